Source: an optimization exercise on an open RTL-to-GDS flow (aim: small area, a short achievable clock period and few clock cycles per item). Production flows keep margins and buffers that such runs may drop. At most, simulation tests tie the RTL to the original design; equivalence was not proved. Order is by start time. A run may have started before the one above it ended, and the first run may already hold edits. Not every run is shown, and edits may drop behaviour that the tests do not exercise. Only the layout flow was run in runs 2 to 6, 10 and 11; the RTL was not checked for function there. Power figures rest on the tool's default switching activity, not on a simulated workload.

File: flow/config.mk
export PLATFORM = sky130hd
export DESIGN_NAME = inv
export DESIGN_NICKNAME = inv
export VERILOG_FILES = /design/flow/design.v
export SDC_FILE = /design/flow/constraint.sdc
export NUM_CORES = 4
export LEC_CHECK = 0
export CAP_MARGIN = 20
export CELL_PAD_IN_SITES_DETAIL_PLACEMENT = 1
export CELL_PAD_IN_SITES_GLOBAL_PLACEMENT = 2
export CORE_MARGIN = 2
export CORE_UTILIZATION = 35
export SLEW_MARGIN = 20
File: flow/constraint.sdc
create_clock -name core_clock -period 10.0 [get_ports {clk}]
set_input_delay 2.0000 -clock core_clock [delete_from_list [all_inputs] [get_ports {clk}]]
set_output_delay 2.0000 -clock core_clock [all_outputs]
set_load 0.01 [all_outputs]
File: flow/run.sh
#!/bin/bash
# synth_recipe.tcl (not shown) runs the flow's synth.tcl, then flattens the netlist and writes it again
# the make line also repeats each setting of config.mk as NAME=value (left out here)
make -C /OpenROAD-flow-scripts/flow DESIGN_CONFIG=/design/flow/config.mk WORK_HOME=/design/flow/orfs CLKGATE_MAP_FILE= SYNTH_SCRIPT=/design/flow/synth_recipe.tcl finish
File: flow/design.v
module FA_CLA_prefix(a,b,cin,s,q);
	input 		a;
	input 		b;
	input 		cin;
	output 		s;
	output	[1:0]	q;
	assign q[0] = a ^ b;
	assign s = q[0] ^ cin;
	assign q[1] = a & b;
endmodule
module cin_generation_logic(r,c0,cin);
	input	[1:0]	r;
	input		c0;
	output		cin;
	assign cin = (r[0] & c0) | r[1];
endmodule
module prefix_logic(ql,qh,r);
	input	[1:0]	ql;
	input	[1:0]	qh;
	output	[1:0]	r;
	assign r[0] = qh[0] & ql[0];
	assign r[1] = (qh[0] & ql[1]) | qh[1];
endmodule
module group_q_generation #(parameter Groupsize = 8)(a,b,cin,s,qg);
	input	[Groupsize - 1:0]	a;
	input	[Groupsize - 1:0]	b;
	input				         cin;
	output	[Groupsize - 1:0]	s;
	output	[1:0]			qg;
	wire	[2 * Groupsize - 1:0]	q;
	wire	[Groupsize - 1:0]	c;
	assign c[0] = cin;
	generate
	genvar i;
	for(i = 0;i < Groupsize;i = i + 1) begin: parallel_FA_CLA_prefix
		FA_CLA_prefix f(.a(a[i]),
						.b(b[i]),
						.cin(c[i]),
						.s(s[i]),
						.q(q[i * 2 + 1:i * 2]));
		if(i != Groupsize - 1)begin: special_case
			assign c[i + 1] = q[i * 2 + 1] | q[i * 2] & c[i];
		end
	end
	if(Groupsize == 1) begin: case_gs1
		assign qg[1] = q[1];
		assign qg[0] = q[0];
	end
	else if(Groupsize == 2) begin: case_gs2
		assign qg[1] = q[3] | (q[1] & q[2]);
		assign qg[0] = q[2] & q[0];
	end
	else if(Groupsize == 4) begin: case_gs4
		assign qg[1] = q[7] | (q[5] & q[6]) | (q[3] & q[6] & q[4]) | (q[1] & q[6] & q[4] & q[2]);
		assign qg[0] = q[6] & q[4] & q[2] & q[0];
	end
	else if(Groupsize == 8) begin: case_gs8b
		assign qg[1] = q[15] | (q[13] & q[14]) | (q[11] & q[14] & q[12]) | (q[9] & q[14] & q[12] & q[10]) | (q[7] & q[14] & q[12] & q[10] & q[8]) | (q[5] & q[14] & q[12] & q[10] & q[8] & q[6]) | (q[3] & q[14] & q[12] & q[10] & q[8] & q[6] & q[4]) | (q[1] & q[14] & q[12] & q[10] & q[8] & q[6] & q[4] & q[2]);
		assign qg[0] = q[14] & q[12] & q[10] & q[8] & q[6] & q[4] & q[2] & q[0];
	end 
	else if(Groupsize == 16) begin: case_gs16
		assign qg[1] = q[31] | (q[29] & q[30]) | (q[27] & q[30] & q[28]) | (q[25] & q[30] & q[28] & q[26]) | (q[7] & q[30] & q[28] & q[26] & q[24]) | (q[21] & q[30] & q[28] & q[26] & q[24] & q[22]) | (q[19] & q[30] & q[28] & q[26] & q[24] & q[22] & q[20]) | (q[17] & q[30] & q[28] & q[26] & q[24] & q[22] & q[20] & q[18]) | (q[15] & q[30] & q[28] & q[26] & q[24] & q[22] & q[20] & q[18] & q[16]) | (q[13] & q[30] & q[28] & q[26] & q[24] & q[22] & q[20] & q[18] & q[16] & q[14]) | (q[11] & q[30] & q[28] & q[26] & q[24] & q[22] & q[20] & q[18] & q[16] & q[14] & q[12]) | (q[9] & q[30] & q[28] & q[26] & q[24] & q[22] & q[20] & q[18] & q[16] & q[14] & q[12] & q[10] ) | (q[7] & q[30] & q[28] & q[26] & q[24] & q[22] & q[20] & q[18] & q[16] & q[14] & q[12] & q[10] & q[8]) | (q[5] & q[30] & q[28] & q[26] & q[24] & q[22] & q[20] & q[18] & q[16] & q[14] & q[12] & q[10] & q[8] & q[6]) | (q[3] & q[30] & q[28] & q[26] & q[24] & q[22] & q[20] & q[18] & q[16] & q[14] & q[12] & q[10] & q[8] & q[6] & q[4]) | (q[1] & q[30] & q[28] & q[26] & q[24] & q[22] & q[20] & q[18] & q[16] & q[14] & q[12] & q[10] & q[8] & q[6] & q[4] & q[2]);
		assign qg[0] = q[30] & q[28] & q[26] & q[24] & q[22] & q[20] & q[18] & q[16] & q[14] & q[12] & q[10] & q[8] & q[6] & q[4] & q[2];
	end	
	endgenerate
endmodule
module parallel_prefix_tree_first_half #(parameter Treesize = 256 / 8)(q,r);
	input	[Treesize * 2 - 1:0]	q;
	output	[Treesize * 2 - 1:0]	r;
	generate
	genvar i;
	if(Treesize == 2) begin: trival_case
		assign r[1:0] = q[1:0];
		prefix_logic f(.ql(q[1:0]),
							.qh(q[3:2]),
							.r(r[3:2])
							);
	end
	else begin: recursive_case
		wire	[Treesize * 2 - 1:0]	r_temp;
		parallel_prefix_tree_first_half #(.Treesize(Treesize / 2))
		recursion_lsbh(.q(q[Treesize - 1:0]),
							.r(r_temp[Treesize - 1:0])
							);
		parallel_prefix_tree_first_half #(.Treesize(Treesize / 2))
		recursion_msbh(.q(q[Treesize * 2 - 1:Treesize]),
							.r(r_temp[Treesize * 2 - 1:Treesize])
							);
		for(i = 0;i < Treesize * 2;i = i + 2) begin: parallel_stitch_up
			if(i != Treesize * 2 - 2) begin: parallel_stitch_up_pass
				assign r[i + 1:i] = r_temp[i + 1:i];
			end
			else begin: parallel_stitch_up_produce
				prefix_logic f(.ql(r_temp[Treesize - 1:Treesize - 2]),
									.qh(r_temp[Treesize * 2 - 1:Treesize * 2 - 2]),
									.r(r[Treesize * 2 - 1:Treesize * 2 - 2])
									);
			end
		end
	end
	endgenerate
endmodule
module parallel_prefix_tree_second_half #(parameter Treesize = 256 / 8)(q,r);
	input	[Treesize * 2 - 1:0]	q;
	output	[Treesize * 2 - 1:0]	r;
	wire	[Treesize * 2 * ($clog2(Treesize) - 1) - 1:0]	r_temp;
	assign r_temp[Treesize * 2 - 1:0] = q[Treesize * 2 - 1:0];
	generate
	genvar i, j;
	for(i = 0;i < $clog2(Treesize) - 2;i = i + 1) begin: second_half_level
		assign r_temp[Treesize * 2 * (i + 1) + ((Treesize / (2 ** i)) - 1 - 2 ** ($clog2(Treesize / 4) - i)) * 2 - 1:Treesize * 2 * (i + 1)] = r_temp[Treesize * 2 * i + ((Treesize / (2 ** i)) - 1 - 2 ** ($clog2(Treesize / 4) - i)) * 2 - 1:Treesize * 2 * i];
		for(j = (Treesize / (2 ** i)) - 1 - 2 ** ($clog2(Treesize / 4) - i);j < Treesize;j = j + 2 ** ($clog2(Treesize / 2) - i)) begin: second_half_level_logic
			prefix_logic f(.ql(r_temp[Treesize * 2 * i + (j - 2 ** ($clog2(Treesize / 4) - i)) * 2 + 1:Treesize * 2 * i + (j - 2 ** ($clog2(Treesize / 4) - i)) * 2]),
						   .qh(r_temp[Treesize * 2 * i + j * 2 + 1:Treesize * 2 * i + j * 2]),
						   .r(r_temp[Treesize * 2 * (i + 1) + j * 2 + 1:Treesize * 2 * (i + 1) + j * 2]));
			if(j != Treesize - 1 - 2 ** ($clog2(Treesize / 4) - i)) begin: second_half_level_direct_connect
				assign r_temp[Treesize * 2 * (i + 1) + (j + 2 ** ($clog2(Treesize / 2) - i)) * 2 - 1:Treesize * 2 * (i + 1) + j * 2 + 2] = r_temp[Treesize * 2 * i + (j + 2 ** ($clog2(Treesize / 2) - i)) * 2 - 1:Treesize * 2 * i + j * 2 + 2];
			end
		end
		assign r_temp[Treesize * 2 * (i + 2) - 1:Treesize * 2 * (i + 2) - (2 ** ($clog2(Treesize / 4) - i)) * 2] = r_temp[Treesize * 2 * (i + 1) - 1:Treesize * 2 * (i + 1) - (2 ** ($clog2(Treesize / 4) - i)) * 2];
	end
	assign r[1:0] = r_temp[Treesize * 2 * ($clog2(Treesize) - 2) + 1:Treesize * 2 * ($clog2(Treesize) - 2)];
	for(i = 1;i < Treesize;i = i + 2) begin: final_r_odd
		assign r[i * 2 + 1:i * 2] = r_temp[Treesize * 2 * ($clog2(Treesize) - 2) + i * 2 + 1:Treesize * 2 * ($clog2(Treesize) - 2) + i * 2];
	end
	for(i = 2;i < Treesize;i = i + 2) begin: final_r_even
		prefix_logic f(.ql(r_temp[Treesize * 2 * ($clog2(Treesize) - 2) + i * 2 - 1:Treesize * 2 * ($clog2(Treesize) - 2) + i * 2 - 2]),
					   .qh(r_temp[Treesize * 2 * ($clog2(Treesize) - 2) + i * 2 + 1:Treesize * 2 * ($clog2(Treesize) - 2) + i * 2]),
					   .r(r[i * 2 + 1:i * 2]));
	end
	endgenerate
endmodule
module register1 #(parameter Groupsize = 8) (
    input wire clk,       
    input wire reset,     
    input wire  [1:0] data_in,   
    output wire [1:0] data_out   
);
    reg [1:0] reg_data;   
    always @(posedge clk or negedge reset) begin
        if (!reset) begin
            reg_data <= 2'b00;   
        end else begin
            reg_data <= data_in;   
        end
    end
    assign data_out = reg_data;   
endmodule
module register2 #(parameter Groupsize = 8) (
    input wire clk,       
    input wire reset,     
    input wire  data_in,   
    output wire data_out   
);
    reg  reg_data;   
    always @(posedge clk or negedge reset) begin
        if (!reset) begin
            reg_data <= 1'b0;   
        end else begin
            reg_data <= data_in;   
        end
    end
    assign data_out = reg_data;   
endmodule
module register3 #(parameter Groupsize = 8) (
    input wire clk,       
    input wire reset,     
    input wire  [7:0] data_in,   
    output wire [7:0] data_out   
);
    reg [7:0] reg_data;   
    always @(posedge clk or negedge reset) begin
        if (!reset) begin
            reg_data <= 8'b0;   
        end else begin
            reg_data <= data_in;   
        end
    end
    assign data_out = reg_data;   
endmodule
module BKAA(
	input wire                      clk,reset,
	input	wire  [256 - 1:0]  A,
	input	wire  [256 - 1:0]  B,
	input                           C_in,
	output wire [256 - 1:0]  Sum,
	output wire                     Cout
	);
	wire  [256 - 1:0]		   S;
	wire  [256 - 1:0]		   S_tmp;
	wire	[256 / 8 * 2 - 1:0]	r;
	wire  [256 / 8 * 2 - 1:0] r_out;	
	wire	[256 / 8 * 2 - 1:0]	r_temp;
	wire	[256 / 8 * 2 - 1:0]	r_temp_out;
	wire	[256 / 8:0]			cin;
	wire	[256 / 8:0]			cin_out;
	wire	[256 / 8 * 2 - 1:0]	q;
	wire	[256 / 8 * 2 - 1:0]	q_out;	
	assign cin[0] = C_in;
	generate
	genvar i;
		register2 #(.Groupsize(8))  
		r0(.clk(clk),
		   .reset(reset),
		   .data_in(cin[0]),
		   .data_out(cin_out[0])
		  );
	for(i = 0;i < 256 / 8;i = i + 1) begin: parallel_FA_CLA_prefix  
		group_q_generation #(.Groupsize(8))
		f(.a(A[8 * (i + 1) - 1:8 * i]),
		  .b(B[8 * (i + 1) - 1:8 * i]),
		  .cin(cin_out[i]),
		  .s(S_tmp[8 * (i + 1) - 1:8 * i]),
		  .qg(q[i * 2 + 1:i * 2]));
	end
	for(i = 0;i < 256 / 8;i = i + 1) begin: registerP0   
		register3 #(.Groupsize(8))
		r3(.clk(clk),
		   .reset(reset),
		   .data_in(S_tmp[8 * (i + 1) - 1:8 * i]),
		   .data_out(S[8 * (i + 1) - 1:8 * i])
		  );
	end	
	for(i = 0;i < 256 / 8;i = i + 1) begin: registerP
		register1 #(.Groupsize(8))
		r4(.clk(clk),
		   .reset(reset),
		   .data_in(q[i * 2 + 1:i * 2]),
		   .data_out(q_out[i * 2 + 1:i * 2])
		  );
	end
	parallel_prefix_tree_first_half #(.Treesize(256 / 8))
	t1(.q(q_out[256 / 8 * 2 - 1:0]),
	   .r(r_temp[256 / 8 * 2 - 1:0])
		);
	for(i = 0;i < 256 / 8;i = i + 1) begin: registerP1  
		register1 #(.Groupsize(8))
		r5(.clk(clk),
		   .reset(reset),
		   .data_in(r_temp[2 * i + 1:2 * i]),
		   .data_out(r_temp_out[2 * i + 1:2 * i])
		  );
	end
	parallel_prefix_tree_second_half #(.Treesize(256 / 8))  
	t2(.q(r_temp_out[256 / 8 * 2 - 1:0]),
	   .r(r[256 / 8 * 2 - 1:0])
		); 
	for(i = 0;i < 256 / 8;i = i + 1) begin: registerC
		register1 #(.Groupsize(8))
		r6(.clk(clk),
		   .reset(reset),
		   .data_in(r[2 * i + 1:2 * i]),
		   .data_out(r_out[2 * i + 1:2 * i])
		  );
	end
	for(i = 0;i < 256 / 8;i = i + 1) begin: cin_generation
		cin_generation_logic f(	.r(r_out[2 * i + 1:2 * i]),
										.c0(C_in),
										.cin(cin[i + 1]));
	end
	for(i = 0;i < 256 / 8;i = i + 1) begin: registerD
		register2 #(.Groupsize(8))
		r7(.clk(clk),
		   .reset(reset),
		   .data_in(cin[i + 1]),
		   .data_out(cin_out[i + 1])
		  );
	end
	assign Sum    = S[256 - 1:0];  
	assign Cout = cin_out[32];  
	endgenerate
endmodule
module e_ppn_add_sub #(parameter LAT = 6) (
   input  wire          clk,
   input  wire          reset_n,
   input  wire          start_add_sub,
   input  wire [256:0]  a_i,
   input  wire [256:0]  b_i,
   input  wire          add_sub_sel,
   output wire          done_add,
   output wire [256:0]  s_o,
   output wire          c_o
);
   wire [256:0] b_eff = add_sub_sel ? ~b_i : b_i;
   wire         c_lo;
   reg  [2:0]   cnt;
   BKAA u_bkaa (
      .clk   (clk),
      .reset (reset_n),
      .A     (a_i[255:0]),
      .B     (b_eff[255:0]),
      .C_in  (add_sub_sel),
      .Sum   (s_o[255:0]),
      .Cout  (c_lo)
   );
   assign s_o[256] = a_i[256] ^ b_eff[256] ^ c_lo;
   assign c_o      = (a_i[256] & b_eff[256]) | (c_lo & (a_i[256] ^ b_eff[256]));
   always @(posedge clk or negedge reset_n) begin
      if (!reset_n)
         cnt <= 3'd0;
      else if (!start_add_sub)
         cnt <= 3'd0;
      else if (cnt != LAT)
         cnt <= cnt + 3'd1;
   end
   assign done_add = start_add_sub && (cnt == LAT);
endmodule
module compare_1bit (
   input  logic a,
   input  logic b,
   output logic eq,
   output logic lt,
   output logic gt
);
assign eq = a~^b;
assign gt = a&(~b);
assign lt = (~a)&b;
endmodule
module compare_32bit (
   input  logic [W-1:0] a,
   input  logic [W-1:0] b,
   output logic         eq,
   output logic         gt,
   output logic         lt
);
parameter W = 32;
/*verilator lint_off UNUSED*/
logic [W-1:0] eq_temp;
logic [W-1:0] gt_temp;
logic [W-1:0] lt_temp;
/*verilator lint_off UNUSED*/
assign eq = eq_temp[0] &
            eq_temp[1] &
            eq_temp[2] &
            eq_temp[3] &
            eq_temp[4] &
            eq_temp[5] &
            eq_temp[6] &
            eq_temp[7] &
            eq_temp[8] &
            eq_temp[9] &
            eq_temp[10]&
            eq_temp[11]&
	    eq_temp[12]&
	    eq_temp[13]&
	    eq_temp[14]&
	    eq_temp[15]&
	    eq_temp[16]&
	    eq_temp[17]&
	    eq_temp[18]&
	    eq_temp[19]&
	    eq_temp[20]&
	    eq_temp[21]&
	    eq_temp[22]&
	    eq_temp[23]&
	    eq_temp[24]&
	    eq_temp[25]&
	    eq_temp[26]&
	    eq_temp[27]&
	    eq_temp[28]&
	    eq_temp[29]&
	    eq_temp[30]&
	    eq_temp[31];    
assign gt = gt_temp[31]| 
            (eq_temp[31]&gt_temp[30])|
	    (eq_temp[31]&eq_temp[30]&gt_temp[29])|
	    (eq_temp[31]&eq_temp[30]&eq_temp[29]&gt_temp[28])| 
	    (eq_temp[31]&eq_temp[30]&eq_temp[29]&eq_temp[28]&gt_temp[27])|
            (eq_temp[31]&eq_temp[30]&eq_temp[29]&eq_temp[28]&eq_temp[27]&gt_temp[26])|
	    (eq_temp[31]&eq_temp[30]&eq_temp[29]&eq_temp[28]&eq_temp[27]&eq_temp[26]&gt_temp[25])|
	    (eq_temp[31]&eq_temp[30]&eq_temp[29]&eq_temp[28]&eq_temp[27]&eq_temp[26]&eq_temp[25]&gt_temp[24])|
	    (eq_temp[31]&eq_temp[30]&eq_temp[29]&eq_temp[28]&eq_temp[27]&eq_temp[26]&eq_temp[25]&eq_temp[24]&gt_temp[23])|
	    (eq_temp[31]&eq_temp[30]&eq_temp[29]&eq_temp[28]&eq_temp[27]&eq_temp[26]&eq_temp[25]&eq_temp[24]&eq_temp[23]&gt_temp[22])|
	    (eq_temp[31]&eq_temp[30]&eq_temp[29]&eq_temp[28]&eq_temp[27]&eq_temp[26]&eq_temp[25]&eq_temp[24]&eq_temp[23]&eq_temp[22]&gt_temp[21])|
	    (eq_temp[31]&eq_temp[30]&eq_temp[29]&eq_temp[28]&eq_temp[27]&eq_temp[26]&eq_temp[25]&eq_temp[24]&eq_temp[23]&eq_temp[22]&eq_temp[21]&gt_temp[20])|
	    (eq_temp[31]&eq_temp[30]&eq_temp[29]&eq_temp[28]&eq_temp[27]&eq_temp[26]&eq_temp[25]&eq_temp[24]&eq_temp[23]&eq_temp[22]&eq_temp[21]&eq_temp[20]&gt_temp[19])|
	    (eq_temp[31]&eq_temp[30]&eq_temp[29]&eq_temp[28]&eq_temp[27]&eq_temp[26]&eq_temp[25]&eq_temp[24]&eq_temp[23]&eq_temp[22]&eq_temp[21]&eq_temp[20]&eq_temp[19]&gt_temp[18])|
	    (eq_temp[31]&eq_temp[30]&eq_temp[29]&eq_temp[28]&eq_temp[27]&eq_temp[26]&eq_temp[25]&eq_temp[24]&eq_temp[23]&eq_temp[22]&eq_temp[21]&eq_temp[20]&eq_temp[19]&eq_temp[18]&gt_temp[17])|
	    (eq_temp[31]&eq_temp[30]&eq_temp[29]&eq_temp[28]&eq_temp[27]&eq_temp[26]&eq_temp[25]&eq_temp[24]&eq_temp[23]&eq_temp[22]&eq_temp[21]&eq_temp[20]&eq_temp[19]&eq_temp[18]&eq_temp[17]&gt_temp[16])|
	    (eq_temp[31]&eq_temp[30]&eq_temp[29]&eq_temp[28]&eq_temp[27]&eq_temp[26]&eq_temp[25]&eq_temp[24]&eq_temp[23]&eq_temp[22]&eq_temp[21]&eq_temp[20]&eq_temp[19]&eq_temp[18]&eq_temp[17]&eq_temp[16]&gt_temp[15])|
            (eq_temp[31]&eq_temp[30]&eq_temp[29]&eq_temp[28]&eq_temp[27]&eq_temp[26]&eq_temp[25]&eq_temp[24]&eq_temp[23]&eq_temp[22]&eq_temp[21]&eq_temp[20]&eq_temp[19]&eq_temp[18]&eq_temp[17]&eq_temp[16]&eq_temp[15]&gt_temp[14])|
	    (eq_temp[31]&eq_temp[30]&eq_temp[29]&eq_temp[28]&eq_temp[27]&eq_temp[26]&eq_temp[25]&eq_temp[24]&eq_temp[23]&eq_temp[22]&eq_temp[21]&eq_temp[20]&eq_temp[19]&eq_temp[18]&eq_temp[17]&eq_temp[16]&eq_temp[15]&eq_temp[14]&gt_temp[13])|
	    (eq_temp[31]&eq_temp[30]&eq_temp[29]&eq_temp[28]&eq_temp[27]&eq_temp[26]&eq_temp[25]&eq_temp[24]&eq_temp[23]&eq_temp[22]&eq_temp[21]&eq_temp[20]&eq_temp[19]&eq_temp[18]&eq_temp[17]&eq_temp[16]&eq_temp[15]&eq_temp[14]&eq_temp[13]&gt_temp[12])|
	    (eq_temp[31]&eq_temp[30]&eq_temp[29]&eq_temp[28]&eq_temp[27]&eq_temp[26]&eq_temp[25]&eq_temp[24]&eq_temp[23]&eq_temp[22]&eq_temp[21]&eq_temp[20]&eq_temp[19]&eq_temp[18]&eq_temp[17]&eq_temp[16]&eq_temp[15]&eq_temp[14]&eq_temp[13]&eq_temp[12]&gt_temp[11])|
	    (eq_temp[31]&eq_temp[30]&eq_temp[29]&eq_temp[28]&eq_temp[27]&eq_temp[26]&eq_temp[25]&eq_temp[24]&eq_temp[23]&eq_temp[22]&eq_temp[21]&eq_temp[20]&eq_temp[19]&eq_temp[18]&eq_temp[17]&eq_temp[16]&eq_temp[15]&eq_temp[14]&eq_temp[13]&eq_temp[12]&eq_temp[11]&gt_temp[10])|
            (eq_temp[31]&eq_temp[30]&eq_temp[29]&eq_temp[28]&eq_temp[27]&eq_temp[26]&eq_temp[25]&eq_temp[24]&eq_temp[23]&eq_temp[22]&eq_temp[21]&eq_temp[20]&eq_temp[19]&eq_temp[18]&eq_temp[17]&eq_temp[16]&eq_temp[15]&eq_temp[14]&eq_temp[13]&eq_temp[12]&eq_temp[11]&eq_temp[10]&gt_temp[9])|
	    (eq_temp[31]&eq_temp[30]&eq_temp[29]&eq_temp[28]&eq_temp[27]&eq_temp[26]&eq_temp[25]&eq_temp[24]&eq_temp[23]&eq_temp[22]&eq_temp[21]&eq_temp[20]&eq_temp[19]&eq_temp[18]&eq_temp[17]&eq_temp[16]&eq_temp[15]&eq_temp[14]&eq_temp[13]&eq_temp[12]&eq_temp[11]&eq_temp[10]&eq_temp[9]&gt_temp[8])|
            (eq_temp[31]&eq_temp[30]&eq_temp[29]&eq_temp[28]&eq_temp[27]&eq_temp[26]&eq_temp[25]&eq_temp[24]&eq_temp[23]&eq_temp[22]&eq_temp[21]&eq_temp[20]&eq_temp[19]&eq_temp[18]&eq_temp[17]&eq_temp[16]&eq_temp[15]&eq_temp[14]&eq_temp[13]&eq_temp[12]&eq_temp[11]&eq_temp[10]&eq_temp[9]&eq_temp[8]&gt_temp[7])|
            (eq_temp[31]&eq_temp[30]&eq_temp[29]&eq_temp[28]&eq_temp[27]&eq_temp[26]&eq_temp[25]&eq_temp[24]&eq_temp[23]&eq_temp[22]&eq_temp[21]&eq_temp[20]&eq_temp[19]&eq_temp[18]&eq_temp[17]&eq_temp[16]&eq_temp[15]&eq_temp[14]&eq_temp[13]&eq_temp[12]&eq_temp[11]&eq_temp[10]&eq_temp[9]&eq_temp[8]&eq_temp[7]&gt_temp[6])|
            (eq_temp[31]&eq_temp[30]&eq_temp[29]&eq_temp[28]&eq_temp[27]&eq_temp[26]&eq_temp[25]&eq_temp[24]&eq_temp[23]&eq_temp[22]&eq_temp[21]&eq_temp[20]&eq_temp[19]&eq_temp[18]&eq_temp[17]&eq_temp[16]&eq_temp[15]&eq_temp[14]&eq_temp[13]&eq_temp[12]&eq_temp[11]&eq_temp[10]&eq_temp[9]&eq_temp[8]&eq_temp[7]&eq_temp[6]&gt_temp[5])|
            (eq_temp[31]&eq_temp[30]&eq_temp[29]&eq_temp[28]&eq_temp[27]&eq_temp[26]&eq_temp[25]&eq_temp[24]&eq_temp[23]&eq_temp[22]&eq_temp[21]&eq_temp[20]&eq_temp[19]&eq_temp[18]&eq_temp[17]&eq_temp[16]&eq_temp[15]&eq_temp[14]&eq_temp[13]&eq_temp[12]&eq_temp[11]&eq_temp[10]&eq_temp[9]&eq_temp[8]&eq_temp[7]&eq_temp[6]&eq_temp[5]&gt_temp[4])|	
            (eq_temp[31]&eq_temp[30]&eq_temp[29]&eq_temp[28]&eq_temp[27]&eq_temp[26]&eq_temp[25]&eq_temp[24]&eq_temp[23]&eq_temp[22]&eq_temp[21]&eq_temp[20]&eq_temp[19]&eq_temp[18]&eq_temp[17]&eq_temp[16]&eq_temp[15]&eq_temp[14]&eq_temp[13]&eq_temp[12]&eq_temp[11]&eq_temp[10]&eq_temp[9]&eq_temp[8]&eq_temp[7]&eq_temp[6]&eq_temp[5]&eq_temp[4]&gt_temp[3])|
            (eq_temp[31]&eq_temp[30]&eq_temp[29]&eq_temp[28]&eq_temp[27]&eq_temp[26]&eq_temp[25]&eq_temp[24]&eq_temp[23]&eq_temp[22]&eq_temp[21]&eq_temp[20]&eq_temp[19]&eq_temp[18]&eq_temp[17]&eq_temp[16]&eq_temp[15]&eq_temp[14]&eq_temp[13]&eq_temp[12]&eq_temp[11]&eq_temp[10]&eq_temp[9]&eq_temp[8]&eq_temp[7]&eq_temp[6]&eq_temp[5]&eq_temp[4]&eq_temp[3]&gt_temp[2])|
            (eq_temp[31]&eq_temp[30]&eq_temp[29]&eq_temp[28]&eq_temp[27]&eq_temp[26]&eq_temp[25]&eq_temp[24]&eq_temp[23]&eq_temp[22]&eq_temp[21]&eq_temp[20]&eq_temp[19]&eq_temp[18]&eq_temp[17]&eq_temp[16]&eq_temp[15]&eq_temp[14]&eq_temp[13]&eq_temp[12]&eq_temp[11]&eq_temp[10]&eq_temp[9]&eq_temp[8]&eq_temp[7]&eq_temp[6]&eq_temp[5]&eq_temp[4]&eq_temp[3]&eq_temp[2]&gt_temp[1])|
            (eq_temp[31]&eq_temp[30]&eq_temp[29]&eq_temp[28]&eq_temp[27]&eq_temp[26]&eq_temp[25]&eq_temp[24]&eq_temp[23]&eq_temp[22]&eq_temp[21]&eq_temp[20]&eq_temp[19]&eq_temp[18]&eq_temp[17]&eq_temp[16]&eq_temp[15]&eq_temp[14]&eq_temp[13]&eq_temp[12]&eq_temp[11]&eq_temp[10]&eq_temp[9]&eq_temp[8]&eq_temp[7]&eq_temp[6]&eq_temp[5]&eq_temp[4]&eq_temp[3]&eq_temp[2]&eq_temp[1]&gt_temp[0])  
	    ;
assign lt = ~(eq|gt);
compare_1bit compare_0  (.a(a[0]),  .b(b[0]),  .eq(eq_temp[0]),  .gt(gt_temp[0]),  .lt(lt_temp[0]));
compare_1bit compare_1  (.a(a[1]),  .b(b[1]),  .eq(eq_temp[1]),  .gt(gt_temp[1]),  .lt(lt_temp[1]));
compare_1bit compare_2  (.a(a[2]),  .b(b[2]),  .eq(eq_temp[2]),  .gt(gt_temp[2]),  .lt(lt_temp[2]));
compare_1bit compare_3  (.a(a[3]),  .b(b[3]),  .eq(eq_temp[3]),  .gt(gt_temp[3]),  .lt(lt_temp[3]));
compare_1bit compare_4  (.a(a[4]),  .b(b[4]),  .eq(eq_temp[4]),  .gt(gt_temp[4]),  .lt(lt_temp[4]));
compare_1bit compare_5  (.a(a[5]),  .b(b[5]),  .eq(eq_temp[5]),  .gt(gt_temp[5]),  .lt(lt_temp[5]));
compare_1bit compare_6  (.a(a[6]),  .b(b[6]),  .eq(eq_temp[6]),  .gt(gt_temp[6]),  .lt(lt_temp[6]));
compare_1bit compare_7  (.a(a[7]),  .b(b[7]),  .eq(eq_temp[7]),  .gt(gt_temp[7]),  .lt(lt_temp[7]));
compare_1bit compare_8  (.a(a[8]),  .b(b[8]),  .eq(eq_temp[8]),  .gt(gt_temp[8]),  .lt(lt_temp[8]));
compare_1bit compare_9  (.a(a[9]),  .b(b[9]),  .eq(eq_temp[9]),  .gt(gt_temp[9]),  .lt(lt_temp[9]));
compare_1bit compare_10 (.a(a[10]), .b(b[10]), .eq(eq_temp[10]), .gt(gt_temp[10]), .lt(lt_temp[10]));
compare_1bit compare_11 (.a(a[11]), .b(b[11]), .eq(eq_temp[11]), .gt(gt_temp[11]), .lt(lt_temp[11]));
compare_1bit compare_12 (.a(a[12]), .b(b[12]), .eq(eq_temp[12]), .gt(gt_temp[12]), .lt(lt_temp[12]));
compare_1bit compare_13 (.a(a[13]), .b(b[13]), .eq(eq_temp[13]), .gt(gt_temp[13]), .lt(lt_temp[13]));
compare_1bit compare_14 (.a(a[14]), .b(b[14]), .eq(eq_temp[14]), .gt(gt_temp[14]), .lt(lt_temp[14]));
compare_1bit compare_15 (.a(a[15]), .b(b[15]), .eq(eq_temp[15]), .gt(gt_temp[15]), .lt(lt_temp[15]));
compare_1bit compare_16 (.a(a[16]), .b(b[16]), .eq(eq_temp[16]), .gt(gt_temp[16]), .lt(lt_temp[16]));
compare_1bit compare_17 (.a(a[17]), .b(b[17]), .eq(eq_temp[17]), .gt(gt_temp[17]), .lt(lt_temp[17]));
compare_1bit compare_18 (.a(a[18]), .b(b[18]), .eq(eq_temp[18]), .gt(gt_temp[18]), .lt(lt_temp[18]));
compare_1bit compare_19 (.a(a[19]), .b(b[19]), .eq(eq_temp[19]), .gt(gt_temp[19]), .lt(lt_temp[19]));
compare_1bit compare_20 (.a(a[20]), .b(b[20]), .eq(eq_temp[20]), .gt(gt_temp[20]), .lt(lt_temp[20]));
compare_1bit compare_21 (.a(a[21]), .b(b[21]), .eq(eq_temp[21]), .gt(gt_temp[21]), .lt(lt_temp[21]));
compare_1bit compare_22 (.a(a[22]), .b(b[22]), .eq(eq_temp[22]), .gt(gt_temp[22]), .lt(lt_temp[22]));
compare_1bit compare_23 (.a(a[23]), .b(b[23]), .eq(eq_temp[23]), .gt(gt_temp[23]), .lt(lt_temp[23]));
compare_1bit compare_24 (.a(a[24]), .b(b[24]), .eq(eq_temp[24]), .gt(gt_temp[24]), .lt(lt_temp[24]));
compare_1bit compare_25 (.a(a[25]), .b(b[25]), .eq(eq_temp[25]), .gt(gt_temp[25]), .lt(lt_temp[25]));
compare_1bit compare_26 (.a(a[26]), .b(b[26]), .eq(eq_temp[26]), .gt(gt_temp[26]), .lt(lt_temp[26]));
compare_1bit compare_27 (.a(a[27]), .b(b[27]), .eq(eq_temp[27]), .gt(gt_temp[27]), .lt(lt_temp[27]));
compare_1bit compare_28 (.a(a[28]), .b(b[28]), .eq(eq_temp[28]), .gt(gt_temp[28]), .lt(lt_temp[28]));
compare_1bit compare_29 (.a(a[29]), .b(b[29]), .eq(eq_temp[29]), .gt(gt_temp[29]), .lt(lt_temp[29]));
compare_1bit compare_30 (.a(a[30]), .b(b[30]), .eq(eq_temp[30]), .gt(gt_temp[30]), .lt(lt_temp[30]));
compare_1bit compare_31 (.a(a[31]), .b(b[31]), .eq(eq_temp[31]), .gt(gt_temp[31]), .lt(lt_temp[31]));
endmodule
module compare_256bit (
   input  logic [W-1:0] a,
   input  logic [W-1:0] b,
   output logic         eq,
   output logic         gt,
   output logic         lt
);
parameter W = 256;
/*verilator lint_off UNUSED*/
logic [7:0] eq_temp;
logic [7:0] gt_temp;
logic [7:0] lt_temp;
assign eq = eq_temp[0] & eq_temp[1] & eq_temp[2] & eq_temp[3] & eq_temp[4] & eq_temp[5] & eq_temp[6] & eq_temp[7];
assign gt = gt_temp[7] | (eq_temp[7] & gt_temp[6]) | (eq_temp[7] & eq_temp[6] & gt_temp[5]) |
            (eq_temp[7] & eq_temp[6] & eq_temp[5] & gt_temp[4]) |
            (eq_temp[7] & eq_temp[6] & eq_temp[5] & eq_temp[4] & gt_temp[3]) |
            (eq_temp[7] & eq_temp[6] & eq_temp[5] & eq_temp[4] & eq_temp[3] & gt_temp[2]) |
            (eq_temp[7] & eq_temp[6] & eq_temp[5] & eq_temp[4] & eq_temp[3] & eq_temp[2] & gt_temp[1]) |
            (eq_temp[7] & eq_temp[6] & eq_temp[5] & eq_temp[4] & eq_temp[3] & eq_temp[2] & eq_temp[1] & gt_temp[0]);
assign lt = (!eq&!gt);
compare_32bit compare_0 (.a(a[31:0]   ), .b(b[31:0]   ), .eq(eq_temp[0]), .gt(gt_temp[0]), .lt(lt_temp[0]));
compare_32bit compare_1 (.a(a[63:32]  ), .b(b[63:32]  ), .eq(eq_temp[1]), .gt(gt_temp[1]), .lt(lt_temp[1]));
compare_32bit compare_2 (.a(a[95:64]  ), .b(b[95:64]  ), .eq(eq_temp[2]), .gt(gt_temp[2]), .lt(lt_temp[2]));
compare_32bit compare_3 (.a(a[127:96] ), .b(b[128:96] ), .eq(eq_temp[3]), .gt(gt_temp[3]), .lt(lt_temp[3]));
compare_32bit compare_4 (.a(a[159:128]), .b(b[159:128]), .eq(eq_temp[4]), .gt(gt_temp[4]), .lt(lt_temp[4]));
compare_32bit compare_5 (.a(a[191:160]), .b(b[191:160]), .eq(eq_temp[5]), .gt(gt_temp[5]), .lt(lt_temp[5]));
compare_32bit compare_6 (.a(a[223:192]), .b(b[223:192]), .eq(eq_temp[6]), .gt(gt_temp[6]), .lt(lt_temp[6]));
compare_32bit compare_7 (.a(a[255:224]), .b(b[255:224]), .eq(eq_temp[7]), .gt(gt_temp[7]), .lt(lt_temp[7]));
endmodule
module inv_control #(
   parameter WIDTH = 256    
) (
  input                     clk,
  input                     reset_n,
  input wire [WIDTH:0]      u,
  input wire [WIDTH:0]      v,
  input wire [WIDTH:0]      r,
  input wire [WIDTH:0]      s,
  input wire [WIDTH-1:0]    P,
  input wire [WIDTH-1:0]    nu_in,
  input wire                start_inv,
  input wire [WIDTH:0]	    denta_result,
  input wire                done_denta,
  input wire                done_sigma,
  output reg [WIDTH:0]      u_cal,
  output reg [WIDTH:0]      v_cal,
  output reg [WIDTH:0]      r_cal,
  output reg [WIDTH:0]      s_cal,
  output reg [1:0]          sel_u,
  output reg [1:0]          sel_v,
  output reg [1:0]          sel_r,
  output reg [1:0]          sel_s,
  output reg [2:0]          sel_denta,
  output reg [1:0]          sel_sigma,
  output reg                start_denta,
  output reg                start_sigma,
  output reg                done_inv,
  output reg [WIDTH:0]      inv
);
  parameter [13:0] IDLE        = 14'b00000000000001;
  parameter [13:0] LOAD        = 14'b00000000000010;
  parameter [13:0] CHECK       = 14'b00000000000100;
  parameter [13:0] P1          = 14'b00000000001000;
  parameter [13:0] P2          = 14'b00000000010000;
  parameter [13:0] P3          = 14'b00000000100000;
  parameter [13:0] P4          = 14'b00000001000000;
  parameter [13:0] P5          = 14'b00000010000000;
  parameter [13:0] P6          = 14'b00000100000000;
  parameter [13:0] P7          = 14'b00001000000000;
  parameter [13:0] CALSIGMA    = 14'b00010000000000;
  parameter [13:0] CALUVRS     = 14'b00100000000000;
  parameter [13:0] STORE       = 14'b01000000000000;
  parameter [13:0] DONE        = 14'b10000000000000;
  reg [13:0] state;
  reg [13:0] n_state;
  reg [13:0] pre_state;
  reg [10:0]  pi0;
  reg         sel;
  wire        uv_gt;
   compare_256bit u_cmp_uv (.a(u), .b(v), .eq(), .gt(uv_gt), .lt());
   always @(*) begin
      case(state)
         IDLE: begin
            n_state = start_inv ? LOAD : IDLE;
         end
         LOAD: begin
            n_state = CHECK;
         end
         CHECK: begin
            n_state = pi0 < 'd512 ? P1 : DONE;
         end
         P1: begin
            if(v > 'd0) begin
              if(u[0] == 'b0) begin
                 n_state = P2;
              end
              else begin
                 if(v[0] == 'b0) begin
                    n_state = P3;
                 end
                 else begin
                    if(uv_gt) begin
                       n_state = P4;
                    end
                    else begin
                       n_state = P5;
                    end
                 end
              end
           end 
           else begin
              if(r > P) begin
                 n_state = P6;
              end
              else begin
                 n_state = P7;
              end
           end
        end
        P2: begin
           if(done_denta) begin
              n_state = CALSIGMA;
           end
           else begin
              n_state = P2;
           end
        end
        P3: begin
           if(done_denta) begin
              n_state = CALSIGMA;
           end
           else begin
              n_state = P3;
           end
        end
        P4: begin
           if(done_denta) begin
              n_state = CALSIGMA;
           end
           else begin
              n_state = P4;
           end
        end
        P5: begin
           if(done_denta) begin
              n_state = CALSIGMA;
           end
           else begin
              n_state = P5;
           end
        end
        P6: begin
           if(done_denta) begin
              n_state = CALSIGMA;
           end
           else begin
              n_state = P6;
           end
        end
        P7: begin
           if(done_denta) begin
              n_state = CALSIGMA;
           end
           else begin
              n_state = P7;
           end
        end
        CALSIGMA: begin
           n_state = done_sigma ? CALUVRS : CALSIGMA;
        end
        CALUVRS: begin
           n_state = STORE;
        end
        STORE: begin
           n_state = CHECK;
        end
        DONE: begin
           n_state = done_denta ? IDLE : DONE;
        end
        default: begin
           n_state = IDLE;
        end
     endcase
  end
  always @(posedge clk or negedge reset_n) begin
     if(!reset_n) begin
        state <= IDLE;
     end
	  else if (!start_inv) begin
		  state <= IDLE;	
	  end
     else begin
        state <= n_state;
     end
  end
 always @(posedge clk or negedge reset_n) begin
      if(!reset_n) begin
         sel <= 1'b0;
      end
      else begin
         sel <= (pi0 == 0 && state != STORE) ? 1'b1 : 1'b0;
      end
  end
  always @(posedge clk or negedge reset_n) begin
     if(!reset_n) begin
        pi0            <= 'd0;
        u_cal          <= 'd0;
        v_cal          <= 'd0;
        r_cal          <= 'd0;
        s_cal          <= 'd0;
        sel_u          <= 'd0;
        sel_v          <= 'd0;
        sel_r          <= 'd0;
        sel_s          <= 'd0;
        start_denta    <= 'd0;
        start_sigma    <= 'd0;
        done_inv       <= 'd0;
        sel_denta      <= 'd0;
        sel_sigma      <= 'd0; 
        pre_state      <= IDLE;
		  inv            <= 'd0;
     end
     else begin
        case(state)
           IDLE: begin
              pi0                <= 'd0;
              u_cal              <= 'd0;
              v_cal              <= 'd0;
              r_cal              <= 'd0;
              s_cal              <= 'd0;
              sel_u              <= 'd0;
              sel_v              <= 'd0;
              sel_r              <= 'd0;
              sel_s              <= 'd0;
              start_denta        <= 'd0;
              start_sigma        <= 'd0;
              done_inv           <= 'd0;
              sel_denta          <= 'd0;
              sel_sigma          <= 'd0; 
              pre_state          <= IDLE;
				  inv                <= 'd0;
           end
           LOAD: begin
              pi0                <= pi0;
				  u_cal              <= sel ? {1'b0,P} : u;
              v_cal              <= sel ? {1'b0,nu_in} : v;
              r_cal              <= sel ? 'd0 : r;
              s_cal              <= sel ? 'd1 : s;
              sel_u              <= 'd0;
              sel_v              <= 'd0;
              sel_r              <= 'd0;  
              sel_s              <= 'd0;
              start_denta        <= 'd0;
              start_sigma        <= 'd0;
              done_inv           <= 'd0;
              sel_denta          <= 'd0;
              sel_sigma          <= 'd0;
              pre_state          <= pre_state;
				  inv                <= 'd0;
           end
           CHECK: begin
              pi0                <= pi0;
				  u_cal              <= sel ? {1'b0,P} : u;
              v_cal              <= sel ? {1'b0,nu_in} : v;
              r_cal              <= sel ? 'd0 : r;
              s_cal              <= sel ? 'd1 : s;
              sel_u              <= 'd0;
              sel_v              <= 'd0;
              sel_r              <= 'd0;  
              sel_s              <= 'd0;
              start_denta        <= 'd0;
              start_sigma        <= 'd0;
              done_inv           <= 'd0;
				  sel_denta          <= 'd0;
              sel_sigma          <= 'd0;
              pre_state          <= pre_state;
				  inv                <= 'd0;
           end
           P1: begin
              pi0                <= pi0;
				  u_cal 					<= u_cal;
              v_cal 					<= v_cal;
              r_cal 					<= r_cal;
              s_cal 					<= s_cal;
              sel_u              <= sel_u;
              sel_v              <= sel_v;
              sel_r              <= sel_r;
              sel_s              <= sel_s;
              start_denta        <= 'd0;
              start_sigma        <= 'd0;
              done_inv           <= 'd0;
              sel_denta          <= sel_denta;
              sel_sigma          <= 'd0;
              pre_state          <= pre_state;
				  inv                <= 'd0;
           end
           P2: begin
              pi0                <= pi0;
				  u_cal 					<= u_cal;
              v_cal 					<= v_cal;
              r_cal 					<= r_cal;
              s_cal 					<= s_cal;
              sel_u              <= sel_u;
              sel_v              <= sel_v;
              sel_r              <= sel_r;
              sel_s              <= sel_s;
				  start_denta        <= 'b1;
              start_sigma        <= (done_denta) ? 1'b1 : 1'b0;
              done_inv           <= 'd0;
              sel_denta          <= 3'b000;    
              sel_sigma          <= 2'b00;     
              pre_state          <= P2;
				  inv                <= 'd0;
           end
           P3: begin
              pi0                <= pi0;
				  u_cal 					<= u_cal;
              v_cal 					<= v_cal;
              r_cal 					<= r_cal;
              s_cal 					<= s_cal;
              sel_u              <= sel_u;
              sel_v              <= sel_v;
              sel_r              <= sel_r;
              sel_s              <= sel_s;    
              start_denta        <= 'b1;
              start_sigma        <= (done_denta) ? 1'b1 : 1'b0;
              done_inv           <= 'd0;
              sel_denta          <= 3'b001;   
              sel_sigma          <= 2'b01;    
              pre_state          <= P3;
				  inv                <= 'd0;
           end
           P4: begin
              pi0                <= pi0;
				  u_cal 					<= u_cal;
              v_cal 					<= v_cal;
              r_cal 					<= r_cal;
              s_cal 					<= s_cal;
              sel_u              <= sel_u;
              sel_v              <= sel_v;
              sel_r              <= sel_r;
              sel_s              <= sel_s;
              start_denta        <= 'b1;
              start_sigma        <= (done_denta) ? 1'b1 : 1'b0;
              done_inv           <= 'd0;
              sel_denta          <= 3'b010;   
              sel_sigma          <= 2'b10;    
              pre_state          <= P4;
				  inv                <= 'd0;
           end
           P5: begin
              pi0                <= pi0;
				  u_cal 					<= u_cal;
              v_cal 					<= v_cal;
              r_cal 					<= r_cal;
              s_cal 					<= s_cal;
              sel_u              <= sel_u;
              sel_v              <= sel_v;
              sel_r              <= sel_r;
              sel_s              <= sel_s;    
              start_denta        <= 'b1;
              start_sigma        <= (done_denta) ? 1'b1 : 1'b0;
              done_inv           <= 'd0;
              sel_denta          <= 3'b011;   
              sel_sigma          <= 2'b10;    
              pre_state          <= P5;
				  inv                <= 'd0;
           end
           P6: begin
              pi0                <= pi0;
				  u_cal 					<= u_cal;
              v_cal 					<= v_cal;
              r_cal 					<= r_cal;
              s_cal 					<= s_cal;
              sel_u              <= sel_u;
              sel_v              <= sel_v;
              sel_r              <= sel_r;
              sel_s              <= sel_s;   
              start_denta        <= 'b1;
              start_sigma        <= (done_denta) ? 1'b1 : 1'b0;
              done_inv           <= 'd0;
              sel_denta          <= 3'b100;   
              sel_sigma          <= 2'b11;    
              pre_state          <= P6;
				  inv                <= 'd0;
           end
           P7: begin
              pi0                <= pi0;
				  u_cal 					<= u_cal;
              v_cal 					<= v_cal;
              r_cal 					<= r_cal;
              s_cal 					<= s_cal;
              sel_u              <= sel_u;
              sel_v              <= sel_v;
              sel_r              <= sel_r;
              sel_s              <= sel_s;   
              start_denta        <= 'b1;
              start_sigma        <= (done_denta) ? 1'b1 : 1'b0;
              done_inv           <= 'd0;
              sel_denta          <= 3'b100;   
              sel_sigma          <= 2'b11;    
              pre_state          <= P7;
				  inv                <= 'd0;
           end
           CALSIGMA: begin
              pi0              <= pi0;
              u_cal            <= u_cal;
              v_cal            <= v_cal;
              r_cal            <= r_cal;
              s_cal            <= s_cal;
              sel_u            <= sel_u;
              sel_v            <= sel_v;
              sel_r            <= sel_r;
              sel_s            <= sel_s;
              start_denta      <= 'd0;
              start_sigma      <= 'd1;
              done_inv         <= 'd0;
              sel_denta        <= sel_denta;
              sel_sigma        <= sel_sigma;
              pre_state        <= pre_state;
				  inv              <= 'd0;
           end
           CALUVRS: begin
              pi0              <= pi0;
              u_cal            <= u_cal;
              v_cal            <= v_cal;
              r_cal            <= r_cal;
              s_cal            <= s_cal;
              case(pre_state)
                 P2: begin
                    sel_u              <= 2'b01;        
                    sel_v              <= 2'b00;        
                    sel_r              <= 2'b10;        
                    sel_s              <= 2'b01;        
                 end 
                 P3: begin
                    sel_u              <= 2'b00;        
                    sel_v              <= 2'b01;        
                    sel_r              <= 2'b01;        
                    sel_s              <= 2'b10;        
                 end
                 P4: begin
                    sel_u              <= 2'b10;        
                    sel_v              <= 2'b00;        
                    sel_r              <= 2'b10;        
                    sel_s              <= 2'b01;        
                 end
                 P5: begin
					     sel_u              <= 2'b00;        
                    sel_v              <= 2'b10;        
						  sel_r              <= 2'b01;        
                    sel_s              <= 2'b10;        
                 end
                 P6: begin
                    sel_u              <= 2'b00;        
                    sel_v              <= 2'b00;        
                    sel_r              <= 2'b11;        
                    sel_s              <= 2'b11;        
                 end
                 P7: begin
                    sel_u              <= 2'b00;        
                    sel_v              <= 2'b00;        
                    sel_r              <= 2'b01;        
                    sel_s              <= 2'b11;        
                 end
                 default: begin
                    sel_u              <= sel_u;
                    sel_v              <= sel_v;
                    sel_r              <= sel_r;
                    sel_s              <= sel_s;
                 end
              endcase
              start_denta      <= 'd0;
              start_sigma      <= 'd0;
              done_inv         <= 'd0;
              sel_denta        <= sel_denta;
              sel_sigma        <= sel_sigma;
              pre_state        <= pre_state;
				  inv              <= 'd0;
           end
           STORE: begin
              pi0              <= pi0 + 11'd1;
              u_cal            <= u_cal;
              v_cal            <= v_cal;
              r_cal            <= r_cal;
              s_cal            <= s_cal;
              sel_u            <= sel_u;
              sel_v            <= sel_v;
              sel_r            <= sel_r;
              sel_s            <= sel_s;
				  start_denta      <= 'd0;
              start_sigma      <= 'd0;
              done_inv         <= 'd0;
              sel_denta        <= sel_denta;
              sel_sigma        <= sel_sigma;
              pre_state        <= IDLE;
				  inv              <= 'd0;
           end
           DONE: begin
              pi0              <= pi0;
              u_cal            <= u_cal;
              v_cal            <= v_cal;
              r_cal            <= r_cal;
              s_cal            <= s_cal;
              sel_u            <= sel_u;
              sel_v            <= sel_v;
              sel_r            <= sel_r;
              sel_s            <= sel_s;
              start_denta      <= 'b1;
              start_sigma      <= 'd0;
              done_inv         <= (done_denta) ? 1'b1 : 1'b0;
              sel_denta        <= (r > 0) ? 3'b110  : 3'b101;
              sel_sigma        <= sel_sigma;
              pre_state        <= IDLE;
				  inv              <= (done_denta) ? denta_result : 'd0;
           end
           default: begin
              pi0              <= 'd0;
              u_cal            <= 'd0;
              v_cal            <= 'd0;
              r_cal            <= 'd0;
              s_cal            <= 'd0;
              sel_u            <= 'd0;
              sel_v            <= 'd0;
              sel_r            <= 'd0;
              sel_s            <= 'd0;
				  start_denta      <= 'd0;
              start_sigma      <= 'd0;
              done_inv         <= 'd0;
              sel_denta        <= 'd0;
              sel_sigma        <= 'd0;
              pre_state        <= IDLE;
				  inv              <= 'd0;
           end
        endcase
     end
  end
endmodule
module inv #(parameter WIDTH = 256)
   (
   input wire               clk,
   input wire               reset_n,
   input wire               start_inv,
   input wire [WIDTH - 1:0] a,   
   input wire [WIDTH - 1:0] P,
   output wire              done_inv,
   output wire [WIDTH:0]    result
   ); 
   reg [WIDTH - 1:0] nu_in;   
   reg               start;
   reg [WIDTH:0]      u;
   reg [WIDTH:0]      v;
   reg [WIDTH:0]      r;
   reg [WIDTH:0]      s;
   wire [WIDTH:0]     u_cal;
   wire [WIDTH:0]     v_cal;
   wire [WIDTH:0]     r_cal;
   wire [WIDTH:0]     s_cal;
   wire               done_denta;
   wire               done_sigma;
   wire [1:0]         sel_u;
   wire [1:0]         sel_v;
   wire [1:0]         sel_r;
   wire [1:0]         sel_s;
   wire [2:0]         sel_denta;
   wire [1:0]         sel_sigma;
   wire               start_denta;
   wire               start_sigma;
   reg  [WIDTH:0] 	 nu1_denta; 
   reg  [WIDTH:0]     nu2_denta;
   wire               c_denta;
	wire [WIDTH:0]     denta_result;
   reg  [WIDTH:0] 	 nu1_sigma;
   reg  [WIDTH:0] 	 nu2_sigma;
   wire               c_sigma;
	wire [WIDTH:0]     sigma_result;
   always @(posedge clk or negedge reset_n) begin
      if(!reset_n) begin
         start  <= 'b0;
         nu_in  <= 'd0;
      end
      else begin
         start  <= start_inv;
         nu_in  <= a;
      end
   end
   inv_control inv_ctrl (
										.clk(clk),
										.reset_n(reset_n),
										.u(u),
										.v(v),
										.r(r),
										.s(s),
										.nu_in(nu_in),
										.P(P),
										.start_inv(start),
										.denta_result(denta_result),
										.done_denta(done_denta),
										.done_sigma(done_sigma),
										.u_cal(u_cal),
										.v_cal(v_cal),
										.r_cal(r_cal),
										.s_cal(s_cal),
										.sel_u(sel_u),
										.sel_v(sel_v),
										.sel_r(sel_r),
										.sel_s(sel_s),
										.sel_denta(sel_denta),
										.sel_sigma(sel_sigma),
										.start_denta(start_denta),
										.start_sigma(start_sigma),
										.done_inv(done_inv),
										.inv(result)
   );
      e_ppn_add_sub u_denta (
										.clk(clk),
										.reset_n(reset_n),
										.start_add_sub(start_denta),
										.a_i(nu1_denta),
										.b_i(nu2_denta),
										.add_sub_sel(1'b1),
										.done_add(done_denta),
										.s_o(denta_result),
										.c_o(c_denta)
   );
      e_ppn_add_sub u_sigma (
										.clk(clk),
										.reset_n(reset_n),
										.start_add_sub(start_sigma),
										.a_i(nu1_sigma),
										.b_i(nu2_sigma),
										.add_sub_sel(1'b0),
										.done_add(done_sigma),
										.s_o(sigma_result),
										.c_o(c_sigma)
   );
always @(posedge clk or negedge reset_n) begin    
      if(!reset_n) begin
         u <= 'd0;
      end
      else begin
         case (sel_u)
            'd0: begin  
               u <= u_cal;
            end
            'd1: begin  
               u <= {1'b0,u_cal[WIDTH:1]};
            end
            'd2: begin  
               u <= {1'b0,denta_result[WIDTH:1]};
            end
            default: begin
               u <= u;
            end
         endcase
      end
   end
   always @(posedge clk or negedge reset_n) begin    
      if(!reset_n) begin
        v <= 'd0;
      end
      else begin
         case (sel_v)
            'd0: begin  
               v <= v_cal;
            end
            'd1: begin  
               v <= {1'b0,v_cal[WIDTH:1]};
            end
            'd2: begin   
               v <= {1'b0,denta_result[WIDTH:1]};
            end
            default: begin
               v <= v;
            end
         endcase
      end
   end
   always @(posedge clk or negedge reset_n) begin    
      if(!reset_n) begin
         r <= 'd0;
      end
      else begin
         case (sel_r)
            'd0: begin  
               r <= r_cal;
            end
            'd1: begin  
               r <= {r_cal[WIDTH - 1:0],1'b0};
            end
            'd2: begin  
               r <= sigma_result[WIDTH:0];
            end
            'd3: begin  
               r <= {denta_result[WIDTH - 1:0],1'b0};
            end
         endcase
      end
   end
   always @(posedge clk or negedge reset_n) begin    
      if(!reset_n) begin
         s <= 'd0;
      end
      else begin
         case (sel_s)
            'd0: begin   
               s <= s_cal;
            end
            'd1: begin  
               s <= {s_cal[WIDTH - 1:0],1'b0};
            end
            'd2: begin  
               s <= sigma_result[WIDTH:0];
            end
            'd3: begin  
               s <= {1'b0,sigma_result[WIDTH:1]};
            end
         endcase
      end
   end
   always @(posedge clk or negedge reset_n) begin
      if(!reset_n) begin                             
         nu1_denta <= 'd0;
         nu2_denta <= 'd0;
      end
      else begin
         case (sel_denta)
            'd0: begin  
                nu1_denta <= r_cal;
                nu2_denta <= s_cal;
            end
            'd1: begin  
                nu1_denta <= s_cal;
                nu2_denta <= r_cal;
            end
				'd2: begin  
                nu1_denta <= u_cal;
                nu2_denta <= v_cal;
            end
				'd3: begin  
                nu1_denta <= v_cal;
                nu2_denta <= u_cal;
            end
				'd4: begin  
                nu1_denta <= r_cal;
                nu2_denta <= {1'b0,P[WIDTH-1:0]};
            end
				'd5: begin  
                nu1_denta <= {1'b0,P[WIDTH-1:0]};
                nu2_denta <= r_cal;
            end
				'd6: begin  
                nu1_denta <= {P[WIDTH-1:0],1'b0};
                nu2_denta <= r_cal;
            end				
            default: begin
                nu1_denta <= nu1_denta;
                nu2_denta <= nu2_denta;
            end
         endcase
      end
   end
   always @(posedge clk or negedge reset_n) begin
      if(!reset_n) begin                             
         nu1_sigma <= 'd0;
         nu2_sigma <= 'd0;
      end
      else begin
         case (sel_sigma)
            'd0: begin  
                nu1_sigma <= denta_result;
                nu2_sigma <= s_cal;
            end
            'd1: begin  
                nu1_sigma <= denta_result;
                nu2_sigma <= r_cal;
            end
            'd2: begin  
                nu1_sigma <= r_cal;
                nu2_sigma <= s_cal;
            end
            'd3: begin  
                nu1_sigma <= s_cal;
                nu2_sigma <= {1'b0,P[WIDTH-1:0]};
            end		
         endcase
      end
   end
endmodule
==> results of run 1 <==
[stage by stage]
step,util,total power (uW)
after global placement,0.376,21600
after global routing,0.406,44600
after CTS,0.406,43800
after detailed placement,0.376,21600
final,0.406,43300
after floorplan,-,20000
[per-layer routing]
metal  wire [um]  vias to the layer above  part of all wire
met1      468000                    98500              0.44
met2      497000                     5042              0.47
met5         356                        -           0.00034
li1            -                    79300                 -
met4       40100                       54             0.038
met3       52100                     1323             0.049
[layout by cell type (no fill, tap or decap), types with 44 or more instances in the layout]
cell type                         instances
sky130_fd_sc_hd__buf_12                  74
sky130_fd_sc_hd__bufinv_16               52
sky130_fd_sc_hd__clkinv_2                93
sky130_fd_sc_hd__a21o_1                 171
sky130_fd_sc_hd__mux2i_1               1029
sky130_fd_sc_hd__o22ai_1                401
sky130_fd_sc_hd__nand3_1                127
sky130_fd_sc_hd__dfrtp_1               4563
sky130_fd_sc_hd__a21oi_1               1849
sky130_fd_sc_hd__clkbuf_8               128
sky130_fd_sc_hd__o31ai_1                264
sky130_fd_sc_hd__clkdlybuf4s50_1        771
sky130_fd_sc_hd__a22oi_1                513
sky130_fd_sc_hd__clkbuf_1                97
sky130_fd_sc_hd__nor4_1                 104
sky130_fd_sc_hd__fa_1                   447
sky130_fd_sc_hd__mux4_2                 511
sky130_fd_sc_hd__buf_4                  270
sky130_fd_sc_hd__diode_2                176
sky130_fd_sc_hd__nand2_1               1598
sky130_fd_sc_hd__ha_1                  1029
sky130_fd_sc_hd__clkbuf_16              576
sky130_fd_sc_hd__nand4_1                179
sky130_fd_sc_hd__inv_1                 1378
sky130_fd_sc_hd__o211ai_1               217
sky130_fd_sc_hd__a221oi_1               461
sky130_fd_sc_hd__o21ai_0               1969
sky130_fd_sc_hd__nor2b_1                131
sky130_fd_sc_hd__a22o_1                 517
sky130_fd_sc_hd__and3_1                  44
sky130_fd_sc_hd__nor3_1                  48
sky130_fd_sc_hd__nor2_1                1972
sky130_fd_sc_hd__nand2b_1               106
sky130_fd_sc_hd__and2_1                 345
sky130_fd_sc_hd__a211oi_1               139
[synthesized netlist by cell type, drive strengths merged, types with 7 or more instances]
| master | count | area [um2] |
|---|---|---|
| a21o | 172 | 1290 |
| nand2 | 1600 | 6010 |
| or2 | 43 | 269 |
| nand2b | 107 | 669 |
| xor2 | 40 | 350 |
| a221oi | 461 | 4040 |
| nor4 | 150 | 938 |
| o21a | 14 | 105 |
| nor3b | 7 | 52.6 |
| dfrtp | 4573 | 114000 |
| and4 | 13 | 114 |
| o211ai | 217 | 1630 |
| xnor2 | 36 | 315 |
| a22o | 517 | 4530 |
| clkbuf | 1207 | 4530 |
| nand3 | 130 | 656 |
| a2111oi | 21 | 184 |
| a22oi | 513 | 3850 |
| nor4b | 10 | 87.6 |
| nand4 | 179 | 1120 |
| nor2 | 1979 | 7430 |
| o2111ai | 9 | 78.8 |
| a211o | 7 | 61.3 |
| o21ai | 1978 | 9900 |
| mux4 | 511 | 11500 |
| ha | 1035 | 12900 |
| and3 | 46 | 288 |
| o21bai | 12 | 90.1 |
| inv | 1378 | 5170 |
| a31oi | 11 | 68.8 |
| or3 | 12 | 75.1 |
| nor2b | 131 | 820 |
| or4 | 12 | 97.6 |
| mux2i | 1029 | 10300 |
| and2 | 345 | 2160 |
| o31ai | 265 | 1990 |
| a21oi | 1850 | 9260 |
| buf | 346 | 1880 |
| a211oi | 140 | 1050 |
| nor3 | 50 | 250 |
| o22ai | 401 | 2510 |
| fa | 447 | 8950 |
[worst max-delay path, delay by kind of cell]
| family | cells | cell delay (ns) |
|---|---|---|
| buf+inv | 2 | 0.86 |
| simple gates | 7 | 3.48 |
| fa+ha+maj | 1 | 0.33 |
| compound gates | 2 | 0.34 |
[cell type report]
class | count | area (um2)
Clock buffer | 801 | 16500
Inverter | 1379 | 5180
Tap cell | 8879 | 11100
Antenna cell | 176 | 440
Fill cell | 71500 | 393000
Timing Repair Buffer | 1120 | 11300
Clock inverter | 232 | 3030
Sequential cell | 4575 | 115000
Multi-Input combinational cell | 14500 | 107000
[power groups by stage]
stage	Clock, uW	Sequential, uW	Combinational [uW]
final	22000	19300	1980
after detailed placement	0	19600	2010
after floorplan	0	19300	650
after global placement	0	19600	1980
after CTS	22400	19300	2030
after global routing	23100	19300	2170
[how the worst max path moves through the flow]
stage | startpoint | depth (start not counted) | end
3_5_place_dp | P[255] | 12 | inv_ctrl.state[8]
4_1_cts | v[252] | 11 | inv_ctrl.state[7]
3_3_place_gp | P[255] | 12 | inv_ctrl.state[8]
6_report | P[255] | 12 | inv_ctrl.state[8]
5_1_grt | P[255] | 12 | inv_ctrl.state[8]
2_1_floorplan | P[253] | 11 | inv_ctrl.state[8]
[kinds of logic (layout without fill, tap and decap cells)]
family | Yosys count | after routing
AOI/OAI and AO/OA | 6620 | 6620
xor gates and xnor gates | 76 | 76
adders and majority gates | 1482 | 1482
buffers and inverters | 2932 | 3532
DFF | 4575 | 4575
muxes | 1542 | 1542
other | 1 | 177
and+or+nand+nor | 4825 | 4825
==> notes.md, run 1 <==
- The reported leakage power is between 0.1 and 0.15 uW.
- The kind of end point of the critical path is a flop.
- The internal power of the cells is around 32000 uW.
- Derived from the worst setup path, the maximum achievable clock frequency is between 0.15 and 0.2 GHz.
- After routing, the total negative slack on setup checks comes to 0 ns.
- The slew at the pin closest to its max-slew limit is ~1.2 ns.
- In this run, the number of DRC markers left after iteration 0 of detailed routing was 15300.
- The distinct cell type count after synthesis is slightly below 80.
- For this design the total switching power over the nets is 10900 uW.
- For this run, global-route usage on met1 was measured as 0.429.
- The area added between synthesis and finish is 15.8%.
- The end of the worst register-to-register path is inv_ctrl.state[7].
- The clock period could shrink to a little over 6 ns.
- Dividing total power by cell area gives a power density of between 150 and 200 nW/um2.
- The global-route wire length before repair is roughly 1500000 um.
- At the later pin of the worst-skew pair, clock insertion delay measures 1.14 ns.
- The TritonCTS buffer count is 571.
- A synthesized cell averages roughly 11 um2.
- The complex-gate fraction of the synthesized area is 0.176.
- The part of the total power dissipated in combinational logic is 0.046.
- The worst-case vdd ir drop is 0.000198 V.
- The total I/O pin count is 773.
- The count of clock tree sinks is 4575.
- Among all flip-flop cells after synthesis, the most frequent one is sky130_fd_sc_hd__dfrtp_1.
- The path class of the lowest-slack min-delay path is flop to flop.
- The signal on the critical path passes through clkdlybuf4s50_1 > inv_1 > ha_1 > nand4_1 > nor3_1 > nand2_1 > or4_1 > nor3_2 > and3_1 > and3_1 > a21oi_1 > a22o_1.
- The register share of total power is 0.446.
- The routing layer with the top usage in global route is met2.
- The number of buffers inserted by port buffering is between 700 and 800.
- The final-report hold violation count is 0.
- The worst max-slew margin expressed relative to the limit is 0.194.
- The initial antenna violation count came to ~170.
- For this run, the register share of the synthesized area comes to 0.492.
- The floorplan step defined a core boundary enclosing 663000 um2.
- The relative contribution of the clock network to total power is 0.508.
- The startpoint of the most critical hold path is u_sigma.u_bkaa.registerC[7].r6.reg_data[1].
- Before antenna repair, the detailed router went through 6 iterations.
- The met3 track utilization from global routing is 0.0424.
- For this block, the via count after detailed routing is 184000.
- Entering global routing, the biggest net connects ~170 pins.
- For this run, the total global-route usage over all layers was measured as 0.310.
- The post-cts gate resize count is 0.
- For hold timing, the worst endpoint is u_sigma.u_bkaa.registerD[7].r7.reg_data.
- Across all hold checks on the routed design, the worst slack comes to about 0.34 ns.
- Using the TritonRoute via totals, the vias-per-cell ratio works out to a little under 6.
- The detail route stage leaves a number of antenna-violating nets equal to 0.
- The critical path startpoint category is an input pin.
- Including well taps, the total number of placed cells is about 30000.
- Of the total synthesized cell area, the portion taken by AND, OR, NAND and NOR gates is 0.0909.
- The beginning of the worst register-to-register path is v[255].
- Of the total synthesized cell area, the portion taken by XOR and XNOR cells is 0.00286.
- For this configuration, the core starts out at a cell density of 0.351.
- Of the total synthesized cell area, the portion taken by full adders, half adders and majority gates is 0.0942.
- On the worst path, the slowest cell contributes a delay of slightly below 0.9 ns.
- The setup slack of the worst register-to-register path is a little under 4 ns.
- In the final routed layout, each cell accounts on average for ~33 um.
- The final clock period utilization by the worst path is 0.606.
- Summing all non-filler instances in the final layout gives an area of between 200000 and 300000 um2.
- The clock passes through at most 4 buffers.
- The most repeated library cell on the critical path is sky130_fd_sc_hd__and3_1.
- Between clock sinks in the finished design, the worst skew comes to 0.0478 ns.
- The number of enable-type register cells in the synthesized netlist is 0.
- Buffers added to address setup during post-CTS repair amount to 0.
- The fraction of final layout cells sized beyond drive strength 1 is 0.0856.
- The final cell count without fillers is about 32000.
- The number of levels in the clock H-tree is 6.
- The flow ran to the end and the layout has no timing, DRC or antenna violations.
- The proportion of synthesized flip-flops having asynchronous set or reset is 1.00.
- The die height is 819 um.
- TritonCTS built the clock tree.
- Along the worst path, the maximum fanout reaches 6.
- Counting every instance in the synthesized netlist gives approximately 22000.
- The clock tree root buffer cell is sky130_fd_sc_hd__clkbuf_16.
- Summing every instance area after synthesis gives 233000 um2.
- Across all setup checks in the final design, the least slack found is about 3.9 ns.
- The multiplexer fraction of the synthesized cell area is 0.0939.
- The number of nets in the final layout is ~24000.
- The post-detailed-routing wire length is between 1000000 and 1500000 um.
- In this run the core area contains around 300 standard-cell rows.
- The die is between 800 and 900 um wide.
- The overall die area is between 600000 and 700000 um2.
- The total grt overflow is 0.
- Routability-driven placement finished with a final weighted congestion of between 0.8 and 0.9.
- For this run, global-route usage on met2 was measured as 0.501.
- The worst hold path passes through 0 cells.
- The worst setup timing slack at the placement stage is just under 3 ns.
- The post-synth net total is between 20000 and 25000.
- The synthesized flop and latch total is 4575.
- Data arrives at the worst endpoint at 7.06 ns.
- The switching share of power is 0.251.
- The number of setup violations in the final report is 0.
- After clock tree synthesis, the flow added hold-fix buffers numbering 0.
- Once detailed placement completed, the half-perimeter wirelength came to ~730000 um.
- The placed instance area is roughly 250000 um2.
- The number of warning messages in the yosys log is 9.
- Clock-pin slew was measured on the worst setup and hold paths at ~0.060 ns.
- The final max-slew violation count is 0.
- The cell depth of the worst flop-to-flop path is 11.
- The slowest stage of the critical path belongs to the cell sky130_fd_sc_hd__nor3_2.
- The number of global-route vias before repair came to between 150k and 200k.
- The main combinational cell family by area after synthesis is compound AO/OA/AOI/OAI gates.
- The residual DRC count is 0.
- Setup repair after global routing left no endpoint under its margin.
- The worst endpoint required time is around 11 ns.
- Max-cap violations in this run came to 0.
- The worst setup path is of the input pin to flop kind.
Testbench counts, summed over its fixed seeds: cycles 701,346, items 72.
==> run 2: too many edits to list; what changed since run 1 <==
flow/design.v: 1219 -> 8816 lines; modules unchanged: 0
  inv: edited, 251 -> 76 lines
  inv_csub: new, 4098 lines, not shown
  inv_add: new, 4642 lines, shown in part
  removed: FA_CLA_prefix, cin_generation_logic, prefix_logic, group_q_generation, parallel_prefix_tree_first_half, parallel_prefix_tree_second_half, register1, register2, register3, BKAA, e_ppn_add_sub, compare_1bit, compare_32bit, compare_256bit, inv_control
==> module inv as of run 2 <==
module inv #(parameter WIDTH = 256)
   (
   input  wire               clk,
   input  wire               reset_n,
   input  wire               start_inv,
   input  wire [WIDTH - 1:0] a,
   input  wire [WIDTH - 1:0] P,
   output wire               done_inv,
   output wire [WIDTH:0]     result
   );
   reg  [255:0] U, V, CV;
   reg  [256:0] CU;
   reg  [9:0]   cnt;
   reg          busy, ph2, done, sig;
   assign done_inv = done;
   assign result   = CU;
   wire         load = start_inv & ~busy & ~done;
   wire [254:0] x = U[255:1];
   wire [254:0] y = V[255:1];
   wire         ge, eq_unused;
   wire [254:0] dm;
   inv_csub u_csub (.x(x), .y(y), .ge(ge), .eq(eq_unused), .d(dm));
   wire         even = ~U[0];
   wire         fin  = ~even & ~(|x) & ~(|y);
   wire [1:0]   m = ph2  ? 2'd0 :
                    even ? (U[1] ? 2'd0 : U[2] ? 2'd1 : 2'd2) :
                    fin  ? 2'd0 :
                    (x[0] ^ y[0]) ? 2'd0 : (x[1] ^ y[1]) ? 2'd1 : 2'd2;
   wire [254:0] z  = even ? x : dm;
   wire [254:0] zs = (m == 2'd0) ? z : (m == 2'd1) ? {1'b0, z[254:1]} : {2'b0, z[254:2]};
   wire         swp = ~even & ~ge & ~ph2;
   wire [256:0] sum;
   wire         sge;
   inv_add u_add (.a(CU), .b(ph2 ? ~{1'b0, CV} : {1'b0, CV}), .ci(ph2), .s(sum), .co(sge));
   wire [256:0] zc  = (swp | (fin & sig)) ? {1'b0, CV} : CU;
   wire [256:0] zcs = (m == 2'd0) ? {zc[255:0], 1'b0} :
                      (m == 2'd1) ? {zc[254:0], 2'b0} : {zc[253:0], 3'b0};
   wire [9:0] cnt_n = cnt + {8'd0, m} + 10'd1;
   always @(posedge clk or negedge reset_n) begin
      if (!reset_n) begin
         busy <= 1'b0;
         done <= 1'b0;
         ph2  <= 1'b0;
         sig  <= 1'b0;
         cnt  <= 10'd0;
      end else if (!start_inv) begin
         busy <= 1'b0;
         done <= 1'b0;
      end else if (load) begin
         busy <= 1'b1;
         ph2  <= 1'b0;
         sig  <= 1'b1;
         cnt  <= 10'd0;
      end else if (busy) begin
         cnt <= cnt_n;
         if (fin)
            ph2 <= 1'b1;
         if (swp)
            sig <= ~sig;
         if (cnt_n[9]) begin
            busy <= 1'b0;
            done <= 1'b1;
         end
      end else begin
         done <= 1'b0;
      end
   end
   always @(posedge clk) begin
      U  <= load ? a : {1'b0, zs};
      if (load | swp)
         V <= load ? P : U;
      CU <= load ? 257'd0 : (ph2 & sge) ? {sum[255:0], 1'b0} : zcs;
      if (load | (busy & ~ph2 & ~even))
         CV <= load ? 256'd1 : sum[255:0];
   end
endmodule
==> module inv_add as of run 2, first 43 of 4642 lines <==
module inv_add (input wire [256:0] a, input wire [256:0] b, input wire ci,
                output wire [256:0] s, output wire co);
   wire [256:0] ad_p = a ^ b;
   wire [256:0] ad_g = {a[256:1] & b[256:1], (a[0] & b[0]) | (ad_p[0] & ci)};
   wire [256:0] ad_G0, ad_P0;
   assign ad_G0[0] = ad_g[0];
   assign ad_P0[0] = ad_p[0];
   assign ad_G0[1] = ad_g[1] | (ad_p[1] & ad_g[0]);
   assign ad_P0[1] = ad_p[1] & ad_p[0];
   assign ad_G0[2] = ad_g[2];
   assign ad_P0[2] = ad_p[2];
   assign ad_G0[3] = ad_g[3] | (ad_p[3] & ad_g[2]);
   assign ad_P0[3] = ad_p[3] & ad_p[2];
   assign ad_G0[4] = ad_g[4];
   assign ad_P0[4] = ad_p[4];
   assign ad_G0[5] = ad_g[5] | (ad_p[5] & ad_g[4]);
   assign ad_P0[5] = ad_p[5] & ad_p[4];
   assign ad_G0[6] = ad_g[6];
   assign ad_P0[6] = ad_p[6];
   assign ad_G0[7] = ad_g[7] | (ad_p[7] & ad_g[6]);
   assign ad_P0[7] = ad_p[7] & ad_p[6];
   assign ad_G0[8] = ad_g[8];
   assign ad_P0[8] = ad_p[8];
   assign ad_G0[9] = ad_g[9] | (ad_p[9] & ad_g[8]);
   assign ad_P0[9] = ad_p[9] & ad_p[8];
   assign ad_G0[10] = ad_g[10];
   assign ad_P0[10] = ad_p[10];
   assign ad_G0[11] = ad_g[11] | (ad_p[11] & ad_g[10]);
   assign ad_P0[11] = ad_p[11] & ad_p[10];
   assign ad_G0[12] = ad_g[12];
   assign ad_P0[12] = ad_p[12];
   assign ad_G0[13] = ad_g[13] | (ad_p[13] & ad_g[12]);
   assign ad_P0[13] = ad_p[13] & ad_p[12];
   assign ad_G0[14] = ad_g[14];
   assign ad_P0[14] = ad_p[14];
   assign ad_G0[15] = ad_g[15] | (ad_p[15] & ad_g[14]);
   assign ad_P0[15] = ad_p[15] & ad_p[14];
   assign ad_G0[16] = ad_g[16];
   assign ad_P0[16] = ad_p[16];
   assign ad_G0[17] = ad_g[17] | (ad_p[17] & ad_g[16]);
   assign ad_P0[17] = ad_p[17] & ad_p[16];
   assign ad_G0[18] = ad_g[18];
   assign ad_P0[18] = ad_p[18];
==> run 2 against run 1 <==
Still clean. Die area decreased by 65%. Register-to-register slack got worse by 2.6 ns. Global-route usage increased by 0.56 points. Non-clock buffer count decreased by 231. Wire length decreased by 64%. Worst setup slack got worse by 2.6 ns. Utilization increased by 1.3 points.
==> notes.md, run 2 <==
- The flow ran to the end and the layout has no timing, DRC or antenna violations.
- In the global route stage, overall resource usage came out at 0.316.
- The DRC marker count from the first detailed-route iteration is 5760.
- Traced cell by cell, the critical path runs through clkinv_2 > nor4_1 > nand4_1 > nor4_1 > nand4_1 > nor2_1 > o21ai_0 > and2_4 > inv_8 > nand2_4 > nand2_4 > buf_4 > a221o_1 > a21oi_1 > a221o_1.
- For this configuration, the core starts out at a cell density of 0.352.
- The finished layout holds about 13000 standard cells, fillers aside.
- In this run the standard cell core region covers 227000 um2.
- The number of levels in the clock H-tree is 4.
- The die height is approximately 480 um.
- The total of hold buffers inserted after clock tree synthesis is 0.
- The slew at the pin closest to its max-slew limit is roughly 1.3 ns.
- The CTS tree is done.
- The library cell used most frequently in the layout, excluding fill and tap cells, is sky130_fd_sc_hd__nand2_1.
- approximately 770 I/O pins were placed.
- The worst max-slew margin expressed relative to the limit is 0.165.
- Clock latency on the worst-skew pair, taken at its later pin, is approximately 0.84 ns.
- The largest registers in the layout are CU (256), CV (256), U (256).
- The floorplan step defined a die boundary enclosing approximately 230000 um2.
- The number of global-route vias before repair is 81100.
- The final-report hold violation count was 0.
- The worst register-to-register path has a depth of 15.
- The total grt overflow is 0.
- The synthesized area per cell is slightly above 8 um2.
- The post-detailed-routing wire length is 380000 um.
- The TritonCTS buffer count is ~140.
- Setup violations remaining at the end of the flow were counted as 0.
- The final max-slew violation count is 0.
- The worst endpoint required time is 10.71 ns.
- The post-route cell area is between 90000 and 100000 um2.
- The clock slew seen by the registers of the worst setup and hold paths is around 0.06 ns.
- The number of enable-type register cells in the synthesized netlist is 511.
- The count of placed standard cells including taps is ~13000.
- Based on the critical path, the design can be clocked at up to between 0.1 and 0.15 GHz.
- The biggest area consumer among synthesized cells is sky130_fd_sc_hd__edfxtp_1.
- In the synthesized netlist, the number of instances is 9713.
- The initial antenna violation count is 34.
- The most used flip-flop cell after synthesis is sky130_fd_sc_hd__dfxtp_1.
- In this run the worst path has a maximum fanout of 84.
- In the finished design, the share of the clock period the worst path needs comes to 0.864.
- Broken down by cell family, the worst path's largest delay share belongs to simple AND/OR/NAND/NOR gates.
- The library cells used most frequently in the layout, excluding fill and tap cells, are sky130_fd_sc_hd__nand2_1 (1235), sky130_fd_sc_hd__nor2_1 (920), sky130_fd_sc_hd__clkdlybuf4s50_1 (770), sky130_fd_sc_hd__a21oi_1 (687), sky130_fd_sc_hd__o21ai_0 (638).
- The worst setup path is of the flop to flop kind.
- The data arrival time of the critical path is ~9.3 ns.
- The residual DRC count is 0.
- The post-route minimum period is about 8.6 ns.
- The min-delay analysis places its worst path in the category flop to flop.
- Along the worst hold path, the cell count comes to 2.
- Synthesis instantiated just over 90 different standard cells from the library.
- At the end of routability-driven placement, the weighted congestion stood at 0.907.
- The critical path startpoint category is a flop.
- After synthesis, the share of flip-flops with an asynchronous set or reset is 0.0135.
- In this run the number of cells on the critical path is 15.
- Across all hold checks on the routed design, the worst slack comes to 0.491 ns.
- After synthesis the cells add up to between 80000 and 90000 um2.
- Once detailed placement completed, the half-perimeter wirelength came to 269000 um.
- After detailed routing, the average wire length per cell comes to approximately 29 um.
- The maximum buffer depth of the clock tree is 3.
- After synthesis, the cell types taking the most area are sky130_fd_sc_hd__edfxtp_1 (19%), sky130_fd_sc_hd__dfxtp_1 (13%), sky130_fd_sc_hd__ha_1 (8.0%).
- In this design, the stage delay of the slowest critical-path cell is approximately 1.0 ns.
- By count the netlist is led by sky130_fd_sc_hd__nand2_1 (1243), sky130_fd_sc_hd__nor2_1 (930), sky130_fd_sc_hd__a21oi_1 (688).
- The detailed-route via count is just under 80000.
- For this run, the number of Yosys warnings is 1.
- The layout has approximately 27000 filler cells.
- Once detail routing completed, the nets flagged for antenna violations numbered 0.
- The die span in x is between 400 and 500 um.
- The share of the synthesized area in the top cell type is 0.192.
- The global-route wire length before repair is ~550000 um.
- Among all cell types in the netlist, the one instantiated most often is sky130_fd_sc_hd__nand2_1.
- The final layout contains ~11000 nets.
- The kind of end point of the critical path is a flop.
- The area added between synthesis and finish is 19.2%.
- Entering global routing, the biggest net connects ~190 pins.
- For this design, the slowest cell found on the critical path is sky130_fd_sc_hd__nand2_4.
- The placed instances occupy a cell area of about 91000 um2.
- The largest clock skew in the final design is approximately 0.038 ns.
- Together, buffers and inverters on the worst path number 3.
- Setup repair after global routing left no endpoint under its margin.
- The post-CTS setup repair buffer count is 0.
- Once the clock tree was built, the resizer swapped 0 gates to a different size.
- After detailed routing, the number of vias per cell comes to around 5.9.
- In this run the clock root is driven by a sky130_fd_sc_hd__clkbuf_16.
- Counting every net in the synthesized netlist gives 10800.
- The count of max-cap constraint violations is 0.
- Synthesis inferred ~1000 register bits.
- Input and output buffers added on the ports amount to 770.
- The iteration count of the initial detailed-routing pass is 9.
- The tree built by TritonCTS fans out to just over 1000 sinks.
- The number of standard-cell rows in the floorplan is 175.
- Of the synthesized area, sequential elements account for 0.324.
- Of the cells placed in the final design, the portion with a size suffix greater than 1 is 0.0480.
- The final sum of negative setup slack is 0 ns.
run 2: changes by cell type after synthesis, sizes merged, moves of 430 or more:
cell / previous run / this run
a21oi: 1850 / 693
dfxtp: 0 / 512
dfrtp: 4573 / 14
a22o: 517 / 20
mux2i: 1029 / 413
clkbuf: 1207 / 403
fa: 447 / 17
edfxtp: 0 / 511
ha: 1035 / 514
inv: 1378 / 398
mux4: 511 / 0
nor2: 1979 / 930
o21ai: 1978 / 683
run 2: final timing paths:
| check | from | to | slack, ns |
|---|---|---|---|
| max in group asynchronous | reset_n | ph2 | 7.86 |
| min in group asynchronous | reset_n | cnt[2] | 1.60 |
| hold reg to reg | cnt[0] | cnt[0] | 0.49 |
| setup reg to reg | U[0] | U[210] | 1.36 |
| setup / recovery | U[0] | U[210] | 1.36 |
| hold / removal | cnt[0] | cnt[0] | 0.49 |
run 2: cell type report:
cell class / instances / area, um2 / share of cell area
multi-input combinational: 7710 / 50500 / 0.529
clock inverter: 56 / 759 / 0.00795
timing repair buffer: 889 / 8940 / 0.0936
inverter: 400 / 1520 / 0.0159
sequential: 1037 / 26000 / 0.272
antenna: 11 / 27.5 / 0.000288
tap: 3009 / 3760 / 0.0394
clock buffer: 209 / 4030 / 0.0422
run 2: logic make-up (layout without fill, tap and decap cells):
| logic type | count (synthesis) | count (layout) | share of synthesized area |
|---|---|---|---|
| and+or+nand+nor | 3059 | 3059 | 0.168 |
| other | 1 | 12 | 0.0000468 |
| AOI/OAI and AO/OA | 2929 | 2929 | 0.237 |
| adders and majority gates | 531 | 531 | 0.0846 |
| xor gates and xnor gates | 726 | 726 | 0.0794 |
| DFF | 1037 | 1037 | 0.324 |
| buffers and inverters | 966 | 1554 | 0.0480 |
| muxes | 464 | 464 | 0.0588 |
run 2: routing by layer:
layer / track usage / vias up / part of all wire
li1: - / 36600 / -
met1: 0.409 / 39600 / 0.43
met2: 0.503 / 2400 / 0.45
met3: 0.0628 / 596 / 0.066
met4: 0.150 / 22 / 0.052
met5: 0 / - / 0.00038
run 2: per-stage QoR:
step	setup slack, ns	utilization
floorplan	0.389	-
global placement	1.82	0.398
detailed placement	1.63	0.399
CTS	1.63	0.420
global route	1.42	0.420
finish	1.36	0.420
run 2: worst min-delay path: stages, from the launching register on:
cell and delay (ns):
sky130_fd_sc_hd__dfrtp_1 0.34, sky130_fd_sc_hd__nand2_1 0.05, sky130_fd_sc_hd__o21ai_0 0.07
Power of run 2 is not shown: default switching activity piles up to over one toggle a cycle in this logic, so the estimate is an artifact.
==> run 3: changes to the inputs <==
--- a/flow/design.v
+++ b/flow/design.v
@@ -26,3 +26,2 @@
                     even ? (U[1] ? 2'd0 : U[2] ? 2'd1 : 2'd2) :
-                    fin  ? 2'd0 :
                     (x[0] ^ y[0]) ? 2'd0 : (x[1] ^ y[1]) ? 2'd1 : 2'd2;
@@ -37,3 +36,3 @@
                       (m == 2'd1) ? {zc[254:0], 2'b0} : {zc[253:0], 3'b0};
-   wire [9:0] cnt_n = cnt + {8'd0, m} + 10'd1;
+   wire [9:0] cnt_n = cnt + (fin ? 10'd1 : {8'd0, m} + 10'd1);
    always @(posedge clk or negedge reset_n) begin
@@ -71,3 +70,4 @@
          V <= load ? P : U;
-      CU <= load ? 257'd0 : (ph2 & sge) ? {sum[255:0], 1'b0} : zcs;
+      CU <= load ? 257'd0 : (ph2 & sge) ? {sum[255:0], 1'b0} :
+            fin ? {zc[255:0], 1'b0} : zcs;
       if (load | (busy & ~ph2 & ~even))
--- a/flow/config.mk
+++ b/flow/config.mk
@@ -7,2 +7,3 @@
 export LEC_CHECK = 0
+export ABC_CLOCK_PERIOD_IN_PS = 4000
 export CAP_MARGIN = 20
@@ -11,3 +12,4 @@
 export CORE_MARGIN = 2
-export CORE_UTILIZATION = 35
+export CORE_UTILIZATION = 40
+export SETUP_SLACK_MARGIN = 5
 export SLEW_MARGIN = 20
==> run 3 against run 2 <==
Still clean on timing, DRC and antenna. Sequential cell count is the same. Sequential share of layout area is 3.9 points lower. Global-route usage increased by 6.3 points. Non-clock buffer count grew 548. Final cell count grew 2.8%. Clock-buffer cell count grew 1. Maximum frequency is 57% higher. Via count increased by 11%. Largest cell class unchanged.
==> notes.md, run 3 <==
- The half-perimeter wire length of the detailed placement result is ~270000 um.
- sky130_fd_sc_hd__edfxtp_1 takes more of the synthesized area than any other cell.
- The final-report hold violation count is 0.
- In this run the clock root is driven by a sky130_fd_sc_hd__clkbuf_16.
- The filler cells instantiated in the layout total roughly 23000.
- The area used by multi-input combinational logic is a little under 60000 um2.
- The kind of end point of the critical path is a flop.
- In this run the tightest slew margin relative to its limit is 0.244.
- After synthesis, the share of flip-flops with an asynchronous set or reset is 0.0135.
- The area used by sequential logic in the layout is about 26000 um2.
- The signal on the critical path passes through nor4_1 > nand4_1 > nor4_1 > nand4_1 > o21ai_4 > buf_6 > buf_6 > nor2_1 > a2111oi_4 > a21o_1.
- The initial antenna violation count came to 36.
- The net count of the finished layout is 11900.
- The category of the critical setup timing path is flop to flop.
- The most common library cell in the layout ignoring fill and taps is sky130_fd_sc_hd__nand2_1.
- Summed over all failing endpoints, the final setup total negative slack is 0 ns.
- The wire length per cell after detailed routing is 32.5 um.
- Measured along the x axis, the die boundary spans approximately 460 um.
- The most used flip-flop cell after synthesis is sky130_fd_sc_hd__dfxtp_1.
- The path class of the lowest-slack min-delay path is flop to flop.
- The total of hold buffers inserted after clock tree synthesis is 0.
- The multiplexer fraction of the synthesized cell area is 0.0671.
- In the post-synthesis netlist, the biggest area contributors are sky130_fd_sc_hd__edfxtp_1 (19%), sky130_fd_sc_hd__dfxtp_1 (12%), sky130_fd_sc_hd__ha_1 (7.8%).
- Setup violations remaining at the end of the flow were counted as 0.
- Port buffering added between 700 and 800 buffers.
- Across all layers, the routed design uses 88100 vias.
- The library cells used most frequently in the layout, excluding fill and tap cells, are sky130_fd_sc_hd__nand2_1 (1326), sky130_fd_sc_hd__clkdlybuf4s50_1 (770), sky130_fd_sc_hd__a21oi_1 (728), sky130_fd_sc_hd__nor2_1 (592), sky130_fd_sc_hd__edfxtp_1 (511).
- The final max-slew violation count came to 0.
- The number of standard-cell rows in the floorplan is roughly 170.
- The netlist uses about 110 different library cells.
- In the final layout, the registers with the most flip-flops are CU (256), CV (256), U (256).
- The pre-antenna-repair detailed-routing pass consisted of 8 iterations.
- The total global routing track utilization is 0.379.
- The number of enable-type register cells in the synthesized netlist is 511.
- The die is between 400 and 500 um tall.
- In the global route stage, met1 resource usage came out at 0.459.
- In the finished design, the share of the clock period the worst path needs comes to 0.550.
- Counting every instance in the synthesized netlist gives a little under 10000.
- The post-synth design cell area is around 83000 um2.
- The flow ran to the end and the layout has no timing, DRC or antenna violations.
- The routed design could run at a clock period as short as between 5 and 6 ns.
- For this design the top-level I/O count stands at between 700 and 800.
- The CTS tree is done.
- The tool flagged a number of max-cap violations equal to 0.
- The total grt overflow is 0.
- The maximum buffer depth of the clock tree is 3.
- Of the total synthesized cell area, the portion taken by XOR and XNOR cells is 0.0738.
- The area of the placeable core is ~200000 um2.
- For this run, global-route usage on met2 was measured as 0.609.
- The clock reaches the later pin of the worst-skew pair after 0.85 ns.
- After detailed routing, the total wire length is approximately 450000 um.
- Entering global routing, the biggest net connects between 150 and 200 pins.
- Relative to the synthesized area, the layout overhead comes to 35.1%.
- Of all nets on the critical path, the largest fanout is 90.
- The slowest library cell on the worst path is sky130_fd_sc_hd__nor4_1.
- The fraction of final layout cells sized beyond drive strength 1 is 0.179.
- For the final database, setup skew stands at around 0.047 ns.
- The H-tree generated during clock tree synthesis spans 4 levels.
- At the pin with the least slew margin, the transition time is approximately 1.1 ns.
- In this run the remaining antenna-violating nets after routing total 0.
- Clock-pin slew was measured on the worst setup and hold paths at 0.06 ns.
- In this run, the number of DRC markers left after iteration 0 of detailed routing was about 7800.
- Derived from the worst setup path, the maximum achievable clock frequency is approximately 0.18 GHz.
- The longest individual stage delay on the worst path is approximately 0.95 ns.
- The number of warning messages in the yosys log is 1.
- The global routing stage identified its most utilized layer as met2.
- The residual DRC count is 0.
- Data on the critical path is required at its endpoint by around 11 ns.
- Counting instances in the post-synthesis netlist gives the leading cell types as sky130_fd_sc_hd__nand2_1 (1420), sky130_fd_sc_hd__a21oi_1 (824), sky130_fd_sc_hd__nor2_1 (617).
- The initial standard-cell utilization of the core is 0.403.
- By area, the combinational part of the netlist is dominated by compound AO/OA/AOI/OAI gates.
- The clock net in this run drives a total of slightly above 1000 sinks.
- The first global-routing pass estimated between 500000 and 600000 um of wire.
- The synthesized flop and latch total is roughly 1000.
- The critical path startpoint category is a flop.
- The synthesized area per cell is around 8.3 um2.
- For this run, the register share of the synthesized area comes to 0.314.
- The die covers 210000 um2.
- The TritonCTS buffer count is 140.
- Among all cell types in the netlist, the one instantiated most often is sky130_fd_sc_hd__nand2_1.
- The post-synth net total is between 10000 and 15000.
- Data arrives at the worst endpoint at 6.28 ns.
- The average via count per standard cell is 6.43.
- The share of synthesized area in the top cell type comes to 0.186.
- The congestion estimate from routability-driven global placement came to between 0.9 and 1.
- For met3 alone, demand over resource in global routing was 0.0653.
- The number of global-route vias before repair is a little under 90000.
- Setup repair after global routing could not meet its margin everywhere.
- The complex-gate fraction of the synthesized area is 0.249.
- Of the total synthesized cell area, the portion taken by AND, OR, NAND and NOR gates is 0.163.
- The fraction of the mapped netlist area in adder cells is 0.0826.
[run 3: cell count changes in the layout (fill, tap and decap cells not counted), sizes merged, moves of 58 or more]
cell / before / now
a21o: 197 / 327
nor2: 930 / 620
clkbuf: 209 / 267
a22oi: 118 / 202
a21oi: 693 / 828
o31ai: 31 / 89
o21ai: 683 / 487
nand2: 1243 / 1429
a2111oi: 11 / 85
buf: 119 / 605
o22ai: 274 / 96
[run 3: through the flow]
step           setup slack [ns]  instances  cell area, um2  hold slack [ns]   util
6_report                   4.50      13700          112000            0.496  0.544
5_1_grt                    4.41      13700          112000            0.518  0.544
4_1_cts                    4.60      13300          102000            0.496  0.499
3_5_place_dp               1.68      12800           92500            0.489  0.451
3_3_place_gp               1.75      12800           92500            0.470  0.451
2_1_floorplan              5.02       9892           82600            0.456      -
[run 3: final timing paths]
path / startpoint / end / slack [ns] / cells after the start
min: cnt[7] / cnt[7] / 0.50 / 1
min in group asynchronous: reset_n / cnt[6] / 1.59 / 1
max in group asynchronous: reset_n / ph2 / 7.88 / 1
max reg2reg: V[212] / CU[147] / 4.50 / 10
min reg2reg: cnt[7] / cnt[7] / 0.50 / 1
max: V[212] / CU[147] / 4.50 / 10
[run 3: cell families after synthesis]
logic type,Yosys count
multiplexers,526
buffers and inverters,1038
AND/OR/NAND/NOR,2997
other,1
adder cells (fa/ha/maj),535
AO/OA/AOI/OAI,3062
flip-flops,1037
XOR/XNOR,696
[run 3: final cells by class]
type	count	share of cell area
repair buffers	1437	0.149
inverters	417	0.0143
clock buffers	210	0.0363
clock inverters	48	0.00498
diodes	25	0.000561
well taps	2688	0.0301
flip-flops and latches	1037	0.233
multi-input cells	7835	0.532
[run 3: per-layer routing]
layer | wire, um | part of all wire
met1 | 170000 | 0.38
met4 | 40300 | 0.090
met5 | 81 | 0.00018
met2 | 201000 | 0.45
met3 | 34400 | 0.077
[run 3: timing repair]
action                                  in CTS  in global routing
endpoints found under the setup margin     994                845
buffers inserted                           145                284
pin swaps                                   76                344
cloned                                      61                 75
resized for setup                          522               1140
[run 3: critical path, delay by kind of cell (launching register included)]
family                 cells  cell delay (ns)
flip-flops                 1             0.62
AO/OA/AOI/OAI              3             0.71
buffers and inverters      2             1.43
AND/OR/NAND/NOR            5             2.47
Power of run 3 is left out for the same reason.
==> run 4: changes to the inputs <==
--- a/flow/design.v
+++ b/flow/design.v
@@ -25,6 +25,8 @@
    wire [1:0]   m = ph2  ? 2'd0 :
-                    even ? (U[1] ? 2'd0 : U[2] ? 2'd1 : 2'd2) :
-                    (x[0] ^ y[0]) ? 2'd0 : (x[1] ^ y[1]) ? 2'd1 : 2'd2;
+                    even ? (U[1] ? 2'd0 : U[2] ? 2'd1 : U[3] ? 2'd2 : 2'd3) :
+                    (x[0] ^ y[0]) ? 2'd0 : (x[1] ^ y[1]) ? 2'd1 :
+                    (x[2] ^ y[2]) ? 2'd2 : 2'd3;
    wire [254:0] z  = even ? x : dm;
-   wire [254:0] zs = (m == 2'd0) ? z : (m == 2'd1) ? {1'b0, z[254:1]} : {2'b0, z[254:2]};
+   wire [254:0] zs = (m == 2'd0) ? z : (m == 2'd1) ? {1'b0, z[254:1]} :
+                     (m == 2'd2) ? {2'b0, z[254:2]} : {3'b0, z[254:3]};
    wire         swp = ~even & ~ge & ~ph2;
@@ -32,6 +34,8 @@
    wire         sge;
-   inv_add u_add (.a(CU), .b(ph2 ? ~{1'b0, CV} : {1'b0, CV}), .ci(ph2), .s(sum), .co(sge));
+   wire [256:0] sumv;
+   inv_add u_add (.a(CU), .b({ph2, CV}), .ci(ph2), .fi(fin), .s(sum), .sv(sumv), .co(sge));
    wire [256:0] zc  = (swp | (fin & sig)) ? {1'b0, CV} : CU;
    wire [256:0] zcs = (m == 2'd0) ? {zc[255:0], 1'b0} :
-                      (m == 2'd1) ? {zc[254:0], 2'b0} : {zc[253:0], 3'b0};
+                      (m == 2'd1) ? {zc[254:0], 2'b0} :
+                      (m == 2'd2) ? {zc[253:0], 3'b0} : {zc[252:0], 4'b0};
    wire [9:0] cnt_n = cnt + (fin ? 10'd1 : {8'd0, m} + 10'd1);
@@ -73,3 +77,3 @@
       if (load | (busy & ~ph2 & ~even))
-         CV <= load ? 256'd1 : sum[255:0];
+         CV <= load ? 256'd1 : sumv[255:0];
    end
@@ -4174,4 +4178,4 @@
 endmodule
-module inv_add (input wire [256:0] a, input wire [256:0] b, input wire ci,
-                output wire [256:0] s, output wire co);
+module inv_add (input wire [256:0] a, input wire [256:0] b, input wire ci, input wire fi,
+                output wire [256:0] s, output wire [256:0] sv, output wire co);
    wire [256:0] ad_p = a ^ b;
@@ -8814,2 +8818,3 @@
    assign s = ad_p ^ {ad_G8[255:0], ci};
+   assign sv = (ad_p ^ {257{fi}}) ^ {ad_G8[255:0], ci};
    assign co = ad_G8[256];
--- a/flow/config.mk
+++ b/flow/config.mk
@@ -7,3 +7,3 @@
 export LEC_CHECK = 0
-export ABC_CLOCK_PERIOD_IN_PS = 4000
+export ABC_CLOCK_PERIOD_IN_PS = 3000
 export CAP_MARGIN = 20
==> run 4 against run 3 <==
Global-route usage shrank 0.13 points. Via count up 3.3%. Critical path depth up 10. Die area grew 3.0%. Largest cell class unchanged. Highest routed layer unchanged.
==> notes.md, run 4 <==
- The initial antenna violation count is 68.
- For this run, the leading register cell type out of synthesis is sky130_fd_sc_hd__dfxtp_1.
- In the final layout, the registers with the most flip-flops are CU (256), CV (256), U (256).
- Fill cells in the final layout number approximately 24000.
- TritonCTS built the clock tree.
- The die is 465 um tall.
- sky130_fd_sc_hd__nand2_1 is the most common cell in the netlist.
- The biggest area consumer among synthesized cells is sky130_fd_sc_hd__edfxtp_1.
- The final-report hold violation count is 0.
- The detailed-route via count is slightly above 90000.
- Setup repair after global routing could not meet its margin everywhere.
- The H-tree was split into 4 levels.
- Clock tree synthesis found a total of slightly above 1000 sinks.
- The synthesized area per cell is a little over 8 um2.
- At the end of the flow, the number of nets in the layout was around 12000.
- In the final routed layout, each cell accounts on average for about 33 um.
- The synthesized design contains approximately 500 enable-type register cells.
- In the synthesized netlist, the cells that appear most often are sky130_fd_sc_hd__nand2_1 (1310), sky130_fd_sc_hd__nor2_1 (900), sky130_fd_sc_hd__a21oi_1 (880).
- The DRC marker count from the first detailed-route iteration is 9195.
- The final max-slew violation count is 0.
- Adding up every negative setup slack in the final design gives 0 ns.
- The synthesized instance count is ~10000.
- At the later pin of the worst-skew pair, clock insertion delay measures about 0.84 ns.
- The routed design has 461000 um of wire.
- Summing all multi-input logic gate instances after layout gives approximately 60000 um2.
- In this run the deepest clock path goes through 3 buffers.
- By area the synthesized netlist is led by sky130_fd_sc_hd__edfxtp_1 (18%), sky130_fd_sc_hd__dfxtp_1 (12%), sky130_fd_sc_hd__ha_1 (7.7%).
- Setup violations remaining at the end of the flow were counted as 0.
- The number of hold buffers added after CTS was 0.
- The die span in x is between 400 and 500 um.
- Of the total synthesized cell area, the portion taken by full adders, half adders and majority gates is 0.0805.
- The worst setup path is launched from a flop.
- The worst max-slew margin expressed relative to the limit is 0.103.
- The peak clock frequency supported by timing is between 0.15 and 0.2 GHz.
- The largest clock skew in the final design is between 0.04 and 0.05 ns.
- Of the total synthesized cell area, the portion taken by AND, OR, NAND and NOR gates is 0.158.
- The top cell types in the final layout, fill and taps aside, are sky130_fd_sc_hd__nand2_1 (1284), sky130_fd_sc_hd__nor2_1 (870), sky130_fd_sc_hd__a21oi_1 (784), sky130_fd_sc_hd__clkdlybuf4s50_1 (769), sky130_fd_sc_hd__xnor2_1 (518).
- The share of the synthesized area in the top cell type is 0.180.
- The largest net degree at the start of global routing is around 180.
- The number of buffers inserted by port buffering is between 700 and 800.
- The final clock period utilization by the worst path is 0.532.
- For this run, the number of Yosys warnings is 1.
- For the pin with the worst max-slew slack, the measured transition is 1.34 ns.
- The overall die area is around 220000 um2.
- The main combinational cell family by area after synthesis is compound AO/OA/AOI/OAI gates.
- After detailed routing, the number of remaining DRC violations is 0.
- The area added between synthesis and finish is 30.2%.
- The post-synth design cell area is approximately 85000 um2.
- The run finished with no timing, DRC or antenna violations.
- The data arrival time of the critical path is between 6 and 7 ns.
- The post-route minimum period is 5.32 ns.
- For this run, the total global-route usage over all layers was measured as 0.378.
- The average via count per standard cell is around 6.5.
- The clock tree root buffer cell is sky130_fd_sc_hd__clkbuf_16.
- Pin placement for this block handled between 700 and 800 I/O pins.
- Detailed placement finished with a half-perimeter wire length of roughly 280000 um.
- The first global-routing pass estimated roughly 610000 um of wire.
- The kind of end point of the critical path is a flop.
- The complex-gate fraction of the synthesized area is 0.246.
- Synthesis inferred around 1000 register bits.
- The placer's final routability congestion estimate is ~0.94.
- The worst endpoint required time is 10.71 ns.
- The number of nets with antenna violations after detailed routing is 0.
- The sequential-to-total area share from yosys stat is 0.305.
- In this run the worst path has a maximum fanout of 7.
- The clock slew seen by the registers of the worst setup and hold paths is around 0.06 ns.
- The number of standard-cell rows in the floorplan is approximately 170.
- The tool flagged a number of max-cap violations equal to 0.
- Of the total synthesized cell area, the portion taken by XOR and XNOR cells is 0.0747.
- The number of global-route vias before repair is ~89000.
- The first detailed-routing pass ran for 7 iterations.
- When the netlist entered floorplanning its net count stood at 11300.
- The multiplexer fraction of the synthesized cell area is 0.0868.
- The initial standard-cell utilization of the core is 0.402.
- The distinct cell type count after synthesis is between 100 and 150.
- Summing all flip-flop and latch instances after layout gives between 20000 and 30000 um2.
- The TritonCTS buffer count is between 100 and 150.
- The area of the placeable core is between 200000 and 250000 um2.
- The worst setup path is of the flop to flop kind.
- The library cell used most frequently in the layout, excluding fill and tap cells, is sky130_fd_sc_hd__nand2_1.
- Summed over all layers, the global routing overflow is 0.
- The proportion of synthesized flip-flops having asynchronous set or reset is 0.0135.
- The path class of the lowest-slack min-delay path is flop to flop.
- The fraction of final layout cells sized beyond drive strength 1 is 0.155.
run 4: changes by cell type after synthesis, moves of 77 or more:
cell,delta
sky130_fd_sc_hd__a2111oi_0,-78
sky130_fd_sc_hd__a21o_1,-101
sky130_fd_sc_hd__mux2_2,+77
sky130_fd_sc_hd__mux2i_1,+131
sky130_fd_sc_hd__nand2_1,-110
sky130_fd_sc_hd__nor2_1,+283
sky130_fd_sc_hd__o21ai_0,+150
sky130_fd_sc_hd__o2bb2ai_1,+97
sky130_fd_sc_hd__xnor2_1,+285
sky130_fd_sc_hd__xor2_1,-256
run 4: final cells by class:
class                   instances  area share
well taps                    2821      0.0319
repair buffers               1311       0.136
inverters                     408      0.0140
clock inverters                65     0.00585
multi-input cells            8208       0.541
diodes                         48     0.00108
flip-flops and latches       1037       0.235
clock buffers                 196      0.0362
run 4: logic make-up (layout without fill, tap and decap cells):
kind of cell             Yosys count  in the layout
XOR/XNOR                         725            725
multiplexers                     720            720
other                              1             49
flip-flops                      1037           1037
adder cells (fa/ha/maj)          537            537
AND/OR/NAND/NOR                 3047           3058
buffers and inverters           1035           1980
AO/OA/AOI/OAI                   3163           3167
run 4: critical path, stage by stage (launching register included):
cell and delay (ns):
sky130_fd_sc_hd__edfxtp_1 0.42, sky130_fd_sc_hd__ha_1 0.36, sky130_fd_sc_hd__nand2_1 0.12, sky130_fd_sc_hd__nor3_1 0.49
sky130_fd_sc_hd__o311ai_1 0.24, sky130_fd_sc_hd__a31oi_1 0.42, sky130_fd_sc_hd__a211oi_1 0.13, sky130_fd_sc_hd__buf_4 0.19
sky130_fd_sc_hd__o21ai_2 0.46, sky130_fd_sc_hd__a21oi_1 0.18, sky130_fd_sc_hd__and2_4 0.23, sky130_fd_sc_hd__a2bb2oi_4 0.20
sky130_fd_sc_hd__o31ai_4 0.33, sky130_fd_sc_hd__a21oi_4 0.13, sky130_fd_sc_hd__buf_6 0.14, sky130_fd_sc_hd__o21ai_4 0.21
sky130_fd_sc_hd__buf_12 0.15, sky130_fd_sc_hd__buf_4 0.11, sky130_fd_sc_hd__buf_8 0.10, sky130_fd_sc_hd__nand2_2 0.23
sky130_fd_sc_hd__o22ai_1 0.34
run 4: layer usage:
| metal | up-vias | share of wire | global-route usage |
|---|---|---|---|
| li1 | 39700 | - | - |
| met1 | 45600 | 0.38 | 0.467 |
| met2 | 4446 | 0.44 | 0.589 |
| met3 | 1211 | 0.098 | 0.0920 |
| met4 | 26 | 0.078 | 0.237 |
| met5 | - | 0.00037 | 0 |
run 4: metrics by stage:
step           worst slack [ns]  hold WS (ns)  instance area, um2  instances   util
6_report                   4.68         0.500              111000      14100  0.523
5_1_grt                    4.69         0.533              111000      14100  0.523
4_1_cts                    4.89         0.503              104000      13800  0.490
3_5_place_dp               2.59         0.491               95100      13300  0.449
3_3_place_gp               2.55         0.473               95100      13300  0.449
2_1_floorplan              2.43         0.456               85200      10300      -
run 4: worst paths after layout:
check | endpoint | start | slack [ns] | depth (start not counted)
max | CU[249] | CV[104] | 4.68 | 20
min | cnt[2] | cnt[2] | 0.50 | 2
max reg2reg | CU[249] | CV[104] | 4.68 | 20
min reg2reg | cnt[2] | cnt[2] | 0.50 | 2
max in group asynchronous | ph2 | reset_n | 7.91 | 1
min in group asynchronous | cnt[8] | reset_n | 1.60 | 1
run 4: repair_timing:
| item | 4_1_cts | 5_1_grt |
|---|---|---|
| gates resized for setup | 396 | 801 |
| buffers inserted | 125 | 195 |
| pin swaps | 66 | 230 |
| cloned | 42 | 87 |
| setup endpoints to repair | 1183 | 990 |
| endpoints found under the hold margin | 0 | 0 |
Power of run 4 is left out for the same reason.
==> run 5: changes to the inputs <==
--- a/flow/config.mk
+++ b/flow/config.mk
@@ -7,3 +7,2 @@
 export LEC_CHECK = 0
-export ABC_CLOCK_PERIOD_IN_PS = 3000
 export CAP_MARGIN = 20
@@ -15 +14,2 @@
 export SLEW_MARGIN = 20
+export TNS_END_PERCENT = 5
==> run 5 against run 4 <==
First-iteration DRC count is 16% lower. Sequential cell count stayed put. Register-to-register slack improved by 0.02 ns. Area after synthesis did not move. Synthesized cell count is the same. Worst setup slack improved by 0.025 ns. Largest cell class unchanged.
==> notes.md, run 5 <==
- Using the TritonRoute via totals, the vias-per-cell ratio works out to 6.33.
- The TritonCTS buffer count is approximately 140.
- Dividing the detail-routed wire length by the instance count gives 30.6 um.
- The post-synth net total is between 10000 and 15000.
- The final-report hold violation count is 0.
- Pin placement for this block handled slightly below 800 I/O pins.
- In the synthesized netlist the async set-or-reset flop fraction comes to 0.0135.
- The portion of synthesized area spent on multiplexers is 0.0868.
- The largest net degree at the start of global routing is between 150 and 200.
- For this design, the sink count on the clock tree is approximately 1000.
- For this block, the initial DRC count from the detailed router was slightly below 8000.
- The share of synthesized area in the top cell type comes to 0.180.
- The post-detailed-routing wire length is about 420000 um.
- The synthesized instance count is ~10000.
- Setup repair after global routing could not meet its margin everywhere.
- The clock tree root buffer cell is sky130_fd_sc_hd__clkbuf_16.
- The worst pin sits at a relative slew slack of 0.123.
- The top cell types in the final layout, fill and taps aside, are sky130_fd_sc_hd__nand2_1 (1295), sky130_fd_sc_hd__nor2_1 (878), sky130_fd_sc_hd__a21oi_1 (857), sky130_fd_sc_hd__clkdlybuf4s50_1 (770), sky130_fd_sc_hd__o21ai_0 (586).
- The most frequently used cell type in the post-synthesis netlist is sky130_fd_sc_hd__nand2_1.
- For this run, the slowest stage of the critical path takes 0.80 ns.
- The CTS tree is done.
- In this run the worst hold path is classified as flop to flop.
- The number of buffers inserted by port buffering is 770.
- The core region is 212000 um2.
- The sequential-to-total area share from yosys stat is 0.305.
- The global-route wire length before repair is between 600000 and 700000 um.
- The category of the critical setup timing path is flop to flop.
- The iteration count of the initial detailed-routing pass is 9.
- In the final design database the tool counted about 12000 nets.
- The peak clock frequency supported by timing is between 0.15 and 0.2 GHz.
- The simple-gate area share of the yosys netlist is 0.158.
- The routed layout has 87600 vias.
- In the final layout, the registers with the most flip-flops are CU (256), CV (256), U (256).
- The post-route minimum period is 5.30 ns.
- Routability-driven placement finished with a final weighted congestion of 0.963.
- The number of filler cells placed in the layout is around 24000.
- The most used flip-flop cell after synthesis is sky130_fd_sc_hd__dfxtp_1.
- By count the netlist is led by sky130_fd_sc_hd__nand2_1 (1310), sky130_fd_sc_hd__nor2_1 (900), sky130_fd_sc_hd__a21oi_1 (880).
- The largest clock skew in the final design is around 0.044 ns.
- The detail route stage leaves a number of antenna-violating nets equal to 0.
- The number of global-route vias before repair is between 80000 and 90000.
- The biggest area consumer among synthesized cells is sky130_fd_sc_hd__edfxtp_1.
- The cell area that synthesis handed to floorplanning was roughly 85000 um2.
- Across every metal layer, demand over resource in global routing totals 0.368.
- The maximum buffer depth of the clock tree is 3.
- The share of the synthesized netlist area taken by xor and xnor gates is 0.0747.
- After floorplanning, the core was divided into approximately 170 placement rows.
- The tool flagged a number of max-cap violations equal to 0.
- The number of setup violations in the final report is 0.
- The insertion delay to the later sink of the worst-skew pair is around 0.8 ns.
- The fraction of the mapped netlist area in adder cells is 0.0805.
- The final max-slew violation count is 0.
- The complex-gate fraction of the synthesized area is 0.246.
- The combined buffer and inverter count along the critical path is 4.
- Registers take roughly 26000 um2.
- In the final layout, the share of cells above drive strength 1 is 0.0992.
- The die height is approximately 470 um.
- The worst setup path is captured at a flop.
- The final clock period utilization by the worst path is 0.530.
- The initial standard-cell utilization of the core is 0.402.
- Along the worst path, the maximum fanout reaches 152.
- The total overflow left after global routing is 0.
- The die span in x is roughly 470 um.
- For the pin with the worst max-slew slack, the measured transition is 1.32 ns.
- The synthesized flop and latch total is 1037.
- Summed over all failing endpoints, the final setup total negative slack is 0 ns.
- The signal on the critical path passes through nor4_2 > nand4_1 > nor4_1 > nand4_1 > buf_4 > o21ai_4 > buf_4 > buf_16 > buf_6 > a222oi_1 > nand2_1 > a21oi_1.
- The multi-input combinational cells in the finished layout cover a total of about 57000 um2.
- The floorplan step defined a die boundary enclosing between 200000 and 250000 um2.
- The run finished with no timing, DRC or antenna violations.
- For this run, the number of Yosys warnings is 1.
- The initial antenna violation count was 46.
- Yosys attributes the largest share of cell area to sky130_fd_sc_hd__edfxtp_1 (18%), sky130_fd_sc_hd__dfxtp_1 (12%), sky130_fd_sc_hd__ha_1 (7.7%).
- The number of levels in the clock H-tree is 4.
- The netlist uses about 120 different library cells.
- The worst setup path is launched from a flop.
- The half-perimeter wire length of the detailed placement result is 282000 um.
- The library cell used most frequently in the layout, excluding fill and tap cells, is sky130_fd_sc_hd__nand2_1.
- Compared with the post-synthesis result, the final layout area differs by 22.7%.
- In the routed design, unresolved DRC markers number 0.
- The clock slew seen by the registers of the worst setup and hold paths is 0.06 ns.
- The family with the most delay on the worst path is simple AND/OR/NAND/NOR gates.
- The worst endpoint required time is approximately 11 ns.
- The main combinational cell family by area after synthesis is compound AO/OA/AOI/OAI gates.
- The synthesized area per cell is 8.28 um2.
- Data on the critical path arrives at its endpoint at about 6.0 ns.
- The slowest stage of the critical path belongs to the cell sky130_fd_sc_hd__nor4_1.
- The synthesized design contains 511 enable-type register cells.
## run 5: cell counts after synthesis
No cell type changed its count.
## run 5: metrics by stage
stage | util | cell area (um2) | hold WS (ns) | setup WS (ns) | instances
2_1_floorplan | - | 85200 | 0.456 | 2.43 | 10300
3_3_place_gp | 0.450 | 95200 | 0.479 | 2.35 | 13300
3_5_place_dp | 0.450 | 95200 | 0.483 | 2.60 | 13300
4_1_cts | 0.485 | 103000 | 0.496 | 4.79 | 13700
5_1_grt | 0.493 | 104000 | 0.529 | 4.67 | 13800
6_report | 0.493 | 104000 | 0.494 | 4.70 | 13800
## run 5: path summary, 6_finish.rpt
check / from / to / slack, ns / cells past startpoint
setup / recovery: V[73] / CU[225] / 4.70 / 12
hold / removal: cnt[2] / cnt[2] / 0.49 / 2
setup reg to reg: V[73] / CU[225] / 4.70 / 12
hold reg to reg: cnt[2] / cnt[2] / 0.49 / 2
max in group asynchronous: reset_n / ph2 / 7.91 / 1
min in group asynchronous: reset_n / cnt[0] / 1.62 / 1
## run 5: kinds of logic after synthesis
group | count (synthesis)
and+or+nand+nor | 3047
DFF | 1037
AOI/OAI and AO/OA | 3163
muxes | 720
other | 1
adders and majority gates | 537
xor gates and xnor gates | 725
buffers and inverters | 1035
## run 5: worst min-delay path, cell delays in order, from the launching register on
cell                      delay, ns
sky130_fd_sc_hd__dfrtp_1       0.35
sky130_fd_sc_hd__nand2_1       0.05
sky130_fd_sc_hd__o21ai_0       0.06
## run 5: timing repair
item | CTS | global route
cloned | 29 | 17
resized for setup | 274 | 201
buffers inserted | 83 | 72
setup endpoints to repair | 1032 | 767
hold buffers | 0 | 0
pin swaps | 44 | 44
## run 5: area by class of cell
cell class	instances	share of cell area
Clock buffer	215	0.0405
Multi-Input combinational cell	8200	0.546
Sequential cell	1037	0.249
Antenna cell	24	0.000576
Timing Repair Buffer	1084	0.111
Inverter	408	0.0148
Tap cell	2821	0.0338
Clock inverter	47	0.00418
## run 5: metal layers
layer | vias to the layer above | part of all wire | global-route usage
li1 | 39200 | - | -
met1 | 43900 | 0.40 | 0.460
met2 | 3566 | 0.44 | 0.584
met3 | 992 | 0.083 | 0.0814
met4 | 26 | 0.070 | 0.212
met5 | - | 0.00036 | 0
Power of run 5 is left out for the same reason.
==> run 6: changes to the inputs <==
==> flow/flow/run.sh (new file) <==
#!/bin/bash
# The standard layout (standard.sh, all steps), except that the
# input and output ports are buffered with the smallest buffer cell.
set -euo pipefail
bash standard.sh 'BUFFER_PORTS_ARGS=-buffer_cell sky130_fd_sc_hd__buf_1' finish > standard_flow.log 2>&1
==> flow/standard.sh (new file) <==
#!/bin/bash
# synth_recipe.tcl (not shown) runs the flow's synth.tcl, then flattens the netlist and writes it again
# the make line also repeats each setting of config.mk as NAME=value (left out here)
make -C /OpenROAD-flow-scripts/flow DESIGN_CONFIG=/design/flow/config.mk WORK_HOME=/design/flow/orfs CLKGATE_MAP_FILE= SYNTH_SCRIPT=/design/flow/synth_recipe.tcl "${@:-finish}"
removed: flow/run.sh
==> run 6 against run 5 <==
Die area is the same. Register-to-register slack gained 0.11 ns. First-iteration DRC count grew 0.96%. Critical path type unchanged. Final cell count grew 0.60%. Maximum frequency grew 2.2%. Clock-buffer cell count grew 5. Worst setup slack gained 0.11 ns. Highest routed layer unchanged. Synthesized cell count is the same. Sequential cell count is the same. Still clean.
==> notes.md, run 6 <==
- The flow ran to the end and the layout has no timing, DRC or antenna violations.
- Counting flops with a built-in enable in the synthesized netlist gives just over 500.
- The fraction of final layout cells sized beyond drive strength 1 is 0.114.
- The longest individual stage delay on the worst path is roughly 0.47 ns.
- The later pin in the worst-skew pair is clocked with a latency of slightly above 0.8 ns.
- The half-perimeter wire length of the detailed placement result is ~280000 um.
- For the pin with the worst max-slew slack, the measured transition is 1.13 ns.
- The number of buffers inserted by port buffering is 770.
- For this run, the register share of the synthesized area comes to 0.305.
- By startpoint and endpoint, the worst setup path is classified as flop to flop.
- Synthesis inferred 1037 register bits.
- The maximum buffer depth of the clock tree is 3.
- The number of global-route vias before repair is between 80000 and 90000.
- The wire length per cell after detailed routing is 30.8 um.
- The number of warning messages in the yosys log is 1.
- The path class of the lowest-slack min-delay path is flop to flop.
- The biggest area consumer among synthesized cells is sky130_fd_sc_hd__edfxtp_1.
- The worst setup path is captured at a flop.
- The most common library cell in the layout ignoring fill and taps is sky130_fd_sc_hd__nand2_1.
- The most used flip-flop cell after synthesis is sky130_fd_sc_hd__dfxtp_1.
- Synthesis handed over a netlist of 10300 instances.
- Once detail routing completed, the nets flagged for antenna violations numbered 0.
- The proportion of synthesized flip-flops having asynchronous set or reset is 0.0135.
- The share of the synthesized area in the top cell type is 0.180.
- The H-tree was split into 4 levels.
- The slowest library cell on the worst path is sky130_fd_sc_hd__o211ai_1.
- The final-report hold violation count is 0.
- The iteration count of the initial detailed-routing pass is 8.
- Entering global routing, the biggest net connects roughly 180 pins.
- The synthesized area per cell is about 8.3 um2.
- The peak clock frequency supported by timing is between 0.15 and 0.2 GHz.
- Compared with the post-synthesis result, the final layout area differs by 19.1%.
- Data on the critical path is required at its endpoint by 10.66 ns.
- In the final design database the tool counted between 10000 and 15000 nets.
- TritonCTS built the clock tree.
- For this design, the sink count on the clock tree is roughly 1000.
- The largest registers in the layout are CU (256), CV (256), U (256).
- The area of the placeable core is ~210000 um2.
- The final max-slew violation count is 0.
- After routing, the total negative slack on setup checks comes to 0 ns.
- The final route contains approximately 90000 vias.
- The worst pin sits at a relative slew slack of 0.239.
- The distinct cell type count after synthesis is 116.
- Traced cell by cell, the critical path runs through inv_1 > ha_1 > and4_1 > and4_4 > inv_1 > o211ai_1 > nand3_2 > buf_4 > nand2_8 > a221oi_4 > buf_12 > a31oi_4 > buf_6 > buf_16 > buf_16 > buf_12 > mux2i_4 > xor2_2 > a21oi_1 > a21oi_1 > o21ai_0 > a21oi_1 > o21ai_0.
- The first routing iteration left a little under 8000 violations.
- In this run the vertical extent of the chip is ~470 um.
- The average via count per standard cell is around 6.3.
- The most frequently used cell type in the post-synthesis netlist is sky130_fd_sc_hd__nand2_1.
- The post-detailed-routing wire length is about 430000 um.
- The number of clock buffers added by TritonCTS is 143.
- In this run the count of I/O pins placed on the die edge is 773.
- The number of hold buffers added after CTS was 0.
- The first global-routing pass estimated around 600000 um of wire.
- The clock slew seen by the registers of the worst setup and hold paths is ~0.060 ns.
- Setup repair after global routing could not meet its margin everywhere.
- The number of nets handed over by synthesis was 11300.
- The commonest cells after synthesis are sky130_fd_sc_hd__nand2_1 (1310), sky130_fd_sc_hd__nor2_1 (900), sky130_fd_sc_hd__a21oi_1 (880).
- The die is approximately 470 um wide.
- At the worst endpoint, the arrival time is a little under 6 ns.
- Setup violations remaining at the end of the flow were counted as 0.
- Sorting the synthesized cells by area gives the leading types as sky130_fd_sc_hd__edfxtp_1 (18%), sky130_fd_sc_hd__dfxtp_1 (12%), sky130_fd_sc_hd__ha_1 (7.7%).
- The overall die area is around 220000 um2.
- The largest fanout on the critical path is 8.
- Of the available clock period, the critical path in the final layout requires 0.519.
- Leaving out fill and tap cells, the most frequent cells in the layout are sky130_fd_sc_hd__nand2_1 (1293), sky130_fd_sc_hd__nor2_1 (879), sky130_fd_sc_hd__a21oi_1 (844), sky130_fd_sc_hd__buf_1 (770), sky130_fd_sc_hd__o21ai_0 (571).
- The mapped netlist covers 85000 um2.
- Subtracting the final worst setup slack from the clock period gives ~5.2 ns.
- The residual DRC count is 0.
- Across the run, the number of max-cap violations was 0.
- The placer's final routability congestion estimate is 0.949.
- The clock tree root buffer cell is sky130_fd_sc_hd__clkbuf_16.
- Between clock sinks in the finished design, the worst skew comes to between 0.03 and 0.04 ns.
- After global routing the overflow that remains totals 0.
- By instance count, the cell type seen most on the critical path is sky130_fd_sc_hd__a21oi_1.
- The worst setup path is launched from a flop.
- The initial antenna violation count is 50.
- In the global route stage, overall resource usage came out at 0.371.
- The number of standard-cell rows in the floorplan is ~170.
- For this configuration, the core starts out at a cell density of 0.402.
==> run 6: cell counts after synthesis <==
Identical to the previous run, type by type.
==> run 6: area by class of cell <==
type,count,area [um2]
antenna,32,80.1
clock buffer,220,4310
clock inverter,44,449
timing repair buffer,1158,7620
multi-input combinational,8199,57800
tap,2821,3530
fill,25000,110000
sequential,1037,26000
inverter,408,1560
==> run 6: final timing paths <==
kind | cells past startpoint | slack (ns) | start | end
max in group asynchronous | 1 | 8.24 | reset_n | ph2
worst min-delay path | 2 | 0.49 | cnt[2] | cnt[2]
worst max register to register | 23 | 4.81 | V[105] | U[224]
worst max-delay path | 23 | 4.81 | V[105] | U[224]
worst min register to register | 2 | 0.49 | cnt[2] | cnt[2]
min in group asynchronous | 1 | 1.23 | reset_n | cnt[5]
==> run 6: critical path, delay by kind of cell, from the launching register on <==
family,cells,cell delay (ns)
AO/OA/AOI/OAI,8,1.61
buffers and inverters,8,1.14
AND/OR/NAND/NOR,4,0.95
adder cells (fa/ha/maj),1,0.39
flip-flops,1,0.38
XOR/XNOR,1,0.27
multiplexers,1,0.25
==> run 6: what timing repair did <==
item,in CTS,in global routing
pin swaps,43,88
buffers inserted,88,135
endpoints found under the setup margin,1028,830
resized for setup,317,336
cloned,35,17
==> run 6: cell families after synthesis <==
family	count (synthesis)	synth area share
AOI/OAI and AO/OA	3163	0.246
and+or+nand+nor	3047	0.158
xor gates and xnor gates	725	0.0747
buffers and inverters	1035	0.0493
other	1	0.0000441
DFF	1037	0.305
muxes	720	0.0868
adders and majority gates	537	0.0805
==> run 6: metal layers <==
layer | global-route usage | wire length [um] | up-vias
met4 | 0.210 | 27500 | 24
met1 | 0.464 | 172000 | 44200
met3 | 0.0870 | 36800 | 899
li1 | - | - | 39300
met5 | 0 | 136 | -
met2 | 0.586 | 192000 | 3547
==> run 6: metrics by stage <==
stage	std cells	util	hold slack [ns]	area [um2]	setup slack, ns
floorplan	10300	-	0.456	85200	2.43
global placement	13300	0.427	0.471	90300	2.70
detailed placement	13300	0.427	0.486	90300	2.58
CTS	13700	0.464	0.501	98200	4.65
global route	13900	0.479	0.533	101000	4.71
finish	13900	0.479	0.493	101000	4.81
Power of run 6 is left out for the same reason.
==> run 7: changes to the inputs <==
--- a/flow/design.v
+++ b/flow/design.v
@@ -24,3 +24,11 @@
    wire         fin  = ~even & ~(|x) & ~(|y);
-   wire [1:0]   m = ph2  ? 2'd0 :
+   wire [31:0]  ctop = CU[256:225];
+   wire [255:0] pm   = ~CV;                     
+   wire         lt1  = ctop < {2'b0, pm[255:226]};
+   wire         lt2  = ctop < {3'b0, pm[255:227]};
+   wire         lt3  = ctop < {4'b0, pm[255:228]};
+   wire [1:0]   jw   = lt3 ? 2'd3 : lt2 ? 2'd2 : lt1 ? 2'd1 : 2'd0;
+   wire [1:0]   jl   = (cnt[8:2] != 7'h7f) ? 2'd3 : ~cnt[1:0];    
+   wire [1:0]   j2   = (jw < jl) ? jw : jl;
+   wire [1:0]   m = ph2  ? j2 :
                     even ? (U[1] ? 2'd0 : U[2] ? 2'd1 : U[3] ? 2'd2 : 2'd3) :
==> run 7 against run 6 <==
Clock skew shrank 0.0044 ns. Highest routed layer unchanged. Die area up 1.4%. Final cell count fell by 0.42%. Largest cell class unchanged. Synthesized cell count decreased by 0.95%. Worst setup slack worse by 0.23 ns. Sequential share of layout area decreased by 0.47 points.
==> notes.md, run 7 <==
- Measured on the finished design, the core utilization comes to 0.481.
- The TritonCTS buffer count is approximately 140.
- From synthesis to final layout, the design area changed by 19.5%.
- The worst pin sits at a relative slew slack of 0.176.
- The data arrival time of the critical path is a little over 6 ns.
- The end point of the critical path is CU[171].
- The average via count per standard cell is around 6.6.
- The library cell used most frequently in the layout, excluding fill and tap cells, is sky130_fd_sc_hd__nand2_1.
- By instance count, the cell type seen most on the critical path is sky130_fd_sc_hd__a31o_4.
- STA classifies the critical path endpoint as a flop.
- The synthesized instance count is about 10000.
- Yosys instantiated no cell more often than sky130_fd_sc_hd__nand2_1.
- The biggest area consumer among synthesized cells is sky130_fd_sc_hd__edfxtp_1.
- The initial antenna violation count came to 43.
- The category of the critical setup timing path is flop to flop.
- The critical path goes through inv_1 > ha_1 > nand4_1 > nor4_4 > and3_1 > and3_2 > nand2_4 > a31o_4 > a31o_4 > a22oi_2 > buf_12 > buf_6 > buf_16 > mux2i_1 > a22oi_1 > a32o_1.
- The synthesized design contains 511 enable-type register cells.
- The proportion of synthesized flip-flops having asynchronous set or reset is 0.0135.
- In the layout the commonest cells are sky130_fd_sc_hd__nand2_1 (1241), sky130_fd_sc_hd__buf_1 (770), sky130_fd_sc_hd__nor2_1 (719), sky130_fd_sc_hd__a21oi_1 (672), sky130_fd_sc_hd__ha_1 (600).
- CTS placed an instance of sky130_fd_sc_hd__clkbuf_16 at the clock tree root.
- The setup slack of the worst register-to-register path is 4.58 ns.
- met2 is the most crowded layer.
- The beginning of the worst register-to-register path is V[2].
- The iteration count of the initial detailed-routing pass is 6.
- The core region is between 200000 and 250000 um2.
- In this run, the number of DRC markers left after iteration 0 of detailed routing was 8968.
- The number of buffers inserted by port buffering is slightly below 800.
- The number of levels in the clock H-tree is 4.
- The synthesized netlist contains 113 unique library cells.
- The count of max-cap constraint violations is 0.
- The critical path contains buffers and inverters numbering 4 combined.
- The longest clock path from root to sink contains 3 buffers.
- The total global routing track utilization is 0.392.
- For met2 alone, demand over resource in global routing was 0.618.
- Timing would allow up to roughly 0.18 GHz.
- For this run, global-route usage on met3 was measured as 0.0831.
- Among all stages on the critical path, the largest delay is contributed by sky130_fd_sc_hd__mux2i_1.
- The final max-slew violation count is 0.
- The total grt overflow is 0.
- The number of global-route vias before repair was ~91000.
- Setup repair after global routing could not meet its margin everywhere.
- The final-report hold violation count is 0.
- For this run, the leading register cell type out of synthesis is sky130_fd_sc_hd__dfxtp_1.
- The largest single stage delay on the critical path is just over 0.5 ns.
- By area the synthesized netlist is led by sky130_fd_sc_hd__edfxtp_1 (18%), sky130_fd_sc_hd__dfxtp_1 (12%), sky130_fd_sc_hd__ha_1 (8.8%).
- Clock skew on the completed layout was measured at around 0.026 ns.
- The die span in x is 468 um.
- The largest fanout on the critical path is 31.
- For this run, global-route usage on met1 was measured as 0.487.
- The post-detailed-routing wire length is approximately 460000 um.
- The area used by sequential logic in the layout is ~26000 um2.
- The total of hold buffers inserted after clock tree synthesis is 0.
- Setup violations remaining at the end of the flow were counted as 0.
- After routing, the total negative slack on setup checks comes to 0 ns.
- The wire length per cell after detailed routing is approximately 33 um.
- The family with the most delay on the worst path is simple AND/OR/NAND/NOR gates.
- The critical path runs through a total of 16 cells.
- The clock reaches the later pin of the worst-skew pair after 0.82 ns.
- The cell depth of the worst flop-to-flop path is 16.
- STA puts the critical path data required time at about 11 ns.
- Routability-driven placement finished with a final weighted congestion of 0.939.
- The global-route wire length before repair is between 600000 and 700000 um.
- Clock-pin slew was measured on the worst setup and hold paths at roughly 0.070 ns.
- The largest net degree at the start of global routing is between 150 and 200.
- The number of nets with antenna violations after detailed routing is 0.
- For the pin with the worst max-slew slack, the measured transition is 1.24 ns.
- In the final layout, the share of cells above drive strength 1 is 0.103.
- The end of the worst register-to-register path is CU[171].
- The synthesized area per cell is roughly 8.5 um2.
- The post-synth net total is between 10000 and 15000.
- The largest registers in the layout are CU (256), CV (256), U (256).
- For this configuration, the core starts out at a cell density of 0.402.
- In this run the worst hold path is classified as flop to flop.
- The share of synthesized area in the top cell type comes to 0.178.
- Counting instances in the post-synthesis netlist gives the leading cell types as sky130_fd_sc_hd__nand2_1 (1260), sky130_fd_sc_hd__nor2_1 (745), sky130_fd_sc_hd__a21oi_1 (689).
- In the routed design, unresolved DRC markers number 0.
- The run finished with no timing, DRC or antenna violations.
- For this run, the register share of the synthesized area comes to 0.301.
- The area used by multi-input combinational logic is around 58000 um2.
- The overall die area is around 220000 um2.
- The post-route minimum period is around 5.4 ns.
- The half-perimeter wire length of the detailed placement result is roughly 290000 um.
- STA classifies the critical path startpoint as a flop.
- The synthesized flop and latch total is approximately 1000.
- Dividing the final minimum period by the clock period gives 0.542.
- During I/O placement, the number of pins put on the boundary was around 770.
- The number of nets in the final layout is 12000.
- The number of warning messages in the yosys log is 1.
- In this run the worst setup path begins at V[2].
- The die height is between 400 and 500 um.
- The number of filler cells placed in the layout is 25000.
- For this design, the sink count on the clock tree is between 1000 and 1500.
- The mapped netlist covers around 86000 um2.
- Summing over every cut layer, the via total after detailed routing is 91100.
- The number of standard-cell rows in the floorplan is 170.
- TritonCTS built the clock tree.
-- run 7: metrics by stage --
step	cells	instance area (um2)	worst slack [ns]	hold slack, ns
2_1_floorplan	10200	86300	4.64	0.449
3_3_place_gp	13300	91600	2.67	0.467
3_5_place_dp	13300	91600	2.81	0.477
4_1_cts	13800	101000	4.71	0.487
5_1_grt	13900	103000	4.43	0.499
6_report	13900	103000	4.58	0.477
-- run 7: per-layer routing --
layer  share of wire  vias to the layer above
li1                -                    39800
met4           0.075                       20
met1            0.39                    45800
met2            0.44                     4296
met3           0.087                     1177
met5         0.00030                        -
-- run 7: logic make-up after synthesis --
kind of cell | after synthesis | synth area share
AO/OA/AOI/OAI | 3216 | 0.263
XOR/XNOR | 649 | 0.0659
adder cells (fa/ha/maj) | 623 | 0.0918
buffers and inverters | 1035 | 0.0483
flip-flops | 1037 | 0.301
multiplexers | 607 | 0.0727
other | 1 | 0.0000435
AND/OR/NAND/NOR | 2999 | 0.158
-- run 7: worst min-delay path by stage --
stage           start     end  slack [ns]  cells past startpoint
4_1_cts        cnt[6]  cnt[6]        0.49                      1
3_3_place_gp   cnt[6]  cnt[6]        0.47                      1
6_report       cnt[6]  cnt[6]        0.48                      1
3_5_place_dp   cnt[6]  cnt[6]        0.48                      1
5_1_grt        cnt[6]  cnt[6]        0.50                      1
2_1_floorplan  cnt[6]  cnt[6]        0.45                      1
-- run 7: layout make-up --
type | count | share of cell area
Inverter | 399 | 0.0150
Sequential cell | 1037 | 0.252
Tap cell | 2838 | 0.0344
Multi-Input combinational cell | 8113 | 0.563
Timing Repair Buffer | 1188 | 0.0900
Clock buffer | 192 | 0.0384
Clock inverter | 67 | 0.00644
Antenna cell | 27 | 0.000655
-- run 7: worst register-to-register path, cell delays in order (launching register included) --
cell and delay [ns]:
sky130_fd_sc_hd__edfxtp_1 0.45, sky130_fd_sc_hd__inv_1 0.12, sky130_fd_sc_hd__ha_1 0.45, sky130_fd_sc_hd__nand4_1 0.29
sky130_fd_sc_hd__nor4_4 0.42, sky130_fd_sc_hd__and3_1 0.36, sky130_fd_sc_hd__and3_2 0.35, sky130_fd_sc_hd__nand2_4 0.22
sky130_fd_sc_hd__a31o_4 0.35, sky130_fd_sc_hd__a31o_4 0.33, sky130_fd_sc_hd__a22oi_2 0.23, sky130_fd_sc_hd__buf_12 0.21
sky130_fd_sc_hd__buf_6 0.24, sky130_fd_sc_hd__buf_16 0.29, sky130_fd_sc_hd__mux2i_1 0.53, sky130_fd_sc_hd__a22oi_1 0.17
sky130_fd_sc_hd__a32o_1 0.31
-- run 7: timing repair --
action	in CTS	in global routing
pin swaps	89	63
buffers inserted	159	47
endpoints found under the setup margin	991	949
gates cloned	73	33
resized for setup	382	162
Testbench counts for the RTL of run 7, summed over its fixed seeds: cycles 22,407, items 72.
Power of run 7 is left out for the same reason.
==> run 8: changes to the inputs <==
--- a/flow/config.mk
+++ b/flow/config.mk
@@ -12,2 +12,3 @@
 export CORE_UTILIZATION = 40
+export CTS_BUF_LIST = sky130_fd_sc_hd__clkbuf_8
 export SETUP_SLACK_MARGIN = 5
==> run 8 against run 7 <==
Still clean on timing, DRC and antenna. Worst hold slack better by 0.0053 ns. Wire length is 2.8% higher. Worst setup slack worse by 0.028 ns. Clock-buffer cell count is 45 higher. Via count is 1.7% higher. Critical path depth is 3 lower. Sequential cell count stayed put. Critical path type unchanged. Highest routed layer unchanged.
==> notes.md, run 8 <==
- The worst setup path is captured at a flop.
- The fraction of the mapped netlist area in adder cells is 0.0918.
- The path class of the lowest-slack min-delay path is flop to flop.
- The met1 routing resource usage after global routing is 0.482.
- The cell count after synthesis came out at 10200.
- The total of hold buffers inserted after clock tree synthesis is 0.
- The later pin in the worst-skew pair is clocked with a latency of approximately 1.0 ns.
- Of the total synthesized cell area, the portion taken by XOR and XNOR cells is 0.0659.
- Among all stages on the critical path, the largest delay is contributed by sky130_fd_sc_hd__nor4_1.
- The family with the most delay on the worst path is simple AND/OR/NAND/NOR gates.
- The share of synthesized area in the top cell type comes to 0.178.
- The tightest hold path in the finished design has a slack of ~0.48 ns.
- The CTS tree is done.
- The simple-gate area share of the yosys netlist is 0.158.
- The die is ~470 um tall.
- The post-route minimum period is 5.45 ns.
- The final max-slew violation count is 0.
- The number of setup violations in the final report is 0.
- The count of nets left with antenna violations once routing finished came out at 0.
- In the final routed layout, each cell accounts on average for ~34 um.
- In this run the cell area of the synthesized design comes to approximately 86000 um2.
- The complex-gate fraction of the synthesized area was 0.263.
- The synthesized design spends more area on one cell type than any other, namely sky130_fd_sc_hd__edfxtp_1.
- The root buffer cell chosen for the clock tree is sky130_fd_sc_hd__clkbuf_8.
- The overall die area is 219000 um2.
- In the finished design, the share of the clock period the worst path needs comes to 0.545.
- The number of enable-type register cells in the synthesized netlist is approximately 510.
- The most common cell in the synthesized netlist is sky130_fd_sc_hd__nand2_1.
- The final-report hold violation count was 0.
- The area used by sequential logic in the layout is around 26000 um2.
- During I/O placement, the number of pins put on the boundary was between 700 and 800.
- The H-tree was split into 4 levels.
- Along the worst hold path, the cell count comes to 1.
- The peak clock frequency supported by timing is about 0.18 GHz.
- STA puts the critical path data required time at around 11 ns.
- After detailed routing, the number of vias per cell comes to between 6 and 7.
- In the layout the commonest cells are sky130_fd_sc_hd__nand2_1 (1240), sky130_fd_sc_hd__buf_1 (770), sky130_fd_sc_hd__nor2_1 (720), sky130_fd_sc_hd__a21oi_1 (671), sky130_fd_sc_hd__ha_1 (597).
- The startpoint of the most critical hold path is cnt[6].
- The iteration count of the initial detailed-routing pass is 6.
- The run finished with no timing, DRC or antenna violations.
- The number of warning messages in the yosys log is 1.
- The maximum buffer depth of the clock tree is 3.
- Buffers inserted during clock tree synthesis total 207.
- Traced cell by cell, the critical path runs through nor4_1 > nand4_1 > nor4_1 > nand4_1 > nor3_2 > buf_4 > a22oi_2 > buf_12 > bufbuf_16 > mux2i_1 > a22oi_1 > o2111ai_1 > o21ai_0.
- The placer's final routability congestion estimate is 0.939.
- The most used flip-flop cell after synthesis is sky130_fd_sc_hd__dfxtp_1.
- Measured along the x axis, the die boundary spans roughly 470 um.
- The synthesized design contains just over 1000 register bits.
- The multiplexer fraction of the synthesized cell area is 0.0727.
- The half-perimeter wire length of the detailed placement result is around 300000 um.
- The number of buffers inserted by port buffering is between 700 and 800.
- The worst hold path endpoint is cnt[6].
- The slew at the pin closest to its max-slew limit is 1.16 ns.
- The global-route wire length before repair is between 600000 and 700000 um.
- The area added between synthesis and finish is 20.1%.
- After the last flow step, the layout net total stands at about 12000.
- For this run, global-route usage on met3 was measured as 0.0878.
- Summing all multi-input logic gate instances after layout gives around 58000 um2.
- After detailed routing, the number of remaining DRC violations is 0.
- The clock net in this run drives a total of 1037 sinks.
- The filler cells instantiated in the layout total about 25000.
- The initial antenna violation count came to 45.
- The number of global-route vias before repair is a little over 90000.
- In this run, distinct cell masters in the synthesized netlist total about 110.
- The beginning of the worst register-to-register path is V[39].
- The end of the worst register-to-register path is CU[96].
- The post-synth net total is 11300.
- Global routing finished with a remaining overflow of 0.
- The setup path with the least slack is of type flop to flop.
- The initial standard-cell utilization of the core is 0.402.
- The synthesized area per cell is between 8 and 9 um2.
- Headroom to the max-slew limit came out at 0.216.
- The largest clock skew in the final design is between 0.05 and 0.06 ns.
- The number of standard-cell rows in the floorplan is 170.
- The share of the Yosys chip area taken by registers is 0.301.
- The longest individual stage delay on the worst path is 0.99 ns.
- The critical path startpoint category is a flop.
- Setup repair after global routing could not meet its margin everywhere.
- In the final layout, the share of cells above drive strength 1 is 0.113.
- The clock slew seen by the registers of the worst setup and hold paths is approximately 0.06 ns.
- The largest fanout on the critical path is between 40 and 50.
- The setup slack of the worst register-to-register path is 4.55 ns.
- The library cell used most frequently in the layout, excluding fill and tap cells, is sky130_fd_sc_hd__nand2_1.
- The total global routing track utilization is 0.391.
- Entering global routing, the biggest net connects around 150 pins.
- The final sum of negative setup slack is 0 ns.
- For met2 alone, demand over resource in global routing was 0.616.
- The first routing iteration left 9255 violations.
- For the worst setup path, the data arrival time is 6.32 ns.
- The largest registers in the layout are CU (256), CV (256), U (256).
- For the worst flop-to-flop path, the logic depth is 13.
- Across the run, the number of max-cap violations was 0.
- After detailed routing, the total wire length is between 400000 and 500000 um.
- Yosys attributes the largest share of cell area to sky130_fd_sc_hd__edfxtp_1 (18%), sky130_fd_sc_hd__dfxtp_1 (12%), sky130_fd_sc_hd__ha_1 (8.8%).
- The commonest cells after synthesis are sky130_fd_sc_hd__nand2_1 (1260), sky130_fd_sc_hd__nor2_1 (745), sky130_fd_sc_hd__a21oi_1 (689).
- The main combinational cell family by area after synthesis is compound AO/OA/AOI/OAI gates.
- The core region is 214000 um2.
- The detailed router placed between 90000 and 100k vias in this run.
- After synthesis, the share of flip-flops with an asynchronous set or reset is 0.0135.
- The combined buffer and inverter count along the critical path is 3.
- The layer flagged by global routing as most heavily used is met2.
## run 8: worst max-delay path by stage
stage,startpoint,to,slack [ns],depth (start not counted)
after detailed placement,CU[226],CU[72],2.81,29
after CTS,CV[229],CU[190],4.70,29
after global placement,ph2,CU[70],2.67,19
after global routing,CV[229],U[233],4.41,31
after floorplan,start_inv,CV[0],4.64,6
final,V[39],CU[96],4.55,13
## run 8: worst register-to-register path, cell delays in order, from the launching register on
cell and delay [ns]:
sky130_fd_sc_hd__edfxtp_1 0.42, sky130_fd_sc_hd__nor4_1 0.77, sky130_fd_sc_hd__nand4_1 0.35, sky130_fd_sc_hd__nor4_1 0.99
sky130_fd_sc_hd__nand4_1 0.32, sky130_fd_sc_hd__nor3_2 0.28, sky130_fd_sc_hd__buf_4 0.37, sky130_fd_sc_hd__a22oi_2 0.19
sky130_fd_sc_hd__buf_12 0.18, sky130_fd_sc_hd__bufbuf_16 0.39, sky130_fd_sc_hd__mux2i_1 0.61, sky130_fd_sc_hd__a22oi_1 0.19
sky130_fd_sc_hd__o2111ai_1 0.14, sky130_fd_sc_hd__o21ai_0 0.12
## run 8: area by class of cell
cell class	instances	area share
Clock inverter	155	0.00837
Multi-Input combinational cell	8114	0.560
Timing Repair Buffer	1261	0.0996
Clock buffer	237	0.0315
Sequential cell	1037	0.250
Antenna cell	30	0.000724
Inverter	399	0.0149
Tap cell	2838	0.0343
## run 8: repair_timing
item | in CTS | in global routing
resized for setup | 390 | 221
endpoints found under the setup margin | 990 | 914
pin swaps | 89 | 74
gates cloned | 71 | 53
hold endpoints to repair | 0 | 0
setup buffers | 155 | 107
## run 8: layer usage
layer  vias to the layer above  share of wire
li1                      40100              -
met1                     46500           0.39
met2                      4677           0.44
met3                      1266          0.094
met4                        22          0.080
met5                         -        0.00031
## run 8: through the flow
stage	utilization	setup WS (ns)	cell area [um2]	std cells
after floorplan	-	4.64	86300	10200
after global placement	0.427	2.67	91600	13300
after detailed placement	0.427	2.81	91600	13300
after CTS	0.470	4.70	101000	13900
after global routing	0.483	4.41	104000	14100
final	0.483	4.55	104000	14100
## run 8: kinds of logic (layout without fill, tap and decap cells)
group	count (synthesis)	after routing
AOI/OAI and AO/OA	3216	3219
xor gates and xnor gates	649	649
adders and majority gates	623	623
buffers and inverters	1035	2052
DFF	1037	1037
muxes	607	607
other	1	31
and+or+nand+nor	2999	3015
Power of run 8 is left out for the same reason.
==> run 9: changes to the inputs <==
==> flow/flow/run.sh (replaced) <==
#!/bin/bash
set -euo pipefail
bash standard.sh 'BUFFER_PORTS_ARGS=-buffer_cell sky130_fd_sc_hd__buf_1' SETUP_SLACK_MARGIN=6.5 finish > standard_flow.log 2>&1
--- a/flow/config.mk
+++ b/flow/config.mk
@@ -12,3 +12,2 @@
 export CORE_UTILIZATION = 40
-export CTS_BUF_LIST = sky130_fd_sc_hd__clkbuf_8
 export SETUP_SLACK_MARGIN = 5
==> run 9 against run 8 <==
Still clean. Cell area decreased by 1.8%. Maximum frequency shrank 0.81%. Clock-buffer cell count is 27 lower. Worst setup slack worse by 0.044 ns. Clock skew shrank 0.030 ns. First-iteration DRC count down 6.8%. Via count fell by 2.2%. Critical path type unchanged.
==> notes.md, run 9 <==
- Counting every net in the synthesized netlist gives ~11000.
- The count of clock tree sinks is between 1000 and 1500.
- The fraction of final layout cells sized beyond drive strength 1 is 0.0933.
- In this run the number of H-tree levels came out at 4.
- Dividing the synthesized area by the synthesized cell count gives 8.49 um2.
- The most used flip-flop cell after synthesis is sky130_fd_sc_hd__dfxtp_1.
- Of the total synthesized cell area, the portion taken by full adders, half adders and majority gates is 0.0918.
- The post-route cell area is 102000 um2.
- Leaving out fill and tap cells, the most frequent cell in the layout is sky130_fd_sc_hd__nand2_1.
- The kind of end point of the critical path is a flop.
- The total I/O pin count is slightly below 800.
- The commonest cells after synthesis are sky130_fd_sc_hd__nand2_1 (1260), sky130_fd_sc_hd__nor2_1 (745), sky130_fd_sc_hd__a21oi_1 (689).
- The CTS tree is done.
- The slowest library cell on the worst path is sky130_fd_sc_hd__edfxtp_1.
- The data arrival time of the critical path is approximately 6.2 ns.
- Summing all placed instances gives a cell area of approximately 90000 um2.
- The TritonCTS buffer count is 143.
- In the layout the commonest cells are sky130_fd_sc_hd__nand2_1 (1238), sky130_fd_sc_hd__buf_1 (770), sky130_fd_sc_hd__nor2_1 (720), sky130_fd_sc_hd__a21oi_1 (676), sky130_fd_sc_hd__ha_1 (597).
- The initial antenna violation count came to 42.
- Of the total synthesized cell area, the portion taken by XOR and XNOR cells is 0.0659.
- The die is 468 um tall.
- The number of setup violations in the final report is 0.
- By area the synthesized netlist is led by sky130_fd_sc_hd__edfxtp_1 (18%), sky130_fd_sc_hd__dfxtp_1 (12%), sky130_fd_sc_hd__ha_1 (8.8%).
- The critical path startpoint category is a flop.
- The total global routing track utilization is 0.396.
- Entering global routing, the biggest net connects 190 pins.
- The number of global-route vias before repair is approximately 90000.
- Timing would allow up to between 0.15 and 0.2 GHz.
- Dividing the final minimum period by the clock period gives 0.549.
- Data on the critical path is required at its endpoint by about 11 ns.
- The die span in x is ~470 um.
- Setup repair after global routing could not meet its margin everywhere.
- The total overflow left after global routing is 0.
- After synthesis, the largest family of logic cells by area is compound AO/OA/AOI/OAI gates.
- Dividing the detail-routed via count by the number of cells gives 6.56.
- Prior to clock tree synthesis, the placed netlist has a worst setup slack of roughly 2.7 ns.
- The tree is rooted in a sky130_fd_sc_hd__clkbuf_16.
- The largest clock skew in the final design is between 0.02 and 0.03 ns.
- The iteration count of the initial detailed-routing pass is 6.
- The complex-gate fraction of the synthesized area was 0.263.
- The largest registers in the layout are CU (256), CV (256), U (256).
- Along the worst path, the maximum fanout reaches 8.
- The final cell count without fillers is 13800.
- The final-report hold violation count came to 0.
- In this run the remaining antenna-violating nets after routing total 0.
- At the pin with the least slew margin, the transition time is approximately 1.3 ns.
- The first routing iteration left 8629 violations.
- The die covers 219000 um2.
- The number of buffers inserted by port buffering is 770.
- The number of nets in the final layout is around 12000.
- Of the total synthesized cell area, the portion taken by AND, OR, NAND and NOR gates is 0.158.
- For this block, the via count after detailed routing is between 90000 and 100k.
- Clock-pin slew was measured on the worst setup and hold paths at roughly 0.06 ns.
- Once placement completed, the tool counted placed cells totaling ~13000.
- After synthesis the netlist holds a flip-flop and latch count of roughly 1000.
- The path class of the tightest hold or removal check is flop to flop.
- The clock reaches the later pin of the worst-skew pair after 0.82 ns.
- The post-synth design cell area is around 86000 um2.
- The placer's final routability congestion estimate is between 0.9 and 1.
- The number of warning messages in the yosys log is 1.
- The final max-slew violation count came to 0.
- The wire length per cell after detailed routing is about 33 um.
- The final sum of negative setup slack is 0 ns.
- In the routed design, unresolved DRC markers number 0.
- The biggest area consumer among synthesized cells is sky130_fd_sc_hd__edfxtp_1.
- The synthesized instance count is around 10000.
- The share of the synthesized area in the top cell type is 0.178.
- Among all cell types in the netlist, the one instantiated most often is sky130_fd_sc_hd__nand2_1.
- The global-route wire length before repair is about 640000 um.
- The proportion of synthesized flip-flops having asynchronous set or reset is 0.0135.
- The worst setup path is of the flop to flop kind.
- The initial standard-cell utilization of the core is 0.402.
- Across all setup checks in the final design, the least slack found is ~4.5 ns.
- The synthesized netlist contains ~110 unique library cells.
- The total of hold buffers inserted after clock tree synthesis is 0.
- The run finished with no timing, DRC or antenna violations.
- The worst max-slew margin expressed relative to the limit is 0.162.
- In this run the deepest clock path goes through 3 buffers.
- The area of the placeable core is approximately 210000 um2.
- The multiplexer fraction of the synthesized cell area is 0.0727.
- The post-route minimum period is approximately 5.5 ns.
- Detailed placement ended at an HPWL of a little under 300000 um.
- Counting flops with a built-in enable in the synthesized netlist gives ~510.
- The most repeated library cell on the critical path is sky130_fd_sc_hd__o21a_1.
- Relative to the synthesized area, the layout overhead comes to 18.0%.
- On the worst path, the slowest cell contributes a delay of between 0.4 and 0.5 ns.
- The share of the Yosys chip area taken by registers is 0.301.
- In this run the core area contains 170 standard-cell rows.
- For this block, the routed nets add up to ~460000 um of wire.
- Across the run, the number of max-cap violations was 0.
==> run 9: area by class of cell <==
cell class	count	area [um2]
inverter	399	1510
tap	2838	3550
sequential	1037	26000
antenna	28	70.1
timing repair buffer	1117	8260
clock buffer	210	4180
multi-input combinational	8110	57800
fill	25200	113000
clock inverter	56	531
==> run 9: kinds of logic after synthesis <==
logic type / after synthesis
other cells: 1
buf+inv: 1035
compound gates: 3216
xor+xnor: 649
fa+ha+maj: 623
mux: 607
simple gates: 2999
flops: 1037
==> run 9: critical path, delay by kind of cell (launching register included) <==
family / cells / cell delay (ns)
buffers and inverters: 7 / 1.02
AO/OA/AOI/OAI: 14 / 2.43
adder cells (fa/ha/maj): 3 / 0.65
flip-flops: 1 / 0.45
AND/OR/NAND/NOR: 6 / 0.81
==> run 9: final timing paths <==
| check | cells after the start | startpoint | slack (ns) | to |
|---|---|---|---|---|
| setup / recovery | 30 | CV[228] | 4.51 | CU[128] |
| hold / removal | 1 | cnt[6] | 0.48 | cnt[6] |
| setup reg to reg | 30 | CV[228] | 4.51 | CU[128] |
| hold reg to reg | 1 | cnt[6] | 0.48 | cnt[6] |
| max in group asynchronous | 1 | reset_n | 8.17 | ph2 |
| min in group asynchronous | 1 | reset_n | 1.27 | cnt[2] |
==> run 9: timing repair <==
action | CTS | global route
pin swaps | 47 | 50
resized for setup | 299 | 94
hold endpoints to repair | 0 | 0
gates cloned | 67 | 24
endpoints found under the setup margin | 1650 | 1656
buffers inserted | 129 | 22
==> run 9: stage by stage <==
stage | utilization | hold slack, ns
floorplan | - | 0.449
global placement | 0.427 | 0.474
detailed placement | 0.427 | 0.497
CTS | 0.469 | 0.505
global route | 0.475 | 0.518
finish | 0.475 | 0.484
==> run 9: per-layer routing <==
| layer | GRT usage | routed length, um | vias to the layer above |
|---|---|---|---|
| met3 | 0.0893 | 39600 | 1187 |
| met1 | 0.482 | 180000 | 45500 |
| li1 | - | - | 39700 |
| met5 | 0 | 154 | - |
| met2 | 0.628 | 205000 | 4135 |
| met4 | 0.262 | 35400 | 24 |
Power of run 9 is left out for the same reason.
==> run 10: changes to the inputs <==
--- a/flow/design.v
+++ b/flow/design.v
@@ -24,7 +24,10 @@
    wire         fin  = ~even & ~(|x) & ~(|y);
-   wire [31:0]  ctop = CU[256:225];
+   wire [15:0]  ctop = CU[256:241];
    wire [255:0] pm   = ~CV;                     
-   wire         lt1  = ctop < {2'b0, pm[255:226]};
-   wire         lt2  = ctop < {3'b0, pm[255:227]};
-   wire         lt3  = ctop < {4'b0, pm[255:228]};
+   wire [15:0]  ptop = {1'b0, pm[255:241]};
+   wire         gtp  = ctop > ptop;             
+   wire [15:0]  wtop = gtp ? ctop - ptop : ctop;
+   wire         lt1  = wtop < {2'b0, pm[255:242]};
+   wire         lt2  = wtop < {3'b0, pm[255:243]};
+   wire         lt3  = wtop < {4'b0, pm[255:244]};
    wire [1:0]   jw   = lt3 ? 2'd3 : lt2 ? 2'd2 : lt1 ? 2'd1 : 2'd0;
@@ -32,9 +35,9 @@
    wire [1:0]   j2   = (jw < jl) ? jw : jl;
-   wire [1:0]   m = ph2  ? j2 :
-                    even ? (U[1] ? 2'd0 : U[2] ? 2'd1 : U[3] ? 2'd2 : 2'd3) :
-                    (x[0] ^ y[0]) ? 2'd0 : (x[1] ^ y[1]) ? 2'd1 :
-                    (x[2] ^ y[2]) ? 2'd2 : 2'd3;
+   wire [1:0]   mu = even ? (U[1] ? 2'd0 : U[2] ? 2'd1 : U[3] ? 2'd2 : 2'd3) :
+                     (x[0] ^ y[0]) ? 2'd0 : (x[1] ^ y[1]) ? 2'd1 :
+                     (x[2] ^ y[2]) ? 2'd2 : 2'd3;
+   wire [1:0]   m  = ph2 ? j2 : mu;
    wire [254:0] z  = even ? x : dm;
-   wire [254:0] zs = (m == 2'd0) ? z : (m == 2'd1) ? {1'b0, z[254:1]} :
-                     (m == 2'd2) ? {2'b0, z[254:2]} : {3'b0, z[254:3]};
+   wire [254:0] zs = (mu == 2'd0) ? z : (mu == 2'd1) ? {1'b0, z[254:1]} :
+                     (mu == 2'd2) ? {2'b0, z[254:2]} : {3'b0, z[254:3]};
    wire         swp = ~even & ~ge & ~ph2;
@@ -44,3 +47,3 @@
    inv_add u_add (.a(CU), .b({ph2, CV}), .ci(ph2), .fi(fin), .s(sum), .sv(sumv), .co(sge));
-   wire [256:0] zc  = (swp | (fin & sig)) ? {1'b0, CV} : CU;
+   wire [256:0] zc  = (ph2 & sge) ? sum : (swp | (fin & sig)) ? {1'b0, CV} : CU;
    wire [256:0] zcs = (m == 2'd0) ? {zc[255:0], 1'b0} :
@@ -82,4 +85,3 @@
          V <= load ? P : U;
-      CU <= load ? 257'd0 : (ph2 & sge) ? {sum[255:0], 1'b0} :
-            fin ? {zc[255:0], 1'b0} : zcs;
+      CU <= load ? 257'd0 : fin ? {zc[255:0], 1'b0} : zcs;
       if (load | (busy & ~ph2 & ~even))
==> flow/flow/run.sh (replaced) <==
#!/bin/bash
# The standard layout (standard.sh, all steps), except that the
# input and output ports are buffered with the smallest buffer cell.
set -euo pipefail
bash standard.sh 'BUFFER_PORTS_ARGS=-buffer_cell sky130_fd_sc_hd__buf_1' finish > standard_flow.log 2>&1
==> run 10 against run 9 <==
Clock skew grew 0.011 ns. Global-route usage shrank 1.5 points. Critical endpoint is now U[103]. Non-clock buffer count grew 8. Cell area grew 2.5%. Maximum frequency shrank 19%. First-iteration DRC count shrank 0.51%. Final cell count grew 8.0%. Synthesized cell count grew 10%. Clock-buffer cell count shrank 23. Sequential cell count is the same.
==> notes.md, run 10 <==
- In this run the deepest clock path goes through 3 buffers.
- The average instance in the mapped netlist occupies 7.97 um2.
- For this block, the via count after detailed routing is between 90000 and 100k.
- Counting every instance in the synthesized netlist gives between 10000 and 15000.
- The clock drives ~1000 sinks.
- By area the synthesized netlist is led by sky130_fd_sc_hd__edfxtp_1 (17%), sky130_fd_sc_hd__dfxtp_1 (11%), sky130_fd_sc_hd__ha_1 (7.8%).
- The count of max-cap constraint violations is 0.
- Buffers inserted during clock tree synthesis total 143.
- Data on the critical path is required at its endpoint by approximately 11 ns.
- The proportion of synthesized flip-flops having asynchronous set or reset is 0.0135.
- The library cell used most frequently in the layout, excluding fill and tap cells, is sky130_fd_sc_hd__nand2_1.
- The combined buffer and inverter count along the critical path is 2.
- Entering global routing, the biggest net connects ~180 pins.
- Setup violations remaining at the end of the flow were counted as 0.
- The category of the critical setup timing path is flop to flop.
- The number of enable-type register cells in the synthesized netlist is 511.
- After synthesis, the share of cell area in mux cells is 0.0708.
- For this design, the slowest cell found on the critical path is sky130_fd_sc_hd__a2111oi_2.
- The distinct cell type count after synthesis is around 110.
- Walking the worst path, the cells encountered are inv_1 > ha_1 > a21oi_1 > o21ai_0 > a211oi_1 > a2111oi_2 > o31ai_4 > nand2_4 > a221o_2 > buf_4 > nor3_1 > a21o_1 > xnor2_1 > a211oi_1 > o21ba_2 > o22ai_1 > a21o_1.
- The final max-slew violation count was 0.
- The sequential-to-total area share from yosys stat is 0.291.
- Sorting the synthesized cells by how often they occur yields sky130_fd_sc_hd__nand2_1 (1680), sky130_fd_sc_hd__nor2_1 (982), sky130_fd_sc_hd__a21oi_1 (836).
- The startpoint of the most critical hold path is sig.
- Between clock sinks in the finished design, the worst skew comes to 0.0372 ns.
- Using the TritonRoute via totals, the vias-per-cell ratio works out to approximately 6.4.
- The synthesized flop and latch total is 1037.
- Clock tree synthesis selected as its root buffer the cell sky130_fd_sc_hd__clkbuf_16.
- The biggest area consumer among synthesized cells is sky130_fd_sc_hd__edfxtp_1.
- The number of standard-cell rows in the floorplan is around 170.
- The initial antenna violation count was 19.
- Setup total negative slack on the finished layout was measured at 0 ns.
- The die height is between 400 and 500 um.
- Synthesis produced a netlist with a net count of 12300.
- After global routing the overflow that remains totals 0.
- The number of filler cells placed in the layout is 26900.
- The final-report hold violation count was 0.
- The finished cells cover between 100000 and 150000 um2.
- The number of nets with antenna violations after detailed routing is 0.
- The residual DRC count is 0.
- The synthesized netlist occupies a cell area of just under 90000 um2.
- The most used flip-flop cell after synthesis is sky130_fd_sc_hd__dfxtp_1.
- The final clock period utilization by the worst path is 0.681.
- The data arrival time of the critical path is 7.55 ns.
- The placer's final routability congestion estimate is between 0.9 and 1.
- The number of buffers inserted by port buffering is between 700 and 800.
- The half-perimeter wire length of the detailed placement result is between 300000 and 400000 um.
- Of the total synthesized cell area, the portion taken by XOR and XNOR cells is 0.0710.
- The most common cell in the synthesized netlist is sky130_fd_sc_hd__nand2_1.
- The total I/O pin count is around 770.
- The post-detailed-routing wire length is about 460000 um.
- Setup repair after global routing could not meet its margin everywhere.
- Clock-pin slew was measured on the worst setup and hold paths at roughly 0.06 ns.
- For the finished layout, the period the worst path requires is a little under 7 ns.
- The flow ran to the end and the layout has no timing, DRC or antenna violations.
- The start point of the critical path is V[142].
- The slew at the pin closest to its max-slew limit is between 1 and 1.5 ns.
- The number of global-route vias before repair is approximately 95000.
- The CTS tree is done.
- The clock tree synthesis step divided the H-tree into 4 levels.
- Of the total synthesized cell area, the portion taken by AND, OR, NAND and NOR gates is 0.190.
- The die span in x is 476 um.
- The main combinational cell family by area after synthesis is compound AO/OA/AOI/OAI gates.
- The critical path startpoint category is a flop.
- For this run, the detailed router's first-pass iteration total came to 6.
- The peak clock frequency supported by timing is roughly 0.15 GHz.
- Of the post-synthesis cell area, the dominant cell type holds 0.172.
- The initial standard-cell utilization of the core is 0.402.
- The first global-routing pass estimated 656000 um of wire.
- In the final routed layout, each cell accounts on average for ~31 um.
- For this run, the number of Yosys warnings is 1.
- The largest registers in the layout are CU (256), CV (256), U (256).
- The longest individual stage delay on the worst path is between 1 and 1.5 ns.
- In this run the tightest slew margin relative to its limit is 0.0836.
- The worst setup path is captured at a flop.
- The total global routing track utilization is 0.382.
- After the last flow step, the layout net total stands at 12900.
- The fraction of the mapped netlist area in adder cells is 0.0824.
- The beginning of the worst register-to-register path is V[142].
- The fraction of final layout cells sized beyond drive strength 1 is 0.0847.
- In this run, the number of DRC markers left after iteration 0 of detailed routing was around 8600.
- Broken down by cell family, the worst path's largest delay share belongs to compound AO/OA/AOI/OAI gates.
- The overall die area is approximately 230000 um2.
- After clock tree synthesis, the flow added hold-fix buffers numbering 0.
- The path class of the lowest-slack min-delay path is flop to flop.
- The area added between synthesis and finish is 16.9%.
- The largest fanout on the critical path is 47.
- The complex-gate fraction of the synthesized area is 0.246.
- The area of the placeable core is around 220000 um2.
- Leaving out fill and tap cells, the most frequent cells in the layout are sky130_fd_sc_hd__nand2_1 (1661), sky130_fd_sc_hd__nor2_1 (952), sky130_fd_sc_hd__a21oi_1 (822), sky130_fd_sc_hd__buf_1 (770), sky130_fd_sc_hd__o21ai_0 (660).
- The clock reaches the later pin of the worst-skew pair after 0.82 ns.
- The placed instance area is between 90000 and 100000 um2.
## run 10: cell type report
class	instances	area, um2	area share
antenna	8	20.0	0.000192
clock buffer	187	4040	0.0387
clock inverter	78	853	0.00818
inverter	409	1580	0.0151
multi-input combinational	9078	60500	0.580
sequential	1037	26000	0.249
tap	2975	3720	0.0357
timing repair buffer	1125	7590	0.0727
timing repair inverter	5	98.8	0.000948
## run 10: worst paths after layout
path / to / slack [ns] / cells past startpoint
hold / removal: sig / 0.49 / 1
hold reg to reg: sig / 0.49 / 1
min in group asynchronous: cnt[0] / 1.28 / 1
setup / recovery: U[103] / 3.19 / 17
max in group asynchronous: ph2 / 8.15 / 1
setup reg to reg: U[103] / 3.19 / 17
## run 10: through the flow
stage | setup WS [ns] | hold WS, ns | std cells | utilization
2_1_floorplan | 3.63 | 0.442 | 11200 | -
3_3_place_gp | 1.51 | 0.468 | 14400 | 0.427
3_5_place_dp | 1.47 | 0.494 | 14400 | 0.427
4_1_cts | 3.36 | 0.502 | 14800 | 0.462
5_1_grt | 2.98 | 0.530 | 14900 | 0.470
6_report | 3.19 | 0.494 | 14900 | 0.470
## run 10: what timing repair did
item	4_1_cts	5_1_grt
gates cloned	43	20
buffers inserted	91	53
endpoints found under the setup margin	995	1024
resized for setup	256	161
endpoints found under the hold margin	0	0
pin swaps	46	38
## run 10: worst reg2reg max path: stages (launching register included)
cell and delay, ns:
sky130_fd_sc_hd__edfxtp_1 0.35, sky130_fd_sc_hd__inv_1 0.08, sky130_fd_sc_hd__ha_1 0.36, sky130_fd_sc_hd__a21oi_1 0.09, sky130_fd_sc_hd__o21ai_0 0.70, sky130_fd_sc_hd__a211oi_1 0.25, sky130_fd_sc_hd__a2111oi_2 1.04, sky130_fd_sc_hd__o31ai_4 0.28
sky130_fd_sc_hd__nand2_4 0.37, sky130_fd_sc_hd__a221o_2 0.75, sky130_fd_sc_hd__buf_4 0.83, sky130_fd_sc_hd__nor3_1 0.20, sky130_fd_sc_hd__a21o_1 0.21, sky130_fd_sc_hd__xnor2_1 0.19, sky130_fd_sc_hd__a211oi_1 0.51, sky130_fd_sc_hd__o21ba_2 0.25
sky130_fd_sc_hd__o22ai_1 0.20, sky130_fd_sc_hd__a21o_1 0.11
## run 10: cell families (layout without fill, tap and decap cells)
| family | count (synthesis) | in the layout |
|---|---|---|
| XOR/XNOR | 723 | 723 |
| buffers and inverters | 1100 | 1804 |
| adder cells (fa/ha/maj) | 577 | 577 |
| flip-flops | 1037 | 1037 |
| AND/OR/NAND/NOR | 3807 | 3816 |
| other | 1 | 9 |
| AO/OA/AOI/OAI | 3341 | 3343 |
| multiplexers | 618 | 618 |
## run 10: metal layers
layer / track usage / vias to the layer above / share of wire
met5: 0 / - / 0.00018
met4: 0.237 / 12 / 0.076
met3: 0.0728 / 1068 / 0.076
met2: 0.607 / 4018 / 0.45
met1: 0.475 / 47500 / 0.40
li1: - / 42300 / -
Power of run 10 is left out for the same reason.
==> run 11: changes to the inputs <==
--- a/flow/design.v
+++ b/flow/design.v
@@ -28,6 +28,11 @@
    wire         gtp  = ctop > ptop;             
-   wire [15:0]  wtop = gtp ? ctop - ptop : ctop;
-   wire         lt1  = wtop < {2'b0, pm[255:242]};
-   wire         lt2  = wtop < {3'b0, pm[255:243]};
-   wire         lt3  = wtop < {4'b0, pm[255:244]};
+   wire [15:0]  t1   = {2'b0, pm[255:242]};
+   wire [15:0]  t2   = {3'b0, pm[255:243]};
+   wire [15:0]  t3   = {4'b0, pm[255:244]};
+   wire [17:0]  e1   = {2'b0, ctop} - {2'b0, ptop} - {2'b0, t1};
+   wire [17:0]  e2   = {2'b0, ctop} - {2'b0, ptop} - {2'b0, t2};
+   wire [17:0]  e3   = {2'b0, ctop} - {2'b0, ptop} - {2'b0, t3};
+   wire         lt1  = gtp ? e1[17] : ctop < t1;
+   wire         lt2  = gtp ? e2[17] : ctop < t2;
+   wire         lt3  = gtp ? e3[17] : ctop < t3;
    wire [1:0]   jw   = lt3 ? 2'd3 : lt2 ? 2'd2 : lt1 ? 2'd1 : 2'd0;
@@ -51,3 +56,9 @@
                       (m == 2'd2) ? {zc[253:0], 3'b0} : {zc[252:0], 4'b0};
-   wire [9:0] cnt_n = cnt + (fin ? 10'd1 : {8'd0, m} + 10'd1);
+   wire [9:0]  cnt1 = cnt + 10'd1;
+   wire [9:0]  cnt2 = cnt + 10'd2;
+   wire [9:0]  cnt3 = cnt + 10'd3;
+   wire [9:0]  cnt4 = cnt + 10'd4;
+   wire [1:0]  mn   = fin ? 2'd0 : m;
+   wire [9:0]  cnt_n = (mn == 2'd0) ? cnt1 : (mn == 2'd1) ? cnt2 :
+                       (mn == 2'd2) ? cnt3 : cnt4;
    always @(posedge clk or negedge reset_n) begin
==> run 11 against run 10 <==
Utilization up 0.66 points. Register-to-register slack better by 1.0 ns. Global-route usage up 3.0 points. Critical path type unchanged.
==> notes.md, run 11 <==
- The H-tree was split into 4 levels.
- For this design the top-level I/O count stands at 773.
- The startpoint of the most critical hold path is cnt[7].
- Ranked by instance count, the synthesized netlist is headed by sky130_fd_sc_hd__nand2_1 (1633), sky130_fd_sc_hd__nor2_1 (1112), sky130_fd_sc_hd__a21oi_1 (1012).
- In this run the worst hold path is classified as flop to flop.
- Counting instances, the worst hold path has a depth of 1.
- The clock passes through at most 3 buffers.
- The number of filler cells placed in the layout is 27200.
- The post-synth net total is about 13000.
- The cell sitting at the root of the clock tree is a sky130_fd_sc_hd__clkbuf_16.
- The area added between synthesis and finish is 18.6%.
- In this run the standard cell core region covers 227000 um2.
- In the final design database the tool counted about 13000 nets.
- Setup violations remaining at the end of the flow were counted as 0.
- The detailed-route via count is approximately 100k.
- The initial standard-cell utilization of the core is 0.402.
- The worst endpoint required time is about 11 ns.
- In the layout the commonest cells are sky130_fd_sc_hd__nand2_1 (1606), sky130_fd_sc_hd__nor2_1 (1070), sky130_fd_sc_hd__a21oi_1 (965), sky130_fd_sc_hd__buf_1 (770), sky130_fd_sc_hd__ha_1 (561).
- The residual DRC count is 0.
- The final-report hold violation count is 0.
- The total of hold buffers inserted after clock tree synthesis is 0.
- The routing layer with the top usage in global route is met2.
- The global-route wire length before repair is 707000 um.
- The largest net degree at the start of global routing is around 180.
- The worst path needs around 5.8 ns of the cycle, external delays included.
- The beginning of the worst register-to-register path is CV[241].
- In the synthesized netlist, the number of instances is approximately 11000.
- The overall die area is approximately 230000 um2.
- The initial antenna violation count came to 28.
- The total global routing track utilization is 0.412.
- The post-synth design cell area is around 91000 um2.
- The worst setup path is captured at a flop.
- Dividing the detail-routed wire length by the instance count gives 33.0 um.
- In this run, CTS created clock tree buffers numbering 139.
- For this run, global-route usage on met1 was measured as 0.505.
- Of the synthesized area, sequential elements account for 0.285.
- The most repeated library cell on the critical path is sky130_fd_sc_hd__ha_4.
- The half-perimeter wire length of the detailed placement result is approximately 330000 um.
- For the pin with the worst max-slew slack, the measured transition is roughly 1.2 ns.
- The most used flip-flop cell after synthesis is sky130_fd_sc_hd__dfxtp_1.
- The worst max-slew margin expressed relative to the limit is 0.181.
- For this run, the number of Yosys warnings is 1.
- The share of synthesized area in the top cell type comes to 0.168.
- For this design, the sink count on the clock tree is about 1000.
- The number of global-route vias before repair was 99400.
- The final max-slew violation count is 0.
- Global routing finished with a remaining overflow of 0.
- The start point of the critical path is CV[241].
- Setup repair after global routing could not meet its margin everywhere.
- For the worst-skew pair, the clock arrives at the later sink with an insertion delay of 0.85 ns.
- In this run the critical register-to-register path is captured at CU[81].
- The largest clock skew in the final design is about 0.032 ns.
- The slowest library cell on the worst path is sky130_fd_sc_hd__nand2_1.
- The category of the critical setup timing path is flop to flop.
- The met2 usage is 0.636.
- The met3 track utilization from global routing is 0.0937.
- TritonCTS built the clock tree.
- The synthesized design spends more area on one cell type than any other, namely sky130_fd_sc_hd__edfxtp_1.
- The run finished with no timing, DRC or antenna violations.
- The final sum of negative setup slack is 0 ns.
- The worst hold path endpoint is cnt[7].
- Once detail routing completed, the nets flagged for antenna violations numbered 0.
- The DRC marker count from the first detailed-route iteration is roughly 9800.
- The library cell used most frequently in the layout, excluding fill and tap cells, is sky130_fd_sc_hd__nand2_1.
- Routability-driven placement finished with a final weighted congestion of 0.984.
- The longest individual stage delay on the worst path is between 0.5 and 0.6 ns.
- The number of buffers inserted by port buffering is a little under 800.
- By instance count, the leading cell after synthesis is sky130_fd_sc_hd__nand2_1.
- By area the synthesized netlist is led by sky130_fd_sc_hd__edfxtp_1 (17%), sky130_fd_sc_hd__dfxtp_1 (11%), sky130_fd_sc_hd__ha_1 (8.2%).
- The average instance in the mapped netlist occupies 7.95 um2.
- The number of enable-type register cells in the synthesized netlist is roughly 510.
- The fraction of final layout cells sized beyond drive strength 1 is 0.109.
- In the synthesized netlist the async set-or-reset flop fraction comes to 0.0135.
- Clock-pin slew was measured on the worst setup and hold paths at ~0.06 ns.
- The data arrival time of the critical path is between 6 and 7 ns.
- In the final layout, the registers with the most flip-flops are CU (256), CV (256), U (256).
- In this run the worst path has a maximum fanout of 7.
- For this run, the top clock speed supported by timing is roughly 0.17 GHz.
- The final clock period utilization by the worst path is 0.580.
- The iteration count of the initial detailed-routing pass is 8.
- In the routed layout, each cell is associated on average with a via count of ~6.6.
- The die is around 480 um wide.
- The critical path startpoint category is a flop.
- Measured in cells, the most critical reg-to-reg path has a length of 29.
- In this run the vertical extent of the chip is slightly below 500 um.
- The distinct cell type count after synthesis is 121.
- Across the run, the number of max-cap violations was 0.
- The worst register-to-register path has a setup slack of 4.20 ns.
- Wires add up to ~500000 um.
- The number of standard-cell rows in the floorplan is around 180.
- Counting flops and latches in the post-synthesis netlist gives 1037.
run 11: changes by cell type after synthesis, moves of 66 or more:
cell	change
sky130_fd_sc_hd__a21oi_1	+176
sky130_fd_sc_hd__o22ai_1	+67
sky130_fd_sc_hd__o21ai_1	+88
sky130_fd_sc_hd__nor2_1	+130
sky130_fd_sc_hd__o21ai_0	-137
sky130_fd_sc_hd__mux2_2	+66
sky130_fd_sc_hd__mux2i_1	-129
run 11: worst max path at each step:
| stage | endpoint | depth (start not counted) | slack [ns] |
|---|---|---|---|
| floorplan | V[100] | 17 | 2.22 |
| global placement | U[240] | 20 | 2.42 |
| detailed placement | U[65] | 17 | 2.37 |
| CTS | CU[226] | 28 | 4.28 |
| global route | cnt[6] | 35 | 4.06 |
| finish | CU[81] | 29 | 4.20 |
run 11: what timing repair did:
item / in CTS / in global routing
gates resized for setup: 495 / 128
pin swaps: 114 / 60
setup buffers: 198 / 53
setup endpoints to repair: 1033 / 935
cloned: 52 / 20
run 11: stage by stage:
step / cells / cell area (um2) / hold WS, ns / setup slack, ns / utilization
after floorplan: 11500 / 91200 / 0.449 / 2.22 / -
after global placement: 14700 / 96600 / 0.489 / 2.42 / 0.426
after detailed placement: 14700 / 96600 / 0.488 / 2.37 / 0.426
after CTS: 15200 / 107000 / 0.480 / 4.28 / 0.470
after global routing: 15300 / 108000 / 0.514 / 4.06 / 0.476
final: 15300 / 108000 / 0.480 / 4.20 / 0.476
run 11: kinds of logic after synthesis:
group           Yosys count  share of synthesized area
simple gates           3798                      0.184
compound gates         3617                      0.263
buf+inv                1118                     0.0500
flops                  1037                      0.285
xor+xnor                724                     0.0696
fa+ha+maj               613                     0.0856
mux                     556                     0.0632
other cells               1                  0.0000412
run 11: layout make-up:
class / count / area, um2 / share of cell area
Multi-Input combinational cell: 9321 / 63000 / 0.583
Sequential cell: 1037 / 26000 / 0.240
Timing Repair Buffer: 1233 / 8880 / 0.0822
Clock buffer: 199 / 4050 / 0.0375
Tap cell: 3009 / 3760 / 0.0348
Inverter: 416 / 1620 / 0.0149
Clock inverter: 60 / 704 / 0.00652
Antenna cell: 16 / 40.0 / 0.000371
run 11: worst max-delay path: cells and delay by family, from the launching register on:
family,cells,cell delay [ns]
simple gates,7,1.15
xor+xnor,1,0.17
fa+ha+maj,4,0.91
buf+inv,6,0.76
compound gates,11,2.24
flops,1,0.40
run 11: layer usage:
metal  up-vias  wire [um]
li1      43700          -
met1     50000     196000
met2      5048     220000
met3      1426      47000
met4        16      42600
met5         -         99
Power of run 11 is left out for the same reason.
==> run 12: changes to the inputs <==
--- a/flow/design.v
+++ b/flow/design.v
@@ -24,15 +24,15 @@
    wire         fin  = ~even & ~(|x) & ~(|y);
-   wire [15:0]  ctop = CU[256:241];
+   wire [7:0]   ctop = CU[256:249];
    wire [255:0] pm   = ~CV;                     
-   wire [15:0]  ptop = {1'b0, pm[255:241]};
+   wire [7:0]   ptop = {1'b0, pm[255:249]};
    wire         gtp  = ctop > ptop;             
-   wire [15:0]  t1   = {2'b0, pm[255:242]};
-   wire [15:0]  t2   = {3'b0, pm[255:243]};
-   wire [15:0]  t3   = {4'b0, pm[255:244]};
-   wire [17:0]  e1   = {2'b0, ctop} - {2'b0, ptop} - {2'b0, t1};
-   wire [17:0]  e2   = {2'b0, ctop} - {2'b0, ptop} - {2'b0, t2};
-   wire [17:0]  e3   = {2'b0, ctop} - {2'b0, ptop} - {2'b0, t3};
-   wire         lt1  = gtp ? e1[17] : ctop < t1;
-   wire         lt2  = gtp ? e2[17] : ctop < t2;
-   wire         lt3  = gtp ? e3[17] : ctop < t3;
+   wire [7:0]   t1   = {2'b0, pm[255:250]};
+   wire [7:0]   t2   = {3'b0, pm[255:251]};
+   wire [7:0]   t3   = {4'b0, pm[255:252]};
+   wire [9:0]   e1   = {2'b0, ctop} - {2'b0, ptop} - {2'b0, t1};
+   wire [9:0]   e2   = {2'b0, ctop} - {2'b0, ptop} - {2'b0, t2};
+   wire [9:0]   e3   = {2'b0, ctop} - {2'b0, ptop} - {2'b0, t3};
+   wire         lt1  = gtp ? e1[9] : ctop < t1;
+   wire         lt2  = gtp ? e2[9] : ctop < t2;
+   wire         lt3  = gtp ? e3[9] : ctop < t3;
    wire [1:0]   jw   = lt3 ? 2'd3 : lt2 ? 2'd2 : lt1 ? 2'd1 : 2'd0;
==> run 12 against run 11 <==
Register-to-register slack improved by 0.58 ns. Maximum frequency increased by 11%. Sequential cell count unchanged. Sequential share of layout area decreased by 0.53 points. Critical path depth decreased by 11. Worst hold slack improved by 0.033 ns. Global-route usage increased by 1.8 points. Worst setup slack improved by 0.58 ns. Utilization increased by 0.58 points.
==> notes.md, run 12 <==
- The flow ran to the end and the layout has no timing, DRC or antenna violations.
- Wire segments on met2 add up to around 230000 um in the final route.
- The number of nets with antenna violations after detailed routing is 0.
- The met1 layer wirelength in the final routing is 201000 um.
- Leaving out fill and tap cells, the most frequent cells in the layout are sky130_fd_sc_hd__nand2_1 (1807), sky130_fd_sc_hd__a21oi_1 (974), sky130_fd_sc_hd__nor2_1 (958), sky130_fd_sc_hd__buf_1 (770), sky130_fd_sc_hd__o21ai_0 (551).
- Setup repair after global routing could not meet its margin everywhere.
- Across all register-to-register paths, the minimum setup slack is between 4 and 5 ns.
- Of all nets on the critical path, the largest fanout is 47.
- After synthesis the netlist holds a flip-flop and latch count of 1037.
- The average via count per standard cell is 6.73.
- The total met3 wirelength after detailed routing is approximately 51000 um.
- Counting instances in the post-synthesis netlist gives the leading cell types as sky130_fd_sc_hd__nand2_1 (1833), sky130_fd_sc_hd__a21oi_1 (1062), sky130_fd_sc_hd__nor2_1 (1007).
- The fraction of final layout cells sized beyond drive strength 1 is 0.127.
- During placement, the flow inserted port buffers numbering 770.
- In the synthesized netlist the async set-or-reset flop fraction comes to 0.0135.
- The CTS tree is done.
- After floorplanning, the core was divided into roughly 180 placement rows.
- Dividing the final minimum period by the clock period gives 0.522.
- The initial antenna violation count is 29.
- The initial utilization of the core area, before any placement, comes to 0.401.
- The final max-slew violation count was 0.
- The core region is ~230000 um2.
- Across the routed clock network, the largest skew measured is around 0.036 ns.
- The clock tree root buffer cell is sky130_fd_sc_hd__clkbuf_16.
- The worst setup path is launched from a flop.
- The final route contains 105000 vias.
- The end point of the critical path is CU[219].
- In this run the number of cells on the critical path is 18.
- At the pin with the least slew margin, the transition time is roughly 1.2 ns.
- In this design, the stage delay of the slowest critical-path cell is 0.52 ns.
- Synthesis produced a netlist with a net count of ~13000.
- The floorplan step defined a die boundary enclosing 234000 um2.
- In the final layout, the registers with the most flip-flops are CU (256), CV (256), U (256).
- The end of the worst register-to-register path is CU[219].
- The number of nets in the final layout is approximately 14000.
- The wire length per cell after detailed routing is approximately 34 um.
- The total of hold buffers inserted after clock tree synthesis is 0.
- STA puts the critical path data required time at 10.73 ns.
- The library cell used most frequently in the layout, excluding fill and tap cells, is sky130_fd_sc_hd__nand2_1.
- The critical path is of the flop to flop type.
- The placer's final routability congestion estimate is a little under 1.
- The slowest stage of the critical path belongs to the cell sky130_fd_sc_hd__nor4_4.
- In this run the cell area of the synthesized design comes to a little over 90000 um2.
- The number of clock buffers added by TritonCTS is between 100 and 150.
- The share of the synthesized area in the top cell type is 0.167.
- Pin placement for this block handled 773 I/O pins.
- The global-route wire length before repair is roughly 750000 um.
- Entering global routing, the biggest net connects approximately 160 pins.
- For the worst-skew pair, the clock arrives at the later sink with an insertion delay of 0.85 ns.
- The final-report hold violation count is 0.
- The die span in x is approximately 480 um.
- The combined buffer and inverter count along the critical path is 6.
- In the global route stage, overall resource usage came out at 0.430.
- Broken down by cell family, the worst path's largest delay share belongs to simple AND/OR/NAND/NOR gates.
- The most frequently used cell type in the post-synthesis netlist is sky130_fd_sc_hd__nand2_1.
- The post-detailed-routing wire length is ~530000 um.
- Data on the critical path arrives at its endpoint at a little under 6 ns.
- By area the synthesized netlist is led by sky130_fd_sc_hd__edfxtp_1 (17%), sky130_fd_sc_hd__dfxtp_1 (11%), sky130_fd_sc_hd__nand2_1 (7.5%).
- Measured against its own limit, the worst slew margin works out to 0.193.
- The total grt overflow is 0.
- The number of different library cells used by synthesis comes to about 130.
- The number of enable-type register cells in the synthesized netlist is a little over 500.
- The clock slew seen by the registers of the worst setup and hold paths is approximately 0.06 ns.
- For this run, the register share of the synthesized area comes to 0.282.
- The final sum of negative setup slack is 0 ns.
- The cell count of the worst hold path is 1.
- The start point of the critical path is V[250].
- For this run, the number of Yosys warnings is 1.
- The number of levels in the clock H-tree is 4.
- The number of setup violations in the final report is 0.
- The worst register-to-register path begins at V[250].
- The maximum buffer depth of the clock tree is 3.
- The DRC marker count from the first detailed-route iteration is approximately 10000.
- The path class of the lowest-slack min-delay path is flop to flop.
- The number of global-route vias before repair was roughly 100k.
- The count of clock tree sinks is slightly above 1000.
- Traced cell by cell, the critical path runs through nor4_4 > nand4_1 > nor4_2 > buf_4 > nand4_1 > nor3_4 > buf_4 > buf_16 > nand2_1 > o31a_4 > buf_12 > buf_12 > buf_12 > mux2_2 > mux2_2 > nand2_1 > a21oi_1 > a211o_1.
- The iteration count of the initial detailed-routing pass is 6.
- The cell depth of the worst flop-to-flop path is 18.
- The top metal layer carrying routed signals is met5.
- The clock period could shrink to between 5 and 6 ns.
- The die height is between 400 and 500 um.
- Max-cap violations in this run came to 0.
- The area added between synthesis and finish is 20.1%.
- The cell count after synthesis came out at roughly 12000.
- The kind of end point of the critical path is a flop.
- The residual DRC count is 0.
- Counting the fill cells in the layout gives 27600.
- The synthesized area per cell is 7.79 um2.
- The most numerous cell type found on the critical path is sky130_fd_sc_hd__buf_12.
- Among all flip-flop cells after synthesis, the most frequent one is sky130_fd_sc_hd__dfxtp_1.
- The peak clock frequency supported by timing is 0.192 GHz.
- The half-perimeter wire length of the detailed placement result is 355000 um.
- Summed over all instances, the cell type with the most area after synthesis is sky130_fd_sc_hd__edfxtp_1.
## run 12: cell types whose count changed in the layout (fill, tap and decap cells not counted), sizes merged, moves of 52 or more
| cell | change |
|---|---|
| mux2i | -148 |
| nand2 | +196 |
| nand3 | +54 |
| xnor2 | -111 |
| mux2 | -66 |
| a31oi | +56 |
| a22oi | +64 |
| nor2 | -107 |
| a21oi | +52 |
| buf | +58 |
| a222oi | -64 |
| o211ai | +58 |
| o21ai | -59 |
## run 12: cell type report
| cell class | instances | area (um2) | share of cell area |
|---|---|---|---|
| timing repair buffer | 1280 | 8930 | 0.0808 |
| clock inverter | 79 | 893 | 0.00808 |
| clock buffer | 184 | 3920 | 0.0355 |
| inverter | 416 | 1590 | 0.0144 |
| antenna | 22 | 55.1 | 0.000498 |
| multi-input combinational | 9600 | 65400 | 0.591 |
| tap | 3026 | 3790 | 0.0343 |
| sequential | 1037 | 26000 | 0.235 |
## run 12: cell families after synthesis
group	after synthesis	share of synthesized area
and+or+nand+nor	4080	0.198
xor gates and xnor gates	642	0.0611
muxes	343	0.0385
buffers and inverters	1181	0.0530
adders and majority gates	565	0.0782
other	1	0.0000408
AOI/OAI and AO/OA	3958	0.289
DFF	1037	0.282
## run 12: worst register-to-register path: stages, from the launching register on
cell                       delay, ns
sky130_fd_sc_hd__edfxtp_1       0.48
sky130_fd_sc_hd__nor4_4         0.52
sky130_fd_sc_hd__nand4_1        0.49
sky130_fd_sc_hd__nor4_2         0.39
sky130_fd_sc_hd__buf_4          0.22
sky130_fd_sc_hd__nand4_1        0.33
sky130_fd_sc_hd__nor3_4         0.25
sky130_fd_sc_hd__buf_4          0.19
sky130_fd_sc_hd__buf_16         0.30
sky130_fd_sc_hd__nand2_1        0.21
sky130_fd_sc_hd__o31a_4         0.19
sky130_fd_sc_hd__buf_12         0.17
sky130_fd_sc_hd__buf_12         0.14
sky130_fd_sc_hd__buf_12         0.15
sky130_fd_sc_hd__mux2_2         0.27
sky130_fd_sc_hd__mux2_2         0.35
sky130_fd_sc_hd__nand2_1        0.10
sky130_fd_sc_hd__a21oi_1        0.07
sky130_fd_sc_hd__a211o_1        0.28
## run 12: stage by stage
stage	instances	setup WS (ns)	hold WS, ns	cell area (um2)	utilization
after detailed placement	15000	2.62	0.498	97500	0.425
after CTS	15500	4.86	0.507	107000	0.469
after floorplan	11800	2.07	0.449	92200	-
after global placement	15000	2.79	0.476	97500	0.425
final	15600	4.78	0.513	111000	0.482
after global routing	15600	4.75	0.528	110000	0.482
## run 12: routing by layer
metal | vias to the layer above | global-route usage
met2 | 5789 | 0.661
li1 | 45200 | -
met4 | 24 | 0.341
met5 | - | 0
met1 | 52500 | 0.517
met3 | 1722 | 0.0982
## run 12: timing repair
item / CTS / global route
gates cloned: 45 / 12
endpoints found under the hold margin: 0 / 0
resized for setup: 561 / 398
setup endpoints to repair: 1014 / 812
buffers inserted: 153 / 128
pin swaps: 78 / 114
## run 12: how the worst min path moves through the flow
stage | slack, ns | to | startpoint
5_1_grt | 0.53 | cnt[7] | cnt[7]
2_1_floorplan | 0.45 | cnt[7] | cnt[7]
4_1_cts | 0.51 | cnt[7] | cnt[7]
6_report | 0.51 | cnt[7] | cnt[7]
3_5_place_dp | 0.50 | cnt[7] | cnt[7]
3_3_place_gp | 0.48 | cnt[7] | cnt[7]
Testbench counts for the RTL of run 12, summed over its fixed seeds: cycles 20,074, items 72.
Power of run 12 is left out for the same reason.
==> run 13: changes to the inputs <==
--- a/flow/config.mk
+++ b/flow/config.mk
@@ -14,2 +14,2 @@
 export SLEW_MARGIN = 20
-export TNS_END_PERCENT = 5
+export TNS_END_PERCENT = 0
==> run 13 against run 12 <==
Area after synthesis unchanged. Via count decreased by 1.3%. Still clean. First-iteration DRC count up 2.1%.
==> notes.md, run 13 <==
- For the final database, setup skew stands at roughly 0.040 ns.
- The largest net degree at the start of global routing is 159.
- STA classifies the critical path endpoint as a flop.
- Clock-pin slew was measured on the worst setup and hold paths at approximately 0.06 ns.
- The final-report hold violation count came to 0.
- The share of the synthesized area in the top cell type is 0.167.
- The die is roughly 480 um wide.
- The layer flagged by global routing as most heavily used is met2.
- The largest registers in the layout are CU (256), CV (256), U (256).
- After the last flow step, the layout net total stands at around 13000.
- The DRC marker count from the first detailed-route iteration is 10400.
- Setup violations remaining at the end of the flow were counted as 0.
- Summed over all layers, the routed wires come to 525000 um.
- Synthesis inferred 1037 register bits.
- The synthesized instance count is about 12000.
- The number of standard-cell rows in the floorplan is 176.
- The CTS tree is done.
- Clock latency on the worst-skew pair, taken at its later pin, is between 0.8 and 0.9 ns.
- In the global route stage, met2 resource usage came out at 0.655.
- In this run, CTS created clock tree buffers numbering 142.
- For this configuration, the core starts out at a cell density of 0.401.
- The count of clock tree sinks is just over 1000.
- The routed design could run at a clock period as short as 5.42 ns.
- Dividing the detail-routed via count by the number of cells gives approximately 6.7.
- The number of buffers inserted by port buffering is slightly below 800.
- The met3 track utilization from global routing is 0.0971.
- STA classifies the critical path startpoint as a flop.
- The number of filler cells placed in the layout is between 20000 and 30000.
- The number of warning messages in the yosys log is 1.
- The tightest min-delay check is of the flop to flop type.
- Sorting the synthesized cells by area gives the leading types as sky130_fd_sc_hd__edfxtp_1 (17%), sky130_fd_sc_hd__dfxtp_1 (11%), sky130_fd_sc_hd__nand2_1 (7.5%).
- Data on the critical path is required at its endpoint by roughly 11 ns.
- The count of max-cap constraint violations is 0.
- The library cells used most frequently in the layout, excluding fill and tap cells, are sky130_fd_sc_hd__nand2_1 (1809), sky130_fd_sc_hd__a21oi_1 (988), sky130_fd_sc_hd__nor2_1 (969), sky130_fd_sc_hd__buf_1 (770), sky130_fd_sc_hd__o21ai_0 (561).
- The iteration count of the initial detailed-routing pass is 6.
- The floorplan step defined a die boundary enclosing 234000 um2.
- Counting instances in the post-synthesis netlist gives the leading cell types as sky130_fd_sc_hd__nand2_1 (1833), sky130_fd_sc_hd__a21oi_1 (1062), sky130_fd_sc_hd__nor2_1 (1007).
- The number of levels in the clock H-tree is 4.
- Compared with the post-synthesis result, the final layout area differs by 18.1%.
- The category of the critical setup timing path is flop to flop.
- The final max-slew violation count is 0.
- The first global-routing pass estimated between 700000 and 800000 um of wire.
- The most frequently used cell type in the post-synthesis netlist is sky130_fd_sc_hd__nand2_1.
- Setup repair after global routing could not meet its margin everywhere.
- When the netlist entered floorplanning its net count stood at between 10000 and 15000.
- The biggest area consumer among synthesized cells is sky130_fd_sc_hd__edfxtp_1.
- In this run the worst path has a maximum fanout of 47.
- The maximum buffer depth of the clock tree is 3.
- The initial antenna violation count is 25.
- The fraction of final layout cells sized beyond drive strength 1 is 0.113.
- The total I/O pin count is slightly below 800.
- The number of nets with antenna violations after detailed routing is 0.
- The area of the placeable core is approximately 230000 um2.
- Leaving out fill and tap cells, the most frequent cell in the layout is sky130_fd_sc_hd__nand2_1.
- The die is just under 500 um tall.
- For the final routed database, the setup TNS stands at 0 ns.
- The peak clock frequency supported by timing is 0.185 GHz.
- The number of global-route vias before repair came to between 100k and 150k.
- For this run, global-route usage on met1 was measured as 0.514.
- The half-perimeter wire length of the detailed placement result is 355000 um.
- The clock tree root buffer cell is sky130_fd_sc_hd__clkbuf_16.
- In the routed design, unresolved DRC markers number 0.
- The total grt overflow is 0.
- In the final routed layout, each cell accounts on average for roughly 34 um.
- A synthesized cell averages ~8 um2.
- The flow ran to the end and the layout has no timing, DRC or antenna violations.
- The most used flip-flop cell after synthesis is sky130_fd_sc_hd__dfxtp_1.
- The congestion estimate from routability-driven global placement came to roughly 0.98.
- The sequential-to-total area share from yosys stat is 0.282.
- Measured against its own limit, the worst slew margin works out to 0.150.
- The number of enable-type register cells in the synthesized netlist is a little over 500.
- The total of hold buffers inserted after clock tree synthesis is 0.
- Across all layers, the routed design uses 104000 vias.
- The post-synth design cell area is between 90000 and 100000 um2.
- Synthesis instantiated 128 different standard cells from the library.
- The slew at the pin closest to its max-slew limit is between 1 and 1.5 ns.
- Counting flops with an async set or reset pin after synthesis yields a share of 0.0135.
- Data on the critical path arrives at its endpoint at about 6.1 ns.
- The total global routing track utilization is 0.427.
- Of the available clock period, the critical path in the final layout requires 0.542.
## run 13: cell counts after synthesis
No cell type changed its count.
## run 13: cell families (layout without fill, tap and decap cells)
kind of cell | after synthesis | after routing | synth area share
AND/OR/NAND/NOR | 4080 | 4089 | 0.198
multiplexers | 343 | 343 | 0.0385
other | 1 | 16 | 0.0000408
adder cells (fa/ha/maj) | 565 | 565 | 0.0782
buffers and inverters | 1181 | 1885 | 0.0530
XOR/XNOR | 642 | 642 | 0.0611
flip-flops | 1037 | 1037 | 0.282
AO/OA/AOI/OAI | 3958 | 3959 | 0.289
## run 13: worst paths after layout
path,startpoint,to,slack (ns),cells past startpoint
worst max-delay path,V[250],CU[199],4.58,16
worst min-delay path,cnt[7],cnt[7],0.51,1
worst max register to register,V[250],CU[199],4.58,16
worst min register to register,cnt[7],cnt[7],0.51,1
max in group asynchronous,reset_n,cnt[3],8.22,1
min in group asynchronous,reset_n,done,1.25,1
## run 13: what timing repair did
action                                  in CTS  in global routing
pin swaps                                   66                 69
buffers inserted                           133                 85
gates cloned                                39                  6
endpoints found under the setup margin    1014                816
gates resized for setup                    460                273
## run 13: final cells by class
| cell class | instances | area, um2 | area share |
|---|---|---|---|
| diodes | 15 | 37.5 | 0.000345 |
| clock inverters | 79 | 893 | 0.00822 |
| well taps | 3026 | 3790 | 0.0348 |
| clock buffers | 184 | 3920 | 0.0361 |
| flip-flops and latches | 1037 | 26000 | 0.239 |
| inverters | 416 | 1590 | 0.0146 |
| repair buffers | 1206 | 8060 | 0.0742 |
| multi-input cells | 9599 | 64400 | 0.593 |
## run 13: critical path: stages, from the launching register on
cell,delay (ns)
sky130_fd_sc_hd__edfxtp_1,0.47
sky130_fd_sc_hd__nor4_4,0.53
sky130_fd_sc_hd__nand4_1,0.48
sky130_fd_sc_hd__nor4_1,0.45
sky130_fd_sc_hd__buf_4,0.24
sky130_fd_sc_hd__nand4_1,0.33
sky130_fd_sc_hd__nor3_4,0.37
sky130_fd_sc_hd__bufbuf_16,0.50
sky130_fd_sc_hd__nand2_1,0.20
sky130_fd_sc_hd__o31a_4,0.19
sky130_fd_sc_hd__buf_12,0.17
sky130_fd_sc_hd__buf_16,0.19
sky130_fd_sc_hd__mux2_1,0.38
sky130_fd_sc_hd__mux2i_4,0.24
sky130_fd_sc_hd__nor2_1,0.06
sky130_fd_sc_hd__o21ai_0,0.25
sky130_fd_sc_hd__o221ai_1,0.18
## run 13: metrics by stage
stage	cell area [um2]	hold slack, ns	util	std cells	setup WS (ns)
6_report	109000	0.507	0.474	15600	4.58
3_3_place_gp	97500	0.476	0.425	15000	2.79
5_1_grt	109000	0.522	0.474	15600	4.71
3_5_place_dp	97500	0.498	0.425	15000	2.62
4_1_cts	107000	0.507	0.465	15500	4.86
2_1_floorplan	92200	0.449	-	11800	2.07
## run 13: routing by layer
| metal | wire, um | vias to the layer above |
|---|---|---|
| met5 | 111 | - |
| met4 | 49400 | 14 |
| met3 | 50000 | 1680 |
| met2 | 227000 | 5518 |
| met1 | 198000 | 51700 |
| li1 | - | 45000 |
Power of run 13 is left out for the same reason.
==> run 14: changes to the inputs <==
--- a/flow/config.mk
+++ b/flow/config.mk
@@ -11,5 +11,5 @@
 export CORE_MARGIN = 2
-export CORE_UTILIZATION = 40
+export CORE_UTILIZATION = 45
 export SETUP_SLACK_MARGIN = 5
 export SLEW_MARGIN = 20
-export TNS_END_PERCENT = 0
+export TNS_END_PERCENT = 5
==> run 14 against run 13 <==
Utilization is 6.6 points higher. Area after synthesis unchanged. Worst hold slack lost 0.022 ns. Clock-buffer cell count grew 19. Wire length decreased by 0.68%. Sequential cell count unchanged.
==> notes.md, run 14 <==
- The run finished with no timing, DRC or antenna violations.
- The longest individual stage delay on the worst path is roughly 0.75 ns.
- The initial antenna violation count was 32.
- The post-route minimum period is roughly 5.3 ns.
- Setup repair after global routing could not meet its margin everywhere.
- The number of levels in the clock H-tree is 4.
- The number of global-route vias before repair was between 100k and 150k.
- The first routing iteration left around 12000 violations.
- The distinct cell type count after synthesis is 128.
- In this run the cell area of the synthesized design comes to 92000 um2.
- After clock tree synthesis, the clock-pin slew on the worst setup and hold paths is 0.06 ns.
- Data on the critical path is required at its endpoint by between 10 and 15 ns.
- The finished layout holds 15300 standard cells, fillers aside.
- The area used by multi-input combinational logic is 64900 um2.
- The number of enable-type register cells in the synthesized netlist is around 510.
- The share of synthesized area in the top cell type comes to 0.167.
- Sorting the synthesized cells by how often they occur yields sky130_fd_sc_hd__nand2_1 (1833), sky130_fd_sc_hd__a21oi_1 (1062), sky130_fd_sc_hd__nor2_1 (1007).
- The sequential-to-total area share from yosys stat is 0.282.
- The most used flip-flop cell after synthesis is sky130_fd_sc_hd__dfxtp_1.
- In the final layout, flip-flops and latches occupy between 20000 and 30000 um2.
- After detailed routing, the number of remaining DRC violations is 0.
- The synthesized area per cell is 7.79 um2.
- TritonCTS built the clock tree.
- The peak clock frequency supported by timing is about 0.19 GHz.
- The worst hold margin is around 0.48 ns.
- sky130_fd_sc_hd__edfxtp_1 takes more of the synthesized area than any other cell.
- The number of buffers inserted by port buffering is 770.
- The net count of the finished layout is 13500.
- The worst max-slew margin expressed relative to the limit is 0.0925.
- The number of standard-cell rows in the floorplan is approximately 170.
- The most common cell in the synthesized netlist is sky130_fd_sc_hd__nand2_1.
- In this run the standard cell core region covers 203000 um2.
- The total grt overflow is 0.
- The setup slack of the worst register-to-register path is approximately 4.7 ns.
- The critical path goes through nor4_4 > nand4_1 > nor4_4 > nand4_1 > nor3_4 > buf_4 > buf_16 > nand2b_4 > clkinvlp_4 > ha_4 > a21oi_1 > nor3_1 > a211oi_1 > nand4_1 > xnor2_2 > a32o_1.
- The number of warning messages in the yosys log is 1.
- Of the cells placed in the final design, the portion with a size suffix greater than 1 is 0.120.
- The largest net degree at the start of global routing is 203.
- The final clock period utilization by the worst path is 0.534.
- Summing all placed instances gives a cell area of around 97000 um2.
- The count of nets left with antenna violations once routing finished came out at 0.
- The wire length per cell after detailed routing is 34.2 um.
- The data arrival time of the critical path is 6.08 ns.
- The die height is about 460 um.
- The initial standard-cell utilization of the core is 0.454.
- Ranked by total cell area, the synthesized netlist is headed by sky130_fd_sc_hd__edfxtp_1 (17%), sky130_fd_sc_hd__dfxtp_1 (11%), sky130_fd_sc_hd__nand2_1 (7.5%).
- TritonCTS created between 100 and 150 clock buffers.
- The most repeated library cell on the critical path is sky130_fd_sc_hd__nand4_1.
- Measured along the x axis, the die boundary spans about 460 um.
- In the synthesized netlist the async set-or-reset flop fraction comes to 0.0135.
- The synthesized instance count is between 10000 and 15000.
- The category of the critical setup timing path is flop to flop.
- Routability-driven placement finished with a final weighted congestion of roughly 1.0.
- The clock tree root buffer cell is sky130_fd_sc_hd__clkbuf_16.
- Synthesis produced a netlist with a net count of 12900.
- Using the TritonRoute via totals, the vias-per-cell ratio works out to between 6 and 7.
- The iteration count of the initial detailed-routing pass is 9.
- The finished cells cover about 110000 um2.
- The final-report hold violation count was 0.
- Clock skew on the completed layout was measured at around 0.040 ns.
- The final sum of negative setup slack is 0 ns.
- STA classifies the critical path startpoint as a flop.
- The number of filler cells placed in the layout is between 20000 and 25000.
- The area added between synthesis and finish is 18.9%.
- ~770 I/O pins were placed.
- At the later pin of the worst-skew pair, clock insertion delay measures around 0.86 ns.
- In the layout the commonest cells are sky130_fd_sc_hd__nand2_1 (1807), sky130_fd_sc_hd__a21oi_1 (983), sky130_fd_sc_hd__nor2_1 (965), sky130_fd_sc_hd__buf_1 (770), sky130_fd_sc_hd__o21ai_0 (563).
- The count of placed standard cells including taps is 14700.
- The first global-routing pass estimated ~730000 um of wire.
- The synthesized flop and latch total is approximately 1000.
- In the global route stage, overall resource usage came out at 0.468.
- Detailed routing inserted a total of about 110k vias.
- The wire-length estimate of the detail-placed layout is between 300000 and 400000 um.
- Counting every sink on the clock net gives between 1000 and 1500.
- The clock passes through at most 3 buffers.
- In the final layout, the registers with the most flip-flops are CU (256), CV (256), U (256).
- The largest individual stage delay along the critical path comes from the cell sky130_fd_sc_hd__nor4_4.
- The final max-slew violation count is 0.
- The die covers 208000 um2.
- Setup violations remaining at the end of the flow were counted as 0.
- The kind of end point of the critical path is a flop.
- Max-cap violations in this run came to 0.
- The library cell used most frequently in the layout, excluding fill and tap cells, is sky130_fd_sc_hd__nand2_1.
- For the pin with the worst max-slew slack, the measured transition is approximately 1.4 ns.
- The largest fanout on the critical path is 27.
- The path class of the lowest-slack min-delay path is flop to flop.
- The routed design has roughly 520000 um of wire.
-- run 14: worst paths after layout --
path | from | to | cells past startpoint
setup / recovery | U[164] | cnt[9] | 16
hold / removal | cnt[7] | cnt[7] | 1
setup reg to reg | U[164] | cnt[9] | 16
hold reg to reg | cnt[7] | cnt[7] | 1
max in group asynchronous | reset_n | ph2 | 1
min in group asynchronous | reset_n | cnt[0] | 1
-- run 14: area by class of cell --
class | instances | area share
Antenna cell | 23 | 0.000526
Clock buffer | 203 | 0.0373
Clock inverter | 56 | 0.00758
Inverter | 416 | 0.0145
Multi-Input combinational cell | 9607 | 0.593
Sequential cell | 1037 | 0.237
Tap cell | 2672 | 0.0306
Timing Repair Buffer | 1246 | 0.0787
-- run 14: per-stage QoR --
stage / setup slack [ns] / utilization
floorplan: 2.07 / -
global placement: 2.75 / 0.478
detailed placement: 2.60 / 0.478
CTS: 4.88 / 0.524
global route: 4.57 / 0.539
finish: 4.66 / 0.540
-- run 14: critical path, delay by kind of cell, from the launching register on --
family,cells,cell delay (ns)
compound gates,3,0.65
xor+xnor,1,0.21
fa+ha+maj,1,0.24
buf+inv,3,0.68
flops,1,0.39
simple gates,8,3.02
-- run 14: cell families (layout without fill, tap and decap cells) --
kind of cell               Yosys count  in the layout  share of synthesized area
and+or+nand+nor                   4080           4095                      0.198
adders and majority gates          565            565                     0.0782
buffers and inverters             1181           1921                     0.0530
other                                1             24                  0.0000408
muxes                              343            344                     0.0385
AOI/OAI and AO/OA                 3958           3960                      0.289
xor gates and xnor gates           642            642                     0.0611
DFF                               1037           1037                      0.282
-- run 14: timing repair --
action,CTS,global route
setup buffers,139,113
hold buffers,0,0
cloned,38,23
resized for setup,474,395
pin swaps,73,94
endpoints found under the setup margin,1070,847
-- run 14: per-layer routing --
metal,wire length [um],vias to the layer above,GRT usage
met2,224000,6638,0.713
met1,185000,52400,0.539
li1,-,45100,-
met5,151,-,0
met4,59300,20,0.448
met3,53500,2238,0.108
Power of run 14 is left out for the same reason.

[afterwards: timing with drivers on the ports]
In the flow no input, the clock included, has a driving cell. The finished layouts below were timed again as built, in two steps.
Step 1 assumes that a clkbuf_16 drives the clock port and a buf_2 every other input.
Step 2 moves the port delays by t, midway between the first and last clock arrival at a register: inputs arrive t later, outputs are due t later. That takes back most of the time a late clock gives input paths.
Three values: no drivers, after step 1, after step 2; two values: the first two.
| run | t (ns) | slack for setup (ns) | hold slack, ns | worst setup path at the end | clock arrival spread, ns |
|---|---|---|---|---|---|
| run 1 | 1.274 | 3.941 / 3.917 / 2.643 | 0.342 / 0.342 / 0.342 | input to register | 0.061 / 0.061 |
| run 2 | 0.905 | 1.365 / 1.365 / 1.365 | 0.491 / 0.491 / 0.491 | register to register | 0.038 / 0.039 |
| run 3 | 0.928 | 4.504 / 4.504 / 4.057 | 0.496 / 0.496 / 0.496 | input to register | 0.047 / 0.047 |
| run 4 | 0.916 | 4.675 / 4.675 / 4.094 | 0.500 / 0.500 / 0.500 | input to register | 0.046 / 0.046 |
| run 5 | 0.899 | 4.700 / 4.700 / 3.993 | 0.494 / 0.494 / 0.494 | input to register | 0.044 / 0.045 |
| run 6 | 0.914 | 4.812 / 4.812 / 4.161 | 0.493 / 0.493 / 0.493 | input to register | 0.030 / 0.030 |
| run 7 | 0.905 | 4.579 / 4.579 / 3.967 | 0.477 / 0.477 / 0.477 | input to register | 0.026 / 0.027 |
| run 8 | 1.077 | 4.552 / 4.552 / 3.940 | 0.482 / 0.482 / 0.482 | input to register | 0.057 / 0.057 |
| run 9 | 0.913 | 4.507 / 4.507 / 4.099 | 0.484 / 0.484 / 0.484 | input to register | 0.027 / 0.027 |
| run 10 | 0.897 | 3.190 / 3.190 / 3.190 | 0.494 / 0.494 / 0.494 | register to register | 0.037 / 0.037 |
| run 11 | 0.928 | 4.201 / 4.201 / 3.909 | 0.480 / 0.480 / 0.480 | input to register | 0.032 / 0.032 |
| run 12 | 0.931 | 4.785 / 4.785 / 4.064 | 0.513 / 0.513 / 0.513 | input to register | 0.036 / 0.035 |
| run 13 | 0.932 | 4.582 / 4.582 / 4.086 | 0.507 / 0.507 / 0.507 | input to register | 0.039 / 0.040 |
| run 14 | 0.937 | 4.661 / 4.661 / 3.746 | 0.484 / 0.484 / 0.484 | input to register | 0.040 / 0.040 |
After both steps every run listed still meets setup and hold. The setup slack of run 1, which loses most, moves by -0.024 ns with the drivers and by -1.298 ns with both steps.
